This design comes from an exercise in tuning for small area, a short achievable clock period and few clock cycles on the open sky130 flow, not from production work.
At most, simulation tests tie the RTL to the original design; equivalence was not proved.
The runs stand in the order in which they began. Some may have run side by side, so a run need not build on the results above it, and the first need not be the original design.
Not every run is shown, and edits may drop behaviour that the tests do not exercise.
For runs 4 to 8, only the layout was checked, not whether the RTL still works.
Power is estimated from default activity; no workload was simulated.

$ cat config.mk
export PLATFORM = sky130hd
export DESIGN_NAME = cache
export DESIGN_NICKNAME = cache
export VERILOG_FILES = /design/flow/design.v
export SDC_FILE = /design/flow/constraint.sdc
export NUM_CORES = 4
export LEC_CHECK = 0
export CAP_MARGIN = 20
export CORE_MARGIN = 2
export CORE_UTILIZATION = 45
export PLACE_DENSITY = 0.6
export SLEW_MARGIN = 20
$ cat constraint.sdc
create_clock -name core_clock -period 8.0 [get_ports {clk}]
set_input_delay 1.6000 -clock core_clock [delete_from_list [all_inputs] [get_ports {clk}]]
set_output_delay 1.6000 -clock core_clock [all_outputs]
set_load 0.01 [all_outputs]
$ cat design.v
module cache(
    clk,
    proc_reset,
    proc_read,
    proc_write,
    proc_addr,
    proc_wdata,
    proc_stall,
    proc_rdata,
    mem_read,
    mem_write,
    mem_addr,
    mem_rdata,
    mem_wdata,
    mem_ready
);
    input          clk;
    input          proc_reset;
    input          proc_read, proc_write;
    input   [29:0] proc_addr;
    input   [31:0] proc_wdata;
    output reg        proc_stall;
    output reg [31:0] proc_rdata;
    input  [127:0] mem_rdata;
    input          mem_ready;
    output reg     mem_read, mem_write;
    output reg [27:0] mem_addr;
    output reg [127:0] mem_wdata;
	reg [127:0] block0, block1, block2, block3, block4, block5, block6, block7, block; 	 
	reg [7:0] valid, valid_save;
	reg [7:0] dirty, dirty_save;
	reg [24:0] tag0, tag1, tag2, tag3, tag4, tag5, tag6, tag7;
	reg [24:0] tag0_save, tag1_save, tag2_save, tag3_save, tag4_save, tag5_save, tag6_save, tag7_save;
	reg hit, stall, dirty_bit, valid_bit;
	reg [24:0] tag, tag_save;
	reg [127:0] data_4word;
	reg [1:0] state, next_state;
	reg [127:0] mem_data;
	reg [127:0] block0_save, block1_save,block2_save,block3_save,block4_save,block5_save,block6_save,block7_save;
	wire clk_i, rst_i;
assign clk_i = clk;
assign rst_i = proc_reset;
	always@ (*) begin   
		case(proc_addr[4:2])
		3'd0: begin
			dirty_bit = dirty_save[0];
			data_4word = block0_save;
			tag = tag0_save;
			valid_bit = valid_save[0];
		end
		3'd1: begin
			dirty_bit = dirty_save[1];
			data_4word = block1_save;
			tag = tag1_save;
			valid_bit = valid_save[1];
		end
		3'd2: begin
			dirty_bit = dirty_save[2];
			data_4word = block2_save;
			tag = tag2_save;
			valid_bit = valid_save[2];
		end
		3'd3: begin
			dirty_bit = dirty_save[3];
			data_4word = block3_save;
			tag = tag3_save;
			valid_bit = valid_save[3];
		end
		3'd4: begin
			dirty_bit = dirty_save[4];
			data_4word = block4_save;
			tag = tag4_save;
			valid_bit = valid_save[4];
		end
		3'd5: begin
			dirty_bit = dirty_save[5];
			data_4word = block5_save;
			tag = tag5_save;
			valid_bit = valid_save[5];
		end
		3'd6: begin
			dirty_bit = dirty_save[6];
			data_4word = block6_save;
			tag = tag6_save;
			valid_bit = valid_save[6];
		end
		3'd7: begin
			dirty_bit = dirty_save[7];
			data_4word = block7_save;
			tag = tag7_save;
			valid_bit = valid_save[7];
		end
		endcase
	end
	always @(valid_bit or tag or proc_addr or state) begin
		if(valid_bit && (tag == proc_addr[29:5]) && ~state[1] && ~state[0]) begin
			stall = 1'b0;
			hit = 1'b1;
		end
		else begin
			stall = 1'b1;
			hit = 1'b0;
		end
	end
	always @(*) begin
			case(proc_addr[1:0])
				2'd0: begin block = data_4word; block[31:0] = proc_wdata; end
				2'd1: begin block = data_4word; block[63:32] = proc_wdata; end
				2'd2: begin block = data_4word; block[95:64] = proc_wdata; end
				2'd3: begin block = data_4word; block[127:96] = proc_wdata; end
			endcase
	end
	always @(*)begin	 
		case(state) 
		2'b00:begin
			tag0 = tag0_save;
			tag1 = tag1_save;
			tag2 = tag2_save;
			tag3 = tag3_save;
			tag4 = tag4_save;
			tag5 = tag5_save;
			tag6 = tag6_save;
			tag7 = tag7_save;
		if(proc_write && hit) begin
			case(proc_addr[4:2])
			3'd0: begin 
				valid = valid_save;
				dirty = dirty_save;
				valid[0] = 1'b1;
				dirty[0] = 1'b1;
				block0 = block;
				block1 = block1_save;
				block2 = block2_save;
				block3 = block3_save;
				block4 = block4_save;
				block5 = block5_save;
				block6 = block6_save;
				block7 = block7_save;
				end
			3'd1: begin 
				valid = valid_save;
				dirty = dirty_save;
				valid[1] = 1'b1; 
				dirty[1] = 1'b1;
				block1 = block;
				block0 = block0_save;
				block2 = block2_save;
				block3 = block3_save;
				block4 = block4_save;
				block5 = block5_save;
				block6 = block6_save;
				block7 = block7_save;				
			end
			3'd2: begin 
				valid = valid_save;
				dirty = dirty_save;
				valid[2] = 1'b1; 
				dirty[2] = 1'b1;
				block2 = block;
				block0 = block0_save;
				block1 = block1_save;
				block3 = block3_save;	
				block4 = block4_save;
				block5 = block5_save;
				block6 = block6_save;
				block7 = block7_save;
			end
			3'd3: begin
				valid = valid_save;
				dirty = dirty_save;
				valid[3] = 1'b1; 
				dirty[3] = 1'b1;
				block3 = block;	
				block0 = block0_save;
				block1 = block1_save;
				block2 = block2_save;
				block4 = block4_save;
				block5 = block5_save;
				block6 = block6_save;
				block7 = block7_save;	
			end
			3'd4: begin 
				valid = valid_save;
				dirty = dirty_save;
				valid[4] = 1'b1; 
				dirty[4] = 1'b1;
				block4 = block; 
				block0 = block0_save;
				block1 = block1_save;
				block2 = block2_save;
				block3 = block3_save;
				block5 = block5_save;
				block6 = block6_save;
				block7 = block7_save;
			end
			3'd5: begin 
				valid = valid_save;
				dirty = dirty_save;
				valid[5] = 1'b1; 
				dirty[5] = 1'b1;
				block5 = block;
				block0 = block0_save;
				block1 = block1_save;
				block2 = block2_save;
				block3 = block3_save;
				block4 = block4_save;
				block6 = block6_save;
				block7 = block7_save; 
			end
			3'd6: begin 
				valid = valid_save;
				dirty = dirty_save;
				valid[6] = 1'b1; 
				dirty[6] = 1'b1;
				block6 = block; 
				block0 = block0_save;
				block1 = block1_save;
				block2 = block2_save;
				block3 = block3_save;
				block4 = block4_save;
				block5 = block5_save;
				block7 = block7_save;
			end
			3'd7: begin 
				valid = valid_save;
				dirty = dirty_save;
				valid[7] = 1'b1; 
				dirty[7] = 1'b1;
				block7 = block; 
				block0 = block0_save;
				block1 = block1_save;
				block2 = block2_save;
				block3 = block3_save;
				block4 = block4_save;
				block5 = block5_save;
				block6 = block6_save;
			end
			endcase
		end
		else begin
			valid = valid_save;
			dirty = dirty_save;
			block0 = block0_save;
			block1 = block1_save;
			block2 = block2_save;
			block3 = block3_save;
			block4 = block4_save;
			block5 = block5_save;
			block6 = block6_save;
			block7 = block7_save;
		end
		end
		2'b10:begin
			case(proc_addr[4:2])
			3'd0: begin 	
				valid = valid_save;
				dirty = dirty_save;
				valid[0] = 1'b1; 
				tag0 = proc_addr[29:5];
				tag1 = tag1_save;
				tag2 = tag2_save;
				tag3 = tag3_save;
				tag4 = tag4_save;
				tag5 = tag5_save;
				tag6 = tag6_save;
				tag7 = tag7_save;
				dirty[0] = 1'b0;
				block0 = mem_rdata;
				block1 = block1_save;
				block2 = block2_save;
				block3 = block3_save;
				block4 = block4_save;
				block5 = block5_save;
				block6 = block6_save;
				block7 = block7_save;				 
			end
			3'd1: begin 
				valid = valid_save;
				dirty = dirty_save;
				valid[1] = 1'b1; 
				tag1 = proc_addr[29:5];
				tag0 = tag0_save;
				tag2 = tag2_save;
				tag3 = tag3_save;
				tag4 = tag4_save;
				tag5 = tag5_save;
				tag6 = tag6_save;
				tag7 = tag7_save;
				dirty[1] = 1'b0;
				block1 = mem_rdata; 
				block0 = block0_save;
				block2 = block2_save;
				block3 = block3_save;
				block4 = block4_save;
				block5 = block5_save;
				block6 = block6_save;
				block7 = block7_save;
			end
			3'd2: begin 
				valid = valid_save;
				dirty = dirty_save;
				valid[2] = 1'b1; 
				tag2 = proc_addr[29:5];
				tag0 = tag0_save;
				tag1 = tag1_save;
				tag3 = tag3_save;
				tag4 = tag4_save;
				tag5 = tag5_save;
				tag6 = tag6_save;
				tag7 = tag7_save;
				dirty[2] = 1'b0;
				block2 = mem_rdata; 
				block0 = block0_save;
				block1 = block1_save;
				block3 = block3_save;
				block4 = block4_save;
				block5 = block5_save;
				block6 = block6_save;
				block7 = block7_save;
			end
			3'd3: begin 
				valid = valid_save;
				dirty = dirty_save;
				valid[3] = 1'b1; 
				tag3 = proc_addr[29:5];
				tag0 = tag0_save;
				tag1 = tag1_save;
				tag2 = tag2_save;
				tag4 = tag4_save;
				tag5 = tag5_save;
				tag6 = tag6_save;
				tag7 = tag7_save;
				dirty[3] = 1'b0;
				block3 = mem_rdata; 
				block0 = block0_save;
				block1 = block1_save;
				block2 = block2_save;
				block4 = block4_save;
				block5 = block5_save;
				block6 = block6_save;
				block7 = block7_save;
			end
			3'd4: begin 
				valid = valid_save;
				dirty = dirty_save;
				valid[4] = 1'b1; 
				tag4 = proc_addr[29:5];
				tag0 = tag0_save;
				tag1 = tag1_save;
				tag2 = tag2_save;
				tag3 = tag3_save;
				tag5 = tag5_save;
				tag6 = tag6_save;
				tag7 = tag7_save;
				dirty[4] = 1'b0;
				block4 = mem_rdata; 
				block0 = block0_save;
				block1 = block1_save;
				block2 = block2_save;
				block3 = block3_save;
				block5 = block5_save;
				block6 = block6_save;
				block7 = block7_save;
			end
			3'd5: begin 
				valid = valid_save;
				dirty = dirty_save;
				valid[5] = 1'b1; 
				tag5 = proc_addr[29:5];
				tag0 = tag0_save;
				tag1 = tag1_save;
				tag2 = tag2_save;
				tag3 = tag3_save;
				tag4 = tag4_save;
				tag6 = tag6_save;
				tag7 = tag7_save;
				dirty[5] = 1'b0;
				block5 = mem_rdata; 
				block0 = block0_save;
				block1 = block1_save;
				block2 = block2_save;
				block3 = block3_save;
				block4 = block4_save;
				block6 = block6_save;
				block7 = block7_save;
			end
			3'd6: begin 
				valid = valid_save;
				dirty = dirty_save;
				valid[6] = 1'b1; 
				tag6 = proc_addr[29:5];
				tag0 = tag0_save;
				tag1 = tag1_save;
				tag2 = tag2_save;
				tag3 = tag3_save;
				tag4 = tag4_save;
				tag5 = tag5_save;
				tag7 = tag7_save;
				dirty[6] = 1'b0;
				block6 = mem_rdata; 
				block0 = block0_save;
				block1 = block1_save;
				block2 = block2_save;
				block3 = block3_save;
				block4 = block4_save;
				block5 = block5_save;
				block7 = block7_save;
			end
			3'd7: begin 
				valid = valid_save;
				dirty = dirty_save;
				valid[7] = 1'b1; 
				tag7 = proc_addr[29:5];
				tag0 = tag0_save;
				tag1 = tag1_save;
				tag2 = tag2_save;
				tag3 = tag3_save;
				tag4 = tag4_save;
				tag5 = tag5_save;
				tag6 = tag6_save;
				dirty[7] = 1'b0;
				block7 = mem_rdata; 
				block0 = block0_save;
				block1 = block1_save;
				block2 = block2_save;
				block3 = block3_save;
				block4 = block4_save;
				block5 = block5_save;
				block6 = block6_save;
			end
			endcase
		end
		default: begin
				valid = valid_save;
				dirty = dirty_save;
				tag0 = tag0_save;
				tag1 = tag1_save;
				tag2 = tag2_save;
				tag3 = tag3_save;
				tag4 = tag4_save;
				tag5 = tag5_save;
				tag6 = tag6_save;
				tag7 = tag7_save;
				block0 = block0_save;
				block1 = block1_save;
				block2 = block2_save;
				block3 = block3_save;
				block4 = block4_save;
				block5 = block5_save;
				block6 = block6_save;
				block7 = block7_save;	
		end
		endcase
	end
	always @(*) begin	 
		case(state) 
			2'b00:begin 	 
				if(hit || ~(proc_read || proc_write)) begin
					next_state = 2'b00;
				end
				else if(dirty_bit) begin
					next_state = 2'b11;
				end
				else begin
					next_state = 2'b10;
				end
			end
			2'b01:begin
				next_state = 2'b00;
			end
			2'b10:begin	 
				if(mem_ready) begin
					next_state = 2'b00;
				end
				else begin
					next_state = 2'b10;
				end
			end
			2'b11:begin	 
				if(mem_ready) begin
					next_state = 2'b10;
				end
				else begin
					next_state = 2'b11;
				end
			end
		endcase
	end
	always @(*) begin	 
		case(state)	
			2'b00:begin	 
				proc_stall = stall;
				mem_read = 1'b0;
				mem_write = 1'b0;
				mem_addr = 28'b0;
				mem_wdata = 128'b0;
				if(proc_read) begin
					case(proc_addr[1:0])
						2'd0: proc_rdata = data_4word[31:0];
						2'd1: proc_rdata = data_4word[63:32];
						2'd2: proc_rdata = data_4word[95:64];
						2'd3: proc_rdata = data_4word[127:96];
					endcase
				end
				else begin
					proc_rdata = 32'b0;
				end
			end
			2'b01: begin
				proc_stall = 1'b0;
				proc_rdata = 32'b0;
				mem_read = 1'b0;
				mem_write = 1'b0;
				mem_addr = 28'b0;
				mem_wdata = 128'b0;
			end
			2'b10:begin	 
				proc_stall = 1'b1;
				proc_rdata = 32'b0;
				mem_read = 1'b1;
				mem_write = 1'b0;
				mem_addr = proc_addr[29:2];
				mem_wdata = 128'b0;
			end
			2'b11:begin	 
				proc_stall = 1'b1;
				proc_rdata = 32'b0;
				mem_read = 1'b0;
				mem_write = 1'b1;
				mem_addr = {tag, proc_addr[4:2]};
				mem_wdata = data_4word;
			end
		endcase
	end
	always@( posedge clk or posedge proc_reset ) begin
	    if( proc_reset ) begin
	    	state <= 2'b00;
			valid_save <= 8'b0;
			dirty_save <= 8'b0;  
			tag0_save <= 25'b0;  
			tag1_save <= 25'b0;  
			tag2_save <= 25'b0;  
			tag3_save <= 25'b0;  
			tag4_save <= 25'b0;  
			tag5_save <= 25'b0;  
			tag6_save <= 25'b0;  
			tag7_save <= 25'b0;  
		end
	    else begin
	    	state <= next_state;
			valid_save <= valid;
			dirty_save <= dirty;
			tag0_save <= tag0;
			tag1_save <= tag1;
			tag2_save <= tag2;
			tag3_save <= tag3;
			tag4_save <= tag4;
			tag5_save <= tag5;
			tag6_save <= tag6;
			tag7_save <= tag7;
	    end
	end
	always @(posedge clk_i or posedge rst_i) begin
		if(rst_i) begin
			block0_save <= 128'b0;
			block1_save <= 128'b0;
			block2_save <= 128'b0;
			block3_save <= 128'b0;
			block4_save <= 128'b0;
			block5_save <= 128'b0;
			block6_save <= 128'b0;
			block7_save <= 128'b0;	
		end
		else begin
			block0_save <= block0;
			block1_save <= block1;
			block2_save <= block2;
			block3_save <= block3;
			block4_save <= block4;
			block5_save <= block5;
			block6_save <= block6;
			block7_save <= block7;
		end
	end
endmodule
$ cat run.sh
#!/bin/bash
# synth_recipe.tcl (not shown) runs the flow's synth.tcl, then flattens the netlist and writes it again
# the make line also repeats each setting of config.mk as NAME=value (left out here)
make -C /OpenROAD-flow-scripts/flow DESIGN_CONFIG=/design/flow/config.mk WORK_HOME=/design/flow/orfs CLKGATE_MAP_FILE= SYNTH_SCRIPT=/design/flow/synth_recipe.tcl finish
==> flow_summary.html, run 1 <==
<table>
<tr><th>Metric</th><th>Value</th></tr>
<tr><th colspan="2">Logic synthesis</th></tr>
<tr><td>Async set or reset register ratio after synthesis</td><td>100.0%</td></tr>
<tr><td>Dominant synthesized flop cell</td><td>sky130_fd_sc_hd__dfrtp_1</td></tr>
<tr><td>Distinct cells, synth</td><td>66</td></tr>
<tr><td>Area contributors post-synth</td><td>sky130_fd_sc_hd__dfrtp_1, sky130_fd_sc_hd__mux2_2, sky130_fd_sc_hd__mux2_1, sky130_fd_sc_hd__mux2i_1, sky130_fd_sc_hd__nand2_1</td></tr>
<tr><td>Count of state elements after synthesis</td><td>1242</td></tr>
<tr><td>Cell count after synthesis</td><td>5150</td></tr>
<tr><td>Number of synthesized flops with an enable pin</td><td>0</td></tr>
<tr><td>Yosys top cell area share</td><td>51.38%</td></tr>
<tr><td>Largest area contributor in the synthesized netlist</td><td>sky130_fd_sc_hd__dfrtp_1</td></tr>
<tr><td>Top-count cell post-synth</td><td>sky130_fd_sc_hd__dfrtp_1</td></tr>
<tr><td>Mean instance size in the synthesized netlist</td><td>11.75 sq um</td></tr>
<tr><td>Cell types with the highest counts after synthesis</td><td>sky130_fd_sc_hd__dfrtp_1, sky130_fd_sc_hd__mux2_2, sky130_fd_sc_hd__nand2_1</td></tr>
<tr><td>Yosys warning count</td><td>1</td></tr>
<tr><td>Post-synthesis instance area</td><td>0.06049 sq mm</td></tr>
<tr><td>Post-synthesis sequential area ratio</td><td>51.38%</td></tr>
<tr><td>Net count of the mapped netlist</td><td>5345</td></tr>
<tr><th colspan="2">Placed design</th></tr>
<tr><td>Post-detail-place hpwl</td><td>156.6 mm</td></tr>
<tr><td>Quantity of I/O buffers inserted on ports</td><td>385</td></tr>
<tr><td>Final estimated routing congestion in global placement</td><td>0.9213</td></tr>
<tr><th colspan="2">GRT</th></tr>
<tr><td>Via count of the first global-routing pass</td><td>46.16k</td></tr>
<tr><td>Number of antenna violations at the first check in global routing</td><td>18</td></tr>
<tr><td>Pin count of the biggest net entering global routing</td><td>160</td></tr>
<tr><td>Global-route wire length before repair</td><td>344.9 mm</td></tr>
<tr><td>Gr ovfl total</td><td>0</td></tr>
<tr><td>Total routing resource utilization after global routing</td><td>35.01%</td></tr>
<tr><th colspan="2">Clock tree</th></tr>
<tr><td>TritonCTS Sinks</td><td>1242</td></tr>
<tr><td>Number of instances resized during post-cts repair</td><td>0</td></tr>
<tr><td>Clock latency reported for the late side of the worst-skew pair</td><td>0.79 ns</td></tr>
<tr><td>TritonCTS clock tree</td><td>done</td></tr>
<tr><td>Largest buffer count on any clock path</td><td>3</td></tr>
<tr><td>Number of buffers inserted to repair setup after CTS</td><td>0</td></tr>
<tr><td>H-tree levels</td><td>4</td></tr>
<tr><td>Total CTS buffers</td><td>141</td></tr>
<tr><td>Clock slew seen by the registers of the worst setup and hold paths</td><td>0.06 ns</td></tr>
<tr><td>Hold-fix buffers, CTS</td><td>0</td></tr>
<tr><td>Cell at the root of the clock tree</td><td>sky130_fd_sc_hd__clkbuf_16</td></tr>
<tr><th colspan="2">Worst setup path</th></tr>
<tr><td>Worst endpoint data arrival time</td><td>5.82 ns</td></tr>
<tr><td>Critical Setup Path Class</td><td>input port to output pin</td></tr>
<tr><td>Worst Setup SP</td><td>proc_addr[2]</td></tr>
<tr><td>Depth of the worst register-to-register path</td><td>7</td></tr>
<tr><td>Nature of the critical path startpoint</td><td>input port</td></tr>
<tr><td>RR Endpoint</td><td>block7_save[105]</td></tr>
<tr><td>Largest driver fanout on the critical path</td><td>57</td></tr>
<tr><td>Critical path required time</td><td>6.40 ns</td></tr>
<tr><td>Setup slack of the worst register-to-register path</td><td>3.49 ns</td></tr>
<tr><td>Capture point of the worst path</td><td>proc_rdata[15]</td></tr>
<tr><td>Setup crit end kind</td><td>output pin</td></tr>
<tr><td>Critical register-to-register path startpoint</td><td>state[1]</td></tr>
<tr><th colspan="2">Finish</th></tr>
<tr><td>Synth-to-Final Area Change</td><td>18.15%</td></tr>
<tr><td>Final #Nets</td><td>5639</td></tr>
<tr><td>Share of post-route cells with drive strength above 1</td><td>28.27%</td></tr>
<tr><td>Total of fill cells in the finished design</td><td>11.73k</td></tr>
<tr><th colspan="2">Timing</th></tr>
<tr><td>Worst slew slack as a fraction of its limit</td><td>12.09%</td></tr>
<tr><td>Setup tns final</td><td>0 ns</td></tr>
<tr><td>Achievable clock frequency</td><td>0.1348 GHz</td></tr>
<tr><td>Clk_skew</td><td>0.02930 ns</td></tr>
<tr><td>Min cycle time layout</td><td>7.416 ns</td></tr>
<tr><td>Number of failing setup endpoints in the final timing report</td><td>0</td></tr>
<tr><td>Final Hold Fails</td><td>0</td></tr>
<tr><td>Slew at the pin closest to its max-slew limit</td><td>1.319 ns</td></tr>
<tr><td>Unrepaired setup endpoints after global routing</td><td>no</td></tr>
<tr><td>Final period util</td><td>92.71%</td></tr>
<tr><td>Final-report max-slew violation count</td><td>0</td></tr>
<tr><th colspan="2">Floorplanning</th></tr>
<tr><td>Die area</td><td>0.1374 sq mm</td></tr>
<tr><td>Io pins</td><td>386</td></tr>
<tr><td>Starting density of the core</td><td>45.33%</td></tr>
<tr><td>Floorplan row count</td><td>134</td></tr>
<tr><td>Core Footprint</td><td>0.1335 sq mm</td></tr>
<tr><td>Die boundary width</td><td>370.6 um</td></tr>
<tr><td>Height of the die</td><td>370.6 um</td></tr>
<tr><th colspan="2">Pwr</th></tr>
<tr><td>Pwr dens</td><td>362.2 mW/mm^2</td></tr>
<tr><td>Power consumption</td><td>25.89 mW</td></tr>
<tr><td>Largest voltage drop on the vdd net</td><td>0.0001670 V</td></tr>
<tr><td>Static leakage</td><td>31.00 nW</td></tr>
<tr><th colspan="2">Drt</th></tr>
<tr><td>Via count normalized by instance count</td><td>6.342</td></tr>
<tr><td>Mean routed wirelength per cell</td><td>32.92 um</td></tr>
<tr><td>1st-pass router iterations</td><td>5</td></tr>
<tr><td>DRC</td><td>0</td></tr>
<tr><td>DRT Wirelength</td><td>241.2 mm</td></tr>
<tr><td>Number of antenna-violating nets in the routed design</td><td>0</td></tr>
<tr><td>Number of violations reported at the end of detailed-routing iteration 0</td><td>5478</td></tr>
<tr><td>Number of vias after detailed routing</td><td>46.47k</td></tr>
<tr><th colspan="2">Run</th></tr>
<tr><td>Max_cap viols</td><td>0</td></tr>
<tr><th colspan="2">Status</th></tr>
<tr><td>Status</td><td>complete, no violations</td></tr>
<tr><th colspan="2">Min path</th></tr>
<tr><td>Worst min path class</td><td>register to register</td></tr>
</table>
==> cell usage in the layout, fill, tap and decap left out, types with 12 or more instances in the layout <==
cell type                         count
sky130_fd_sc_hd__clkbuf_16          152
sky130_fd_sc_hd__o22ai_1            101
sky130_fd_sc_hd__nand2_1            405
sky130_fd_sc_hd__clkbuf_1            37
sky130_fd_sc_hd__nand2b_1            24
sky130_fd_sc_hd__clkbuf_8            31
sky130_fd_sc_hd__nor2b_1             54
sky130_fd_sc_hd__mux4_2              51
sky130_fd_sc_hd__clkinv_2            21
sky130_fd_sc_hd__mux2_2            1067
sky130_fd_sc_hd__o21ai_0            199
sky130_fd_sc_hd__o221ai_1            35
sky130_fd_sc_hd__o21ai_1             49
sky130_fd_sc_hd__a31oi_1             87
sky130_fd_sc_hd__nor3_1              87
sky130_fd_sc_hd__a22o_1              30
sky130_fd_sc_hd__a221oi_1            88
sky130_fd_sc_hd__a21oi_1            150
sky130_fd_sc_hd__a22oi_1             45
sky130_fd_sc_hd__o21a_1              25
sky130_fd_sc_hd__dfrtp_1           1241
sky130_fd_sc_hd__mux2_1             159
sky130_fd_sc_hd__buf_12              36
sky130_fd_sc_hd__xnor2_1             12
sky130_fd_sc_hd__mux2i_1            176
sky130_fd_sc_hd__clkdlybuf4s50_1    380
sky130_fd_sc_hd__buf_4              149
sky130_fd_sc_hd__and2_1              58
sky130_fd_sc_hd__inv_1               31
sky130_fd_sc_hd__a211oi_1            42
sky130_fd_sc_hd__nor2_1             381
==> report_power, final <==
part	total, mW	switching (mW)	internal [mW]	leakage [nW]
clock network	6.61	2.71	3.90	2.31
registers	10.7	1.47	9.25	15.3
logic	8.56	4.60	3.96	13.4
total	25.9	8.79	17.1	31.0
==> flip-flops by register name, summed over array words and instances (netlist names), 128 cells and up <==
register / cells
block7_save: 128
block0_save: 128
block6_save: 128
block5_save: 128
block2_save: 128
block4_save: 128
block3_save: 128
block1_save: 128
==> cell families (layout without fill, tap and decap cells) <==
kind of cell	after synthesis	in the layout	synth area share, %
buffers and inverters	456	860	3.349
other	0	5	0
multiplexers	1453	1453	27.63
XOR/XNOR	14	14	0.2027
AO/OA/AOI/OAI	927	927	9.914
flip-flops	1242	1242	51.38
AND/OR/NAND/NOR	1058	1058	7.523
==> layout make-up <==
cell class,instances,area [sq um],share of cell area (%)
clock inverter,34,329.1,0.4604
clock buffer,219,4355,6.094
sequential,1242,31080,43.49
multi-input combinational,3452,27620,38.65
antenna,5,12.51,0.01751
timing repair buffer,569,5692,7.964
inverter,38,163.9,0.2293
tap,1768,2212,3.095
==> per-stage QoR <==
stage	utilization [%]	std cells	setup slack [ns]	cell area, sq um	hold slack, ns
floorplan	-	5150	-10.76	60500	0.4275
global placement	50.02	7069	0.7469	66760	0.4474
detailed placement	50.03	7069	0.7986	66770	0.4546
CTS	53.54	7322	0.7828	71460	0.4717
global route	53.54	7322	0.6155	71460	0.4878
finish	53.55	7327	0.5835	71470	0.4699
==> worst min-delay path by stage <==
stage	cells after the start	end	slack [ns]	start
floorplan	1	valid_save[0]	0.43	valid_save[0]
global placement	1	valid_save[4]	0.45	valid_save[4]
detailed placement	1	valid_save[4]	0.45	valid_save[4]
CTS	1	valid_save[4]	0.47	valid_save[4]
global route	1	valid_save[0]	0.49	valid_save[0]
finish	1	valid_save[4]	0.47	valid_save[4]
==> worst max-delay path: stages <==
cell and delay (ns):
sky130_fd_sc_hd__buf_8 0.45, sky130_fd_sc_hd__or3_4 0.64, sky130_fd_sc_hd__buf_12 0.29, sky130_fd_sc_hd__buf_4 0.17
sky130_fd_sc_hd__nor2_1 0.04, sky130_fd_sc_hd__a21oi_1 0.66, sky130_fd_sc_hd__a211oi_1 0.34, sky130_fd_sc_hd__buf_4 0.23
sky130_fd_sc_hd__a211oi_1 0.60, sky130_fd_sc_hd__clkdlybuf4s50_1 0.68
==> metal layers <==
layer	routed length (um)	track usage [%]
met1	100600	48.98
met2	103100	50.87
met3	23340	7.915
met4	14040	18.06
met5	122	0
Testbench counts, summed over its fixed seeds: cycles 238,859.
==> run 2, diff against run 1 <==
==> design.v (replaced) <==
module cache(
    clk,
    proc_reset,
    proc_read,
    proc_write,
    proc_addr,
    proc_wdata,
    proc_stall,
    proc_rdata,
    mem_read,
    mem_write,
    mem_addr,
    mem_rdata,
    mem_wdata,
    mem_ready
);
    input          clk;
    input          proc_reset;
    input          proc_read, proc_write;
    input   [29:0] proc_addr;
    input   [31:0] proc_wdata;
    output         proc_stall;
    output  [31:0] proc_rdata;
    input  [127:0] mem_rdata;
    input          mem_ready;
    output         mem_read, mem_write;
    output  [27:0] mem_addr;
    output [127:0] mem_wdata;
    reg        done_q;       
    reg        wb_q;         
    reg        rd_q;         
    reg [31:0]  rdata_q;
    reg [27:0]  maddr_q;
    reg [127:0] mwdata_q;
    reg [127:0] line  [0:7];
    reg [24:0]  tag   [0:7];
    reg [7:0]   valid;
    reg [7:0]   dirty;
    wire [2:0]  idx  = proc_addr[4:2];
    wire [1:0]  wsel = proc_addr[1:0];
    wire        req  = proc_read | proc_write;
    wire        look = ~done_q & ~wb_q & ~rd_q;
    wire [7:0] dec = 8'd1 << idx;
    reg  [7:0] match;
    reg  [127:0] line_sel;
    reg  [24:0]  tag_sel;
    integer i;
    always @(*) begin
        line_sel = 128'd0;
        tag_sel  = 25'd0;
        for (i = 0; i < 8; i = i + 1) begin
            match[i] = valid[i] & (tag[i] == proc_addr[29:5]);
            line_sel = line_sel | (line[i] & {128{dec[i]}});
            tag_sel  = tag_sel  | (tag[i]  & {25{dec[i]}});
        end
    end
    wire hit       = |(match & dec);
    wire vd        = |(valid & dirty & dec);
    wire go_wb     = look & req & ~hit & vd;
    wire go_rd     = (look & req & ~hit & ~vd) | (wb_q & mem_ready);
    wire fill      = rd_q & mem_ready;
    wire [31:0] cache_word = line_sel[32*wsel +: 32];
    wire [31:0] mem_word   = mem_rdata[32*wsel +: 32];
    always @(posedge clk or posedge proc_reset) begin
        if (proc_reset) begin
            done_q <= 1'b0;
            wb_q   <= 1'b0;
            rd_q   <= 1'b0;
        end else begin
            done_q <= (look & req & hit) | fill;
            wb_q   <= go_wb | (wb_q & ~mem_ready);
            rd_q   <= go_rd | (rd_q & ~mem_ready);
        end
    end
    always @(posedge clk) begin
        rdata_q       <= rd_q ? mem_word : cache_word;
        mwdata_q      <= line_sel;
        maddr_q[2:0]  <= idx;
        maddr_q[27:3] <= (go_wb | (wb_q & ~mem_ready)) ? tag_sel : proc_addr[29:5];
    end
    wire         wr    = done_q & proc_write;
    wire [127:0] wbus  = rd_q ? mem_rdata : {4{proc_wdata}};
    wire [3:0]   wdec  = 4'd1 << wsel;
    genvar g, w;
    generate
        for (g = 0; g < 8; g = g + 1) begin : L
            for (w = 0; w < 4; w = w + 1) begin : W
                always @(posedge clk)
                    if (dec[g] & (fill | (wr & wdec[w])))
                        line[g][32*w +: 32] <= wbus[32*w +: 32];
            end
            always @(posedge clk)
                if (dec[g] & fill)
                    tag[g] <= proc_addr[29:5];
            always @(posedge clk or posedge proc_reset) begin
                if (proc_reset)
                    valid[g] <= 1'b0;
                else if (dec[g] & fill)
                    valid[g] <= 1'b1;
            end
            always @(posedge clk)
                if (dec[g] & (fill | wr))
                    dirty[g] <= wr;
        end
    endgenerate
    assign proc_stall = ~done_q;
    assign proc_rdata = rdata_q;
    assign mem_read   = rd_q;
    assign mem_write  = wb_q;
    assign mem_addr   = maddr_q;
    assign mem_wdata  = mwdata_q;
endmodule
==> run 2 against run 1 <==
  * Synthesized area shrank 10%
  * Non-clock buffer count shrank 109
  * Routed wire length shrank 26%
  * Largest power group unchanged
  * Utilization grew 0.76 points
  * Still clean
==> flow_summary.html, run 2 <==
<table>
<tr><th>Metric</th><th>Value</th></tr>
<tr><th colspan="2">Min path</th></tr>
<tr><td>Worst min path class</td><td>register to register (unchanged)</td></tr>
<tr><td>Hold_sp</td><td>valid[6] (was valid_save[4])</td></tr>
<tr><th colspan="2">Pwr</th></tr>
<tr><td>Net switching fraction of the power</td><td>26.88% (was 33.94%)</td></tr>
<tr><td>Proportion of power drawn by the clock network</td><td>35.7% (was 25.5%)</td></tr>
<tr><td>Static leakage</td><td>21.31 nW (was 31.00 nW)</td></tr>
<tr><td>Relative contribution of sequential cells to total power</td><td>48.8% (was 41.4%)</td></tr>
<tr><td>Portion of total power attributed to combinational logic</td><td>15.5% (was 33.1%)</td></tr>
<tr><td>Largest voltage drop on the vdd net</td><td>0.0002353 V (was 0.0001670 V)</td></tr>
<tr><td>Pwr dens</td><td>295.0 mW/mm^2 (was 362.2 mW/mm^2)</td></tr>
<tr><td>Internal</td><td>14.03 mW (was 17.10 mW)</td></tr>
<tr><td>Sw power</td><td>5.161 mW (was 8.787 mW)</td></tr>
<tr><th colspan="2">Logic synthesis</th></tr>
<tr><td>Dominant synthesized flop cell</td><td>sky130_fd_sc_hd__edfxtp_1 (was sky130_fd_sc_hd__dfrtp_1)</td></tr>
<tr><td>Cell types with the highest counts after synthesis</td><td>sky130_fd_sc_hd__edfxtp_1, sky130_fd_sc_hd__a22oi_1, sky130_fd_sc_hd__nand2_1 (was sky130_fd_sc_hd__dfrtp_1, sky130_fd_sc_hd__mux2_2, sky130_fd_sc_hd__nand2_1)</td></tr>
<tr><td>Async set or reset register ratio after synthesis</td><td>0.7687% (was 100.0%)</td></tr>
<tr><td>Mean instance size in the synthesized netlist</td><td>16.53 sq um (was 11.75 sq um)</td></tr>
<tr><td>Yosys top cell area share</td><td>68.18% (was 51.38%)</td></tr>
<tr><td>Number of synthesized flops with an enable pin</td><td>1232 (was 0)</td></tr>
<tr><td>Cell count after synthesis</td><td>3283 (was 5150)</td></tr>
<tr><td>Largest area contributor in the synthesized netlist</td><td>sky130_fd_sc_hd__edfxtp_1 (was sky130_fd_sc_hd__dfrtp_1)</td></tr>
<tr><td>Post-synthesis sequential area ratio</td><td>75.62% (was 51.38%)</td></tr>
<tr><td>Yosys warning count</td><td>3 (was 1)</td></tr>
<tr><td>Top-count cell post-synth</td><td>sky130_fd_sc_hd__edfxtp_1 (was sky130_fd_sc_hd__dfrtp_1)</td></tr>
<tr><td>Post-synthesis instance area</td><td>0.05426 sq mm (was 0.06049 sq mm)</td></tr>
<tr><td>Distinct cells, synth</td><td>45 (was 66)</td></tr>
<tr><td>Area contributors post-synth</td><td>sky130_fd_sc_hd__edfxtp_1, sky130_fd_sc_hd__dfxtp_1, sky130_fd_sc_hd__a22oi_1, sky130_fd_sc_hd__xnor2_1, sky130_fd_sc_hd__mux4_2 (was sky130_fd_sc_hd__dfrtp_1, sky130_fd_sc_hd__mux2_2, sky130_fd_sc_hd__mux2_1, sky130_fd_sc_hd__mux2i_1, sky130_fd_sc_hd__nand2_1)</td></tr>
<tr><td>Count of state elements after synthesis</td><td>1431 (was 1242)</td></tr>
<tr><td>Net count of the mapped netlist</td><td>3478 (was 5345)</td></tr>
<tr><th colspan="2">Clock tree</th></tr>
<tr><td>Largest buffer count on any clock path</td><td>3 (unchanged)</td></tr>
<tr><td>Clock latency reported for the late side of the worst-skew pair</td><td>0.76 ns (was 0.79 ns)</td></tr>
<tr><td>Cell at the root of the clock tree</td><td>sky130_fd_sc_hd__clkbuf_16 (unchanged)</td></tr>
<tr><td>Hold-fix buffers, CTS</td><td>0 (unchanged)</td></tr>
<tr><td>Clock slew seen by the registers of the worst setup and hold paths</td><td>0.06 ns (about the same)</td></tr>
<tr><td>Number of instances resized during post-cts repair</td><td>0 (unchanged)</td></tr>
<tr><td>H-tree levels</td><td>4 (unchanged)</td></tr>
<tr><td>TritonCTS clock tree</td><td>done (unchanged)</td></tr>
<tr><td>TritonCTS Sinks</td><td>1431 (was 1242)</td></tr>
<tr><td>Total CTS buffers</td><td>149 (was 141)</td></tr>
<tr><td>Number of buffers inserted to repair setup after CTS</td><td>0 (unchanged)</td></tr>
<tr><th colspan="2">Drt</th></tr>
<tr><td>DRT Wirelength</td><td>178.3 mm (was 241.2 mm)</td></tr>
<tr><td>DRC</td><td>0 (unchanged)</td></tr>
<tr><td>Number of violations reported at the end of detailed-routing iteration 0</td><td>4650 (was 5478)</td></tr>
<tr><td>Number of antenna-violating nets in the routed design</td><td>0 (unchanged)</td></tr>
<tr><td>1st-pass router iterations</td><td>9 (was 5)</td></tr>
<tr><td>Via count normalized by instance count</td><td>6.106 (was 6.342)</td></tr>
<tr><td>Mean routed wirelength per cell</td><td>32.85 um (was 32.92 um)</td></tr>
<tr><td>Number of vias after detailed routing</td><td>33.14k (was 46.47k)</td></tr>
<tr><th colspan="2">Worst setup path</th></tr>
<tr><td>Setup slack of the worst register-to-register path</td><td>4.57 ns (was 3.49 ns)</td></tr>
<tr><td>Worst endpoint data arrival time</td><td>5.15 ns (was 5.82 ns)</td></tr>
<tr><td>Largest driver fanout on the critical path</td><td>78 (was 57)</td></tr>
<tr><td>Critical register-to-register path startpoint</td><td>rd_q (was state[1])</td></tr>
<tr><td>Worst Setup SP</td><td>proc_addr[2] (unchanged)</td></tr>
<tr><td>Setup crit end kind</td><td>register (was output pin)</td></tr>
<tr><td>Critical Setup Path Class</td><td>input port to register (was input port to output pin)</td></tr>
<tr><td>Critical path required time</td><td>8.45 ns (was 6.40 ns)</td></tr>
<tr><td>Nature of the critical path startpoint</td><td>input port (unchanged)</td></tr>
<tr><th colspan="2">Finish</th></tr>
<tr><td>Commonest cells after routing, fill and taps aside</td><td>sky130_fd_sc_hd__edfxtp_1, sky130_fd_sc_hd__clkdlybuf4s50_1, sky130_fd_sc_hd__a22oi_1 (was sky130_fd_sc_hd__dfrtp_1, sky130_fd_sc_hd__mux2_2, sky130_fd_sc_hd__nand2_1)</td></tr>
<tr><td>Share of post-route cells with drive strength above 1</td><td>13.69% (was 28.27%)</td></tr>
<tr><td>Max FFs per register</td><td>1024</td></tr>
<tr><td>Final cell utilization of the core</td><td>54.31% (was 53.55%)</td></tr>
<tr><td>Commonest non-fill, non-tap cell in the layout</td><td>sky130_fd_sc_hd__edfxtp_1 (was sky130_fd_sc_hd__dfrtp_1)</td></tr>
<tr><td>Largest registers</td><td>line: 1024 flops, tag: 200 flops, mwdata_q: 128 flops</td></tr>
<tr><td>Final #Nets</td><td>3885 (was 5639)</td></tr>
<tr><td>Synth-to-Final Area Change</td><td>19.92% (was 18.15%)</td></tr>
<tr><td>Top reg by flops</td><td>line</td></tr>
<tr><th colspan="2">Timing</th></tr>
<tr><td>Unrepaired setup endpoints after global routing</td><td>no (unchanged)</td></tr>
<tr><td>Final period util</td><td>58.73% (was 92.71%)</td></tr>
<tr><td>Number of failing setup endpoints in the final timing report</td><td>0 (unchanged)</td></tr>
<tr><td>Achievable clock frequency</td><td>0.2128 GHz (was 0.1348 GHz)</td></tr>
<tr><td>Slew at the pin closest to its max-slew limit</td><td>1.087 ns (was 1.319 ns)</td></tr>
<tr><td>Clk_skew</td><td>0.02389 ns (was 0.02930 ns)</td></tr>
<tr><td>Setup tns final</td><td>0 ns (unchanged)</td></tr>
<tr><td>Final-report max-slew violation count</td><td>0 (unchanged)</td></tr>
<tr><td>Worst slew slack as a fraction of its limit</td><td>27.51% (was 12.09%)</td></tr>
<tr><td>Min cycle time layout</td><td>4.699 ns (was 7.416 ns)</td></tr>
<tr><td>Final Hold Fails</td><td>0 (unchanged)</td></tr>
<tr><th colspan="2">Floorplanning</th></tr>
<tr><td>Die area</td><td>0.1234 sq mm (was 0.1374 sq mm)</td></tr>
<tr><td>Starting density of the core</td><td>45.29% (was 45.33%)</td></tr>
<tr><td>Floorplan row count</td><td>127 (was 134)</td></tr>
<tr><td>Height of the die</td><td>351.3 um (was 370.6 um)</td></tr>
<tr><td>Die boundary width</td><td>351.3 um (was 370.6 um)</td></tr>
<tr><td>Io pins</td><td>386 (unchanged)</td></tr>
<tr><td>Core Footprint</td><td>0.1198 sq mm (was 0.1335 sq mm)</td></tr>
<tr><th colspan="2">GRT</th></tr>
<tr><td>Via count of the first global-routing pass</td><td>31.72k (was 46.16k)</td></tr>
<tr><td>Number of antenna violations at the first check in global routing</td><td>8 (was 18)</td></tr>
<tr><td>Gr ovfl total</td><td>0 (unchanged)</td></tr>
<tr><td>Total routing resource utilization after global routing</td><td>28.69% (was 35.01%)</td></tr>
<tr><td>Global-route wire length before repair</td><td>246.6 mm (was 344.9 mm)</td></tr>
<tr><td>Pin count of the biggest net entering global routing</td><td>119 (was 160)</td></tr>
<tr><th colspan="2">Placed design</th></tr>
<tr><td>Quantity of I/O buffers inserted on ports</td><td>385 (unchanged)</td></tr>
<tr><td>Final estimated routing congestion in global placement</td><td>0.9497 (was 0.9213)</td></tr>
<tr><td>Post-detail-place hpwl</td><td>115.2 mm (was 156.6 mm)</td></tr>
<tr><th colspan="2">Status</th></tr>
<tr><td>Status</td><td>complete, no violations (unchanged)</td></tr>
<tr><th colspan="2">Run</th></tr>
<tr><td>Max_cap viols</td><td>0 (unchanged)</td></tr>
</table>
-- run 2: cell count changes in the layout (fill, tap and decap cells not counted), moves of 188 or more --
| cell | change |
|---|---|
| sky130_fd_sc_hd__dfxtp_1 | +188 |
| sky130_fd_sc_hd__edfxtp_1 | +1232 |
| sky130_fd_sc_hd__dfrtp_1 | -1231 |
| sky130_fd_sc_hd__nor2_1 | -325 |
| sky130_fd_sc_hd__mux2_2 | -989 |
| sky130_fd_sc_hd__a22oi_1 | +335 |
| sky130_fd_sc_hd__xnor2_1 | +188 |
-- run 2: area by class of cell --
cell class	count	area, sq um
inverter	17	63.81
timing repair buffer	460	4502
clock buffer	208	4239
tap	1612	2017
fill	9651	54740
multi-input combinational	1631	12610
sequential	1431	41040
clock inverter	67	598.1
antenna	2	5.005
-- run 2: critical path: stages --
cell and delay (ns):
sky130_fd_sc_hd__buf_4 0.48, sky130_fd_sc_hd__and3b_4 0.84, sky130_fd_sc_hd__buf_12 0.43, sky130_fd_sc_hd__nand2_1 0.41, sky130_fd_sc_hd__nor2_4 0.85, sky130_fd_sc_hd__buf_4 0.36
-- run 2: worst paths after layout --
kind                               end  depth (start not counted)
max                        line[3][14]                          6
min                           valid[6]                          1
max reg2reg                line[3][82]                          4
min reg2reg                   valid[6]                          1
max in group asynchronous         rd_q                          2
min in group asynchronous     valid[3]                          2
-- run 2: metrics by stage --
stage | hold slack, ns | std cells | power [mW] | setup WS (ns) | area [sq um]
2_1_floorplan | 0.4311 | 3283 | 10.87 | 2.971 | 54260
3_3_place_gp | 0.4452 | 5150 | 12.41 | 2.470 | 60200
3_5_place_dp | 0.4535 | 5151 | 12.46 | 2.532 | 60230
4_1_cts | 0.4683 | 5426 | 19.24 | 3.316 | 65070
5_1_grt | 0.4942 | 5427 | 19.73 | 3.169 | 65070
6_report | 0.4751 | 5428 | 19.20 | 3.301 | 65070
-- run 2: metal layers --
layer  part of all wire (%)  GRT usage [%]
met3                     10          6.451
met5                 0.0073              0
met2                     48          46.10
met1                     38          38.67
met4                    3.6          9.855
-- run 2: kinds of logic (layout without fill, tap and decap cells) --
logic type                after synthesis  count (layout)  share of synthesized area (%)
AOI/OAI and AO/OA                     595             595                          8.382
xor gates and xnor gates              200             200                          3.228
buffers and inverters                 221             752                          1.706
DFF                                  1431            1431                          75.62
muxes                                 193             193                          5.502
other                                   0               2                              0
and+or+nand+nor                       643             643                          5.559
-- run 2: power groups by stage --
| stage | Sequential [mW] | Combinational [mW] | Clock [mW] |
|---|---|---|---|
| after detailed placement | 9.52 | 2.95 | 0 |
| after floorplan | 9.48 | 1.39 | 0 |
| after global routing | 9.39 | 3.13 | 7.20 |
| final | 9.37 | 2.98 | 6.85 |
| after global placement | 9.52 | 2.89 | 0 |
| after CTS | 9.37 | 2.96 | 6.91 |
Testbench counts for the RTL of run 2, summed over its fixed seeds: cycles 247,454.
==> run 3, diff against run 2 <==
--- a/config.mk
+++ b/config.mk
@@ -10,3 +10,4 @@
 export CORE_UTILIZATION = 45
 export PLACE_DENSITY = 0.6
+export SETUP_SLACK_MARGIN = 5
 export SLEW_MARGIN = 20
==> run 3 against run 2 <==
  * Final cell count rose by 7.9%
  * Synthesized area did not move
  * Routed wire length rose by 20%
  * Register-to-register slack improved by 0.32 ns
  * Critical path type unchanged
==> flow_summary.html, run 3 <==
<table>
<tr><th>Metric</th><th>Value</th></tr>
<tr><th colspan="2">Status</th></tr>
<tr><td>Status</td><td>complete, no violations (unchanged)</td></tr>
<tr><th colspan="2">Clock tree</th></tr>
<tr><td>TritonCTS Sinks</td><td>1431 (unchanged)</td></tr>
<tr><td>TritonCTS clock tree</td><td>done (unchanged)</td></tr>
<tr><td>Clock slew seen by the registers of the worst setup and hold paths</td><td>0.06 ns (about the same)</td></tr>
<tr><td>Hold-fix buffers, CTS</td><td>0 (unchanged)</td></tr>
<tr><td>Total CTS buffers</td><td>148 (was 149)</td></tr>
<tr><td>Clock latency reported for the late side of the worst-skew pair</td><td>0.77 ns (was 0.76 ns)</td></tr>
<tr><td>Cell at the root of the clock tree</td><td>sky130_fd_sc_hd__clkbuf_16 (unchanged)</td></tr>
<tr><td>Largest buffer count on any clock path</td><td>3 (unchanged)</td></tr>
<tr><td>H-tree levels</td><td>4 (unchanged)</td></tr>
<tr><th colspan="2">Finish</th></tr>
<tr><td>Share of post-route cells with drive strength above 1</td><td>33.80% (was 13.69%)</td></tr>
<tr><td>Top reg by flops</td><td>line (unchanged)</td></tr>
<tr><td>Max FFs per register</td><td>1024 (unchanged)</td></tr>
<tr><td>Commonest non-fill, non-tap cell in the layout</td><td>sky130_fd_sc_hd__edfxtp_1 (unchanged)</td></tr>
<tr><td>Final #Nets</td><td>4311 (was 3885)</td></tr>
<tr><td>Final instance area</td><td>0.07389 sq mm (was 0.06507 sq mm)</td></tr>
<tr><td>Largest registers</td><td>line: 1024 flops, tag: 200 flops, mwdata_q: 128 flops (unchanged)</td></tr>
<tr><td>Total of fill cells in the finished design</td><td>8604 (was 9651)</td></tr>
<tr><td>Commonest cells after routing, fill and taps aside</td><td>sky130_fd_sc_hd__edfxtp_1, sky130_fd_sc_hd__nand2_1, sky130_fd_sc_hd__a22oi_1 (was sky130_fd_sc_hd__edfxtp_1, sky130_fd_sc_hd__clkdlybuf4s50_1, sky130_fd_sc_hd__a22oi_1)</td></tr>
<tr><td>Synth-to-Final Area Change</td><td>36.17% (was 19.92%)</td></tr>
<tr><td>Finished Layout Cells</td><td>5855 (was 5428)</td></tr>
<tr><td>Final cell utilization of the core</td><td>61.67% (was 54.31%)</td></tr>
<tr><th colspan="2">Placed design</th></tr>
<tr><td>Quantity of I/O buffers inserted on ports</td><td>385 (unchanged)</td></tr>
<tr><td>Worst-case setup slack after placement</td><td>2.539 ns (was 2.532 ns)</td></tr>
<tr><td>Final estimated routing congestion in global placement</td><td>0.8845 (was 0.9497)</td></tr>
<tr><td>Post-detail-place hpwl</td><td>114.4 mm (was 115.2 mm)</td></tr>
<tr><td>Cell count after placement</td><td>5149 (was 5151)</td></tr>
<tr><td>Area of placed instances</td><td>0.06101 sq mm (was 0.06023 sq mm)</td></tr>
<tr><th colspan="2">Timing</th></tr>
<tr><td>Final worst hold slack</td><td>0.4840 ns (was 0.4751 ns)</td></tr>
<tr><td>Unrepaired setup endpoints after global routing</td><td>yes (was no)</td></tr>
<tr><td>Final period util</td><td>41.68% (was 58.73%)</td></tr>
<tr><td>Final Hold Fails</td><td>0 (unchanged)</td></tr>
<tr><td>Setup tns final</td><td>0 ns (unchanged)</td></tr>
<tr><td>Min cycle time layout</td><td>3.334 ns (was 4.699 ns)</td></tr>
<tr><td>Final critical-path setup slack</td><td>4.666 ns (was 3.301 ns)</td></tr>
<tr><td>Achievable clock frequency</td><td>0.2999 GHz (was 0.2128 GHz)</td></tr>
<tr><td>Number of failing setup endpoints in the final timing report</td><td>0 (unchanged)</td></tr>
<tr><td>Clk_skew</td><td>0.03636 ns (was 0.02389 ns)</td></tr>
<tr><td>Final-report max-slew violation count</td><td>0 (unchanged)</td></tr>
<tr><td>Worst slew slack as a fraction of its limit</td><td>41.61% (was 27.51%)</td></tr>
<tr><td>Slew at the pin closest to its max-slew limit</td><td>0.8678 ns (was 1.087 ns)</td></tr>
<tr><th colspan="2">Pwr</th></tr>
<tr><td>Internal</td><td>14.53 mW (was 14.03 mW)</td></tr>
<tr><td>Static leakage</td><td>25.70 nW (was 21.31 nW)</td></tr>
<tr><td>Sw power</td><td>5.582 mW (was 5.161 mW)</td></tr>
<tr><td>Pwr dens</td><td>272.2 mW/mm^2 (was 295.0 mW/mm^2)</td></tr>
<tr><td>Largest voltage drop on the vdd net</td><td>0.0002155 V (was 0.0002353 V)</td></tr>
<tr><td>Net switching fraction of the power</td><td>27.75% (was 26.88%)</td></tr>
<tr><td>Relative contribution of sequential cells to total power</td><td>46.7% (was 48.8%)</td></tr>
<tr><td>Proportion of power drawn by the clock network</td><td>34.6% (was 35.7%)</td></tr>
<tr><td>Portion of total power attributed to combinational logic</td><td>18.6% (was 15.5%)</td></tr>
<tr><td>Power consumption</td><td>20.11 mW (was 19.20 mW)</td></tr>
<tr><th colspan="2">Min path</th></tr>
<tr><td>End of the worst hold path</td><td>mwdata_q[40] (was valid[6])</td></tr>
<tr><td>Worst Hold Path Cells</td><td>2 (was 1)</td></tr>
<tr><td>Worst min path class</td><td>register to register (unchanged)</td></tr>
<tr><td>Hold_sp</td><td>line[1][40] (was valid[6])</td></tr>
<tr><th colspan="2">GRT</th></tr>
<tr><td>Number of antenna violations at the first check in global routing</td><td>6 (was 8)</td></tr>
<tr><td>Global routing usage on met1</td><td>45.48% (was 38.67%)</td></tr>
<tr><td>Total routing resource utilization after global routing</td><td>33.36% (was 28.69%)</td></tr>
<tr><td>Via count of the first global-routing pass</td><td>34.79k (was 31.72k)</td></tr>
<tr><td>Global routing's busiest layer</td><td>met2 (unchanged)</td></tr>
<tr><td>Global Route met2 Usage</td><td>51.38% (was 46.10%)</td></tr>
<tr><td>Global-route wire length before repair</td><td>281.1 mm (was 246.6 mm)</td></tr>
<tr><td>Met3 capacity usage during global routing</td><td>7.430% (was 6.451%)</td></tr>
<tr><td>Pin count of the biggest net entering global routing</td><td>138 (was 119)</td></tr>
<tr><td>Gr ovfl total</td><td>0 (unchanged)</td></tr>
<tr><th colspan="2">Logic synthesis</th></tr>
<tr><td>Post-synthesis sequential area ratio</td><td>75.62% (unchanged)</td></tr>
<tr><td>Cell count after synthesis</td><td>3283 (unchanged)</td></tr>
<tr><td>Net count of the mapped netlist</td><td>3478 (unchanged)</td></tr>
<tr><td>Yosys top cell area share</td><td>68.18% (unchanged)</td></tr>
<tr><td>Dominant synthesized flop cell</td><td>sky130_fd_sc_hd__edfxtp_1 (unchanged)</td></tr>
<tr><td>Count of state elements after synthesis</td><td>1431 (unchanged)</td></tr>
<tr><td>Post-synthesis instance area</td><td>0.05426 sq mm (unchanged)</td></tr>
<tr><td>Yosys warning count</td><td>3 (unchanged)</td></tr>
<tr><td>Largest area contributor in the synthesized netlist</td><td>sky130_fd_sc_hd__edfxtp_1 (unchanged)</td></tr>
<tr><td>Area contributors post-synth</td><td>sky130_fd_sc_hd__edfxtp_1, sky130_fd_sc_hd__dfxtp_1, sky130_fd_sc_hd__a22oi_1, sky130_fd_sc_hd__xnor2_1, sky130_fd_sc_hd__mux4_2 (unchanged)</td></tr>
<tr><td>Async set or reset register ratio after synthesis</td><td>0.7687% (unchanged)</td></tr>
<tr><td>Number of synthesized flops with an enable pin</td><td>1232 (unchanged)</td></tr>
<tr><td>Cell types with the highest counts after synthesis</td><td>sky130_fd_sc_hd__edfxtp_1, sky130_fd_sc_hd__a22oi_1, sky130_fd_sc_hd__nand2_1 (unchanged)</td></tr>
<tr><td>Top-count cell post-synth</td><td>sky130_fd_sc_hd__edfxtp_1 (unchanged)</td></tr>
<tr><td>Distinct cells, synth</td><td>45 (unchanged)</td></tr>
<tr><td>Mean instance size in the synthesized netlist</td><td>16.53 sq um (unchanged)</td></tr>
<tr><th colspan="2">Floorplanning</th></tr>
<tr><td>Die area</td><td>0.1234 sq mm (unchanged)</td></tr>
<tr><td>Height of the die</td><td>351.3 um (unchanged)</td></tr>
<tr><td>Io pins</td><td>386 (unchanged)</td></tr>
<tr><td>Starting density of the core</td><td>45.29% (unchanged)</td></tr>
<tr><td>Floorplan row count</td><td>127 (unchanged)</td></tr>
<tr><td>Core Footprint</td><td>0.1198 sq mm (unchanged)</td></tr>
<tr><td>Die boundary width</td><td>351.3 um (unchanged)</td></tr>
<tr><th colspan="2">Worst setup path</th></tr>
<tr><td>Critical Setup Path Class</td><td>input port to register (unchanged)</td></tr>
<tr><td>Nature of the critical path startpoint</td><td>input port (unchanged)</td></tr>
<tr><td>Setup slack of the worst register-to-register path</td><td>4.89 ns (was 4.57 ns)</td></tr>
<tr><td>Setup crit end kind</td><td>register (unchanged)</td></tr>
<tr><td>Depth of the worst register-to-register path</td><td>5 (was 4)</td></tr>
<tr><td>Critical register-to-register path startpoint</td><td>rd_q (unchanged)</td></tr>
<tr><td>Largest driver fanout on the critical path</td><td>6 (was 78)</td></tr>
<tr><td>Worst-path cell with the longest stage delay</td><td>sky130_fd_sc_hd__mux4_2 (was sky130_fd_sc_hd__nor2_4)</td></tr>
<tr><td>RR Endpoint</td><td>line[0][74] (was line[3][82])</td></tr>
<tr><td>Most common cell on crit path</td><td>sky130_fd_sc_hd__buf_16 (was sky130_fd_sc_hd__buf_4)</td></tr>
<tr><td>Worst endpoint data arrival time</td><td>3.98 ns (was 5.15 ns)</td></tr>
<tr><td>Critical path, cell by cell</td><td>buf_16 &gt; buf_12 &gt; nor3b_4 &gt; buf_4 &gt; buf_8 &gt; buf_6 &gt; buf_16 &gt; a22o_1 &gt; a221oi_2 &gt; nand3_1 &gt; mux4_2 &gt; mux2_4 (was buf_4 &gt; and3b_4 &gt; buf_12 &gt; nand2_1 &gt; nor2_4 &gt; buf_4)</td></tr>
<tr><td>Critical path required time</td><td>8.65 ns (was 8.45 ns)</td></tr>
<tr><td>Longest individual stage delay on the worst path</td><td>0.62 ns (was 0.85 ns)</td></tr>
<tr><th colspan="2">Drt</th></tr>
<tr><td>DRT Wirelength</td><td>213.4 mm (was 178.3 mm)</td></tr>
<tr><td>Mean routed wirelength per cell</td><td>36.45 um (was 32.85 um)</td></tr>
<tr><td>Number of antenna-violating nets in the routed design</td><td>0 (unchanged)</td></tr>
<tr><td>DRC</td><td>0 (unchanged)</td></tr>
<tr><td>Via count normalized by instance count</td><td>6.297 (was 6.106)</td></tr>
<tr><td>Number of vias after detailed routing</td><td>36.87k (was 33.14k)</td></tr>
<tr><td>Number of violations reported at the end of detailed-routing iteration 0</td><td>5807 (was 4650)</td></tr>
<tr><td>1st-pass router iterations</td><td>6 (was 9)</td></tr>
<tr><th colspan="2">Run</th></tr>
<tr><td>Max_cap viols</td><td>0 (unchanged)</td></tr>
</table>
-- run 3: cell types whose count changed in the layout (fill, tap and decap cells not counted), moves of 50 or more --
cell / previous run / this run
sky130_fd_sc_hd__clkdlybuf4s50_1: 381 / 164
sky130_fd_sc_hd__a22oi_1: 380 / 234
sky130_fd_sc_hd__a22oi_2: 0 / 146
sky130_fd_sc_hd__buf_4: 72 / 216
sky130_fd_sc_hd__buf_6: 0 / 105
sky130_fd_sc_hd__dlygate4sd2_1: 0 / 86
sky130_fd_sc_hd__buf_16: 1 / 68
sky130_fd_sc_hd__buf_12: 6 / 72
sky130_fd_sc_hd__a221oi_1: 82 / 21
sky130_fd_sc_hd__dfxtp_1: 188 / 127
sky130_fd_sc_hd__a221oi_2: 0 / 50
sky130_fd_sc_hd__mux2_4: 0 / 50
-- run 3: cell type report --
class	count	area [sq um]	area share [%]
sequential	1431	41180	55.73
timing repair buffer	882	10850	14.68
clock buffer	207	4160	5.630
clock inverter	67	689.4	0.9330
antenna	3	7.507	0.01016
multi-input combinational	1636	14900	20.17
tap	1612	2017	2.730
inverter	17	83.83	0.1135
-- run 3: repair_timing --
item                                    in CTS  in global routing
buffers inserted                           265                 67
endpoints found under the setup margin    1565                938
resized for setup                         1086                191
pin swaps                                  140                 90
cloned                                      70                 27
-- run 3: power by group through the flow --
stage	registers (mW)	logic [mW]	clock network, mW
2_1_floorplan	9.47	1.55	0
3_3_place_gp	9.56	2.97	0
3_5_place_dp	9.56	3.02	0
4_1_cts	9.39	3.47	6.97
5_1_grt	9.42	3.85	7.29
6_report	9.40	3.75	6.97
-- run 3: kinds of logic (layout without fill, tap and decap cells) --
kind of cell	after synthesis	after routing	synth area share, %
AO/OA/AOI/OAI	595	595	8.382
XOR/XNOR	200	200	3.228
buffers and inverters	221	1173	1.706
flip-flops	1431	1431	75.62
multiplexers	193	193	5.502
other	0	3	0
AND/OR/NAND/NOR	643	648	5.559
-- run 3: per-layer routing --
| metal | share of wire (%) | up-vias | wire length [um] |
|---|---|---|---|
| li1 | - | 14791 | - |
| met1 | 37 | 18741 | 78910 |
| met2 | 45 | 2852 | 96850 |
| met3 | 12 | 482 | 26070 |
| met4 | 5.4 | 2 | 11570 |
| met5 | 0.0061 | - | 13 |
-- run 3: worst max path at each step --
stage                       startpoint      endpoint  cells after the start  slack (ns)
after detailed placement  proc_addr[4]  line[7][112]                      7        2.54
after CTS                 proc_addr[4]    maddr_q[5]                     11        4.66
final                     proc_addr[4]   rdata_q[11]                     12        4.67
after floorplan           proc_addr[4]    line[1][0]                      8        4.37
after global placement    proc_addr[4]   line[7][35]                      7        2.58
after global routing      proc_addr[4]    rdata_q[2]                     11        4.64
-- run 3: critical path: cells and delay by family --
family,cells,cell delay (ns)
buffers and inverters,6,0.80
multiplexers,2,0.93
AND/OR/NAND/NOR,2,0.22
AO/OA/AOI/OAI,2,0.42
==> run 4, diff against run 3 <==
--- a/design.v
+++ b/design.v
@@ -30,7 +30,11 @@
     reg        wb_q;         
     reg        rd_q;         
+    reg        fill_q;       
     reg [31:0]  rdata_q;
     reg [27:0]  maddr_q;
-    reg [127:0] mwdata_q;
+    reg [127:0] buf_q;       
+    reg [7:0]   ldec_q;      
+    reg [3:0]   wen_q;       
+    reg [3:0]   wsrc_q;      
     reg [127:0] line  [0:7];
     reg [24:0]  tag   [0:7];
@@ -41,5 +45,6 @@
     wire        req  = proc_read | proc_write;
     wire        look = ~done_q & ~wb_q & ~rd_q;
-    wire [7:0] dec = 8'd1 << idx;
+    wire [7:0] dec  = 8'd1 << idx;
+    wire [3:0] wdec = 4'd1 << wsel;
     reg  [7:0] match;
     reg  [127:0] line_sel;
@@ -55,9 +60,6 @@
         end
     end
-    wire hit       = |(match & dec);
-    wire vd        = |(valid & dirty & dec);
-    wire go_wb     = look & req & ~hit & vd;
-    wire go_rd     = (look & req & ~hit & ~vd) | (wb_q & mem_ready);
-    wire fill      = rd_q & mem_ready;
+    wire hit   = |(match & dec);
+    wire vd    = |(valid & dirty & dec);
     wire [31:0] cache_word = line_sel[32*wsel +: 32];
     wire [31:0] mem_word   = mem_rdata[32*wsel +: 32];
@@ -68,38 +70,44 @@
             rd_q   <= 1'b0;
         end else begin
-            done_q <= (look & req & hit) | fill;
-            wb_q   <= go_wb | (wb_q & ~mem_ready);
-            rd_q   <= go_rd | (rd_q & ~mem_ready);
+            done_q <= (look & req & hit) | (rd_q & mem_ready);
+            wb_q   <= (look & req & ~hit & vd) | (wb_q & ~mem_ready);
+            rd_q   <= (look & req & ~hit & ~vd) | (wb_q & mem_ready) | (rd_q & ~mem_ready);
         end
     end
     always @(posedge clk) begin
+        fill_q        <= rd_q;
         rdata_q       <= rd_q ? mem_word : cache_word;
-        mwdata_q      <= line_sel;
+        buf_q         <= rd_q ? mem_rdata : line_sel;
         maddr_q[2:0]  <= idx;
-        maddr_q[27:3] <= (go_wb | (wb_q & ~mem_ready)) ? tag_sel : proc_addr[29:5];
+        maddr_q[27:3] <= (vd & ~rd_q & ~(wb_q & mem_ready)) ? tag_sel : proc_addr[29:5];
+        ldec_q        <= dec;
+        wen_q         <= rd_q ? 4'b1111 : (proc_write ? wdec : 4'b0000);
+        wsrc_q        <= rd_q ? ~(proc_write ? wdec : 4'b0000) : 4'b0000;
     end
-    wire         wr    = done_q & proc_write;
-    wire [127:0] wbus  = rd_q ? mem_rdata : {4{proc_wdata}};
-    wire [3:0]   wdec  = 4'd1 << wsel;
+    wire [127:0] wbus;
     genvar g, w;
     generate
+        for (w = 0; w < 4; w = w + 1) begin : B
+            assign wbus[32*w +: 32] = wsrc_q[w] ? buf_q[32*w +: 32] : proc_wdata;
+        end
         for (g = 0; g < 8; g = g + 1) begin : L
+            wire sel = done_q & ldec_q[g];
             for (w = 0; w < 4; w = w + 1) begin : W
                 always @(posedge clk)
-                    if (dec[g] & (fill | (wr & wdec[w])))
+                    if (sel & wen_q[w])
                         line[g][32*w +: 32] <= wbus[32*w +: 32];
             end
             always @(posedge clk)
-                if (dec[g] & fill)
-                    tag[g] <= proc_addr[29:5];
+                if (sel & fill_q)
+                    tag[g] <= maddr_q[27:3];
             always @(posedge clk or posedge proc_reset) begin
                 if (proc_reset)
                     valid[g] <= 1'b0;
-                else if (dec[g] & fill)
+                else if (sel & fill_q)
                     valid[g] <= 1'b1;
             end
             always @(posedge clk)
-                if (dec[g] & (fill | wr))
-                    dirty[g] <= wr;
+                if (sel & (fill_q | proc_write))
+                    dirty[g] <= proc_write;
         end
     endgenerate
@@ -109,4 +117,4 @@
     assign mem_write  = wb_q;
     assign mem_addr   = maddr_q;
-    assign mem_wdata  = mwdata_q;
+    assign mem_wdata  = buf_q;
 endmodule
==> run 4 against run 3 <==
  * Synthesized area rose by 6.5%
  * Fmax rose by 10%
  * Via count fell by 0.42%
  * Largest cell class unchanged
  * Sequential power rose by 9.6%
  * Still clean
  * Critical path depth fell by 5
  * Highest routed layer unchanged
  * First-iteration DRC count fell by 3.4%
  * Clock skew fell by 0.0080 ns
  * Utilization fell by 6.4 points
  * Die area rose by 6.4%
  * Final area fell by 4.6%
  * Global-route usage fell by 1.5 points
==> flow_summary.html, run 4 <==
<table>
<tr><th>Metric</th><th>Value</th></tr>
<tr><th colspan="2">Status</th></tr>
<tr><td>Status</td><td>complete, no violations (unchanged)</td></tr>
<tr><th colspan="2">Finish</th></tr>
<tr><td>Finished Layout Cells</td><td>5659 (was 5855)</td></tr>
<tr><td>Commonest non-fill, non-tap cell in the layout</td><td>sky130_fd_sc_hd__edfxtp_1 (unchanged)</td></tr>
<tr><td>Largest registers</td><td>line: 1024 flops, tag: 200 flops, buf_q: 128 flops (was line: 1024 flops, tag: 200 flops, mwdata_q: 128 flops)</td></tr>
<tr><td>Commonest cells after routing, fill and taps aside</td><td>sky130_fd_sc_hd__edfxtp_1, sky130_fd_sc_hd__mux2_2, sky130_fd_sc_hd__xnor2_1 (was sky130_fd_sc_hd__edfxtp_1, sky130_fd_sc_hd__nand2_1, sky130_fd_sc_hd__a22oi_1)</td></tr>
<tr><td>Synth-to-Final Area Change</td><td>21.94% (was 36.17%)</td></tr>
<tr><td>Final #Nets</td><td>4059 (was 4311)</td></tr>
<tr><td>Top reg by flops</td><td>line (unchanged)</td></tr>
<tr><td>Final cell utilization of the core</td><td>55.25% (was 61.67%)</td></tr>
<tr><td>Max FFs per register</td><td>1024 (unchanged)</td></tr>
<tr><td>Total of fill cells in the finished design</td><td>10.05k (was 8604)</td></tr>
<tr><td>Share of post-route cells with drive strength above 1</td><td>29.49% (was 33.80%)</td></tr>
<tr><th colspan="2">Clock tree</th></tr>
<tr><td>Clock latency reported for the late side of the worst-skew pair</td><td>0.79 ns (was 0.77 ns)</td></tr>
<tr><td>Clock slew seen by the registers of the worst setup and hold paths</td><td>0.06 ns (about the same)</td></tr>
<tr><td>Largest buffer count on any clock path</td><td>3 (unchanged)</td></tr>
<tr><td>H-tree levels</td><td>4 (unchanged)</td></tr>
<tr><td>TritonCTS Sinks</td><td>1448 (was 1431)</td></tr>
<tr><td>TritonCTS clock tree</td><td>done (unchanged)</td></tr>
<tr><td>Cell at the root of the clock tree</td><td>sky130_fd_sc_hd__clkbuf_16 (unchanged)</td></tr>
<tr><td>Hold-fix buffers, CTS</td><td>0 (unchanged)</td></tr>
<tr><td>Total CTS buffers</td><td>153 (was 148)</td></tr>
<tr><th colspan="2">Worst setup path</th></tr>
<tr><td>Largest driver fanout on the critical path</td><td>9 (was 6)</td></tr>
<tr><td>Critical path required time</td><td>8.63 ns (was 8.65 ns)</td></tr>
<tr><td>Setup crit end kind</td><td>register (unchanged)</td></tr>
<tr><td>Worst-path cell with the longest stage delay</td><td>sky130_fd_sc_hd__dlygate4sd2_1 (was sky130_fd_sc_hd__mux4_2)</td></tr>
<tr><td>Critical Setup Path Class</td><td>input port to register (unchanged)</td></tr>
<tr><td>Most common cell on crit path</td><td>sky130_fd_sc_hd__nand4_1 (was sky130_fd_sc_hd__buf_16)</td></tr>
<tr><td>Critical path, cell by cell</td><td>dlygate4sd2_1 &gt; xnor2_2 &gt; nand4_1 &gt; nor4_1 &gt; a22oi_1 &gt; nand4_1 &gt; o221ai_1 (was buf_16 &gt; buf_12 &gt; nor3b_4 &gt; buf_4 &gt; buf_8 &gt; buf_6 &gt; buf_16 &gt; a22o_1 &gt; a221oi_2 &gt; nand3_1 &gt; mux4_2 &gt; mux2_4)</td></tr>
<tr><td>Worst endpoint data arrival time</td><td>3.65 ns (was 3.98 ns)</td></tr>
<tr><td>Nature of the critical path startpoint</td><td>input port (unchanged)</td></tr>
<tr><td>Longest individual stage delay on the worst path</td><td>0.63 ns (was 0.62 ns)</td></tr>
<tr><th colspan="2">Drt</th></tr>
<tr><td>Via count normalized by instance count</td><td>6.487 (was 6.297)</td></tr>
<tr><td>DRC</td><td>0 (unchanged)</td></tr>
<tr><td>1st-pass router iterations</td><td>6 (unchanged)</td></tr>
<tr><td>DRT Wirelength</td><td>214.4 mm (was 213.4 mm)</td></tr>
<tr><td>Number of vias after detailed routing</td><td>36.71k (was 36.87k)</td></tr>
<tr><td>Mean routed wirelength per cell</td><td>37.89 um (was 36.45 um)</td></tr>
<tr><td>Number of violations reported at the end of detailed-routing iteration 0</td><td>5609 (was 5807)</td></tr>
<tr><td>Number of antenna-violating nets in the routed design</td><td>0 (unchanged)</td></tr>
<tr><th colspan="2">Logic synthesis</th></tr>
<tr><td>Area contributors post-synth</td><td>sky130_fd_sc_hd__edfxtp_1, sky130_fd_sc_hd__dfxtp_1, sky130_fd_sc_hd__mux2_2, sky130_fd_sc_hd__mux4_2, sky130_fd_sc_hd__xnor2_1 (was sky130_fd_sc_hd__edfxtp_1, sky130_fd_sc_hd__dfxtp_1, sky130_fd_sc_hd__a22oi_1, sky130_fd_sc_hd__xnor2_1, sky130_fd_sc_hd__mux4_2)</td></tr>
<tr><td>Yosys warning count</td><td>3 (unchanged)</td></tr>
<tr><td>Post-synthesis instance area</td><td>0.05778 sq mm (was 0.05426 sq mm)</td></tr>
<tr><td>Post-synthesis sequential area ratio</td><td>71.61% (was 75.62%)</td></tr>
<tr><td>Cell types with the highest counts after synthesis</td><td>sky130_fd_sc_hd__edfxtp_1, sky130_fd_sc_hd__mux2_2, sky130_fd_sc_hd__dfxtp_1 (was sky130_fd_sc_hd__edfxtp_1, sky130_fd_sc_hd__a22oi_1, sky130_fd_sc_hd__nand2_1)</td></tr>
<tr><td>Distinct cells, synth</td><td>78 (was 45)</td></tr>
<tr><td>Mean instance size in the synthesized netlist</td><td>16.99 sq um (was 16.53 sq um)</td></tr>
<tr><td>Async set or reset register ratio after synthesis</td><td>0.7597% (was 0.7687%)</td></tr>
<tr><td>Dominant synthesized flop cell</td><td>sky130_fd_sc_hd__edfxtp_1 (unchanged)</td></tr>
<tr><td>Cell count after synthesis</td><td>3400 (was 3283)</td></tr>
<tr><td>Yosys top cell area share</td><td>64.03% (was 68.18%)</td></tr>
<tr><td>Net count of the mapped netlist</td><td>3595 (was 3478)</td></tr>
<tr><td>Largest area contributor in the synthesized netlist</td><td>sky130_fd_sc_hd__edfxtp_1 (unchanged)</td></tr>
<tr><td>Count of state elements after synthesis</td><td>1448 (was 1431)</td></tr>
<tr><td>Top-count cell post-synth</td><td>sky130_fd_sc_hd__edfxtp_1 (unchanged)</td></tr>
<tr><td>Number of synthesized flops with an enable pin</td><td>1232 (unchanged)</td></tr>
<tr><th colspan="2">Pwr</th></tr>
<tr><td>Largest voltage drop on the vdd net</td><td>0.0002726 V (was 0.0002155 V)</td></tr>
<tr><td>Power consumption</td><td>21.69 mW (was 20.11 mW)</td></tr>
<tr><td>Static leakage</td><td>23.67 nW (was 25.70 nW)</td></tr>
<tr><td>Pwr dens</td><td>307.8 mW/mm^2 (was 272.2 mW/mm^2)</td></tr>
<tr><th colspan="2">Timing</th></tr>
<tr><td>Setup tns final</td><td>0 ns (unchanged)</td></tr>
<tr><td>Achievable clock frequency</td><td>0.3306 GHz (was 0.2999 GHz)</td></tr>
<tr><td>Number of failing setup endpoints in the final timing report</td><td>0 (unchanged)</td></tr>
<tr><td>Slew at the pin closest to its max-slew limit</td><td>1.029 ns (was 0.8678 ns)</td></tr>
<tr><td>Final critical-path setup slack</td><td>4.975 ns (was 4.666 ns)</td></tr>
<tr><td>Min cycle time layout</td><td>3.025 ns (was 3.334 ns)</td></tr>
<tr><td>Final-report max-slew violation count</td><td>0 (unchanged)</td></tr>
<tr><td>Unrepaired setup endpoints after global routing</td><td>yes (unchanged)</td></tr>
<tr><td>Worst slew slack as a fraction of its limit</td><td>31.39% (was 41.61%)</td></tr>
<tr><td>Clk_skew</td><td>0.02840 ns (was 0.03636 ns)</td></tr>
<tr><td>Final Hold Fails</td><td>0 (unchanged)</td></tr>
<tr><td>Final period util</td><td>37.81% (was 41.68%)</td></tr>
<tr><th colspan="2">GRT</th></tr>
<tr><td>Total routing resource utilization after global routing</td><td>31.88% (was 33.36%)</td></tr>
<tr><td>Gr ovfl total</td><td>0 (unchanged)</td></tr>
<tr><td>Pin count of the biggest net entering global routing</td><td>53 (was 138)</td></tr>
<tr><td>Via count of the first global-routing pass</td><td>35.34k (was 34.79k)</td></tr>
<tr><td>Global-route wire length before repair</td><td>289.0 mm (was 281.1 mm)</td></tr>
<tr><td>Number of antenna violations at the first check in global routing</td><td>9 (was 6)</td></tr>
<tr><th colspan="2">Placed design</th></tr>
<tr><td>Quantity of I/O buffers inserted on ports</td><td>385 (unchanged)</td></tr>
<tr><td>Post-detail-place hpwl</td><td>119.3 mm (was 114.4 mm)</td></tr>
<tr><td>Final estimated routing congestion in global placement</td><td>0.8966 (was 0.8845)</td></tr>
<tr><td>Cell count after placement</td><td>5275 (was 5149)</td></tr>
<tr><td>Worst-case setup slack after placement</td><td>2.899 ns (was 2.539 ns)</td></tr>
<tr><th colspan="2">Run</th></tr>
<tr><td>Max_cap viols</td><td>0 (unchanged)</td></tr>
<tr><th colspan="2">Floorplanning</th></tr>
<tr><td>Die boundary width</td><td>362.3 um (was 351.3 um)</td></tr>
<tr><td>Starting density of the core</td><td>45.31% (was 45.29%)</td></tr>
<tr><td>Floorplan row count</td><td>131 (was 127)</td></tr>
<tr><td>Die area</td><td>0.1313 sq mm (was 0.1234 sq mm)</td></tr>
<tr><td>Height of the die</td><td>362.3 um (was 351.3 um)</td></tr>
<tr><td>Core Footprint</td><td>0.1275 sq mm (was 0.1198 sq mm)</td></tr>
<tr><td>Io pins</td><td>386 (unchanged)</td></tr>
<tr><th colspan="2">Min path</th></tr>
<tr><td>Worst min path class</td><td>register to register (unchanged)</td></tr>
</table>
==> run 4: cell types whose count changed after synthesis, sizes merged, moves of 38 or more <==
| cell | before | now |
|---|---|---|
| mux2i | 35 | 110 |
| mux2 | 82 | 265 |
| buf | 78 | 151 |
| a22oi | 380 | 141 |
| a221oi | 82 | 124 |
| o21ai | 21 | 84 |
| clkbuf | 126 | 88 |
| nand4 | 115 | 50 |
| nand3 | 62 | 19 |
| and3 | 3 | 48 |
| nand2 | 295 | 105 |
==> run 4: final timing paths <==
path | start | endpoint | slack, ns | cells after the start
max in group asynchronous | proc_reset | rd_q | 6.36 | 2
min in group asynchronous | proc_reset | done_q | 1.26 | 2
worst max-delay path | proc_addr[19] | rd_q | 4.98 | 7
worst max register to register | rd_q | rdata_q[19] | 5.12 | 6
worst min register to register | maddr_q[24] | tag[0][21] | 0.46 | 0
worst min-delay path | maddr_q[24] | tag[0][21] | 0.46 | 0
==> run 4: routing by layer <==
metal / up-vias / part of all wire, % / global-route usage [%]
met4: 2 / 3.9 / 12.15
met2: 2611 / 46 / 49.56
met1: 19093 / 39 / 44.17
li1: 14594 / - / -
met5: - / 0.0061 / 0
met3: 412 / 11 / 6.732
==> run 4: area by class of cell <==
type / count / area [sq um] / area share, %
Clock buffer: 201 / 4109 / 5.832
Timing Repair Buffer: 546 / 5904 / 8.380
Multi-Input combinational cell: 1695 / 15760 / 22.36
Tap cell: 1662 / 2079 / 2.951
Clock inverter: 84 / 823.3 / 1.169
Inverter: 19 / 95.09 / 0.1350
Sequential cell: 1448 / 41670 / 59.15
Antenna cell: 3 / 7.507 / 0.01066
Timing Repair inverter: 1 / 8.758 / 0.01243
==> run 4: cells by family (layout without fill, tap and decap cells) <==
family | count (synthesis) | count (layout) | synth area share, %
muxes | 466 | 466 | 10.70
AOI/OAI and AO/OA | 658 | 658 | 8.679
buffers and inverters | 258 | 851 | 2.707
other | 0 | 3 | 0
xor gates and xnor gates | 200 | 200 | 3.032
and+or+nand+nor | 370 | 371 | 3.281
DFF | 1448 | 1448 | 71.61
==> run 4: what timing repair did <==
item | CTS | global route
pin swaps | 8 | 8
buffers inserted | 51 | 19
endpoints found under the setup margin | 365 | 70
gates resized for setup | 878 | 53
gates cloned | 20 | 6
==> run 4: critical path, delay by kind of cell <==
kind	cells	cell delay [ns]
compound gates	2	0.29
simple gates	3	0.90
xor+xnor	1	0.23
buf+inv	1	0.63
==> run 4: stage by stage <==
step / hold slack [ns] / area [sq um]
2_1_floorplan: 0.4474 / 58360
3_3_place_gp: 0.4755 / 63330
3_5_place_dp: 0.4888 / 63330
4_1_cts: 0.4643 / 70030
5_1_grt: 0.4586 / 70450
6_report: 0.4619 / 70460
==> run 4: power breakdown <==
group	internal, mW	total (mW)	leakage [nW]	switching, mW
clock	4.00	7.04	2.40	3.04
sequential	9.65	10.3	13.0	0.630
combinational	1.60	4.37	8.30	2.77
total	15.3	21.7	23.7	6.44
==> run 5, diff against run 4 <==
==> design.v (replaced) <==
module cache(
    clk,
    proc_reset,
    proc_read,
    proc_write,
    proc_addr,
    proc_wdata,
    proc_stall,
    proc_rdata,
    mem_read,
    mem_write,
    mem_addr,
    mem_rdata,
    mem_wdata,
    mem_ready
);
    input          clk;
    input          proc_reset;
    input          proc_read, proc_write;
    input   [29:0] proc_addr;
    input   [31:0] proc_wdata;
    output         proc_stall;
    output  [31:0] proc_rdata;
    input  [127:0] mem_rdata;
    input          mem_ready;
    output         mem_read, mem_write;
    output  [27:0] mem_addr;
    output [127:0] mem_wdata;
    reg        done_q;       
    reg        wt_q;         
    reg        wb_q;         
    reg        rd_q;         
    reg        ph;           
    reg        fill_q;       
    reg [31:0]  rdata_q;
    reg [27:0]  maddr_q;
    reg [127:0] buf_q;       
    reg [3:0]   wen_q;       
    reg [127:0] sa [0:3];    
    reg [127:0] sb [0:3];    
    reg [24:0]  ta [0:3];
    reg [24:0]  tb [0:3];
    reg [7:0]   valid;
    reg [7:0]   dirty;
    wire [2:0]  idx  = proc_addr[4:2];
    wire [1:0]  wsel = proc_addr[1:0];
    wire        req  = proc_read | proc_write;
    wire        look = ~done_q & ~wt_q & ~wb_q & ~rd_q;
    wire        inb  = idx[0] ^ ph;             
    wire [7:0] dec  = 8'd1 << idx;
    wire [3:0] pdec = 4'd1 << idx[2:1];
    wire [3:0] wdec = 4'd1 << wsel;
    reg  [127:0] line_sel;
    reg  [24:0]  tag_sel;
    integer i;
    always @(*) begin
        line_sel = 128'd0;
        tag_sel  = 25'd0;
        for (i = 0; i < 4; i = i + 1) begin
            line_sel = line_sel | ((inb ? sb[i] : sa[i]) & {128{pdec[i]}});
            tag_sel  = tag_sel  | ((inb ? tb[i] : ta[i]) & {25{pdec[i]}});
        end
    end
    wire vld   = |(valid & dec);
    wire hit   = vld & (tag_sel == proc_addr[29:5]);
    wire vd    = |(valid & dirty & dec);
    wire hitw  = look & req & hit & proc_write & inb;    
    wire [31:0] cache_word = line_sel[32*wsel +: 32];
    wire [31:0] mem_word   = mem_rdata[32*wsel +: 32];
    always @(posedge clk or posedge proc_reset) begin
        if (proc_reset) begin
            done_q <= 1'b0;
            wt_q   <= 1'b0;
            wb_q   <= 1'b0;
            rd_q   <= 1'b0;
            ph     <= 1'b0;
        end else begin
            done_q <= (look & req & hit & ~hitw) | wt_q | (rd_q & mem_ready);
            wt_q   <= hitw;
            wb_q   <= (look & req & ~hit & vd) | (wb_q & ~mem_ready);
            rd_q   <= (look & req & ~hit & ~vd) | (wb_q & mem_ready) | (rd_q & ~mem_ready);
            ph     <= ~ph;
        end
    end
    always @(posedge clk) begin
        fill_q        <= rd_q;
        rdata_q       <= rd_q ? mem_word : cache_word;
        buf_q         <= rd_q ? mem_rdata : line_sel;
        maddr_q[2:0]  <= idx;
        maddr_q[27:3] <= (vd & ~rd_q & ~(wb_q & mem_ready)) ? tag_sel : proc_addr[29:5];
        wen_q         <= rd_q ? 4'b1111 : (proc_write ? wdec : 4'b0000);
    end
    wire         st_mem = rd_q & mem_ready;          
    wire [127:0] wbus;
    genvar g, w;
    generate
        for (w = 0; w < 4; w = w + 1) begin : B
            assign wbus[32*w +: 32] = (proc_write & wdec[w]) ? proc_wdata :
                                      rd_q ? mem_rdata[32*w +: 32] : buf_q[32*w +: 32];
        end
        for (g = 0; g < 4; g = g + 1) begin : P
            wire sel = pdec[g] & inb;
            for (w = 0; w < 4; w = w + 1) begin : W
                always @(posedge clk)
                    sa[g][32*w +: 32] <= (sel & (st_mem | (done_q & wen_q[w]))) ?
                                         wbus[32*w +: 32] : sb[g][32*w +: 32];
            end
            always @(posedge clk) begin
                sb[g] <= sa[g];
                tb[g] <= ta[g];
                ta[g] <= (sel & (st_mem | (done_q & fill_q))) ? proc_addr[29:5] : tb[g];
            end
        end
        for (g = 0; g < 8; g = g + 1) begin : L
            always @(posedge clk or posedge proc_reset) begin
                if (proc_reset)
                    valid[g] <= 1'b0;
                else if (done_q & dec[g] & fill_q)
                    valid[g] <= 1'b1;
            end
            always @(posedge clk)
                if (done_q & dec[g] & (fill_q | proc_write))
                    dirty[g] <= proc_write;
        end
    endgenerate
    assign proc_stall = ~done_q;
    assign proc_rdata = rdata_q;
    assign mem_read   = rd_q;
    assign mem_write  = wb_q;
    assign mem_addr   = maddr_q;
    assign mem_wdata  = buf_q;
endmodule
==> run 5 against run 4 <==
  * Clock-buffer cell count up 28
  * Synthesized area down 12%
  * Final area down 6.0%
  * Clock power down 1%
  * Utilization up 3.7 points
  * Global-route usage up 0.17 points
  * Worst setup slack worse by 0.63 ns
  * Via count up 15%
  * Total power up 25%
  * Sequential power up 22%
==> flow_summary.html, run 5 <==
<table>
<tr><th>Metric</th><th>Value</th></tr>
<tr><th colspan="2">Status</th></tr>
<tr><td>Status</td><td>complete, no violations (unchanged)</td></tr>
<tr><th colspan="2">GRT</th></tr>
<tr><td>Total routing resource utilization after global routing</td><td>32.04% (was 31.88%)</td></tr>
<tr><td>Global-route wire length before repair</td><td>273.3 mm (was 289.0 mm)</td></tr>
<tr><td>Gr ovfl total</td><td>0 (unchanged)</td></tr>
<tr><td>Via count of the first global-routing pass</td><td>39.06k (was 35.34k)</td></tr>
<tr><td>Number of antenna violations at the first check in global routing</td><td>18 (was 9)</td></tr>
<tr><td>Pin count of the biggest net entering global routing</td><td>77 (was 53)</td></tr>
<tr><th colspan="2">Placed design</th></tr>
<tr><td>Post-detail-place hpwl</td><td>107.6 mm (was 119.3 mm)</td></tr>
<tr><td>Cell count after placement</td><td>6932 (was 5275)</td></tr>
<tr><td>Quantity of I/O buffers inserted on ports</td><td>385 (unchanged)</td></tr>
<tr><td>Final estimated routing congestion in global placement</td><td>0.8693 (was 0.8966)</td></tr>
<tr><th colspan="2">Timing</th></tr>
<tr><td>Final-report max-slew violation count</td><td>0 (unchanged)</td></tr>
<tr><td>Setup tns final</td><td>0 ns (unchanged)</td></tr>
<tr><td>Worst slew slack as a fraction of its limit</td><td>22.94% (was 31.39%)</td></tr>
<tr><td>Final worst hold slack</td><td>0.3359 ns (was 0.4619 ns)</td></tr>
<tr><td>Clk_skew</td><td>0.03347 ns (was 0.02840 ns)</td></tr>
<tr><td>Achievable clock frequency</td><td>0.2734 GHz (was 0.3306 GHz)</td></tr>
<tr><td>Min cycle time layout</td><td>3.657 ns (was 3.025 ns)</td></tr>
<tr><td>Number of failing setup endpoints in the final timing report</td><td>0 (unchanged)</td></tr>
<tr><td>Unrepaired setup endpoints after global routing</td><td>yes (unchanged)</td></tr>
<tr><td>Final period util</td><td>45.71% (was 37.81%)</td></tr>
<tr><td>Final Hold Fails</td><td>0 (unchanged)</td></tr>
<tr><td>Slew at the pin closest to its max-slew limit</td><td>1.152 ns (was 1.029 ns)</td></tr>
<tr><th colspan="2">Worst setup path</th></tr>
<tr><td>CP bufs+invs</td><td>4 (was 1)</td></tr>
<tr><td>Setup slack of the worst register-to-register path</td><td>4.72 ns (was 5.12 ns)</td></tr>
<tr><td>Critical Setup Path Class</td><td>input port to register (unchanged)</td></tr>
<tr><td>Largest driver fanout on the critical path</td><td>4 (was 9)</td></tr>
<tr><td>Setup crit end kind</td><td>register (unchanged)</td></tr>
<tr><td>Family with the most delay on the worst path</td><td>simple AND/OR/NAND/NOR gates (unchanged)</td></tr>
<tr><td>Critical path required time</td><td>8.70 ns (was 8.63 ns)</td></tr>
<tr><td>Longest individual stage delay on the worst path</td><td>0.46 ns (was 0.63 ns)</td></tr>
<tr><td>Nature of the critical path startpoint</td><td>input port (unchanged)</td></tr>
<tr><td>Worst endpoint data arrival time</td><td>4.36 ns (was 3.65 ns)</td></tr>
<tr><td>Critical path, cell by cell</td><td>buf_12 &gt; xnor2_4 &gt; buf_12 &gt; buf_16 &gt; buf_6 &gt; mux2_4 &gt; or4_4 &gt; xor2_4 &gt; nor4_4 &gt; nand4_1 &gt; nor4_4 &gt; and4_1 (was dlygate4sd2_1 &gt; xnor2_2 &gt; nand4_1 &gt; nor4_1 &gt; a22oi_1 &gt; nand4_1 &gt; o221ai_1)</td></tr>
<tr><td>Worst-path cell with the longest stage delay</td><td>sky130_fd_sc_hd__or4_4 (was sky130_fd_sc_hd__dlygate4sd2_1)</td></tr>
<tr><th colspan="2">Min path</th></tr>
<tr><td>Worst min path class</td><td>register to register (unchanged)</td></tr>
<tr><th colspan="2">Logic synthesis</th></tr>
<tr><td>Area contributors post-synth</td><td>sky130_fd_sc_hd__dfxtp_1, sky130_fd_sc_hd__nand2_1, sky130_fd_sc_hd__mux2i_1, sky130_fd_sc_hd__o21ai_0, sky130_fd_sc_hd__a21oi_1 (was sky130_fd_sc_hd__edfxtp_1, sky130_fd_sc_hd__dfxtp_1, sky130_fd_sc_hd__mux2_2, sky130_fd_sc_hd__mux4_2, sky130_fd_sc_hd__xnor2_1)</td></tr>
<tr><td>Distinct cells, synth</td><td>42 (was 78)</td></tr>
<tr><td>Yosys top cell area share</td><td>55.75% (was 64.03%)</td></tr>
<tr><td>Number of synthesized flops with an enable pin</td><td>8 (was 1232)</td></tr>
<tr><td>Cell count after synthesis</td><td>5381 (was 3400)</td></tr>
<tr><td>Net count of the mapped netlist</td><td>5576 (was 3595)</td></tr>
<tr><td>Count of state elements after synthesis</td><td>1438 (was 1448)</td></tr>
<tr><td>Yosys warning count</td><td>5 (was 3)</td></tr>
<tr><td>Dominant synthesized flop cell</td><td>sky130_fd_sc_hd__dfxtp_1 (was sky130_fd_sc_hd__edfxtp_1)</td></tr>
<tr><td>Cell types with the highest counts after synthesis</td><td>sky130_fd_sc_hd__dfxtp_1, sky130_fd_sc_hd__nand2_1, sky130_fd_sc_hd__o21ai_0 (was sky130_fd_sc_hd__edfxtp_1, sky130_fd_sc_hd__mux2_2, sky130_fd_sc_hd__dfxtp_1)</td></tr>
<tr><td>Mean instance size in the synthesized netlist</td><td>9.456 sq um (was 16.99 sq um)</td></tr>
<tr><td>Top-count cell post-synth</td><td>sky130_fd_sc_hd__dfxtp_1 (was sky130_fd_sc_hd__edfxtp_1)</td></tr>
<tr><td>Largest area contributor in the synthesized netlist</td><td>sky130_fd_sc_hd__dfxtp_1 (was sky130_fd_sc_hd__edfxtp_1)</td></tr>
<tr><td>Post-synthesis instance area</td><td>0.05089 sq mm (was 0.05778 sq mm)</td></tr>
<tr><td>Async set or reset register ratio after synthesis</td><td>0.9040% (was 0.7597%)</td></tr>
<tr><td>Post-synthesis sequential area ratio</td><td>56.86% (was 71.61%)</td></tr>
<tr><th colspan="2">Finish</th></tr>
<tr><td>Synth-to-Final Area Change</td><td>30.16% (was 21.94%)</td></tr>
<tr><td>Commonest cells after routing, fill and taps aside</td><td>sky130_fd_sc_hd__dfxtp_1, sky130_fd_sc_hd__nand2_1, sky130_fd_sc_hd__o21ai_0 (was sky130_fd_sc_hd__edfxtp_1, sky130_fd_sc_hd__mux2_2, sky130_fd_sc_hd__xnor2_1)</td></tr>
<tr><td>Share of post-route cells with drive strength above 1</td><td>19.37% (was 29.49%)</td></tr>
<tr><td>Finished Layout Cells</td><td>7409 (was 5659)</td></tr>
<tr><td>Total of fill cells in the finished design</td><td>9429 (was 10.05k)</td></tr>
<tr><td>Final #Nets</td><td>5982 (was 4059)</td></tr>
<tr><td>Largest registers</td><td>sa: 512 flops, sb: 512 flops, buf_q: 128 flops (was line: 1024 flops, tag: 200 flops, buf_q: 128 flops)</td></tr>
<tr><td>Commonest non-fill, non-tap cell in the layout</td><td>sky130_fd_sc_hd__dfxtp_1 (was sky130_fd_sc_hd__edfxtp_1)</td></tr>
<tr><th colspan="2">Floorplanning</th></tr>
<tr><td>Height of the die</td><td>340.3 um (was 362.3 um)</td></tr>
<tr><td>Io pins</td><td>386 (unchanged)</td></tr>
<tr><td>Core Footprint</td><td>0.1123 sq mm (was 0.1275 sq mm)</td></tr>
<tr><td>Starting density of the core</td><td>45.29% (was 45.31%)</td></tr>
<tr><td>Die boundary width</td><td>340.3 um (was 362.3 um)</td></tr>
<tr><td>Die area</td><td>0.1158 sq mm (was 0.1313 sq mm)</td></tr>
<tr><td>Floorplan row count</td><td>123 (was 131)</td></tr>
<tr><th colspan="2">Drt</th></tr>
<tr><td>DRC</td><td>0 (unchanged)</td></tr>
<tr><td>Mean routed wirelength per cell</td><td>26.02 um (was 37.89 um)</td></tr>
<tr><td>Number of violations reported at the end of detailed-routing iteration 0</td><td>4499 (was 5609)</td></tr>
<tr><td>1st-pass router iterations</td><td>8 (was 6)</td></tr>
<tr><td>DRT Wirelength</td><td>192.7 mm (was 214.4 mm)</td></tr>
<tr><td>Via count normalized by instance count</td><td>5.695 (was 6.487)</td></tr>
<tr><td>Number of antenna-violating nets in the routed design</td><td>0 (unchanged)</td></tr>
<tr><td>Number of vias after detailed routing</td><td>42.19k (was 36.71k)</td></tr>
<tr><th colspan="2">Clock tree</th></tr>
<tr><td>Total CTS buffers</td><td>148 (was 153)</td></tr>
<tr><td>Largest buffer count on any clock path</td><td>3 (unchanged)</td></tr>
<tr><td>Cell at the root of the clock tree</td><td>sky130_fd_sc_hd__clkbuf_16 (unchanged)</td></tr>
<tr><td>Clock latency reported for the late side of the worst-skew pair</td><td>0.77 ns (was 0.79 ns)</td></tr>
<tr><td>TritonCTS Sinks</td><td>1438 (was 1448)</td></tr>
<tr><td>Clock slew seen by the registers of the worst setup and hold paths</td><td>0.06 ns (about the same)</td></tr>
<tr><td>H-tree levels</td><td>4 (unchanged)</td></tr>
<tr><td>Hold-fix buffers, CTS</td><td>0 (unchanged)</td></tr>
<tr><td>TritonCTS clock tree</td><td>done (unchanged)</td></tr>
<tr><th colspan="2">Pwr</th></tr>
<tr><td>Pwr dens</td><td>410.0 mW/mm^2 (was 307.8 mW/mm^2)</td></tr>
<tr><td>Static leakage</td><td>27.04 nW (was 23.67 nW)</td></tr>
<tr><td>Largest voltage drop on the vdd net</td><td>0.0002464 V (was 0.0002726 V)</td></tr>
<tr><th colspan="2">Run</th></tr>
<tr><td>Max_cap viols</td><td>0 (unchanged)</td></tr>
</table>
## run 5: cell count changes after synthesis, moves of 189 or more
| cell | delta |
|---|---|
| sky130_fd_sc_hd__a21oi_1 | +405 |
| sky130_fd_sc_hd__mux2i_1 | +324 |
| sky130_fd_sc_hd__dfxtp_1 | +1212 |
| sky130_fd_sc_hd__clkbuf_1 | +208 |
| sky130_fd_sc_hd__xnor2_1 | -189 |
| sky130_fd_sc_hd__edfxtp_1 | -1224 |
| sky130_fd_sc_hd__nand2_1 | +1136 |
| sky130_fd_sc_hd__o21ai_0 | +551 |
## run 5: worst paths after layout
check	start	endpoint	cells after the start
max in group asynchronous	proc_reset	rd_q	2
worst min-delay path	ta[1][15]	tb[1][15]	0
worst max-delay path	proc_addr[2]	wt_q	12
worst min register to register	ta[1][15]	tb[1][15]	0
min in group asynchronous	proc_reset	ph	2
worst max register to register	ph	wt_q	11
## run 5: repair_timing
item	in CTS	in global routing
buffers inserted	83	42
cloned	68	12
endpoints found under the setup margin	998	664
pin swaps	70	62
resized for setup	980	231
## run 5: per-stage QoR
stage               power, mW  utilization, %  cell area, sq um  setup WS (ns)
CTS                     26.68           57.75             64880          4.442
floorplan               16.00               -             52540          4.084
global placement        19.04           49.78             55920          2.292
finish                  27.15           58.96             66230          4.343
detailed placement      19.21           49.78             55920          2.228
global route            28.37           58.93             66200          4.250
## run 5: final cells by class
type / count / area, sq um / area share [%]
diodes: 12 / 30.03 / 0.04534
clock buffers: 229 / 4503 / 6.799
clock inverters: 31 / 364.1 / 0.5497
inverters: 133 / 505.5 / 0.7632
multi-input cells: 3441 / 21860 / 33.01
flip-flops and latches: 1438 / 29220 / 44.11
well taps: 1500 / 1877 / 2.834
repair buffers: 625 / 7874 / 11.89
## run 5: routing by layer
metal / up-vias / global-route usage, % / routed length (um)
li1: 19312 / - / -
met1: 20490 / 45.09 / 83450
met2: 2025 / 47.21 / 81800
met3: 355 / 6.909 / 18490
met4: 10 / 14.06 / 8946
met5: - / 0 / 62
## run 5: cell families after synthesis
group / Yosys count / synth area share [%]
flip-flops: 1438 / 56.86
buffers and inverters: 512 / 3.956
AND/OR/NAND/NOR: 1584 / 13.36
XOR/XNOR: 26 / 0.4844
multiplexers: 591 / 12.83
AO/OA/AOI/OAI: 1230 / 12.51
## run 5: power breakdown
part	total (mW)	leakage [nW]	switching, mW	internal, mW
logic	7.55	12.6	4.34	3.21
registers	12.6	12.1	1.98	10.7
clock network	6.97	2.40	2.88	4.09
==> run 6, diff against run 5 <==
--- a/config.mk
+++ b/config.mk
@@ -12,2 +12,3 @@
 export SETUP_SLACK_MARGIN = 5
 export SLEW_MARGIN = 20
+export TNS_END_PERCENT = 5
==> run 6 against run 5 <==
  * Sequential share of layout area up 1.2 points
  * Combinational power fell by 0.8%
  * Global-route usage shrank 2.0 points
  * Highest routed layer unchanged
  * Now fails the layout checks on antenna rules
  * Clock-buffer cell count grew 4
  * Critical endpoint unchanged
==> flow_summary.html, run 6 <==
<table>
<tr><th>Metric</th><th>Value</th></tr>
<tr><th colspan="2">Finish</th></tr>
<tr><td>Synth-to-Final Area Change</td><td>25.50% (was 30.16%)</td></tr>
<tr><td>Total of fill cells in the finished design</td><td>9736 (was 9429)</td></tr>
<tr><td>Sequential cell area in the final layout</td><td>0.02894 sq mm (was 0.02922 sq mm)</td></tr>
<tr><td>Commonest non-fill, non-tap cell in the layout</td><td>sky130_fd_sc_hd__dfxtp_1 (unchanged)</td></tr>
<tr><td>Share of post-route cells with drive strength above 1</td><td>12.00% (was 19.37%)</td></tr>
<tr><td>Largest registers</td><td>sa: 512 flops, sb: 512 flops, buf_q: 128 flops (unchanged)</td></tr>
<tr><td>Final cell utilization of the core</td><td>56.84% (was 58.96%)</td></tr>
<tr><td>Multi-input gate area</td><td>0.02092 sq mm (was 0.02186 sq mm)</td></tr>
<tr><td>Final #Nets</td><td>5916 (was 5982)</td></tr>
<tr><td>Commonest cells after routing, fill and taps aside</td><td>sky130_fd_sc_hd__dfxtp_1, sky130_fd_sc_hd__nand2_1, sky130_fd_sc_hd__o21ai_0 (unchanged)</td></tr>
<tr><th colspan="2">Pwr</th></tr>
<tr><td>Internal</td><td>17.92 mW (was 17.94 mW)</td></tr>
<tr><td>Net switching fraction of the power</td><td>33.28% (was 33.92%)</td></tr>
<tr><td>Static leakage</td><td>26.15 nW (was 27.04 nW)</td></tr>
<tr><td>Proportion of power drawn by the clock network</td><td>26.2% (was 25.7%)</td></tr>
<tr><td>Sw power</td><td>8.938 mW (was 9.210 mW)</td></tr>
<tr><td>Largest voltage drop on the vdd net</td><td>0.0002483 V (was 0.0002464 V)</td></tr>
<tr><td>Pwr dens</td><td>420.5 mW/mm^2 (was 410.0 mW/mm^2)</td></tr>
<tr><td>Relative contribution of sequential cells to total power</td><td>45.9% (was 46.5%)</td></tr>
<tr><td>Portion of total power attributed to combinational logic</td><td>27.9% (was 27.8%)</td></tr>
<tr><th colspan="2">Clock tree</th></tr>
<tr><td>Clock slew seen by the registers of the worst setup and hold paths</td><td>0.06 ns (about the same)</td></tr>
<tr><td>TritonCTS Sinks</td><td>1438 (unchanged)</td></tr>
<tr><td>Total CTS buffers</td><td>148 (unchanged)</td></tr>
<tr><td>TritonCTS clock tree</td><td>done (unchanged)</td></tr>
<tr><td>H-tree levels</td><td>4 (unchanged)</td></tr>
<tr><td>Hold-fix buffers, CTS</td><td>0 (unchanged)</td></tr>
<tr><td>Clock latency reported for the late side of the worst-skew pair</td><td>0.76 ns (was 0.77 ns)</td></tr>
<tr><td>Cell at the root of the clock tree</td><td>sky130_fd_sc_hd__clkbuf_16 (unchanged)</td></tr>
<tr><td>Largest buffer count on any clock path</td><td>3 (unchanged)</td></tr>
<tr><th colspan="2">Drt</th></tr>
<tr><td>1st-pass router iterations</td><td>7 (was 8)</td></tr>
<tr><td>DRT Wirelength</td><td>180.6 mm (was 192.7 mm)</td></tr>
<tr><td>Number of violations reported at the end of detailed-routing iteration 0</td><td>3935 (was 4499)</td></tr>
<tr><td>Mean routed wirelength per cell</td><td>24.58 um (was 26.02 um)</td></tr>
<tr><td>DRC</td><td>0 (unchanged)</td></tr>
<tr><td>Number of vias after detailed routing</td><td>41.03k (was 42.19k)</td></tr>
<tr><td>Number of antenna-violating nets in the routed design</td><td>1 (was 0)</td></tr>
<tr><td>Via count normalized by instance count</td><td>5.585 (was 5.695)</td></tr>
<tr><th colspan="2">GRT</th></tr>
<tr><td>Total routing resource utilization after global routing</td><td>30.03% (was 32.04%)</td></tr>
<tr><td>Number of antenna violations at the first check in global routing</td><td>20 (was 18)</td></tr>
<tr><td>Via count of the first global-routing pass</td><td>38.36k (was 39.06k)</td></tr>
<tr><td>Gr ovfl total</td><td>0 (unchanged)</td></tr>
<tr><td>Global-route wire length before repair</td><td>259.0 mm (was 273.3 mm)</td></tr>
<tr><td>Pin count of the biggest net entering global routing</td><td>139 (was 77)</td></tr>
<tr><th colspan="2">Logic synthesis</th></tr>
<tr><td>Yosys warning count</td><td>5 (unchanged)</td></tr>
<tr><td>Yosys top cell area share</td><td>55.75% (unchanged)</td></tr>
<tr><td>Post-synthesis sequential area ratio</td><td>56.86% (unchanged)</td></tr>
<tr><td>Top-count cell post-synth</td><td>sky130_fd_sc_hd__dfxtp_1 (unchanged)</td></tr>
<tr><td>Number of synthesized flops with an enable pin</td><td>8 (unchanged)</td></tr>
<tr><td>Largest area contributor in the synthesized netlist</td><td>sky130_fd_sc_hd__dfxtp_1 (unchanged)</td></tr>
<tr><td>Cell count after synthesis</td><td>5381 (unchanged)</td></tr>
<tr><td>Async set or reset register ratio after synthesis</td><td>0.9040% (unchanged)</td></tr>
<tr><td>Area contributors post-synth</td><td>sky130_fd_sc_hd__dfxtp_1, sky130_fd_sc_hd__nand2_1, sky130_fd_sc_hd__mux2i_1, sky130_fd_sc_hd__o21ai_0, sky130_fd_sc_hd__a21oi_1 (unchanged)</td></tr>
<tr><td>Dominant synthesized flop cell</td><td>sky130_fd_sc_hd__dfxtp_1 (unchanged)</td></tr>
<tr><td>Cell types with the highest counts after synthesis</td><td>sky130_fd_sc_hd__dfxtp_1, sky130_fd_sc_hd__nand2_1, sky130_fd_sc_hd__o21ai_0 (unchanged)</td></tr>
<tr><td>Net count of the mapped netlist</td><td>5576 (unchanged)</td></tr>
<tr><td>Distinct cells, synth</td><td>42 (unchanged)</td></tr>
<tr><td>Mean instance size in the synthesized netlist</td><td>9.456 sq um (unchanged)</td></tr>
<tr><td>Post-synthesis instance area</td><td>0.05089 sq mm (unchanged)</td></tr>
<tr><td>Count of state elements after synthesis</td><td>1438 (unchanged)</td></tr>
<tr><th colspan="2">Run</th></tr>
<tr><td>Max_cap viols</td><td>0 (unchanged)</td></tr>
<tr><th colspan="2">Worst setup path</th></tr>
<tr><td>RR Endpoint</td><td>wt_q (unchanged)</td></tr>
<tr><td>Worst endpoint data arrival time</td><td>4.37 ns (was 4.36 ns)</td></tr>
<tr><td>Critical path required time</td><td>8.68 ns (was 8.70 ns)</td></tr>
<tr><td>Setup crit end kind</td><td>register (unchanged)</td></tr>
<tr><td>Nature of the critical path startpoint</td><td>input port (unchanged)</td></tr>
<tr><td>Largest driver fanout on the critical path</td><td>7 (was 4)</td></tr>
<tr><td>Worst Setup SP</td><td>proc_addr[2] (unchanged)</td></tr>
<tr><td>Worst-path cell with the longest stage delay</td><td>sky130_fd_sc_hd__or4_4 (unchanged)</td></tr>
<tr><td>Critical path, cell by cell</td><td>buf_16 &gt; xnor2_4 &gt; buf_6 &gt; buf_6 &gt; buf_16 &gt; buf_4 &gt; buf_4 &gt; mux2i_1 &gt; or4_4 &gt; xor2_2 &gt; nor4_4 &gt; nand4_1 &gt; nor4_4 &gt; and4_1 (was buf_12 &gt; xnor2_4 &gt; buf_12 &gt; buf_16 &gt; buf_6 &gt; mux2_4 &gt; or4_4 &gt; xor2_4 &gt; nor4_4 &gt; nand4_1 &gt; nor4_4 &gt; and4_1)</td></tr>
<tr><td>Critical Setup Path Class</td><td>input port to register (unchanged)</td></tr>
<tr><td>Depth of the worst register-to-register path</td><td>13 (was 11)</td></tr>
<tr><td>Critical register-to-register path startpoint</td><td>ph (unchanged)</td></tr>
<tr><td>Setup slack of the worst register-to-register path</td><td>4.66 ns (was 4.72 ns)</td></tr>
<tr><td>Longest individual stage delay on the worst path</td><td>0.43 ns (was 0.46 ns)</td></tr>
<tr><th colspan="2">Floorplanning</th></tr>
<tr><td>Die boundary width</td><td>340.3 um (unchanged)</td></tr>
<tr><td>Io pins</td><td>386 (unchanged)</td></tr>
<tr><td>Die area</td><td>0.1158 sq mm (unchanged)</td></tr>
<tr><td>Core Footprint</td><td>0.1123 sq mm (unchanged)</td></tr>
<tr><td>Starting density of the core</td><td>45.29% (unchanged)</td></tr>
<tr><td>Height of the die</td><td>340.3 um (unchanged)</td></tr>
<tr><td>Floorplan row count</td><td>123 (unchanged)</td></tr>
<tr><th colspan="2">Min path</th></tr>
<tr><td>Hold_sp</td><td>sa[0][15] (was ta[1][15])</td></tr>
<tr><td>Worst min path class</td><td>register to register (unchanged)</td></tr>
<tr><td>Worst Hold Path Cells</td><td>0 (unchanged)</td></tr>
<tr><td>End of the worst hold path</td><td>sb[0][15] (was tb[1][15])</td></tr>
<tr><th colspan="2">Timing</th></tr>
<tr><td>Final Hold Fails</td><td>0 (unchanged)</td></tr>
<tr><td>Min cycle time layout</td><td>3.687 ns (was 3.657 ns)</td></tr>
<tr><td>Final period util</td><td>46.09% (was 45.71%)</td></tr>
<tr><td>Unrepaired setup endpoints after global routing</td><td>yes (unchanged)</td></tr>
<tr><td>Final-report max-slew violation count</td><td>0 (unchanged)</td></tr>
<tr><td>Number of failing setup endpoints in the final timing report</td><td>0 (unchanged)</td></tr>
<tr><td>Worst slew slack as a fraction of its limit</td><td>28.15% (was 22.94%)</td></tr>
<tr><td>Final critical-path setup slack</td><td>4.313 ns (was 4.343 ns)</td></tr>
<tr><td>Clk_skew</td><td>0.03247 ns (was 0.03347 ns)</td></tr>
<tr><td>Achievable clock frequency</td><td>0.2712 GHz (was 0.2734 GHz)</td></tr>
<tr><td>Slew at the pin closest to its max-slew limit</td><td>1.078 ns (was 1.152 ns)</td></tr>
<tr><td>Setup tns final</td><td>0 ns (unchanged)</td></tr>
<tr><td>Final worst hold slack</td><td>0.3353 ns (was 0.3359 ns)</td></tr>
<tr><th colspan="2">Placed design</th></tr>
<tr><td>Quantity of I/O buffers inserted on ports</td><td>385 (unchanged)</td></tr>
<tr><td>Worst-case setup slack after placement</td><td>1.866 ns (was 2.228 ns)</td></tr>
<tr><td>Post-detail-place hpwl</td><td>107.0 mm (was 107.6 mm)</td></tr>
<tr><td>Final estimated routing congestion in global placement</td><td>0.8546 (was 0.8693)</td></tr>
<tr><th colspan="2">Status</th></tr>
<tr><td>Blocking Checks</td><td>antenna rules</td></tr>
<tr><td>Status</td><td>failed layout checks (was complete, no violations)</td></tr>
</table>
## run 6: cell types whose count changed in the layout (fill, tap and decap cells not counted), sizes merged, moves of 2 or more
cell | before | now
clkdlybuf4s50 | 188 | 375
buf | 278 | 164
clkdlybuf4s15 | 98 | 0
dlygate4sd2 | 34 | 0
clkbuf | 250 | 241
nand2 | 1248 | 1243
bufbuf | 6 | 10
clkinv | 18 | 15
diode | 12 | 15
dlymetal6s2s | 0 | 3
nand3 | 33 | 35
## run 6: kinds of logic after synthesis
family / synth area share, %
compound gates: 12.51
flops: 56.86
xor+xnor: 0.4844
simple gates: 13.36
mux: 12.83
buf+inv: 3.956
## run 6: power by group through the flow
stage,clock (mW),sequential (mW),combinational [mW]
CTS,7.10,12.3,7.19
finish,7.03,12.3,7.49
detailed placement,0,12.4,6.78
global placement,0,12.3,6.72
floorplan,0,12.0,3.90
global route,7.40,12.6,8.08
## run 6: stage by stage
step           std cells  instance area, sq um  total power [mW]
2_1_floorplan       5381                 51250             15.88
3_3_place_gp        6950                 55920             19.01
3_5_place_dp        6950                 55920             19.18
4_1_cts             7296                 63100             26.56
5_1_grt             7332                 63830             28.12
6_report            7346                 63860             26.86
## run 6: layout make-up
class | count | share of cell area, %
repair buffers | 560 | 10.36
well taps | 1500 | 2.939
clock inverters | 27 | 0.5133
clock buffers | 233 | 7.253
inverters | 133 | 0.7876
multi-input cells | 3440 | 32.76
flip-flops and latches | 1438 | 45.32
diodes | 15 | 0.05878
## run 6: repair_timing
action                                  4_1_cts  5_1_grt
hold endpoints to repair                      0        0
buffers inserted                             48       29
resized for setup                           185       74
pin swaps                                    23       24
cloned                                       38        6
endpoints found under the setup margin      993      889
## run 6: how the worst max path moves through the flow
stage          cells after the start    endpoint  slack [ns]
6_report                          14        wt_q        4.31
4_1_cts                            2  proc_stall        4.30
2_1_floorplan                     10        wt_q        4.08
5_1_grt                           12        wt_q        4.23
3_3_place_gp                      10        wt_q        1.95
3_5_place_dp                      11        wt_q        1.87
## run 6: worst max-delay path: cells and delay by family
family                    cells  cell delay (ns)
xor gates and xnor gates      2             0.34
buffers and inverters         6             0.82
muxes                         1             0.11
and+or+nand+nor               5             1.46
## run 6: layer usage
metal / wire length [um] / vias up / part of all wire [%] / global-route usage, %
li1: - / 19151 / - / -
met1: 78290 / 19756 / 43 / 42.05
met2: 76650 / 1800 / 42 / 44.28
met3: 17550 / 314 / 9.7 / 6.937
met4: 8049 / 8 / 4.5 / 12.93
met5: 54 / - / 0.030 / 0
==> run 7, diff against run 6 <==
--- a/design.v
+++ b/design.v
@@ -62,6 +62,13 @@
         end
     end
+    reg  [3:0] mta, mtb;
+    always @(*)
+        for (i = 0; i < 4; i = i + 1) begin
+            mta[i] = (ta[i] == proc_addr[29:5]);
+            mtb[i] = (tb[i] == proc_addr[29:5]);
+        end
+    wire [3:0] mt  = inb ? mtb : mta;
     wire vld   = |(valid & dec);
-    wire hit   = vld & (tag_sel == proc_addr[29:5]);
+    wire hit   = vld & |(mt & pdec);
     wire vd    = |(valid & dirty & dec);
     wire hitw  = look & req & hit & proc_write & inb;    
==> flow/run.sh (new file) <==
#!/bin/bash
set -euo pipefail
export BUFFER_PORTS_ARGS="-buffer_cell sky130_fd_sc_hd__buf_2"
bash standard.sh > orfs_make.log 2>&1
==> standard.sh (new file) <==
#!/bin/bash
# synth_recipe.tcl (not shown) runs the flow's synth.tcl, then flattens the netlist and writes it again
# the make line also repeats each setting of config.mk as NAME=value (left out here)
make -C /OpenROAD-flow-scripts/flow DESIGN_CONFIG=/design/flow/config.mk WORK_HOME=/design/flow/orfs CLKGATE_MAP_FILE= SYNTH_SCRIPT=/design/flow/synth_recipe.tcl "${@:-finish}"
--- a/config.mk
+++ b/config.mk
@@ -12,3 +12,2 @@
 export SETUP_SLACK_MARGIN = 5
 export SLEW_MARGIN = 20
-export TNS_END_PERCENT = 5
removed: run.sh
==> run 7 against run 6 <==
  * Now clean on timing, DRC and antenna
  * Clock-buffer cell count decreased by 21
  * Non-clock buffer count increased by 73
  * Hold slack got worse by 0.020 ns
  * Largest power group unchanged
  * Final area increased by 3.3%
  * First-iteration DRC count increased by 35%
  * Fmax increased by 6.9%
==> flow_summary.html, run 7 <==
<table>
<tr><th>Metric</th><th>Value</th></tr>
<tr><th colspan="2">Drt</th></tr>
<tr><td>1st-pass router iterations</td><td>6 (was 7)</td></tr>
<tr><td>Number of violations reported at the end of detailed-routing iteration 0</td><td>5328 (was 3935)</td></tr>
<tr><td>DRC</td><td>0 (unchanged)</td></tr>
<tr><td>DRT Wirelength</td><td>213.1 mm (was 180.6 mm)</td></tr>
<tr><td>Detailed route wirelength on metal3</td><td>23.58 mm (was 17.55 mm)</td></tr>
<tr><td>Uppermost metal layer occupied by signal nets</td><td>met5 (unchanged)</td></tr>
<tr><td>DR WL met2</td><td>91.87 mm (was 76.65 mm)</td></tr>
<tr><td>Number of vias after detailed routing</td><td>45.02k (was 41.03k)</td></tr>
<tr><td>Mean routed wirelength per cell</td><td>27.95 um (was 24.58 um)</td></tr>
<tr><td>Via count normalized by instance count</td><td>5.906 (was 5.585)</td></tr>
<tr><td>Wire length on met1</td><td>85.11 mm (was 78.29 mm)</td></tr>
<tr><td>Number of antenna-violating nets in the routed design</td><td>0 (was 1)</td></tr>
<tr><th colspan="2">Floorplanning</th></tr>
<tr><td>Die area</td><td>0.1188 sq mm (was 0.1158 sq mm)</td></tr>
<tr><td>Floorplan row count</td><td>124 (was 123)</td></tr>
<tr><td>Io pins</td><td>386 (unchanged)</td></tr>
<tr><td>Height of the die</td><td>344.6 um (was 340.3 um)</td></tr>
<tr><td>Core Footprint</td><td>0.1147 sq mm (was 0.1123 sq mm)</td></tr>
<tr><td>Starting density of the core</td><td>45.53% (was 45.29%)</td></tr>
<tr><td>Die boundary width</td><td>344.6 um (was 340.3 um)</td></tr>
<tr><th colspan="2">Finish</th></tr>
<tr><td>Synth-to-Final Area Change</td><td>26.39% (was 25.50%)</td></tr>
<tr><td>Sequential cell area in the final layout</td><td>0.02902 sq mm (was 0.02894 sq mm)</td></tr>
<tr><td>Final instance area</td><td>0.06599 sq mm (was 0.06386 sq mm)</td></tr>
<tr><td>Total of fill cells in the finished design</td><td>9782 (was 9736)</td></tr>
<tr><td>Share of post-route cells with drive strength above 1</td><td>21.83% (was 12.00%)</td></tr>
<tr><td>Commonest cells after routing, fill and taps aside</td><td>sky130_fd_sc_hd__dfxtp_1, sky130_fd_sc_hd__nand2_1, sky130_fd_sc_hd__mux2i_1 (was sky130_fd_sc_hd__dfxtp_1, sky130_fd_sc_hd__nand2_1, sky130_fd_sc_hd__o21ai_0)</td></tr>
<tr><td>Largest registers</td><td>sa: 512 flops, sb: 512 flops, buf_q: 128 flops (unchanged)</td></tr>
<tr><td>Multi-input gate area</td><td>0.02320 sq mm (was 0.02092 sq mm)</td></tr>
<tr><td>Commonest non-fill, non-tap cell in the layout</td><td>sky130_fd_sc_hd__dfxtp_1 (unchanged)</td></tr>
<tr><td>Final #Nets</td><td>6174 (was 5916)</td></tr>
<tr><th colspan="2">Logic synthesis</th></tr>
<tr><td>Post-synthesis instance area</td><td>0.05221 sq mm (was 0.05089 sq mm)</td></tr>
<tr><td>Top-count cell post-synth</td><td>sky130_fd_sc_hd__dfxtp_1 (unchanged)</td></tr>
<tr><td>Distinct cells, synth</td><td>68 (was 42)</td></tr>
<tr><td>Count of state elements after synthesis</td><td>1438 (unchanged)</td></tr>
<tr><td>Largest area contributor in the synthesized netlist</td><td>sky130_fd_sc_hd__dfxtp_1 (unchanged)</td></tr>
<tr><td>Post-synthesis sequential area ratio</td><td>55.42% (was 56.86%)</td></tr>
<tr><td>Number of synthesized flops with an enable pin</td><td>8 (unchanged)</td></tr>
<tr><td>Cell types with the highest counts after synthesis</td><td>sky130_fd_sc_hd__dfxtp_1, sky130_fd_sc_hd__nand2_1, sky130_fd_sc_hd__o21ai_0 (unchanged)</td></tr>
<tr><td>Async set or reset register ratio after synthesis</td><td>0.9040% (unchanged)</td></tr>
<tr><td>Yosys warning count</td><td>5 (unchanged)</td></tr>
<tr><td>Net count of the mapped netlist</td><td>5764 (was 5576)</td></tr>
<tr><td>Cell count after synthesis</td><td>5569 (was 5381)</td></tr>
<tr><td>Mean instance size in the synthesized netlist</td><td>9.375 sq um (was 9.456 sq um)</td></tr>
<tr><td>Dominant synthesized flop cell</td><td>sky130_fd_sc_hd__dfxtp_1 (unchanged)</td></tr>
<tr><td>Area contributors post-synth</td><td>sky130_fd_sc_hd__dfxtp_1, sky130_fd_sc_hd__nand2_1, sky130_fd_sc_hd__mux2i_1, sky130_fd_sc_hd__o21ai_0, sky130_fd_sc_hd__a21oi_1 (unchanged)</td></tr>
<tr><td>Yosys top cell area share</td><td>54.34% (was 55.75%)</td></tr>
<tr><th colspan="2">Clock tree</th></tr>
<tr><td>H-tree levels</td><td>4 (unchanged)</td></tr>
<tr><td>Clock slew seen by the registers of the worst setup and hold paths</td><td>0.06 ns (about the same)</td></tr>
<tr><td>Cell at the root of the clock tree</td><td>sky130_fd_sc_hd__clkbuf_16 (unchanged)</td></tr>
<tr><td>Largest buffer count on any clock path</td><td>3 (unchanged)</td></tr>
<tr><td>TritonCTS Sinks</td><td>1438 (unchanged)</td></tr>
<tr><td>Clock latency reported for the late side of the worst-skew pair</td><td>0.79 ns (was 0.76 ns)</td></tr>
<tr><td>Hold-fix buffers, CTS</td><td>0 (unchanged)</td></tr>
<tr><td>Total CTS buffers</td><td>151 (was 148)</td></tr>
<tr><td>TritonCTS clock tree</td><td>done (unchanged)</td></tr>
<tr><th colspan="2">Timing</th></tr>
<tr><td>Final period util</td><td>43.11% (was 46.09%)</td></tr>
<tr><td>Achievable clock frequency</td><td>0.2900 GHz (was 0.2712 GHz)</td></tr>
<tr><td>Unrepaired setup endpoints after global routing</td><td>yes (unchanged)</td></tr>
<tr><td>Final worst hold slack</td><td>0.3156 ns (was 0.3353 ns)</td></tr>
<tr><td>Final-report max-slew violation count</td><td>0 (unchanged)</td></tr>
<tr><td>Setup tns final</td><td>0 ns (unchanged)</td></tr>
<tr><td>Number of failing setup endpoints in the final timing report</td><td>0 (unchanged)</td></tr>
<tr><td>Min cycle time layout</td><td>3.449 ns (was 3.687 ns)</td></tr>
<tr><td>Worst slew slack as a fraction of its limit</td><td>41.76% (was 28.15%)</td></tr>
<tr><td>Clk_skew</td><td>0.05279 ns (was 0.03247 ns)</td></tr>
<tr><td>Final Hold Fails</td><td>0 (unchanged)</td></tr>
<tr><td>Slew at the pin closest to its max-slew limit</td><td>0.8706 ns (was 1.078 ns)</td></tr>
<tr><th colspan="2">GRT</th></tr>
<tr><td>Via count of the first global-routing pass</td><td>41.50k (was 38.36k)</td></tr>
<tr><td>Number of antenna violations at the first check in global routing</td><td>37 (was 20)</td></tr>
<tr><td>Global-route wire length before repair</td><td>290.8 mm (was 259.0 mm)</td></tr>
<tr><td>Gr ovfl total</td><td>0 (unchanged)</td></tr>
<tr><td>Pin count of the biggest net entering global routing</td><td>73 (was 139)</td></tr>
<tr><td>Total routing resource utilization after global routing</td><td>33.60% (was 30.03%)</td></tr>
<tr><th colspan="2">Pwr</th></tr>
<tr><td>Largest voltage drop on the vdd net</td><td>0.0002588 V (was 0.0002483 V)</td></tr>
<tr><td>Relative contribution of sequential cells to total power</td><td>45.1% (was 45.9%)</td></tr>
<tr><td>Sw power</td><td>10.26 mW (was 8.938 mW)</td></tr>
<tr><td>Internal</td><td>18.33 mW (was 17.92 mW)</td></tr>
<tr><td>Net switching fraction of the power</td><td>35.87% (was 33.28%)</td></tr>
<tr><td>Static leakage</td><td>27.75 nW (was 26.15 nW)</td></tr>
<tr><td>Proportion of power drawn by the clock network</td><td>25.7% (was 26.2%)</td></tr>
<tr><td>Pwr dens</td><td>433.3 mW/mm^2 (was 420.5 mW/mm^2)</td></tr>
<tr><td>Portion of total power attributed to combinational logic</td><td>29.2% (was 27.9%)</td></tr>
<tr><th colspan="2">Worst setup path</th></tr>
<tr><td>Worst endpoint data arrival time</td><td>4.15 ns (was 4.37 ns)</td></tr>
<tr><td>Critical Setup Path Class</td><td>input port to register (unchanged)</td></tr>
<tr><td>Largest driver fanout on the critical path</td><td>5 (was 7)</td></tr>
<tr><td>Critical path required time</td><td>8.70 ns (was 8.68 ns)</td></tr>
<tr><td>Critical register-to-register path startpoint</td><td>ph (unchanged)</td></tr>
<tr><td>Worst Setup SP</td><td>proc_addr[2] (unchanged)</td></tr>
<tr><td>Setup crit end kind</td><td>register (unchanged)</td></tr>
<tr><td>Nature of the critical path startpoint</td><td>input port (unchanged)</td></tr>
<tr><th colspan="2">Placed design</th></tr>
<tr><td>Quantity of I/O buffers inserted on ports</td><td>385 (unchanged)</td></tr>
<tr><td>Post-detail-place hpwl</td><td>117.7 mm (was 107.0 mm)</td></tr>
<tr><td>Area of placed instances</td><td>0.05544 sq mm (was 0.05592 sq mm)</td></tr>
<tr><td>Final estimated routing congestion in global placement</td><td>0.8980 (was 0.8546)</td></tr>
<tr><th colspan="2">Min path</th></tr>
<tr><td>Worst min path class</td><td>register to register (unchanged)</td></tr>
<tr><td>Hold_sp</td><td>sa[0][51] (was sa[0][15])</td></tr>
<tr><th colspan="2">Status</th></tr>
<tr><td>Status</td><td>complete, no violations (was failed layout checks)</td></tr>
<tr><th colspan="2">Run</th></tr>
<tr><td>Max_cap viols</td><td>0 (unchanged)</td></tr>
</table>
-- run 7: cell types whose count changed after synthesis, sizes merged, moves of 13 or more --
| cell | previous run | this run |
|---|---|---|
| a21oi | 452 | 467 |
| inv | 133 | 173 |
| nand3 | 33 | 17 |
| xnor2 | 12 | 50 |
| mux2i | 434 | 449 |
| nand3b | 61 | 4 |
| mux2 | 120 | 89 |
| nor3b | 29 | 1 |
| o21ai | 629 | 651 |
| nor2 | 47 | 62 |
| o22ai | 133 | 151 |
| xor2 | 14 | 35 |
| nand2 | 1241 | 1228 |
| buf | 89 | 114 |
-- run 7: power groups by stage --
stage	combinational, mW	sequential, mW	clock [mW]
finish	8.34	12.9	7.36
global route	8.90	13.2	7.69
CTS	7.88	12.7	7.39
detailed placement	7.05	12.8	0
global placement	6.98	12.7	0
floorplan	4.64	12.3	0
-- run 7: final timing paths --
path / endpoint / slack (ns) / cells past startpoint
min in group asynchronous: valid[7] / 0.87 / 2
setup / recovery: wt_q / 4.55 / 11
hold / removal: sb[0][51] / 0.32 / 0
hold reg to reg: sb[0][51] / 0.32 / 0
max in group asynchronous: rd_q / 6.71 / 2
setup reg to reg: wt_q / 4.91 / 10
-- run 7: critical path, cell delays in order --
cell and delay (ns):
sky130_fd_sc_hd__buf_16 0.12, sky130_fd_sc_hd__xnor2_4 0.27, sky130_fd_sc_hd__buf_12 0.18, sky130_fd_sc_hd__bufbuf_16 0.30, sky130_fd_sc_hd__mux2i_2 0.35, sky130_fd_sc_hd__xnor2_1 0.24
sky130_fd_sc_hd__nand4_1 0.19, sky130_fd_sc_hd__nor4_2 0.24, sky130_fd_sc_hd__a41oi_1 0.11, sky130_fd_sc_hd__a31oi_4 0.29, sky130_fd_sc_hd__and4_1 0.23
-- run 7: logic make-up (layout without fill, tap and decap cells) --
group / after synthesis / after routing / share of synthesized area, %
buffers and inverters: 573 / 1082 / 4.326
AO/OA/AOI/OAI: 1377 / 1377 / 14.29
AND/OR/NAND/NOR: 1511 / 1533 / 11.95
other: 0 / 9 / 0
multiplexers: 585 / 585 / 12.56
flip-flops: 1438 / 1438 / 55.42
XOR/XNOR: 85 / 86 / 1.455
-- run 7: area by class of cell --
cell class	instances	area share (%)
Antenna cell	9	0.03413
Multi-Input combinational cell	3581	35.16
Clock inverter	63	1.354
Sequential cell	1438	43.99
Clock buffer	212	6.563
Timing Repair Buffer	633	9.016
Inverter	174	1.020
Tap cell	1512	2.867
-- run 7: metal layers --
layer / GRT usage [%] / vias up
met4: 17.47 / 30
li1: - / 20091
met3: 8.982 / 506
met2: 50.52 / 2581
met1: 44.30 / 21807
met5: 0 / -
-- run 7: what timing repair did --
item,4_1_cts,5_1_grt
gates cloned,62,21
buffers inserted,83,54
pin swaps,42,38
gates resized for setup,341,129
endpoints found under the hold margin,0,0
setup endpoints to repair,853,473
-- run 7: metrics by stage --
step	setup slack [ns]	std cells	util [%]	power (mW)
after global placement	2.813	7118	48.35	19.70
after CTS	4.672	7538	56.22	28.00
after detailed placement	2.744	7118	48.35	19.88
after floorplan	4.461	5569	-	16.91
after global routing	4.509	7615	57.54	29.75
final	4.551	7622	57.55	28.59
==> run 8, diff against run 7 <==
==> run.sh (new file) <==
#!/bin/bash
# synth_recipe.tcl (not shown) runs the flow's synth.tcl, then flattens the netlist and writes it again
# the make line also repeats each setting of config.mk as NAME=value (left out here)
make -C /OpenROAD-flow-scripts/flow DESIGN_CONFIG=/design/flow/config.mk WORK_HOME=/design/flow/orfs CLKGATE_MAP_FILE= SYNTH_SCRIPT=/design/flow/synth_recipe.tcl finish
removed: flow/run.sh
removed: standard.sh
==> run 8 against run 7 <==
  * First-iteration DRC count is 9.4% higher
  * Total power rose by 0.20%
  * Synthesized cell count unchanged
  * Hold slack better by 0.013 ns
  * Die area is the same
  * Clock-buffer cell count grew 4
  * Highest routed layer unchanged
  * Critical path depth stayed put
  * Fmax decreased by 1.5%
  * Worst setup slack worse by 0.053 ns
  * Global-route usage decreased by 0.095 points
  * Synthesized area did not move
  * Utilization grew 1.4 points
==> flow_summary.html, run 8 <==
<table>
<tr><th>Metric</th><th>Value</th></tr>
<tr><th colspan="2">Status</th></tr>
<tr><td>Status</td><td>complete, no violations (unchanged)</td></tr>
<tr><th colspan="2">Placed design</th></tr>
<tr><td>Quantity of I/O buffers inserted on ports</td><td>385 (unchanged)</td></tr>
<tr><td>Final estimated routing congestion in global placement</td><td>0.9183 (was 0.8980)</td></tr>
<tr><td>Post-detail-place hpwl</td><td>121.6 mm (was 117.7 mm)</td></tr>
<tr><td>Cell count after placement</td><td>7130 (was 7118)</td></tr>
<tr><th colspan="2">Drt</th></tr>
<tr><td>Number of vias after detailed routing</td><td>45.82k (was 45.02k)</td></tr>
<tr><td>Number of violations reported at the end of detailed-routing iteration 0</td><td>5827 (was 5328)</td></tr>
<tr><td>Via count normalized by instance count</td><td>6.010 (was 5.906)</td></tr>
<tr><td>Number of antenna-violating nets in the routed design</td><td>0 (unchanged)</td></tr>
<tr><td>DRT Wirelength</td><td>217.2 mm (was 213.1 mm)</td></tr>
<tr><td>1st-pass router iterations</td><td>6 (unchanged)</td></tr>
<tr><td>Mean routed wirelength per cell</td><td>28.49 um (was 27.95 um)</td></tr>
<tr><td>DRC</td><td>0 (unchanged)</td></tr>
<tr><th colspan="2">Logic synthesis</th></tr>
<tr><td>Mean instance size in the synthesized netlist</td><td>9.375 sq um (unchanged)</td></tr>
<tr><td>Largest area contributor in the synthesized netlist</td><td>sky130_fd_sc_hd__dfxtp_1 (unchanged)</td></tr>
<tr><td>Post-synthesis sequential area ratio</td><td>55.42% (unchanged)</td></tr>
<tr><td>Async set or reset register ratio after synthesis</td><td>0.9040% (unchanged)</td></tr>
<tr><td>Number of synthesized flops with an enable pin</td><td>8 (unchanged)</td></tr>
<tr><td>Count of state elements after synthesis</td><td>1438 (unchanged)</td></tr>
<tr><td>Dominant synthesized flop cell</td><td>sky130_fd_sc_hd__dfxtp_1 (unchanged)</td></tr>
<tr><td>Yosys top cell area share</td><td>54.34% (unchanged)</td></tr>
<tr><td>Distinct cells, synth</td><td>68 (unchanged)</td></tr>
<tr><td>Yosys warning count</td><td>5 (unchanged)</td></tr>
<tr><td>Post-synthesis instance area</td><td>0.05221 sq mm (unchanged)</td></tr>
<tr><td>Top-count cell post-synth</td><td>sky130_fd_sc_hd__dfxtp_1 (unchanged)</td></tr>
<tr><td>Net count of the mapped netlist</td><td>5764 (unchanged)</td></tr>
<tr><td>Cell types with the highest counts after synthesis</td><td>sky130_fd_sc_hd__dfxtp_1, sky130_fd_sc_hd__nand2_1, sky130_fd_sc_hd__o21ai_0 (unchanged)</td></tr>
<tr><td>Area contributors post-synth</td><td>sky130_fd_sc_hd__dfxtp_1, sky130_fd_sc_hd__nand2_1, sky130_fd_sc_hd__mux2i_1, sky130_fd_sc_hd__o21ai_0, sky130_fd_sc_hd__a21oi_1 (unchanged)</td></tr>
<tr><td>Cell count after synthesis</td><td>5569 (unchanged)</td></tr>
<tr><th colspan="2">Min path</th></tr>
<tr><td>Worst min path class</td><td>register to register (unchanged)</td></tr>
<tr><th colspan="2">Worst setup path</th></tr>
<tr><td>Setup crit end kind</td><td>register (unchanged)</td></tr>
<tr><td>Critical register-to-register path startpoint</td><td>ph (unchanged)</td></tr>
<tr><td>Critical path required time</td><td>8.70 ns (about the same)</td></tr>
<tr><td>Critical Setup Path Class</td><td>input port to register (unchanged)</td></tr>
<tr><td>Worst endpoint data arrival time</td><td>4.21 ns (was 4.15 ns)</td></tr>
<tr><td>RR Endpoint</td><td>wt_q (unchanged)</td></tr>
<tr><td>Capture point of the worst path</td><td>wt_q (unchanged)</td></tr>
<tr><td>Setup slack of the worst register-to-register path</td><td>4.88 ns (was 4.91 ns)</td></tr>
<tr><td>Worst Setup SP</td><td>proc_addr[2] (unchanged)</td></tr>
<tr><td>Largest driver fanout on the critical path</td><td>24 (was 5)</td></tr>
<tr><td>Nature of the critical path startpoint</td><td>input port (unchanged)</td></tr>
<tr><td>Depth of the worst register-to-register path</td><td>10 (unchanged)</td></tr>
<tr><th colspan="2">Timing</th></tr>
<tr><td>Final period util</td><td>43.78% (was 43.11%)</td></tr>
<tr><td>Number of failing setup endpoints in the final timing report</td><td>0 (unchanged)</td></tr>
<tr><td>Unrepaired setup endpoints after global routing</td><td>yes (unchanged)</td></tr>
<tr><td>Final-report max-slew violation count</td><td>0 (unchanged)</td></tr>
<tr><td>Clk_skew</td><td>0.03673 ns (was 0.05279 ns)</td></tr>
<tr><td>Achievable clock frequency</td><td>0.2855 GHz (was 0.2900 GHz)</td></tr>
<tr><td>Worst slew slack as a fraction of its limit</td><td>35.96% (was 41.76%)</td></tr>
<tr><td>Min cycle time layout</td><td>3.502 ns (was 3.449 ns)</td></tr>
<tr><td>Final Hold Fails</td><td>0 (unchanged)</td></tr>
<tr><td>Setup tns final</td><td>0 ns (unchanged)</td></tr>
<tr><td>Slew at the pin closest to its max-slew limit</td><td>0.9575 ns (was 0.8706 ns)</td></tr>
<tr><th colspan="2">GRT</th></tr>
<tr><td>Via count of the first global-routing pass</td><td>41.19k (was 41.50k)</td></tr>
<tr><td>Pin count of the biggest net entering global routing</td><td>72 (was 73)</td></tr>
<tr><td>Total routing resource utilization after global routing</td><td>33.51% (was 33.60%)</td></tr>
<tr><td>Global-route wire length before repair</td><td>290.8 mm (about the same)</td></tr>
<tr><td>Number of antenna violations at the first check in global routing</td><td>22 (was 37)</td></tr>
<tr><td>Gr ovfl total</td><td>0 (unchanged)</td></tr>
<tr><th colspan="2">Finish</th></tr>
<tr><td>Multi-input gate area</td><td>0.02314 sq mm (was 0.02320 sq mm)</td></tr>
<tr><td>Commonest non-fill, non-tap cell in the layout</td><td>sky130_fd_sc_hd__dfxtp_1 (unchanged)</td></tr>
<tr><td>Commonest cells after routing, fill and taps aside</td><td>sky130_fd_sc_hd__dfxtp_1, sky130_fd_sc_hd__nand2_1, sky130_fd_sc_hd__o21ai_1 (was sky130_fd_sc_hd__dfxtp_1, sky130_fd_sc_hd__nand2_1, sky130_fd_sc_hd__mux2i_1)</td></tr>
<tr><td>Share of post-route cells with drive strength above 1</td><td>18.88% (was 21.83%)</td></tr>
<tr><td>Total of fill cells in the finished design</td><td>9712 (was 9782)</td></tr>
<tr><td>Largest registers</td><td>sa: 512 flops, sb: 512 flops, buf_q: 128 flops (unchanged)</td></tr>
<tr><td>Synth-to-Final Area Change</td><td>29.57% (was 26.39%)</td></tr>
<tr><td>Final #Nets</td><td>6190 (was 6174)</td></tr>
<tr><td>Sequential cell area in the final layout</td><td>0.02923 sq mm (was 0.02902 sq mm)</td></tr>
<tr><td>Finished Layout Cells</td><td>7623 (was 7622)</td></tr>
<tr><th colspan="2">Clock tree</th></tr>
<tr><td>H-tree levels</td><td>4 (unchanged)</td></tr>
<tr><td>Largest buffer count on any clock path</td><td>3 (unchanged)</td></tr>
<tr><td>Hold-fix buffers, CTS</td><td>0 (unchanged)</td></tr>
<tr><td>Total CTS buffers</td><td>149 (was 151)</td></tr>
<tr><td>Cell at the root of the clock tree</td><td>sky130_fd_sc_hd__clkbuf_16 (unchanged)</td></tr>
<tr><td>TritonCTS clock tree</td><td>done (unchanged)</td></tr>
<tr><td>Clock slew seen by the registers of the worst setup and hold paths</td><td>0.06 ns (about the same)</td></tr>
<tr><td>Clock latency reported for the late side of the worst-skew pair</td><td>0.78 ns (was 0.79 ns)</td></tr>
<tr><td>TritonCTS Sinks</td><td>1438 (unchanged)</td></tr>
<tr><th colspan="2">Floorplanning</th></tr>
<tr><td>Die boundary width</td><td>344.6 um (unchanged)</td></tr>
<tr><td>Floorplan row count</td><td>124 (unchanged)</td></tr>
<tr><td>Starting density of the core</td><td>45.53% (unchanged)</td></tr>
<tr><td>Core Footprint</td><td>0.1147 sq mm (unchanged)</td></tr>
<tr><td>Die area</td><td>0.1188 sq mm (unchanged)</td></tr>
<tr><td>Height of the die</td><td>344.6 um (unchanged)</td></tr>
<tr><td>Io pins</td><td>386 (unchanged)</td></tr>
<tr><th colspan="2">Pwr</th></tr>
<tr><td>Static leakage</td><td>27.80 nW (was 27.75 nW)</td></tr>
<tr><td>Pwr dens</td><td>423.5 mW/mm^2 (was 433.3 mW/mm^2)</td></tr>
<tr><td>Largest voltage drop on the vdd net</td><td>0.0002664 V (was 0.0002588 V)</td></tr>
<tr><th colspan="2">Run</th></tr>
<tr><td>Max_cap viols</td><td>0 (unchanged)</td></tr>
</table>
## run 8: cell counts after synthesis
Identical to the previous run, type by type.
## run 8: cell families after synthesis
logic type      count (synthesis)  share of synthesized area (%)
buf+inv                       573                          4.326
simple gates                 1511                          11.95
compound gates               1377                          14.29
mux                           585                          12.56
xor+xnor                       85                          1.455
flops                        1438                          55.42
## run 8: repair_timing
item / CTS / global route
endpoints found under the setup margin: 993 / 553
buffers inserted: 115 / 32
resized for setup: 1106 / 207
gates cloned: 55 / 24
pin swaps: 78 / 75
## run 8: power breakdown
part / leakage, nW / switching (mW) / total (mW) / internal (mW)
sequential: 12.1 / 2.34 / 13.1 / 10.8
clock: 2.40 / 2.95 / 7.03 / 4.08
combinational: 13.3 / 4.83 / 8.48 / 3.65
## run 8: worst min path at each step
stage | start | endpoint | slack [ns] | cells past startpoint
3_5_place_dp | sa[0][65] | sb[0][65] | 0.33 | 0
6_report | sa[1][107] | sb[1][107] | 0.33 | 0
5_1_grt | sa[3][118] | sb[3][118] | 0.34 | 0
2_1_floorplan | sa[0][0] | sb[0][0] | 0.33 | 0
4_1_cts | sa[3][63] | sb[3][63] | 0.33 | 0
3_3_place_gp | sa[1][69] | sb[1][69] | 0.33 | 0
## run 8: worst max-delay path: stages
cell,delay (ns)
sky130_fd_sc_hd__buf_16,0.12
sky130_fd_sc_hd__xnor2_4,0.17
sky130_fd_sc_hd__buf_12,0.15
sky130_fd_sc_hd__buf_12,0.19
sky130_fd_sc_hd__mux2i_2,0.32
sky130_fd_sc_hd__xnor2_1,0.27
sky130_fd_sc_hd__nand4_1,0.26
sky130_fd_sc_hd__nor4_2,0.41
sky130_fd_sc_hd__a41oi_2,0.10
sky130_fd_sc_hd__a31oi_4,0.36
sky130_fd_sc_hd__and4_1,0.23
## run 8: cell type report
cell class	instances	area share [%]
clock inverters	42	0.7546
diodes	9	0.03329
well taps	1512	2.797
clock buffers	216	6.457
inverters	174	1.001
multi-input cells	3576	34.21
repair buffers	656	11.53
flip-flops and latches	1438	43.22
## run 8: metrics by stage
stage / worst slack [ns] / hold WS, ns / util (%) / power, mW / cell area, sq um
floorplan: 4.461 / 0.3301 / - / 16.91 / 53780
global placement: 2.254 / 0.3313 / 50.18 / 20.23 / 57540
detailed placement: 2.209 / 0.3339 / 50.18 / 20.38 / 57540
CTS: 4.648 / 0.3345 / 57.70 / 27.93 / 66160
global route: 4.509 / 0.3371 / 58.99 / 29.82 / 67630
finish: 4.498 / 0.3283 / 59.00 / 28.65 / 67650
## run 8: metal layers
metal / up-vias / GRT usage, % / routed length (um)
met1: 22335 / 46.14 / 87980
li1: 20096 / - / -
met4: 4 / 16.39 / 11950
met5: - / 0 / 27
met2: 2848 / 50.46 / 94460
met3: 532 / 6.409 / 22760
==> run 9, diff against run 8 <==
--- a/design.v
+++ b/design.v
@@ -32,5 +32,8 @@
     reg        rd_q;         
     reg        ph;           
+    reg [3:0]  phd [0:3];
+    reg [3:0]  pht;
     reg        fill_q;       
+    reg        done_o, wb_o, rd_o;   
     reg [31:0]  rdata_q;
     reg [27:0]  maddr_q;
@@ -53,11 +56,16 @@
     reg  [127:0] line_sel;
     reg  [24:0]  tag_sel;
-    integer i;
+    integer i, j;
     always @(*) begin
         line_sel = 128'd0;
         tag_sel  = 25'd0;
         for (i = 0; i < 4; i = i + 1) begin
-            line_sel = line_sel | ((inb ? sb[i] : sa[i]) & {128{pdec[i]}});
-            tag_sel  = tag_sel  | ((inb ? tb[i] : ta[i]) & {25{pdec[i]}});
+            for (j = 0; j < 4; j = j + 1)
+                line_sel[32*j +: 32] = line_sel[32*j +: 32] |
+                    (sa[i][32*j +: 32] & {32{pdec[i] & ~(idx[0] ^ phd[i][j])}}) |
+                    (sb[i][32*j +: 32] & {32{pdec[i] &  (idx[0] ^ phd[i][j])}});
+            tag_sel  = tag_sel |
+                    (ta[i] & {25{pdec[i] & ~(idx[0] ^ pht[i])}}) |
+                    (tb[i] & {25{pdec[i] &  (idx[0] ^ pht[i])}});
         end
     end
@@ -68,7 +76,7 @@
             mtb[i] = (tb[i] == proc_addr[29:5]);
         end
-    wire [3:0] mt  = inb ? mtb : mta;
-    wire vld   = |(valid & dec);
-    wire hit   = vld & |(mt & pdec);
+    wire [7:0] mline = ph ? {mta[3], mtb[3], mta[2], mtb[2], mta[1], mtb[1], mta[0], mtb[0]}
+                          : {mtb[3], mta[3], mtb[2], mta[2], mtb[1], mta[1], mtb[0], mta[0]};
+    wire hit   = |(mline & valid & dec);
     wire vd    = |(valid & dirty & dec);
     wire hitw  = look & req & hit & proc_write & inb;    
@@ -82,5 +90,14 @@
             rd_q   <= 1'b0;
             ph     <= 1'b0;
+            pht    <= 4'b0000;
+            for (i = 0; i < 4; i = i + 1)
+                phd[i] <= 4'b0000;
+            done_o <= 1'b0;
+            wb_o   <= 1'b0;
+            rd_o   <= 1'b0;
         end else begin
+            done_o <= (~done_o & ~wt_q & ~wb_o & ~rd_o & req & hit & ~hitw) | wt_q | (rd_o & mem_ready);
+            wb_o   <= (~done_o & ~wt_q & ~wb_o & ~rd_o & req & ~hit & vd) | (wb_o & ~mem_ready);
+            rd_o   <= (~done_o & ~wt_q & ~wb_o & ~rd_o & req & ~hit & ~vd) | (wb_o & mem_ready) | (rd_o & ~mem_ready);
             done_q <= (look & req & hit & ~hitw) | wt_q | (rd_q & mem_ready);
             wt_q   <= hitw;
@@ -88,4 +105,7 @@
             rd_q   <= (look & req & ~hit & ~vd) | (wb_q & mem_ready) | (rd_q & ~mem_ready);
             ph     <= ~ph;
+            pht    <= ~pht;
+            for (i = 0; i < 4; i = i + 1)
+                phd[i] <= ~phd[i];
         end
     end
@@ -107,6 +127,6 @@
         end
         for (g = 0; g < 4; g = g + 1) begin : P
-            wire sel = pdec[g] & inb;
             for (w = 0; w < 4; w = w + 1) begin : W
+                wire sel = pdec[g] & (idx[0] ^ phd[g][w]);
                 always @(posedge clk)
                     sa[g][32*w +: 32] <= (sel & (st_mem | (done_q & wen_q[w]))) ?
@@ -116,5 +136,6 @@
                 sb[g] <= sa[g];
                 tb[g] <= ta[g];
-                ta[g] <= (sel & (st_mem | (done_q & fill_q))) ? proc_addr[29:5] : tb[g];
+                ta[g] <= (pdec[g] & (idx[0] ^ pht[g]) & (st_mem | (done_q & fill_q))) ?
+                         proc_addr[29:5] : tb[g];
             end
         end
@@ -131,8 +152,8 @@
         end
     endgenerate
-    assign proc_stall = ~done_q;
+    assign proc_stall = ~done_o;
     assign proc_rdata = rdata_q;
-    assign mem_read   = rd_q;
-    assign mem_write  = wb_q;
+    assign mem_read   = rd_o;
+    assign mem_write  = wb_o;
     assign mem_addr   = maddr_q;
     assign mem_wdata  = buf_q;
==> flow/run.sh (new file) <==
#!/bin/bash
set -euo pipefail
export BUFFER_PORTS_ARGS="-buffer_cell sky130_fd_sc_hd__buf_2"
bash standard.sh > orfs_make.log 2>&1
==> standard.sh (new file) <==
#!/bin/bash
# synth_recipe.tcl (not shown) runs the flow's synth.tcl, then flattens the netlist and writes it again
# the make line also repeats each setting of config.mk as NAME=value (left out here)
make -C /OpenROAD-flow-scripts/flow DESIGN_CONFIG=/design/flow/config.mk WORK_HOME=/design/flow/orfs CLKGATE_MAP_FILE= SYNTH_SCRIPT=/design/flow/synth_recipe.tcl "${@:-finish}"
--- a/config.mk
+++ b/config.mk
@@ -8,6 +8,8 @@
 export CAP_MARGIN = 20
 export CORE_MARGIN = 2
-export CORE_UTILIZATION = 45
-export PLACE_DENSITY = 0.6
+export CORE_UTILIZATION = 65
+export CTS_CLUSTER_DIAMETER = 150
+export CTS_CLUSTER_SIZE = 20
+export PLACE_DENSITY = 0.75
 export SETUP_SLACK_MARGIN = 5
 export SLEW_MARGIN = 20
removed: run.sh
==> run 9 against run 8 <==
  * Critical path depth down 2
  * Fmax up 4.8%
  * First-iteration DRC count up 0.91%
  * Total power down 15%
  * Final area down 10%
  * Non-clock buffer count down 44
  * Synthesized area down 3.5%
  * Synthesized cell count down 14%
  * Clock power down 39%
==> flow_summary.html, run 9 <==
<table>
<tr><th>Metric</th><th>Value</th></tr>
<tr><th colspan="2">Worst setup path</th></tr>
<tr><td>Setup slack of the worst register-to-register path</td><td>5.04 ns (was 4.88 ns)</td></tr>
<tr><td>Nature of the critical path startpoint</td><td>input port (unchanged)</td></tr>
<tr><td>Critical path required time</td><td>8.56 ns (was 8.70 ns)</td></tr>
<tr><td>Worst endpoint data arrival time</td><td>3.91 ns (was 4.21 ns)</td></tr>
<tr><td>Setup crit end kind</td><td>register (unchanged)</td></tr>
<tr><td>Largest driver fanout on the critical path</td><td>13 (was 24)</td></tr>
<tr><td>Critical Setup Path Class</td><td>input port to register (unchanged)</td></tr>
<tr><th colspan="2">GRT</th></tr>
<tr><td>Number of antenna violations at the first check in global routing</td><td>31 (was 22)</td></tr>
<tr><td>Gr ovfl total</td><td>0 (unchanged)</td></tr>
<tr><td>Global-route wire length before repair</td><td>258.7 mm (was 290.8 mm)</td></tr>
<tr><td>Total routing resource utilization after global routing</td><td>44.13% (was 33.51%)</td></tr>
<tr><td>Via count of the first global-routing pass</td><td>39.00k (was 41.19k)</td></tr>
<tr><td>Pin count of the biggest net entering global routing</td><td>149 (was 72)</td></tr>
<tr><th colspan="2">Floorplanning</th></tr>
<tr><td>Die area</td><td>0.07973 sq mm (was 0.1188 sq mm)</td></tr>
<tr><td>Floorplan row count</td><td>102 (was 124)</td></tr>
<tr><td>Height of the die</td><td>282.4 um (was 344.6 um)</td></tr>
<tr><td>Io pins</td><td>386 (unchanged)</td></tr>
<tr><td>Core Footprint</td><td>0.07708 sq mm (was 0.1147 sq mm)</td></tr>
<tr><td>Die boundary width</td><td>282.4 um (was 344.6 um)</td></tr>
<tr><td>Starting density of the core</td><td>65.34% (was 45.53%)</td></tr>
<tr><th colspan="2">Logic synthesis</th></tr>
<tr><td>Mean instance size in the synthesized netlist</td><td>10.57 sq um (was 9.375 sq um)</td></tr>
<tr><td>Number of synthesized flops with an enable pin</td><td>8 (unchanged)</td></tr>
<tr><td>Area contributors post-synth</td><td>sky130_fd_sc_hd__dfxtp_1, sky130_fd_sc_hd__a22oi_1, sky130_fd_sc_hd__o21ai_0, sky130_fd_sc_hd__mux2_2, sky130_fd_sc_hd__nand2_1 (was sky130_fd_sc_hd__dfxtp_1, sky130_fd_sc_hd__nand2_1, sky130_fd_sc_hd__mux2i_1, sky130_fd_sc_hd__o21ai_0, sky130_fd_sc_hd__a21oi_1)</td></tr>
<tr><td>Post-synthesis instance area</td><td>0.05037 sq mm (was 0.05221 sq mm)</td></tr>
<tr><td>Cell types with the highest counts after synthesis</td><td>sky130_fd_sc_hd__dfxtp_1, sky130_fd_sc_hd__nand2_1, sky130_fd_sc_hd__o21ai_0 (unchanged)</td></tr>
<tr><td>Post-synthesis sequential area ratio</td><td>58.59% (was 55.42%)</td></tr>
<tr><td>Distinct cells, synth</td><td>49 (was 68)</td></tr>
<tr><td>Yosys warning count</td><td>6 (was 5)</td></tr>
<tr><td>Largest area contributor in the synthesized netlist</td><td>sky130_fd_sc_hd__dfxtp_1 (unchanged)</td></tr>
<tr><td>Cell count after synthesis</td><td>4765 (was 5569)</td></tr>
<tr><td>Async set or reset register ratio after synthesis</td><td>2.464% (was 0.9040%)</td></tr>
<tr><td>Top-count cell post-synth</td><td>sky130_fd_sc_hd__dfxtp_1 (unchanged)</td></tr>
<tr><td>Yosys top cell area share</td><td>56.32% (was 54.34%)</td></tr>
<tr><td>Net count of the mapped netlist</td><td>4960 (was 5764)</td></tr>
<tr><td>Count of state elements after synthesis</td><td>1461 (was 1438)</td></tr>
<tr><td>Dominant synthesized flop cell</td><td>sky130_fd_sc_hd__dfxtp_1 (unchanged)</td></tr>
<tr><th colspan="2">Clock tree</th></tr>
<tr><td>Clock latency reported for the late side of the worst-skew pair</td><td>0.68 ns (was 0.78 ns)</td></tr>
<tr><td>Total CTS buffers</td><td>83 (was 149)</td></tr>
<tr><td>TritonCTS clock tree</td><td>done (unchanged)</td></tr>
<tr><td>H-tree levels</td><td>3 (was 4)</td></tr>
<tr><td>Largest buffer count on any clock path</td><td>3 (unchanged)</td></tr>
<tr><td>TritonCTS Sinks</td><td>1461 (was 1438)</td></tr>
<tr><td>Cell at the root of the clock tree</td><td>sky130_fd_sc_hd__clkbuf_16 (unchanged)</td></tr>
<tr><td>Clock slew seen by the registers of the worst setup and hold paths</td><td>0.09 ns (was 0.06 ns)</td></tr>
<tr><th colspan="2">Drt</th></tr>
<tr><td>Number of violations reported at the end of detailed-routing iteration 0</td><td>5880 (was 5827)</td></tr>
<tr><td>DRT Wirelength</td><td>187.7 mm (was 217.2 mm)</td></tr>
<tr><td>Via count normalized by instance count</td><td>6.763 (was 6.010)</td></tr>
<tr><td>Number of vias after detailed routing</td><td>42.15k (was 45.82k)</td></tr>
<tr><td>1st-pass router iterations</td><td>7 (was 6)</td></tr>
<tr><td>DRC</td><td>0 (unchanged)</td></tr>
<tr><td>Mean routed wirelength per cell</td><td>30.12 um (was 28.49 um)</td></tr>
<tr><td>Number of antenna-violating nets in the routed design</td><td>0 (unchanged)</td></tr>
<tr><th colspan="2">Timing</th></tr>
<tr><td>Final Hold Fails</td><td>0 (unchanged)</td></tr>
<tr><td>Final worst hold slack</td><td>0.3435 ns (was 0.3283 ns)</td></tr>
<tr><td>Min cycle time layout</td><td>3.342 ns (was 3.502 ns)</td></tr>
<tr><td>Setup tns final</td><td>0 ns (unchanged)</td></tr>
<tr><td>Final-report max-slew violation count</td><td>0 (unchanged)</td></tr>
<tr><td>Final period util</td><td>41.77% (was 43.78%)</td></tr>
<tr><td>Slew at the pin closest to its max-slew limit</td><td>1.281 ns (was 0.9575 ns)</td></tr>
<tr><td>Worst slew slack as a fraction of its limit</td><td>14.63% (was 35.96%)</td></tr>
<tr><td>Unrepaired setup endpoints after global routing</td><td>yes (unchanged)</td></tr>
<tr><td>Clk_skew</td><td>0.03168 ns (was 0.03673 ns)</td></tr>
<tr><td>Number of failing setup endpoints in the final timing report</td><td>0 (unchanged)</td></tr>
<tr><td>Achievable clock frequency</td><td>0.2992 GHz (was 0.2855 GHz)</td></tr>
<tr><th colspan="2">Finish</th></tr>
<tr><td>Commonest non-fill, non-tap cell in the layout</td><td>sky130_fd_sc_hd__dfxtp_1 (unchanged)</td></tr>
<tr><td>Final instance area</td><td>0.06079 sq mm (was 0.06765 sq mm)</td></tr>
<tr><td>Commonest cells after routing, fill and taps aside</td><td>sky130_fd_sc_hd__dfxtp_1, sky130_fd_sc_hd__nand2_1, sky130_fd_sc_hd__o21ai_0 (was sky130_fd_sc_hd__dfxtp_1, sky130_fd_sc_hd__nand2_1, sky130_fd_sc_hd__o21ai_1)</td></tr>
<tr><td>Synth-to-Final Area Change</td><td>20.70% (was 29.57%)</td></tr>
<tr><td>Final #Nets</td><td>5342 (was 6190)</td></tr>
<tr><td>Final cell utilization of the core</td><td>78.87% (was 59.00%)</td></tr>
<tr><td>Share of post-route cells with drive strength above 1</td><td>24.65% (was 18.88%)</td></tr>
<tr><td>Largest registers</td><td>sa: 512 flops, sb: 512 flops, buf_q: 128 flops (unchanged)</td></tr>
<tr><th colspan="2">Pwr</th></tr>
<tr><td>Pwr dens</td><td>399.5 mW/mm^2 (was 423.5 mW/mm^2)</td></tr>
<tr><td>Largest voltage drop on the vdd net</td><td>0.0002334 V (was 0.0002664 V)</td></tr>
<tr><td>Power consumption</td><td>24.29 mW (was 28.65 mW)</td></tr>
<tr><td>Static leakage</td><td>24.76 nW (was 27.80 nW)</td></tr>
<tr><th colspan="2">Min path</th></tr>
<tr><td>Worst min path class</td><td>register to register (unchanged)</td></tr>
<tr><th colspan="2">Status</th></tr>
<tr><td>Status</td><td>complete, no violations (unchanged)</td></tr>
<tr><th colspan="2">Placed design</th></tr>
<tr><td>Quantity of I/O buffers inserted on ports</td><td>385 (unchanged)</td></tr>
<tr><td>Final estimated routing congestion in global placement</td><td>0.9347 (was 0.9183)</td></tr>
<tr><td>Post-detail-place hpwl</td><td>106.0 mm (was 121.6 mm)</td></tr>
<tr><td>Area of placed instances</td><td>0.05346 sq mm (was 0.05754 sq mm)</td></tr>
<tr><th colspan="2">Run</th></tr>
<tr><td>Max_cap viols</td><td>0 (unchanged)</td></tr>
</table>
-- run 9: timing repair --
| action | in CTS | in global routing |
|---|---|---|
| setup buffers | 99 | 43 |
| pin swaps | 120 | 79 |
| endpoints found under the setup margin | 786 | 396 |
| hold buffers | 0 | 0 |
| gates resized for setup | 390 | 163 |
| cloned | 45 | 15 |
-- run 9: metrics by stage --
step / cells / worst slack (ns)
after floorplan: 4765 / 4.582
after global placement: 5900 / 3.058
after detailed placement: 5900 / 2.913
after CTS: 6142 / 4.789
after global routing: 6209 / 4.661
final: 6232 / 4.658
-- run 9: cell families after synthesis --
| family | Yosys count | synth area share, % |
|---|---|---|
| flops | 1461 | 58.59 |
| mux | 390 | 9.117 |
| compound gates | 1338 | 16.91 |
| xor+xnor | 221 | 3.843 |
| simple gates | 980 | 8.533 |
| buf+inv | 375 | 3.016 |
-- run 9: path summary, 6_finish.rpt --
check / start / to / depth (start not counted)
max: proc_addr[15] / wb_o / 9
min: sa[2][62] / sb[2][62] / 0
max reg2reg: rd_q / sa[1][90] / 5
min reg2reg: sa[2][62] / sb[2][62] / 0
max in group asynchronous: proc_reset / rd_q / 3
min in group asynchronous: proc_reset / valid[7] / 3
-- run 9: cell type report --
class	instances	area [sq um]
Sequential cell	1461	29510
Tap cell	1040	1301
Fill cell	4829	16290
Clock buffer	95	2165
Clock inverter	3	37.54
Inverter	27	101.3
Antenna cell	32	80.08
Timing Repair Buffer	612	5259
Multi-Input combinational cell	2962	22340
-- run 9: power breakdown --
group	internal [mW]	leakage, nW	total (mW)	switching (mW)
logic	2.99	11.4	6.97	3.98
clock network	1.92	1.08	4.31	2.39
registers	10.6	12.3	13.0	2.37
-- run 9: critical path, stage by stage --
cell and delay [ns]:
sky130_fd_sc_hd__buf_4 0.19, sky130_fd_sc_hd__xnor2_1 0.38, sky130_fd_sc_hd__nand4_1 0.16, sky130_fd_sc_hd__nor3_1 0.28
sky130_fd_sc_hd__nand4_1 0.32, sky130_fd_sc_hd__o211a_4 0.34, sky130_fd_sc_hd__a22oi_2 0.24, sky130_fd_sc_hd__nor4_4 0.10
sky130_fd_sc_hd__a32o_1 0.29
-- run 9: routing by layer --
| metal | part of all wire, % | vias to the layer above | global-route usage (%) |
|---|---|---|---|
| li1 | - | 17857 | - |
| met4 | 8.6 | 24 | 31.07 |
| met5 | 0.099 | - | 0 |
| met1 | 36 | 20304 | 57.03 |
| met2 | 43 | 3156 | 64.39 |
| met3 | 13 | 808 | 11.79 |
Testbench counts for the RTL of run 9, summed over its fixed seeds: cycles 248,862.
==> run 10, diff against run 9 <==
==> run.sh (new file) <==
#!/bin/bash
# synth_recipe.tcl (not shown) runs the flow's synth.tcl, then flattens the netlist and writes it again
# the make line also repeats each setting of config.mk as NAME=value (left out here)
make -C /OpenROAD-flow-scripts/flow DESIGN_CONFIG=/design/flow/config.mk WORK_HOME=/design/flow/orfs CLKGATE_MAP_FILE= SYNTH_SCRIPT=/design/flow/synth_recipe.tcl finish
removed: flow/run.sh
removed: standard.sh
==> run 10 against run 9 <==
  * Non-clock buffer count increased by 59
  * Critical path type unchanged
  * Hold slack got worse by 0.0071 ns
  * Final area increased by 5.4%
  * Synthesized cell count unchanged
  * Sequential power about the same
==> flow_summary.html, run 10 <==
<table>
<tr><th>Metric</th><th>Value</th></tr>
<tr><th colspan="2">Finish</th></tr>
<tr><td>Commonest cells after routing, fill and taps aside</td><td>sky130_fd_sc_hd__dfxtp_1, sky130_fd_sc_hd__nand2_1, sky130_fd_sc_hd__o21ai_0 (unchanged)</td></tr>
<tr><td>Commonest non-fill, non-tap cell in the layout</td><td>sky130_fd_sc_hd__dfxtp_1 (unchanged)</td></tr>
<tr><td>Final instance area</td><td>0.06408 sq mm (was 0.06079 sq mm)</td></tr>
<tr><td>Total of fill cells in the finished design</td><td>4483 (was 4829)</td></tr>
<tr><td>Synth-to-Final Area Change</td><td>27.22% (was 20.70%)</td></tr>
<tr><td>Multi-input gate area</td><td>0.02261 sq mm (was 0.02234 sq mm)</td></tr>
<tr><td>Largest registers</td><td>sa: 512 flops, sb: 512 flops, buf_q: 128 flops (unchanged)</td></tr>
<tr><td>Final #Nets</td><td>5383 (was 5342)</td></tr>
<tr><td>Sequential cell area in the final layout</td><td>0.02955 sq mm (was 0.02951 sq mm)</td></tr>
<tr><td>Share of post-route cells with drive strength above 1</td><td>20.59% (was 24.65%)</td></tr>
<tr><th colspan="2">Logic synthesis</th></tr>
<tr><td>Yosys top cell area share</td><td>56.32% (unchanged)</td></tr>
<tr><td>Dominant synthesized flop cell</td><td>sky130_fd_sc_hd__dfxtp_1 (unchanged)</td></tr>
<tr><td>Largest area contributor in the synthesized netlist</td><td>sky130_fd_sc_hd__dfxtp_1 (unchanged)</td></tr>
<tr><td>Post-synthesis instance area</td><td>0.05037 sq mm (unchanged)</td></tr>
<tr><td>Count of state elements after synthesis</td><td>1461 (unchanged)</td></tr>
<tr><td>Async set or reset register ratio after synthesis</td><td>2.464% (unchanged)</td></tr>
<tr><td>Number of synthesized flops with an enable pin</td><td>8 (unchanged)</td></tr>
<tr><td>Net count of the mapped netlist</td><td>4960 (unchanged)</td></tr>
<tr><td>Top-count cell post-synth</td><td>sky130_fd_sc_hd__dfxtp_1 (unchanged)</td></tr>
<tr><td>Cell types with the highest counts after synthesis</td><td>sky130_fd_sc_hd__dfxtp_1, sky130_fd_sc_hd__nand2_1, sky130_fd_sc_hd__o21ai_0 (unchanged)</td></tr>
<tr><td>Cell count after synthesis</td><td>4765 (unchanged)</td></tr>
<tr><td>Post-synthesis sequential area ratio</td><td>58.59% (unchanged)</td></tr>
<tr><td>Area contributors post-synth</td><td>sky130_fd_sc_hd__dfxtp_1, sky130_fd_sc_hd__a22oi_1, sky130_fd_sc_hd__o21ai_0, sky130_fd_sc_hd__mux2_2, sky130_fd_sc_hd__nand2_1 (unchanged)</td></tr>
<tr><td>Distinct cells, synth</td><td>49 (unchanged)</td></tr>
<tr><td>Yosys warning count</td><td>6 (unchanged)</td></tr>
<tr><td>Mean instance size in the synthesized netlist</td><td>10.57 sq um (unchanged)</td></tr>
<tr><th colspan="2">Placed design</th></tr>
<tr><td>Area of placed instances</td><td>0.05543 sq mm (was 0.05346 sq mm)</td></tr>
<tr><td>Post-detail-place hpwl</td><td>107.0 mm (was 106.0 mm)</td></tr>
<tr><td>Quantity of I/O buffers inserted on ports</td><td>385 (unchanged)</td></tr>
<tr><td>Final estimated routing congestion in global placement</td><td>0.9399 (was 0.9347)</td></tr>
<tr><th colspan="2">Drt</th></tr>
<tr><td>DRT Wirelength</td><td>196.3 mm (was 187.7 mm)</td></tr>
<tr><td>Number of antenna-violating nets in the routed design</td><td>0 (unchanged)</td></tr>
<tr><td>Number of vias after detailed routing</td><td>42.84k (was 42.15k)</td></tr>
<tr><td>Mean routed wirelength per cell</td><td>31.38 um (was 30.12 um)</td></tr>
<tr><td>Via count normalized by instance count</td><td>6.846 (was 6.763)</td></tr>
<tr><td>Number of violations reported at the end of detailed-routing iteration 0</td><td>6325 (was 5880)</td></tr>
<tr><td>DRC</td><td>0 (unchanged)</td></tr>
<tr><td>1st-pass router iterations</td><td>6 (was 7)</td></tr>
<tr><th colspan="2">Floorplanning</th></tr>
<tr><td>Die area</td><td>0.07973 sq mm (unchanged)</td></tr>
<tr><td>Starting density of the core</td><td>65.34% (unchanged)</td></tr>
<tr><td>Floorplan row count</td><td>102 (unchanged)</td></tr>
<tr><td>Io pins</td><td>386 (unchanged)</td></tr>
<tr><td>Core Footprint</td><td>0.07708 sq mm (unchanged)</td></tr>
<tr><td>Die boundary width</td><td>282.4 um (unchanged)</td></tr>
<tr><td>Height of the die</td><td>282.4 um (unchanged)</td></tr>
<tr><th colspan="2">GRT</th></tr>
<tr><td>Global Route met2 Usage</td><td>66.97% (was 64.39%)</td></tr>
<tr><td>Via count of the first global-routing pass</td><td>39.96k (was 39.00k)</td></tr>
<tr><td>Pin count of the biggest net entering global routing</td><td>67 (was 149)</td></tr>
<tr><td>Met3 capacity usage during global routing</td><td>14.00% (was 11.79%)</td></tr>
<tr><td>Gr ovfl total</td><td>0 (unchanged)</td></tr>
<tr><td>Global routing usage on met1</td><td>58.52% (was 57.03%)</td></tr>
<tr><td>Total routing resource utilization after global routing</td><td>46.14% (was 44.13%)</td></tr>
<tr><td>Global-route wire length before repair</td><td>268.9 mm (was 258.7 mm)</td></tr>
<tr><td>Global routing's busiest layer</td><td>met2 (unchanged)</td></tr>
<tr><td>Number of antenna violations at the first check in global routing</td><td>27 (was 31)</td></tr>
<tr><th colspan="2">Timing</th></tr>
<tr><td>Final period util</td><td>42.47% (was 41.77%)</td></tr>
<tr><td>Setup tns final</td><td>0 ns (unchanged)</td></tr>
<tr><td>Final Hold Fails</td><td>0 (unchanged)</td></tr>
<tr><td>Number of failing setup endpoints in the final timing report</td><td>0 (unchanged)</td></tr>
<tr><td>Worst slew slack as a fraction of its limit</td><td>24.76% (was 14.63%)</td></tr>
<tr><td>Slew at the pin closest to its max-slew limit</td><td>1.125 ns (was 1.281 ns)</td></tr>
<tr><td>Clk_skew</td><td>0.02118 ns (was 0.03168 ns)</td></tr>
<tr><td>Final-report max-slew violation count</td><td>0 (unchanged)</td></tr>
<tr><td>Unrepaired setup endpoints after global routing</td><td>yes (unchanged)</td></tr>
<tr><td>Achievable clock frequency</td><td>0.2943 GHz (was 0.2992 GHz)</td></tr>
<tr><td>Min cycle time layout</td><td>3.398 ns (was 3.342 ns)</td></tr>
<tr><th colspan="2">Worst setup path</th></tr>
<tr><td>Setup slack of the worst register-to-register path</td><td>5.14 ns (was 5.04 ns)</td></tr>
<tr><td>Largest driver fanout on the critical path</td><td>8 (was 13)</td></tr>
<tr><td>Critical Setup Path Class</td><td>input port to register (unchanged)</td></tr>
<tr><td>Worst endpoint data arrival time</td><td>3.94 ns (was 3.91 ns)</td></tr>
<tr><td>Setup crit end kind</td><td>register (unchanged)</td></tr>
<tr><td>Critical path required time</td><td>8.54 ns (was 8.56 ns)</td></tr>
<tr><td>Nature of the critical path startpoint</td><td>input port (unchanged)</td></tr>
<tr><th colspan="2">Pwr</th></tr>
<tr><td>Largest voltage drop on the vdd net</td><td>0.0003002 V (was 0.0002334 V)</td></tr>
<tr><td>Static leakage</td><td>25.85 nW (was 24.76 nW)</td></tr>
<tr><td>Pwr dens</td><td>387.7 mW/mm^2 (was 399.5 mW/mm^2)</td></tr>
<tr><th colspan="2">Clock tree</th></tr>
<tr><td>TritonCTS Sinks</td><td>1461 (unchanged)</td></tr>
<tr><td>TritonCTS clock tree</td><td>done (unchanged)</td></tr>
<tr><td>Cell at the root of the clock tree</td><td>sky130_fd_sc_hd__clkbuf_16 (unchanged)</td></tr>
<tr><td>Clock slew seen by the registers of the worst setup and hold paths</td><td>0.09 ns (about the same)</td></tr>
<tr><td>Largest buffer count on any clock path</td><td>3 (unchanged)</td></tr>
<tr><td>Hold-fix buffers, CTS</td><td>0 (unchanged)</td></tr>
<tr><td>Clock latency reported for the late side of the worst-skew pair</td><td>0.68 ns (about the same)</td></tr>
<tr><td>Total CTS buffers</td><td>83 (unchanged)</td></tr>
<tr><td>H-tree levels</td><td>3 (unchanged)</td></tr>
<tr><th colspan="2">Run</th></tr>
<tr><td>Max_cap viols</td><td>0 (unchanged)</td></tr>
<tr><th colspan="2">Status</th></tr>
<tr><td>Status</td><td>complete, no violations (unchanged)</td></tr>
<tr><th colspan="2">Min path</th></tr>
<tr><td>Worst min path class</td><td>register to register (unchanged)</td></tr>
</table>
==> run 10: final timing paths <==
check,from,depth (start not counted),endpoint
min in group asynchronous,proc_reset,3,rd_o
worst min register to register,sa[2][17],0,sb[2][17]
worst max register to register,rd_q,4,rdata_q[6]
worst max-delay path,proc_addr[3],11,rdata_q[29]
max in group asynchronous,proc_reset,3,rd_q
worst min-delay path,sa[2][17],0,sb[2][17]
==> run 10: cell families after synthesis <==
group	Yosys count	share of synthesized area, %
multiplexers	390	9.117
XOR/XNOR	221	3.843
AO/OA/AOI/OAI	1338	16.91
AND/OR/NAND/NOR	980	8.533
flip-flops	1461	58.59
buffers and inverters	375	3.016
==> run 10: cell type report <==
cell class,instances,area share (%)
repair buffers,671,12.84
flip-flops and latches,1461,46.12
clock buffers,93,3.366
multi-input cells,2944,35.29
inverters,27,0.1582
diodes,17,0.06639
clock inverters,5,0.1269
well taps,1040,2.031
==> run 10: through the flow <==
stage	utilization [%]	setup WS, ns	instances	hold WS (ns)	total power, mW
floorplan	-	4.582	4765	0.3308	16.09
global placement	71.85	2.967	5904	0.3320	19.00
detailed placement	71.91	2.943	5906	0.3355	19.21
CTS	80.95	4.777	6180	0.3389	23.85
global route	83.10	4.667	6251	0.3391	25.64
finish	83.13	4.602	6258	0.3364	24.84
==> run 10: power breakdown <==
part	internal (mW)	total (mW)	switching (mW)
Clock	1.93	4.35	2.42
Sequential	10.7	13.1	2.41
Combinational	3.27	7.42	4.15
==> run 10: timing repair <==
action,in CTS,in global routing
cloned,67,13
endpoints found under the setup margin,995,549
pin swaps,130,107
gates resized for setup,895,235
buffers inserted,109,48
==> run 10: worst max-delay path, cell delays in order <==
cell	delay, ns
sky130_fd_sc_hd__buf_12	0.12
sky130_fd_sc_hd__or2_4	0.17
sky130_fd_sc_hd__buf_4	0.14
sky130_fd_sc_hd__buf_12	0.14
sky130_fd_sc_hd__nor2_4	0.07
sky130_fd_sc_hd__buf_12	0.14
sky130_fd_sc_hd__buf_16	0.14
sky130_fd_sc_hd__a22oi_1	0.18
sky130_fd_sc_hd__nand4_1	0.37
sky130_fd_sc_hd__mux2_4	0.41
sky130_fd_sc_hd__mux4_2	0.45
==> run 10: layer usage <==
metal / up-vias / wire, um
li1: 17900 / -
met1: 20613 / 69880
met2: 3404 / 82880
met3: 903 / 25450
met4: 24 / 17920
met5: - / 218
==> run 11, diff against run 10 <==
--- a/design.v
+++ b/design.v
@@ -81,6 +81,8 @@
     wire vd    = |(valid & dirty & dec);
     wire hitw  = look & req & hit & proc_write & inb;    
-    wire [31:0] cache_word = line_sel[32*wsel +: 32];
-    wire [31:0] mem_word   = mem_rdata[32*wsel +: 32];
+    wire [3:0]  wdl = wdec & {4{~rd_q}};
+    wire [31:0] rd_word = (line_sel[31:0]   & {32{wdl[0]}}) | (line_sel[63:32]  & {32{wdl[1]}}) |
+                          (line_sel[95:64]  & {32{wdl[2]}}) | (line_sel[127:96] & {32{wdl[3]}}) |
+                          (mem_rdata[32*wsel +: 32] & {32{rd_q}});
     always @(posedge clk or posedge proc_reset) begin
         if (proc_reset) begin
@@ -112,5 +114,5 @@
     always @(posedge clk) begin
         fill_q        <= rd_q;
-        rdata_q       <= rd_q ? mem_word : cache_word;
+        rdata_q       <= rd_word;
         buf_q         <= rd_q ? mem_rdata : line_sel;
         maddr_q[2:0]  <= idx;
==> flow/run.sh (new file) <==
#!/bin/bash
set -euo pipefail
export BUFFER_PORTS_ARGS="-buffer_cell sky130_fd_sc_hd__buf_2"
bash standard.sh > orfs_make.log 2>&1
==> standard.sh (new file) <==
#!/bin/bash
# synth_recipe.tcl (not shown) runs the flow's synth.tcl, then flattens the netlist and writes it again
# the make line also repeats each setting of config.mk as NAME=value (left out here)
make -C /OpenROAD-flow-scripts/flow DESIGN_CONFIG=/design/flow/config.mk WORK_HOME=/design/flow/orfs CLKGATE_MAP_FILE= SYNTH_SCRIPT=/design/flow/synth_recipe.tcl "${@:-finish}"
--- a/config.mk
+++ b/config.mk
@@ -8,8 +8,8 @@
 export CAP_MARGIN = 20
 export CORE_MARGIN = 2
-export CORE_UTILIZATION = 65
+export CORE_UTILIZATION = 55
 export CTS_CLUSTER_DIAMETER = 150
 export CTS_CLUSTER_SIZE = 20
-export PLACE_DENSITY = 0.75
+export PLACE_DENSITY = 0.65
 export SETUP_SLACK_MARGIN = 5
 export SLEW_MARGIN = 20
removed: run.sh
==> run 11 against run 10 <==
  * Worst setup slack gained 0.25 ns
  * Clock-buffer cell count did not move
  * Register-to-register slack worse by 0.14 ns
  * Critical endpoint is now rdata_q[20]
  * Largest power group unchanged
==> flow_summary.html, run 11 <==
<table>
<tr><th>Metric</th><th>Value</th></tr>
<tr><th colspan="2">Status</th></tr>
<tr><td>Status</td><td>complete, no violations (unchanged)</td></tr>
<tr><th colspan="2">Pwr</th></tr>
<tr><td>Internal</td><td>15.23 mW (was 15.85 mW)</td></tr>
<tr><td>Sw power</td><td>8.602 mW (was 8.985 mW)</td></tr>
<tr><td>Static leakage</td><td>24.70 nW (was 25.85 nW)</td></tr>
<tr><td>Proportion of power drawn by the clock network</td><td>18.2% (was 17.5%)</td></tr>
<tr><td>Largest voltage drop on the vdd net</td><td>0.0002438 V (was 0.0003002 V)</td></tr>
<tr><td>Net switching fraction of the power</td><td>36.09% (was 36.17%)</td></tr>
<tr><td>Pwr dens</td><td>391.4 mW/mm^2 (was 387.7 mW/mm^2)</td></tr>
<tr><td>Portion of total power attributed to combinational logic</td><td>27.9% (was 29.9%)</td></tr>
<tr><td>Relative contribution of sequential cells to total power</td><td>53.9% (was 52.6%)</td></tr>
<tr><th colspan="2">Logic synthesis</th></tr>
<tr><td>Cell types with the highest counts after synthesis</td><td>sky130_fd_sc_hd__dfxtp_1, sky130_fd_sc_hd__nand2_1, sky130_fd_sc_hd__o21ai_0 (unchanged)</td></tr>
<tr><td>Post-synthesis instance area</td><td>0.05170 sq mm (was 0.05037 sq mm)</td></tr>
<tr><td>Yosys warning count</td><td>6 (unchanged)</td></tr>
<tr><td>Dominant synthesized flop cell</td><td>sky130_fd_sc_hd__dfxtp_1 (unchanged)</td></tr>
<tr><td>Synth Area in Compound Gates</td><td>18.91% (was 16.91%)</td></tr>
<tr><td>Distinct cells, synth</td><td>66 (was 49)</td></tr>
<tr><td>Mean instance size in the synthesized netlist</td><td>10.20 sq um (was 10.57 sq um)</td></tr>
<tr><td>Net count of the mapped netlist</td><td>5265 (was 4960)</td></tr>
<tr><td>Count of state elements after synthesis</td><td>1461 (unchanged)</td></tr>
<tr><td>Yosys top cell area share</td><td>54.87% (was 56.32%)</td></tr>
<tr><td>Area contributors post-synth</td><td>sky130_fd_sc_hd__dfxtp_1, sky130_fd_sc_hd__a22oi_1, sky130_fd_sc_hd__o21ai_0, sky130_fd_sc_hd__nand2_1, sky130_fd_sc_hd__mux2_2 (was sky130_fd_sc_hd__dfxtp_1, sky130_fd_sc_hd__a22oi_1, sky130_fd_sc_hd__o21ai_0, sky130_fd_sc_hd__mux2_2, sky130_fd_sc_hd__nand2_1)</td></tr>
<tr><td>Post-synthesis sequential area ratio</td><td>57.08% (was 58.59%)</td></tr>
<tr><td>Synth Area in XOR/XNOR</td><td>3.759% (was 3.843%)</td></tr>
<tr><td>Async set or reset register ratio after synthesis</td><td>2.464% (unchanged)</td></tr>
<tr><td>Fraction of the mapped netlist area in simple logic gates</td><td>9.952% (was 8.533%)</td></tr>
<tr><td>Cell count after synthesis</td><td>5070 (was 4765)</td></tr>
<tr><td>Top-count cell post-synth</td><td>sky130_fd_sc_hd__dfxtp_1 (unchanged)</td></tr>
<tr><td>Number of synthesized flops with an enable pin</td><td>8 (unchanged)</td></tr>
<tr><td>Largest area contributor in the synthesized netlist</td><td>sky130_fd_sc_hd__dfxtp_1 (unchanged)</td></tr>
<tr><td>Adder and majority cell fraction of the synthesized area</td><td>0% (unchanged)</td></tr>
<tr><td>Dominant combinational cell family by area after synthesis</td><td>compound AO/OA/AOI/OAI gates (unchanged)</td></tr>
<tr><td>Share of synthesized area spent on multiplexers</td><td>6.643% (was 9.117%)</td></tr>
<tr><th colspan="2">Worst setup path</th></tr>
<tr><td>Setup crit end kind</td><td>register (unchanged)</td></tr>
<tr><td>Nature of the critical path startpoint</td><td>input port (unchanged)</td></tr>
<tr><td>RR Endpoint</td><td>sa[0][51] (was rdata_q[6])</td></tr>
<tr><td>Largest driver fanout on the critical path</td><td>56 (was 8)</td></tr>
<tr><td>Critical path required time</td><td>8.59 ns (was 8.54 ns)</td></tr>
<tr><td>Worst endpoint data arrival time</td><td>3.73 ns (was 3.94 ns)</td></tr>
<tr><td>Critical register-to-register path startpoint</td><td>rd_q (unchanged)</td></tr>
<tr><td>Setup slack of the worst register-to-register path</td><td>5.00 ns (was 5.14 ns)</td></tr>
<tr><td>Critical Setup Path Class</td><td>input port to register (unchanged)</td></tr>
<tr><td>Depth of the worst register-to-register path</td><td>6 (was 4)</td></tr>
<tr><th colspan="2">Clock tree</th></tr>
<tr><td>TritonCTS clock tree</td><td>done (unchanged)</td></tr>
<tr><td>Clock latency reported for the late side of the worst-skew pair</td><td>0.70 ns (was 0.68 ns)</td></tr>
<tr><td>Clock slew seen by the registers of the worst setup and hold paths</td><td>0.09 ns (about the same)</td></tr>
<tr><td>Total CTS buffers</td><td>83 (unchanged)</td></tr>
<tr><td>H-tree levels</td><td>3 (unchanged)</td></tr>
<tr><td>Largest buffer count on any clock path</td><td>3 (unchanged)</td></tr>
<tr><td>Cell at the root of the clock tree</td><td>sky130_fd_sc_hd__clkbuf_16 (unchanged)</td></tr>
<tr><td>TritonCTS Sinks</td><td>1461 (unchanged)</td></tr>
<tr><th colspan="2">Timing</th></tr>
<tr><td>Final critical-path setup slack</td><td>4.854 ns (was 4.602 ns)</td></tr>
<tr><td>Setup tns final</td><td>0 ns (unchanged)</td></tr>
<tr><td>Unrepaired setup endpoints after global routing</td><td>yes (unchanged)</td></tr>
<tr><td>Final Hold Fails</td><td>0 (unchanged)</td></tr>
<tr><td>Worst slew slack as a fraction of its limit</td><td>35.93% (was 24.76%)</td></tr>
<tr><td>Slew at the pin closest to its max-slew limit</td><td>0.9600 ns (was 1.125 ns)</td></tr>
<tr><td>Final-report max-slew violation count</td><td>0 (unchanged)</td></tr>
<tr><td>Final period util</td><td>39.33% (was 42.47%)</td></tr>
<tr><td>Number of failing setup endpoints in the final timing report</td><td>0 (unchanged)</td></tr>
<tr><td>Min cycle time layout</td><td>3.146 ns (was 3.398 ns)</td></tr>
<tr><td>Achievable clock frequency</td><td>0.3178 GHz (was 0.2943 GHz)</td></tr>
<tr><td>Final worst hold slack</td><td>0.3342 ns (was 0.3364 ns)</td></tr>
<tr><td>Clk_skew</td><td>0.03080 ns (was 0.02118 ns)</td></tr>
<tr><th colspan="2">Finish</th></tr>
<tr><td>Synth-to-Final Area Change</td><td>17.80% (was 27.22%)</td></tr>
<tr><td>Largest registers</td><td>sa: 512 flops, sb: 512 flops, buf_q: 128 flops (unchanged)</td></tr>
<tr><td>Final #Nets</td><td>5603 (was 5383)</td></tr>
<tr><td>Commonest cells after routing, fill and taps aside</td><td>sky130_fd_sc_hd__dfxtp_1, sky130_fd_sc_hd__nand2_1, sky130_fd_sc_hd__o21ai_0 (unchanged)</td></tr>
<tr><td>Commonest non-fill, non-tap cell in the layout</td><td>sky130_fd_sc_hd__dfxtp_1 (unchanged)</td></tr>
<tr><td>Share of post-route cells with drive strength above 1</td><td>21.35% (was 20.59%)</td></tr>
<tr><th colspan="2">Run</th></tr>
<tr><td>Max_cap viols</td><td>0 (unchanged)</td></tr>
<tr><th colspan="2">Floorplanning</th></tr>
<tr><td>Io pins</td><td>386 (unchanged)</td></tr>
<tr><td>Core Footprint</td><td>0.09319 sq mm (was 0.07708 sq mm)</td></tr>
<tr><td>Die boundary width</td><td>310.6 um (was 282.4 um)</td></tr>
<tr><td>Die area</td><td>0.09647 sq mm (was 0.07973 sq mm)</td></tr>
<tr><td>Starting density of the core</td><td>55.48% (was 65.34%)</td></tr>
<tr><td>Height of the die</td><td>310.6 um (was 282.4 um)</td></tr>
<tr><td>Floorplan row count</td><td>112 (was 102)</td></tr>
<tr><th colspan="2">Min path</th></tr>
<tr><td>Worst Hold Path Cells</td><td>0 (unchanged)</td></tr>
<tr><td>Hold_sp</td><td>sa[1][123] (was sa[2][17])</td></tr>
<tr><td>Worst min path class</td><td>register to register (unchanged)</td></tr>
<tr><td>End of the worst hold path</td><td>sb[1][123] (was sb[2][17])</td></tr>
<tr><th colspan="2">Placed design</th></tr>
<tr><td>Quantity of I/O buffers inserted on ports</td><td>385 (unchanged)</td></tr>
<tr><td>Final estimated routing congestion in global placement</td><td>1.017 (was 0.9399)</td></tr>
<tr><td>Worst-case setup slack after placement</td><td>2.882 ns (was 2.943 ns)</td></tr>
<tr><td>Post-detail-place hpwl</td><td>122.8 mm (was 107.0 mm)</td></tr>
<tr><th colspan="2">GRT</th></tr>
<tr><td>Global-route wire length before repair</td><td>279.3 mm (was 268.9 mm)</td></tr>
<tr><td>Number of antenna violations at the first check in global routing</td><td>28 (was 27)</td></tr>
<tr><td>Pin count of the biggest net entering global routing</td><td>78 (was 67)</td></tr>
<tr><td>Via count of the first global-routing pass</td><td>39.15k (was 39.96k)</td></tr>
<tr><td>Total routing resource utilization after global routing</td><td>39.05% (was 46.14%)</td></tr>
<tr><td>Gr ovfl total</td><td>0 (unchanged)</td></tr>
<tr><th colspan="2">Drt</th></tr>
<tr><td>1st-pass router iterations</td><td>9 (was 6)</td></tr>
<tr><td>Mean routed wirelength per cell</td><td>30.05 um (was 31.38 um)</td></tr>
<tr><td>DRC</td><td>0 (unchanged)</td></tr>
<tr><td>Number of violations reported at the end of detailed-routing iteration 0</td><td>6423 (was 6325)</td></tr>
<tr><td>Via count normalized by instance count</td><td>6.429 (was 6.846)</td></tr>
<tr><td>Number of vias after detailed routing</td><td>43.01k (was 42.84k)</td></tr>
<tr><td>Number of antenna-violating nets in the routed design</td><td>0 (unchanged)</td></tr>
<tr><td>DRT Wirelength</td><td>201.0 mm (was 196.3 mm)</td></tr>
</table>
==> run 11: how the worst max path moves through the flow <==
stage / cells after the start / start / endpoint
CTS: 10 / proc_addr[4] / rdata_q[28]
global placement: 9 / proc_addr[2] / rdata_q[12]
finish: 6 / proc_addr[1] / rdata_q[20]
floorplan: 11 / proc_addr[2] / buf_q[56]
detailed placement: 9 / proc_addr[2] / rdata_q[12]
global route: 6 / proc_addr[1] / sa[2][37]
==> run 11: area by class of cell <==
class,instances,area [sq um]
diodes,13,32.53
well taps,1254,1569
inverters,63,241.5
clock buffers,93,2136
flip-flops and latches,1461,29520
fillers,7465,32290
repair buffers,609,4996
clock inverters,7,80.08
multi-input cells,3190,22320
==> run 11: critical path: stages <==
cell and delay [ns]:
sky130_fd_sc_hd__buf_6 0.35, sky130_fd_sc_hd__buf_6 0.61, sky130_fd_sc_hd__or2_2 0.44, sky130_fd_sc_hd__a41oi_1 0.09, sky130_fd_sc_hd__o21a_2 0.29, sky130_fd_sc_hd__a221o_1 0.27
==> run 11: layer usage <==
| metal | routed length [um] | track usage [%] |
|---|---|---|
| met1 | 81240 | 55.46 |
| met2 | 84210 | 55.97 |
| met3 | 26570 | 11.33 |
| met4 | 8942 | 14.98 |
| met5 | 48 | 0 |
==> run 11: logic make-up (layout without fill, tap and decap cells) <==
kind of cell              Yosys count  after routing
AOI/OAI and AO/OA                1484           1484
xor gates and xnor gates          221            221
buffers and inverters             436            772
DFF                              1461           1461
muxes                             294            294
other                               0             13
and+or+nand+nor                  1174           1191
==> run 11: stage by stage <==
stage               cells  power (mW)  cell area, sq um  utilization (%)
floorplan            5070       15.89             52460                -
global placement     6398       18.50             54540            58.52
detailed placement   6398       18.62             54540            58.52
CTS                  6594       23.20             58940            63.25
global route         6684       24.79             60890            65.34
finish               6690       23.84             60900            65.35
==> run 11: what timing repair did <==
action,CTS,global route
setup endpoints to repair,810,311
cloned,25,14
hold buffers,0,0
pin swaps,51,95
resized for setup,241,228
setup buffers,71,69
==> run 11: power groups by stage <==
stage,Sequential [mW],Clock (mW),Combinational (mW)
floorplan,12.3,0,3.64
CTS,12.6,4.34,6.21
detailed placement,12.8,0,5.84
global route,13.1,4.59,7.10
finish,12.8,4.35,6.64
global placement,12.7,0,5.76
Testbench counts for the RTL of run 11, summed over its fixed seeds: cycles 248,862.
==> run 12, diff against run 11 <==
--- a/design.v
+++ b/design.v
@@ -32,15 +32,14 @@
     reg        rd_q;         
     reg        ph;           
-    reg [3:0]  phd [0:3];
-    reg [3:0]  pht;
+    reg [3:0]  pht;          
+    reg        done_o, wb_o, rd_o;   
     reg        fill_q;       
-    reg        done_o, wb_o, rd_o;   
     reg [31:0]  rdata_q;
     reg [27:0]  maddr_q;
     reg [127:0] buf_q;       
     reg [3:0]   wen_q;       
-    reg [127:0] sa [0:3];    
-    reg [127:0] sb [0:3];    
-    reg [24:0]  ta [0:3];
+    reg [63:0]  da [0:7];    
+    reg [63:0]  db [0:7];    
+    reg [24:0]  ta [0:3];    
     reg [24:0]  tb [0:3];
     reg [7:0]   valid;
@@ -50,24 +49,25 @@
     wire        req  = proc_read | proc_write;
     wire        look = ~done_q & ~wt_q & ~wb_q & ~rd_q;
-    wire        inb  = idx[0] ^ ph;             
     wire [7:0] dec  = 8'd1 << idx;
     wire [3:0] pdec = 4'd1 << idx[2:1];
     wire [3:0] wdec = 4'd1 << wsel;
-    reg  [127:0] line_sel;
-    reg  [24:0]  tag_sel;
-    integer i, j;
+    reg  [63:0] raw_a, raw_b;    
+    reg  [24:0] tag_sel;
+    integer i;
     always @(*) begin
-        line_sel = 128'd0;
-        tag_sel  = 25'd0;
-        for (i = 0; i < 4; i = i + 1) begin
-            for (j = 0; j < 4; j = j + 1)
-                line_sel[32*j +: 32] = line_sel[32*j +: 32] |
-                    (sa[i][32*j +: 32] & {32{pdec[i] & ~(idx[0] ^ phd[i][j])}}) |
-                    (sb[i][32*j +: 32] & {32{pdec[i] &  (idx[0] ^ phd[i][j])}});
-            tag_sel  = tag_sel |
-                    (ta[i] & {25{pdec[i] & ~(idx[0] ^ pht[i])}}) |
-                    (tb[i] & {25{pdec[i] &  (idx[0] ^ pht[i])}});
+        raw_a   = 64'd0;
+        raw_b   = 64'd0;
+        tag_sel = 25'd0;
+        for (i = 0; i < 8; i = i + 1) begin
+            raw_a = raw_a | (da[i] & {64{dec[i]}});
+            raw_b = raw_b | (db[i] & {64{dec[i]}});
         end
+        for (i = 0; i < 4; i = i + 1)
+            tag_sel = tag_sel |
+                (ta[i] & {25{pdec[i] & ~(idx[0] ^ pht[i])}}) |
+                (tb[i] & {25{pdec[i] &  (idx[0] ^ pht[i])}});
     end
+    wire [127:0] line_sel = ph ? {raw_a[63:32], raw_b[63:32], raw_a[31:0], raw_b[31:0]}
+                               : {raw_b[63:32], raw_a[63:32], raw_b[31:0], raw_a[31:0]};
     reg  [3:0] mta, mtb;
     always @(*)
@@ -80,8 +80,11 @@
     wire hit   = |(mline & valid & dec);
     wire vd    = |(valid & dirty & dec);
-    wire hitw  = look & req & hit & proc_write & inb;    
-    wire [3:0]  wdl = wdec & {4{~rd_q}};
-    wire [31:0] rd_word = (line_sel[31:0]   & {32{wdl[0]}}) | (line_sel[63:32]  & {32{wdl[1]}}) |
-                          (line_sel[95:64]  & {32{wdl[2]}}) | (line_sel[127:96] & {32{wdl[3]}}) |
+    wire inbw  = wsel[0] ^ ph;                           
+    wire hitw  = look & req & hit & proc_write & inbw;   
+    wire [1:0]  ws  = {wsel[1], 1'b0};
+    wire        rsa = ~rd_q & ~inbw;
+    wire        rsb = ~rd_q &  inbw;
+    wire [31:0] rd_word = (raw_a[31:0]  & {32{rsa & ~wsel[1]}}) | (raw_b[31:0]  & {32{rsb & ~wsel[1]}}) |
+                          (raw_a[63:32] & {32{rsa &  wsel[1]}}) | (raw_b[63:32] & {32{rsb &  wsel[1]}}) |
                           (mem_rdata[32*wsel +: 32] & {32{rd_q}});
     always @(posedge clk or posedge proc_reset) begin
@@ -93,6 +96,4 @@
             ph     <= 1'b0;
             pht    <= 4'b0000;
-            for (i = 0; i < 4; i = i + 1)
-                phd[i] <= 4'b0000;
             done_o <= 1'b0;
             wb_o   <= 1'b0;
@@ -108,6 +109,4 @@
             ph     <= ~ph;
             pht    <= ~pht;
-            for (i = 0; i < 4; i = i + 1)
-                phd[i] <= ~phd[i];
         end
     end
@@ -120,21 +119,23 @@
         wen_q         <= rd_q ? 4'b1111 : (proc_write ? wdec : 4'b0000);
     end
-    wire         st_mem = rd_q & mem_ready;          
-    wire [127:0] wbus;
-    genvar g, w;
+    wire st_mem = rd_q & mem_ready;          
+    genvar g, p;
     generate
-        for (w = 0; w < 4; w = w + 1) begin : B
-            assign wbus[32*w +: 32] = (proc_write & wdec[w]) ? proc_wdata :
-                                      rd_q ? mem_rdata[32*w +: 32] : buf_q[32*w +: 32];
+        for (p = 0; p < 2; p = p + 1) begin : W
+            wire [1:0]  win  = {p[0], ~ph};
+            wire [31:0] wbus = (proc_write & (wsel == win)) ? proc_wdata :
+                               rd_q ? mem_rdata[32*win +: 32] : buf_q[32*win +: 32];
+            wire        wst  = st_mem | (done_q & wen_q[win]);
+            for (g = 0; g < 8; g = g + 1) begin : L
+                always @(posedge clk)
+                    da[g][32*p +: 32] <= (dec[g] & wst) ? wbus : db[g][32*p +: 32];
+            end
         end
-        for (g = 0; g < 4; g = g + 1) begin : P
-            for (w = 0; w < 4; w = w + 1) begin : W
-                wire sel = pdec[g] & (idx[0] ^ phd[g][w]);
-                always @(posedge clk)
-                    sa[g][32*w +: 32] <= (sel & (st_mem | (done_q & wen_q[w]))) ?
-                                         wbus[32*w +: 32] : sb[g][32*w +: 32];
-            end
+        for (g = 0; g < 8; g = g + 1) begin : D
+            always @(posedge clk)
+                db[g] <= da[g];
+        end
+        for (g = 0; g < 4; g = g + 1) begin : T
             always @(posedge clk) begin
-                sb[g] <= sa[g];
                 tb[g] <= ta[g];
                 ta[g] <= (pdec[g] & (idx[0] ^ pht[g]) & (st_mem | (done_q & fill_q))) ?
@@ -142,5 +143,5 @@
             end
         end
-        for (g = 0; g < 8; g = g + 1) begin : L
+        for (g = 0; g < 8; g = g + 1) begin : V
             always @(posedge clk or posedge proc_reset) begin
                 if (proc_reset)
==> run 12 against run 11 <==
  * Sequential cell count is 16 lower
  * Sequential power is 5% higher
  * Final cell count shrank 5.0%
  * Worst setup slack better by 0.10 ns
  * First-iteration DRC count is 17% lower
  * Clock power about the same
  * Combinational power is 12% higher
  * Clock-buffer cell count stayed put
  * Fmax up 3.3%
  * Global-route usage down 0.85 points
  * Critical endpoint is now wb_q
==> flow_summary.html, run 12 <==
<table>
<tr><th>Metric</th><th>Value</th></tr>
<tr><th colspan="2">Clock tree</th></tr>
<tr><td>Largest buffer count on any clock path</td><td>3 (unchanged)</td></tr>
<tr><td>Clock latency reported for the late side of the worst-skew pair</td><td>0.70 ns (about the same)</td></tr>
<tr><td>Total CTS buffers</td><td>82 (was 83)</td></tr>
<tr><td>Hold-fix buffers, CTS</td><td>0 (unchanged)</td></tr>
<tr><td>Clock slew seen by the registers of the worst setup and hold paths</td><td>0.09 ns (about the same)</td></tr>
<tr><td>TritonCTS clock tree</td><td>done (unchanged)</td></tr>
<tr><td>H-tree levels</td><td>3 (unchanged)</td></tr>
<tr><td>TritonCTS Sinks</td><td>1445 (was 1461)</td></tr>
<tr><td>Cell at the root of the clock tree</td><td>sky130_fd_sc_hd__clkbuf_16 (unchanged)</td></tr>
<tr><th colspan="2">Run</th></tr>
<tr><td>Max_cap viols</td><td>0 (unchanged)</td></tr>
<tr><th colspan="2">Status</th></tr>
<tr><td>Status</td><td>complete, no violations (unchanged)</td></tr>
<tr><th colspan="2">Logic synthesis</th></tr>
<tr><td>Cell count after synthesis</td><td>4840 (was 5070)</td></tr>
<tr><td>Post-synthesis sequential area ratio</td><td>56.55% (was 57.08%)</td></tr>
<tr><td>Share of synthesized area spent on multiplexers</td><td>10.93% (was 6.643%)</td></tr>
<tr><td>Fraction of the mapped netlist area in simple logic gates</td><td>8.058% (was 9.952%)</td></tr>
<tr><td>Synth Area in Compound Gates</td><td>17.83% (was 18.91%)</td></tr>
<tr><td>Async set or reset register ratio after synthesis</td><td>1.384% (was 2.464%)</td></tr>
<tr><td>Yosys top cell area share</td><td>55.11% (was 54.87%)</td></tr>
<tr><td>Dominant combinational cell family by area after synthesis</td><td>compound AO/OA/AOI/OAI gates (unchanged)</td></tr>
<tr><td>Post-synthesis instance area</td><td>0.05148 sq mm (was 0.05170 sq mm)</td></tr>
<tr><td>Largest area contributor in the synthesized netlist</td><td>sky130_fd_sc_hd__dfxtp_1 (unchanged)</td></tr>
<tr><td>Synth Area in XOR/XNOR</td><td>3.488% (was 3.759%)</td></tr>
<tr><td>Mean instance size in the synthesized netlist</td><td>10.64 sq um (was 10.20 sq um)</td></tr>
<tr><td>Top-count cell post-synth</td><td>sky130_fd_sc_hd__dfxtp_1 (unchanged)</td></tr>
<tr><td>Cell types with the highest counts after synthesis</td><td>sky130_fd_sc_hd__dfxtp_1, sky130_fd_sc_hd__a22oi_1, sky130_fd_sc_hd__nor2_1 (was sky130_fd_sc_hd__dfxtp_1, sky130_fd_sc_hd__nand2_1, sky130_fd_sc_hd__o21ai_0)</td></tr>
<tr><td>Distinct cells, synth</td><td>54 (was 66)</td></tr>
<tr><td>Count of state elements after synthesis</td><td>1445 (was 1461)</td></tr>
<tr><td>Adder and majority cell fraction of the synthesized area</td><td>0% (unchanged)</td></tr>
<tr><td>Area contributors post-synth</td><td>sky130_fd_sc_hd__dfxtp_1, sky130_fd_sc_hd__a22oi_1, sky130_fd_sc_hd__a21oi_1, sky130_fd_sc_hd__mux4_2, sky130_fd_sc_hd__nor2_1 (was sky130_fd_sc_hd__dfxtp_1, sky130_fd_sc_hd__a22oi_1, sky130_fd_sc_hd__o21ai_0, sky130_fd_sc_hd__nand2_1, sky130_fd_sc_hd__mux2_2)</td></tr>
<tr><td>Dominant synthesized flop cell</td><td>sky130_fd_sc_hd__dfxtp_1 (unchanged)</td></tr>
<tr><td>Yosys warning count</td><td>5 (was 6)</td></tr>
<tr><td>Number of synthesized flops with an enable pin</td><td>8 (unchanged)</td></tr>
<tr><td>Net count of the mapped netlist</td><td>5035 (was 5265)</td></tr>
<tr><th colspan="2">Drt</th></tr>
<tr><td>1st-pass router iterations</td><td>6 (was 9)</td></tr>
<tr><td>Number of violations reported at the end of detailed-routing iteration 0</td><td>5363 (was 6423)</td></tr>
<tr><td>DRC</td><td>0 (unchanged)</td></tr>
<tr><td>DRT Wirelength</td><td>190.4 mm (was 201.0 mm)</td></tr>
<tr><td>Number of vias after detailed routing</td><td>41.16k (was 43.01k)</td></tr>
<tr><td>Number of antenna-violating nets in the routed design</td><td>0 (unchanged)</td></tr>
<tr><td>Mean routed wirelength per cell</td><td>29.94 um (was 30.05 um)</td></tr>
<tr><td>Detailed route wirelength on metal3</td><td>21.63 mm (was 26.57 mm)</td></tr>
<tr><td>DR WL met2</td><td>81.75 mm (was 84.21 mm)</td></tr>
<tr><td>Wire length on met1</td><td>78.51 mm (was 81.24 mm)</td></tr>
<tr><td>Via count normalized by instance count</td><td>6.475 (was 6.429)</td></tr>
<tr><td>Uppermost metal layer occupied by signal nets</td><td>met5 (unchanged)</td></tr>
<tr><th colspan="2">GRT</th></tr>
<tr><td>Total routing resource utilization after global routing</td><td>38.20% (was 39.05%)</td></tr>
<tr><td>Number of antenna violations at the first check in global routing</td><td>15 (was 28)</td></tr>
<tr><td>Gr ovfl total</td><td>0 (unchanged)</td></tr>
<tr><td>Via count of the first global-routing pass</td><td>38.59k (was 39.15k)</td></tr>
<tr><td>Pin count of the biggest net entering global routing</td><td>195 (was 78)</td></tr>
<tr><td>Global-route wire length before repair</td><td>268.7 mm (was 279.3 mm)</td></tr>
<tr><th colspan="2">Placed design</th></tr>
<tr><td>Area of placed instances</td><td>0.05599 sq mm (was 0.05454 sq mm)</td></tr>
<tr><td>Post-detail-place hpwl</td><td>109.1 mm (was 122.8 mm)</td></tr>
<tr><td>Final estimated routing congestion in global placement</td><td>0.9513 (was 1.017)</td></tr>
<tr><td>Quantity of I/O buffers inserted on ports</td><td>385 (unchanged)</td></tr>
<tr><th colspan="2">Finish</th></tr>
<tr><td>Final instance area</td><td>0.06085 sq mm (was 0.06090 sq mm)</td></tr>
<tr><td>Total of fill cells in the finished design</td><td>7439 (was 7465)</td></tr>
<tr><td>Final #Nets</td><td>5277 (was 5603)</td></tr>
<tr><td>Largest registers</td><td>da: 512 flops, db: 512 flops, buf_q: 128 flops (was sa: 512 flops, sb: 512 flops, buf_q: 128 flops)</td></tr>
<tr><td>Synth-to-Final Area Change</td><td>18.22% (was 17.80%)</td></tr>
<tr><td>Share of post-route cells with drive strength above 1</td><td>24.03% (was 21.35%)</td></tr>
<tr><td>Final cell utilization of the core</td><td>65.40% (was 65.35%)</td></tr>
<tr><td>Commonest non-fill, non-tap cell in the layout</td><td>sky130_fd_sc_hd__dfxtp_1 (unchanged)</td></tr>
<tr><td>Commonest cells after routing, fill and taps aside</td><td>sky130_fd_sc_hd__dfxtp_1, sky130_fd_sc_hd__nor2_1, sky130_fd_sc_hd__a21oi_1 (was sky130_fd_sc_hd__dfxtp_1, sky130_fd_sc_hd__nand2_1, sky130_fd_sc_hd__o21ai_0)</td></tr>
<tr><th colspan="2">Floorplanning</th></tr>
<tr><td>Height of the die</td><td>309.9 um (was 310.6 um)</td></tr>
<tr><td>Die area</td><td>0.09606 sq mm (was 0.09647 sq mm)</td></tr>
<tr><td>Starting density of the core</td><td>55.32% (was 55.48%)</td></tr>
<tr><td>Core Footprint</td><td>0.09305 sq mm (was 0.09319 sq mm)</td></tr>
<tr><td>Floorplan row count</td><td>112 (unchanged)</td></tr>
<tr><td>Die boundary width</td><td>309.9 um (was 310.6 um)</td></tr>
<tr><td>Io pins</td><td>386 (unchanged)</td></tr>
<tr><th colspan="2">Worst setup path</th></tr>
<tr><td>Depth of the worst register-to-register path</td><td>8 (was 6)</td></tr>
<tr><td>Longest individual stage delay on the worst path</td><td>0.36 ns (was 0.61 ns)</td></tr>
<tr><td>Setup crit end kind</td><td>register (unchanged)</td></tr>
<tr><td>Critical path, cell by cell</td><td>buf_6 &gt; xnor2_1 &gt; nand4_1 &gt; nor4_1 &gt; nand3_1 &gt; o21ai_1 &gt; a2111oi_4 &gt; buf_6 &gt; a32o_1 (was buf_6 &gt; buf_6 &gt; or2_2 &gt; a41oi_1 &gt; o21a_2 &gt; a221o_1)</td></tr>
<tr><td>Nature of the critical path startpoint</td><td>input port (unchanged)</td></tr>
<tr><td>Critical path required time</td><td>8.58 ns (was 8.59 ns)</td></tr>
<tr><td>Most common cell on crit path</td><td>sky130_fd_sc_hd__buf_6 (unchanged)</td></tr>
<tr><td>Worst endpoint data arrival time</td><td>3.62 ns (was 3.73 ns)</td></tr>
<tr><td>Critical Setup Path Class</td><td>input port to register (unchanged)</td></tr>
<tr><td>Largest driver fanout on the critical path</td><td>13 (was 56)</td></tr>
<tr><td>Worst-path cell with the longest stage delay</td><td>sky130_fd_sc_hd__nor4_1 (was sky130_fd_sc_hd__buf_6)</td></tr>
<tr><th colspan="2">Pwr</th></tr>
<tr><td>Pwr dens</td><td>413.8 mW/mm^2 (was 391.4 mW/mm^2)</td></tr>
<tr><td>Power consumption</td><td>25.18 mW (was 23.84 mW)</td></tr>
<tr><td>Static leakage</td><td>23.82 nW (was 24.70 nW)</td></tr>
<tr><td>Largest voltage drop on the vdd net</td><td>0.0002494 V (was 0.0002438 V)</td></tr>
<tr><th colspan="2">Timing</th></tr>
<tr><td>Worst slew slack as a fraction of its limit</td><td>28.19% (was 35.93%)</td></tr>
<tr><td>Clk_skew</td><td>0.03497 ns (was 0.03080 ns)</td></tr>
<tr><td>Slew at the pin closest to its max-slew limit</td><td>1.076 ns (was 0.9600 ns)</td></tr>
<tr><td>Final worst hold slack</td><td>0.3437 ns (was 0.3342 ns)</td></tr>
<tr><td>Min cycle time layout</td><td>3.045 ns (was 3.146 ns)</td></tr>
<tr><td>Final period util</td><td>38.06% (was 39.33%)</td></tr>
<tr><td>Setup tns final</td><td>0 ns (unchanged)</td></tr>
<tr><td>Final Hold Fails</td><td>0 (unchanged)</td></tr>
<tr><td>Achievable clock frequency</td><td>0.3285 GHz (was 0.3178 GHz)</td></tr>
<tr><td>Final-report max-slew violation count</td><td>0 (unchanged)</td></tr>
<tr><td>Number of failing setup endpoints in the final timing report</td><td>0 (unchanged)</td></tr>
<tr><td>Unrepaired setup endpoints after global routing</td><td>yes (unchanged)</td></tr>
<tr><th colspan="2">Min path</th></tr>
<tr><td>Worst min path class</td><td>register to register (unchanged)</td></tr>
<tr><td>Worst Hold Path Cells</td><td>0 (unchanged)</td></tr>
</table>
run 12: cell count changes in the layout (fill, tap and decap cells not counted), sizes merged, moves of 43 or more:
cell,before,now
a21oi,64,515
a22oi,496,630
a41o,52,0
buf,585,509
inv,69,12
mux2i,126,192
mux4,25,96
nand2,778,150
nand2b,74,5
nand3,55,12
nand4,59,162
nor2,104,554
o21ai,621,165
run 12: metal layers:
layer	vias to the layer above	global-route usage (%)
met4	8	16.23
met5	-	0
met2	2324	55.80
li1	18096	-
met1	20280	54.06
met3	452	9.256
run 12: power breakdown:
part           total [mW]  switching, mW  internal (mW)
Combinational        7.41           4.18           3.23
Sequential           13.4           2.45           11.0
Clock                4.33           2.38           1.95
Total                25.2           9.01           16.2
run 12: cell type report:
| class | instances | area (sq um) | share of cell area [%] |
|---|---|---|---|
| multi-input cells | 3022 | 23830 | 39.16 |
| well taps | 1254 | 1569 | 2.578 |
| repair buffers | 521 | 4036 | 6.633 |
| clock buffers | 93 | 2200 | 3.615 |
| clock inverters | 2 | 25.02 | 0.04112 |
| flip-flops and latches | 1445 | 29120 | 47.85 |
| diodes | 10 | 25.02 | 0.04112 |
| inverters | 10 | 45.04 | 0.07402 |
run 12: per-stage QoR:
| stage | cells | setup WS [ns] |
|---|---|---|
| floorplan | 4840 | 4.697 |
| global placement | 6151 | 3.072 |
| detailed placement | 6152 | 3.024 |
| CTS | 6307 | 4.988 |
| global route | 6355 | 4.948 |
| finish | 6357 | 4.955 |
run 12: cell families (layout without fill, tap and decap cells):
kind of cell	Yosys count	in the layout
DFF	1445	1445
AOI/OAI and AO/OA	1439	1439
and+or+nand+nor	940	953
muxes	425	425
buffers and inverters	386	626
xor gates and xnor gates	205	205
other	0	10
run 12: critical path, delay by kind of cell:
family          cells  cell delay, ns
xor+xnor            1            0.33
simple gates        3            0.79
buf+inv             2            0.31
compound gates      3            0.59
run 12: worst paths after layout:
path | from | to | slack, ns
min reg2reg | da[4][4] | db[4][4] | 0.34
min in group asynchronous | proc_reset | pht[0] | 1.13
min | da[4][4] | db[4][4] | 0.34
max reg2reg | ph | wb_q | 5.01
max in group asynchronous | proc_reset | ph | 6.15
max | proc_addr[25] | wb_q | 4.96
run 12: what timing repair did:
action | CTS | global route
resized for setup | 222 | 61
endpoints found under the setup margin | 762 | 383
setup buffers | 37 | 36
pin swaps | 39 | 34
cloned | 23 | 4
Testbench counts for the RTL of run 12, summed over its fixed seeds: cycles 248,918.
==> run 13, diff against run 12 <==
--- a/config.mk
+++ b/config.mk
@@ -9,6 +9,6 @@
 export CORE_MARGIN = 2
 export CORE_UTILIZATION = 55
-export CTS_CLUSTER_DIAMETER = 150
-export CTS_CLUSTER_SIZE = 20
+export CTS_CLUSTER_DIAMETER = 120
+export CTS_CLUSTER_SIZE = 24
 export PLACE_DENSITY = 0.65
 export SETUP_SLACK_MARGIN = 5
==> run 13 against run 12 <==
  * Still clean on timing, DRC and antenna
  * Routed wire length down 0.95%
  * Worst setup slack worse by 0.038 ns
  * Total power down 1.5%
==> flow_summary.html, run 13 <==
<table>
<tr><th>Metric</th><th>Value</th></tr>
<tr><th colspan="2">Logic synthesis</th></tr>
<tr><td>Cell types with the highest counts after synthesis</td><td>sky130_fd_sc_hd__dfxtp_1, sky130_fd_sc_hd__a22oi_1, sky130_fd_sc_hd__nor2_1 (unchanged)</td></tr>
<tr><td>Dominant synthesized flop cell</td><td>sky130_fd_sc_hd__dfxtp_1 (unchanged)</td></tr>
<tr><td>Yosys top cell area share</td><td>55.11% (unchanged)</td></tr>
<tr><td>Post-synthesis instance area</td><td>0.05148 sq mm (unchanged)</td></tr>
<tr><td>Area contributors post-synth</td><td>sky130_fd_sc_hd__dfxtp_1, sky130_fd_sc_hd__a22oi_1, sky130_fd_sc_hd__a21oi_1, sky130_fd_sc_hd__mux4_2, sky130_fd_sc_hd__nor2_1 (unchanged)</td></tr>
<tr><td>Yosys warning count</td><td>5 (unchanged)</td></tr>
<tr><td>Post-synthesis sequential area ratio</td><td>56.55% (unchanged)</td></tr>
<tr><td>Net count of the mapped netlist</td><td>5035 (unchanged)</td></tr>
<tr><td>Largest area contributor in the synthesized netlist</td><td>sky130_fd_sc_hd__dfxtp_1 (unchanged)</td></tr>
<tr><td>Async set or reset register ratio after synthesis</td><td>1.384% (unchanged)</td></tr>
<tr><td>Count of state elements after synthesis</td><td>1445 (unchanged)</td></tr>
<tr><td>Cell count after synthesis</td><td>4840 (unchanged)</td></tr>
<tr><td>Mean instance size in the synthesized netlist</td><td>10.64 sq um (unchanged)</td></tr>
<tr><td>Distinct cells, synth</td><td>54 (unchanged)</td></tr>
<tr><td>Number of synthesized flops with an enable pin</td><td>8 (unchanged)</td></tr>
<tr><td>Top-count cell post-synth</td><td>sky130_fd_sc_hd__dfxtp_1 (unchanged)</td></tr>
<tr><th colspan="2">Finish</th></tr>
<tr><td>Final #Nets</td><td>5257 (was 5277)</td></tr>
<tr><td>Synth-to-Final Area Change</td><td>17.37% (was 18.22%)</td></tr>
<tr><td>Share of post-route cells with drive strength above 1</td><td>23.67% (was 24.03%)</td></tr>
<tr><td>Largest registers</td><td>da: 512 flops, db: 512 flops, buf_q: 128 flops (unchanged)</td></tr>
<tr><td>Commonest cells after routing, fill and taps aside</td><td>sky130_fd_sc_hd__dfxtp_1, sky130_fd_sc_hd__nor2_1, sky130_fd_sc_hd__a21oi_1 (unchanged)</td></tr>
<tr><td>Final cell utilization of the core</td><td>64.93% (was 65.40%)</td></tr>
<tr><td>Commonest non-fill, non-tap cell in the layout</td><td>sky130_fd_sc_hd__dfxtp_1 (unchanged)</td></tr>
<tr><td>Final instance area</td><td>0.06042 sq mm (was 0.06085 sq mm)</td></tr>
<tr><th colspan="2">Worst setup path</th></tr>
<tr><td>Depth of the worst register-to-register path</td><td>9 (was 8)</td></tr>
<tr><td>Worst-path cell with the longest stage delay</td><td>sky130_fd_sc_hd__buf_4 (was sky130_fd_sc_hd__nor4_1)</td></tr>
<tr><td>Nature of the critical path startpoint</td><td>input port (unchanged)</td></tr>
<tr><td>Longest individual stage delay on the worst path</td><td>0.71 ns (was 0.36 ns)</td></tr>
<tr><td>Worst endpoint data arrival time</td><td>3.64 ns (was 3.62 ns)</td></tr>
<tr><td>Setup crit end kind</td><td>register (unchanged)</td></tr>
<tr><td>Critical Setup Path Class</td><td>input port to register (unchanged)</td></tr>
<tr><td>Critical path required time</td><td>8.56 ns (was 8.58 ns)</td></tr>
<tr><td>Largest driver fanout on the critical path</td><td>39 (was 13)</td></tr>
<tr><td>Critical path, cell by cell</td><td>buf_6 &gt; buf_4 &gt; mux4_2 &gt; a22oi_1 &gt; o21ai_1 (was buf_6 &gt; xnor2_1 &gt; nand4_1 &gt; nor4_1 &gt; nand3_1 &gt; o21ai_1 &gt; a2111oi_4 &gt; buf_6 &gt; a32o_1)</td></tr>
<tr><th colspan="2">Timing</th></tr>
<tr><td>Final-report max-slew violation count</td><td>0 (unchanged)</td></tr>
<tr><td>Final Hold Fails</td><td>0 (unchanged)</td></tr>
<tr><td>Final critical-path setup slack</td><td>4.918 ns (was 4.955 ns)</td></tr>
<tr><td>Setup tns final</td><td>0 ns (unchanged)</td></tr>
<tr><td>Achievable clock frequency</td><td>0.3244 GHz (was 0.3285 GHz)</td></tr>
<tr><td>Unrepaired setup endpoints after global routing</td><td>yes (unchanged)</td></tr>
<tr><td>Final period util</td><td>38.53% (was 38.06%)</td></tr>
<tr><td>Worst slew slack as a fraction of its limit</td><td>28.77% (was 28.19%)</td></tr>
<tr><td>Slew at the pin closest to its max-slew limit</td><td>1.067 ns (was 1.076 ns)</td></tr>
<tr><td>Min cycle time layout</td><td>3.082 ns (was 3.045 ns)</td></tr>
<tr><td>Clk_skew</td><td>0.03471 ns (was 0.03497 ns)</td></tr>
<tr><td>Number of failing setup endpoints in the final timing report</td><td>0 (unchanged)</td></tr>
<tr><th colspan="2">Placed design</th></tr>
<tr><td>Final estimated routing congestion in global placement</td><td>0.9513 (unchanged)</td></tr>
<tr><td>Worst-case setup slack after placement</td><td>3.024 ns (unchanged)</td></tr>
<tr><td>Quantity of I/O buffers inserted on ports</td><td>385 (unchanged)</td></tr>
<tr><td>Area of placed instances</td><td>0.05599 sq mm (unchanged)</td></tr>
<tr><td>Post-detail-place hpwl</td><td>109.1 mm (unchanged)</td></tr>
<tr><th colspan="2">Floorplanning</th></tr>
<tr><td>Floorplan row count</td><td>112 (unchanged)</td></tr>
<tr><td>Core Footprint</td><td>0.09305 sq mm (unchanged)</td></tr>
<tr><td>Die boundary width</td><td>309.9 um (unchanged)</td></tr>
<tr><td>Io pins</td><td>386 (unchanged)</td></tr>
<tr><td>Height of the die</td><td>309.9 um (unchanged)</td></tr>
<tr><td>Die area</td><td>0.09606 sq mm (unchanged)</td></tr>
<tr><td>Starting density of the core</td><td>55.32% (unchanged)</td></tr>
<tr><th colspan="2">Clock tree</th></tr>
<tr><td>Total CTS buffers</td><td>70 (was 82)</td></tr>
<tr><td>Cell at the root of the clock tree</td><td>sky130_fd_sc_hd__clkbuf_16 (unchanged)</td></tr>
<tr><td>TritonCTS Sinks</td><td>1445 (unchanged)</td></tr>
<tr><td>H-tree levels</td><td>3 (unchanged)</td></tr>
<tr><td>Clock slew seen by the registers of the worst setup and hold paths</td><td>0.10 ns (was 0.09 ns)</td></tr>
<tr><td>Clock latency reported for the late side of the worst-skew pair</td><td>0.70 ns (about the same)</td></tr>
<tr><td>Largest buffer count on any clock path</td><td>3 (unchanged)</td></tr>
<tr><td>TritonCTS clock tree</td><td>done (unchanged)</td></tr>
<tr><th colspan="2">Drt</th></tr>
<tr><td>Number of antenna-violating nets in the routed design</td><td>0 (unchanged)</td></tr>
<tr><td>DRC</td><td>0 (unchanged)</td></tr>
<tr><td>1st-pass router iterations</td><td>6 (unchanged)</td></tr>
<tr><td>Via count normalized by instance count</td><td>6.475 (about the same)</td></tr>
<tr><td>Number of vias after detailed routing</td><td>41.02k (was 41.16k)</td></tr>
<tr><td>Number of violations reported at the end of detailed-routing iteration 0</td><td>5023 (was 5363)</td></tr>
<tr><td>DRT Wirelength</td><td>188.5 mm (was 190.4 mm)</td></tr>
<tr><td>Mean routed wirelength per cell</td><td>29.76 um (was 29.94 um)</td></tr>
<tr><th colspan="2">Pwr</th></tr>
<tr><td>Largest voltage drop on the vdd net</td><td>0.0002055 V (was 0.0002494 V)</td></tr>
<tr><td>Static leakage</td><td>23.59 nW (was 23.82 nW)</td></tr>
<tr><td>Power consumption</td><td>24.81 mW (was 25.18 mW)</td></tr>
<tr><td>Pwr dens</td><td>410.6 mW/mm^2 (was 413.8 mW/mm^2)</td></tr>
<tr><th colspan="2">Min path</th></tr>
<tr><td>Worst min path class</td><td>register to register (unchanged)</td></tr>
<tr><td>Worst Hold Path Cells</td><td>0 (unchanged)</td></tr>
<tr><th colspan="2">Status</th></tr>
<tr><td>Status</td><td>complete, no violations (unchanged)</td></tr>
<tr><th colspan="2">Run</th></tr>
<tr><td>Max_cap viols</td><td>0 (unchanged)</td></tr>
<tr><th colspan="2">GRT</th></tr>
<tr><td>Pin count of the biggest net entering global routing</td><td>195 (unchanged)</td></tr>
<tr><td>Gr ovfl total</td><td>0 (unchanged)</td></tr>
<tr><td>Total routing resource utilization after global routing</td><td>38.01% (was 38.20%)</td></tr>
<tr><td>Number of antenna violations at the first check in global routing</td><td>15 (unchanged)</td></tr>
<tr><td>Global-route wire length before repair</td><td>266.8 mm (was 268.7 mm)</td></tr>
<tr><td>Via count of the first global-routing pass</td><td>38.20k (was 38.59k)</td></tr>
</table>
run 13: cell count changes in the layout (fill, tap and decap cells not counted), sizes merged:
cell,previous run,this run
buf,509,504
bufbuf,8,6
clkbuf,97,83
diode,10,7
inv,12,15
nand2,150,149
run 13: routing by layer:
| layer | GRT usage, % | vias to the layer above | share of wire [%] |
|---|---|---|---|
| met5 | 0 | - | 0.030 |
| met3 | 9.195 | 448 | 11 |
| met4 | 15.98 | 10 | 4.8 |
| met1 | 53.83 | 20328 | 42 |
| li1 | - | 18044 | - |
| met2 | 55.54 | 2191 | 42 |
run 13: worst paths after layout:
path | endpoint | start | slack [ns]
worst max-delay path | rdata_q[2] | proc_addr[1] | 4.92
max in group asynchronous | ph | proc_reset | 6.16
worst min-delay path | db[2][28] | da[2][28] | 0.34
worst max register to register | wb_q | ph | 4.97
min in group asynchronous | pht[0] | proc_reset | 1.14
worst min register to register | db[2][28] | da[2][28] | 0.34
run 13: power breakdown:
part / leakage [nW] / switching, mW / internal [mW]
sequential: 12.2 / 2.44 / 11.0
combinational: 10.4 / 4.15 / 3.22
clock: 0.935 / 2.34 / 1.67
run 13: area by class of cell:
cell class | instances | area, sq um
antenna | 7 | 17.52
multi-input combinational | 3021 | 23830
clock buffer | 79 | 1849
inverter | 10 | 42.54
timing repair buffer | 514 | 3926
clock inverter | 5 | 55.05
fill | 7523 | 32630
sequential | 1445 | 29130
tap | 1254 | 1569
run 13: critical path, delay by kind of cell:
kind	cells	cell delay, ns
buffers and inverters	2	1.07
AO/OA/AOI/OAI	2	0.47
multiplexers	1	0.42
run 13: repair_timing:
item | CTS | global route
pin swaps | 37 | 41
hold buffers | 0 | 0
gates cloned | 22 | 3
gates resized for setup | 199 | 73
setup buffers | 37 | 30
setup endpoints to repair | 762 | 405
run 13: stage by stage:
step | hold slack, ns | instances
final | 0.3438 | 6335
after global routing | 0.3450 | 6334
after CTS | 0.3463 | 6295
after detailed placement | 0.3367 | 6152
after global placement | 0.3318 | 6151
after floorplan | 0.3311 | 4840
run 13: kinds of logic after synthesis:
family,synth area share (%)
flops,56.55
compound gates,17.83
simple gates,8.058
mux,10.93
buf+inv,3.143
xor+xnor,3.488
==> run 14, diff against run 13 <==
--- a/config.mk
+++ b/config.mk
@@ -14,2 +14,3 @@
 export SETUP_SLACK_MARGIN = 5
 export SLEW_MARGIN = 20
+export TNS_END_PERCENT = 20
==> run 14 against run 13 <==
  * First-iteration DRC count increased by 6.0%
  * Synthesized cell count unchanged
  * Total power decreased by 0.99%
  * Final area decreased by 2.8%
  * Sequential cell count unchanged
  * Combinational power decreased by 4.2%
  * Sequential power about the same
  * Critical endpoint is now mem_wdata[115]
  * Largest cell class unchanged
==> flow_summary.html, run 14 <==
<table>
<tr><th>Metric</th><th>Value</th></tr>
<tr><th colspan="2">Worst setup path</th></tr>
<tr><td>Critical path required time</td><td>6.40 ns (was 8.56 ns)</td></tr>
<tr><td>Setup crit end kind</td><td>output pin (was register)</td></tr>
<tr><td>Longest individual stage delay on the worst path</td><td>0.73 ns (was 0.71 ns)</td></tr>
<tr><td>Worst endpoint data arrival time</td><td>1.65 ns (was 3.64 ns)</td></tr>
<tr><td>Critical path, cell by cell</td><td>buf_2 (was buf_6 &gt; buf_4 &gt; mux4_2 &gt; a22oi_1 &gt; o21ai_1)</td></tr>
<tr><td>Family with the most delay on the worst path</td><td>flip-flops (was buffers and inverters)</td></tr>
<tr><td>Critical register-to-register path startpoint</td><td>ph (unchanged)</td></tr>
<tr><td>Depth of the worst register-to-register path</td><td>4 (was 9)</td></tr>
<tr><td>RR Endpoint</td><td>buf_q[116] (was wb_q)</td></tr>
<tr><td>Worst Setup SP</td><td>buf_q[115] (was proc_addr[1])</td></tr>
<tr><td>Setup slack of the worst register-to-register path</td><td>5.00 ns (was 4.97 ns)</td></tr>
<tr><td>Worst-path cell with the longest stage delay</td><td>sky130_fd_sc_hd__dfxtp_1 (was sky130_fd_sc_hd__buf_4)</td></tr>
<tr><td>CP bufs+invs</td><td>1 (was 2)</td></tr>
<tr><td>Nature of the critical path startpoint</td><td>register (was input port)</td></tr>
<tr><td>Critical Setup Path Class</td><td>register to output pin (was input port to register)</td></tr>
<tr><td>Largest driver fanout on the critical path</td><td>2 (was 39)</td></tr>
<tr><th colspan="2">Timing</th></tr>
<tr><td>Worst slew slack as a fraction of its limit</td><td>26.64% (was 28.77%)</td></tr>
<tr><td>Final period util</td><td>40.61% (was 38.53%)</td></tr>
<tr><td>Final critical-path setup slack</td><td>4.751 ns (was 4.918 ns)</td></tr>
<tr><td>Min cycle time layout</td><td>3.249 ns (was 3.082 ns)</td></tr>
<tr><td>Slew at the pin closest to its max-slew limit</td><td>1.099 ns (was 1.067 ns)</td></tr>
<tr><td>Setup tns final</td><td>0 ns (unchanged)</td></tr>
<tr><td>Clk_skew</td><td>0.02570 ns (was 0.03471 ns)</td></tr>
<tr><td>Final Hold Fails</td><td>0 (unchanged)</td></tr>
<tr><td>Final worst hold slack</td><td>0.3356 ns (was 0.3438 ns)</td></tr>
<tr><td>Achievable clock frequency</td><td>0.3078 GHz (was 0.3244 GHz)</td></tr>
<tr><td>Number of failing setup endpoints in the final timing report</td><td>0 (unchanged)</td></tr>
<tr><td>Final-report max-slew violation count</td><td>0 (unchanged)</td></tr>
<tr><td>Unrepaired setup endpoints after global routing</td><td>yes (unchanged)</td></tr>
<tr><th colspan="2">Floorplanning</th></tr>
<tr><td>Starting density of the core</td><td>55.32% (unchanged)</td></tr>
<tr><td>Io pins</td><td>386 (unchanged)</td></tr>
<tr><td>Floorplan row count</td><td>112 (unchanged)</td></tr>
<tr><td>Height of the die</td><td>309.9 um (unchanged)</td></tr>
<tr><td>Die boundary width</td><td>309.9 um (unchanged)</td></tr>
<tr><td>Die area</td><td>0.09606 sq mm (unchanged)</td></tr>
<tr><td>Core Footprint</td><td>0.09305 sq mm (unchanged)</td></tr>
<tr><th colspan="2">Logic synthesis</th></tr>
<tr><td>Top-count cell post-synth</td><td>sky130_fd_sc_hd__dfxtp_1 (unchanged)</td></tr>
<tr><td>Dominant combinational cell family by area after synthesis</td><td>compound AO/OA/AOI/OAI gates (unchanged)</td></tr>
<tr><td>Dominant synthesized flop cell</td><td>sky130_fd_sc_hd__dfxtp_1 (unchanged)</td></tr>
<tr><td>Async set or reset register ratio after synthesis</td><td>1.384% (unchanged)</td></tr>
<tr><td>Largest area contributor in the synthesized netlist</td><td>sky130_fd_sc_hd__dfxtp_1 (unchanged)</td></tr>
<tr><td>Share of synthesized area spent on multiplexers</td><td>10.93% (unchanged)</td></tr>
<tr><td>Yosys top cell area share</td><td>55.11% (unchanged)</td></tr>
<tr><td>Net count of the mapped netlist</td><td>5035 (unchanged)</td></tr>
<tr><td>Adder and majority cell fraction of the synthesized area</td><td>0% (unchanged)</td></tr>
<tr><td>Synth Area in XOR/XNOR</td><td>3.488% (unchanged)</td></tr>
<tr><td>Synth Area in Compound Gates</td><td>17.83% (unchanged)</td></tr>
<tr><td>Cell types with the highest counts after synthesis</td><td>sky130_fd_sc_hd__dfxtp_1, sky130_fd_sc_hd__a22oi_1, sky130_fd_sc_hd__nor2_1 (unchanged)</td></tr>
<tr><td>Yosys warning count</td><td>5 (unchanged)</td></tr>
<tr><td>Fraction of the mapped netlist area in simple logic gates</td><td>8.058% (unchanged)</td></tr>
<tr><td>Post-synthesis sequential area ratio</td><td>56.55% (unchanged)</td></tr>
<tr><td>Number of synthesized flops with an enable pin</td><td>8 (unchanged)</td></tr>
<tr><td>Distinct cells, synth</td><td>54 (unchanged)</td></tr>
<tr><td>Count of state elements after synthesis</td><td>1445 (unchanged)</td></tr>
<tr><td>Cell count after synthesis</td><td>4840 (unchanged)</td></tr>
<tr><td>Mean instance size in the synthesized netlist</td><td>10.64 sq um (unchanged)</td></tr>
<tr><td>Post-synthesis instance area</td><td>0.05148 sq mm (unchanged)</td></tr>
<tr><td>Area contributors post-synth</td><td>sky130_fd_sc_hd__dfxtp_1, sky130_fd_sc_hd__a22oi_1, sky130_fd_sc_hd__a21oi_1, sky130_fd_sc_hd__mux4_2, sky130_fd_sc_hd__nor2_1 (unchanged)</td></tr>
<tr><th colspan="2">Drt</th></tr>
<tr><td>Number of antenna-violating nets in the routed design</td><td>0 (unchanged)</td></tr>
<tr><td>Number of vias after detailed routing</td><td>41.23k (was 41.02k)</td></tr>
<tr><td>DRC</td><td>0 (unchanged)</td></tr>
<tr><td>Via count normalized by instance count</td><td>6.518 (was 6.475)</td></tr>
<tr><td>Mean routed wirelength per cell</td><td>30.43 um (was 29.76 um)</td></tr>
<tr><td>Number of violations reported at the end of detailed-routing iteration 0</td><td>5325 (was 5023)</td></tr>
<tr><td>DRT Wirelength</td><td>192.5 mm (was 188.5 mm)</td></tr>
<tr><td>1st-pass router iterations</td><td>6 (unchanged)</td></tr>
<tr><th colspan="2">Placed design</th></tr>
<tr><td>Post-detail-place hpwl</td><td>115.7 mm (was 109.1 mm)</td></tr>
<tr><td>Final estimated routing congestion in global placement</td><td>0.9605 (was 0.9513)</td></tr>
<tr><td>Area of placed instances</td><td>0.05462 sq mm (was 0.05599 sq mm)</td></tr>
<tr><td>Quantity of I/O buffers inserted on ports</td><td>385 (unchanged)</td></tr>
<tr><td>Cell count after placement</td><td>6153 (was 6152)</td></tr>
<tr><td>Worst-case setup slack after placement</td><td>3.068 ns (was 3.024 ns)</td></tr>
<tr><th colspan="2">GRT</th></tr>
<tr><td>Global-route wire length before repair</td><td>269.9 mm (was 266.8 mm)</td></tr>
<tr><td>Via count of the first global-routing pass</td><td>38.45k (was 38.20k)</td></tr>
<tr><td>Pin count of the biggest net entering global routing</td><td>185 (was 195)</td></tr>
<tr><td>Number of antenna violations at the first check in global routing</td><td>56 (was 15)</td></tr>
<tr><td>Total routing resource utilization after global routing</td><td>38.55% (was 38.01%)</td></tr>
<tr><td>Gr ovfl total</td><td>0 (unchanged)</td></tr>
<tr><th colspan="2">Min path</th></tr>
<tr><td>End of the worst hold path</td><td>db[4][34] (was db[2][28])</td></tr>
<tr><td>Worst Hold Path Cells</td><td>0 (unchanged)</td></tr>
<tr><td>Hold_sp</td><td>da[4][34] (was da[2][28])</td></tr>
<tr><td>Worst min path class</td><td>register to register (unchanged)</td></tr>
<tr><th colspan="2">Finish</th></tr>
<tr><td>Commonest cells after routing, fill and taps aside</td><td>sky130_fd_sc_hd__dfxtp_1, sky130_fd_sc_hd__a22oi_1, sky130_fd_sc_hd__nor2_1 (was sky130_fd_sc_hd__dfxtp_1, sky130_fd_sc_hd__nor2_1, sky130_fd_sc_hd__a21oi_1)</td></tr>
<tr><td>Final instance area</td><td>0.05870 sq mm (was 0.06042 sq mm)</td></tr>
<tr><td>Total of fill cells in the finished design</td><td>7682 (was 7523)</td></tr>
<tr><td>Finished Layout Cells</td><td>6325 (was 6335)</td></tr>
<tr><td>Share of post-route cells with drive strength above 1</td><td>19.67% (was 23.67%)</td></tr>
<tr><td>Largest registers</td><td>da: 512 flops, db: 512 flops, buf_q: 128 flops (unchanged)</td></tr>
<tr><td>Commonest non-fill, non-tap cell in the layout</td><td>sky130_fd_sc_hd__dfxtp_1 (unchanged)</td></tr>
<tr><td>Final cell utilization of the core</td><td>63.08% (was 64.93%)</td></tr>
<tr><td>Final #Nets</td><td>5233 (was 5257)</td></tr>
<tr><td>Synth-to-Final Area Change</td><td>14.03% (was 17.37%)</td></tr>
<tr><th colspan="2">Clock tree</th></tr>
<tr><td>Cell at the root of the clock tree</td><td>sky130_fd_sc_hd__clkbuf_16 (unchanged)</td></tr>
<tr><td>Total CTS buffers</td><td>70 (unchanged)</td></tr>
<tr><td>TritonCTS clock tree</td><td>done (unchanged)</td></tr>
<tr><td>TritonCTS Sinks</td><td>1445 (unchanged)</td></tr>
<tr><td>H-tree levels</td><td>3 (unchanged)</td></tr>
<tr><td>Clock slew seen by the registers of the worst setup and hold paths</td><td>0.09 ns (was 0.10 ns)</td></tr>
<tr><td>Largest buffer count on any clock path</td><td>3 (unchanged)</td></tr>
<tr><td>Hold-fix buffers, CTS</td><td>0 (unchanged)</td></tr>
<tr><td>Clock latency reported for the late side of the worst-skew pair</td><td>0.68 ns (was 0.70 ns)</td></tr>
<tr><th colspan="2">Pwr</th></tr>
<tr><td>Largest voltage drop on the vdd net</td><td>0.0002227 V (was 0.0002055 V)</td></tr>
<tr><td>Static leakage</td><td>22.97 nW (was 23.59 nW)</td></tr>
<tr><td>Pwr dens</td><td>418.5 mW/mm^2 (was 410.6 mW/mm^2)</td></tr>
<tr><td>Power consumption</td><td>24.56 mW (was 24.81 mW)</td></tr>
<tr><th colspan="2">Run</th></tr>
<tr><td>Max_cap viols</td><td>0 (unchanged)</td></tr>
<tr><th colspan="2">Status</th></tr>
<tr><td>Status</td><td>complete, no violations (unchanged)</td></tr>
</table>
[run 14: logic make-up (layout without fill, tap and decap cells)]
logic type             count (synthesis)  in the layout
AO/OA/AOI/OAI                       1439           1439
XOR/XNOR                             205            205
buffers and inverters                386            583
flip-flops                          1445           1445
multiplexers                         425            425
other                                  0             23
AND/OR/NAND/NOR                      940            951
[run 14: power by group]
group / switching (mW) / internal, mW / total, mW
Combinational: 4.08 / 2.99 / 7.06
Clock: 2.32 / 1.68 / 4.00
Sequential: 2.52 / 11.0 / 13.5
[run 14: worst max-delay path by stage]
stage	slack, ns	end	depth (start not counted)
final	4.75	mem_wdata[115]	1
after global routing	4.77	mem_wdata[115]	1
after CTS	4.67	wb_o	8
after detailed placement	3.07	da[7][1]	7
after global placement	3.10	maddr_q[25]	8
after floorplan	4.69	wb_q	7
[run 14: cell type report]
class,count,area [sq um],area share [%]
sequential,1445,29120,49.61
multi-input combinational,3020,22390,38.15
timing repair buffer,491,3598,6.130
clock buffer,78,1867,3.180
tap,1254,1569,2.673
antenna,23,57.56,0.09805
clock inverter,4,53.80,0.09166
inverter,10,40.04,0.06821
[run 14: worst reg2reg max path, cell delays in order, from the launching register on]
cell and delay [ns]:
sky130_fd_sc_hd__dfrtp_4 0.69, sky130_fd_sc_hd__inv_4 0.67, sky130_fd_sc_hd__buf_4 0.87, sky130_fd_sc_hd__mux2i_1 0.48
sky130_fd_sc_hd__o21ai_0 0.16
[run 14: repair_timing]
action / 4_1_cts / 5_1_grt
endpoints found under the setup margin: 789 / 501
resized for setup: 114 / 182
gates cloned: 15 / 5
pin swaps: 21 / 28
setup buffers: 28 / 19
[run 14: routing by layer]
layer,vias to the layer above,share of wire (%),global-route usage [%]
met5,-,0.35,3.539
met1,20139,40,52.72
li1,18008,-,-
met4,54,4.6,15.43
met3,545,13,13.44
met2,2482,42,55.40

## re-timing with driven ports
The results above use ideal ports. As a check the final layouts listed here were re-extracted and re-timed, cells and wires unchanged.
Step 1 sets driving cells, clkbuf_16 on the clock port and buf_2 on the other inputs (assumed; they add their load-dependent delay and slew).
Step 2 moves the port delays by t, midway between the first and last clock arrival at a register: inputs arrive t later, outputs are due t later. That takes back most of the time a late clock gives input paths.
Slacks: no drivers / after step 1 / after step 2; pairs: no drivers / after step 1.
run | t (ns) | slack for setup (ns) | worst setup path at the end | worst data-port slew with drivers (ns) | cell pins on the clock port's net
run 1 | 0.869 | 0.584 / 0.533 / 0.533 | input to output | 0.12 | 1
run 2 | 0.833 | 3.301 / 3.357 / 2.524 | input to register | 0.11 | 1
run 3 | 0.839 | 4.666 / 4.492 / 3.654 | input to register | 0.28 | 1
run 4 | 0.851 | 4.975 / 4.806 / 3.956 | input to register | 0.36 | 1
run 5 | 0.829 | 4.343 / 4.369 / 3.540 | input to register | 0.20 | 1
run 6 | 0.820 | 4.313 / 4.327 / 3.507 | input to register | 0.14 | 1
run 7 | 0.845 | 4.551 / 4.570 / 3.725 | input to register | 0.15 | 1
run 8 | 0.841 | 4.498 / 4.512 / 3.671 | input to register | 0.17 | 1
run 9 | 0.737 | 4.658 / 4.568 / 3.831 | input to register | 0.32 | 1
run 10 | 0.738 | 4.602 / 4.608 / 3.871 | input to register | 0.12 | 1
run 11 | 0.764 | 4.854 / 4.840 / 4.076 | input to register | 0.13 | 1
run 12 | 0.752 | 4.955 / 4.866 / 4.114 | input to register | 0.18 | 1
run 13 | 0.756 | 4.918 / 4.876 / 4.120 | input to register | 0.18 | 1
run 14 | 0.746 | 4.751 / 4.674 / 4.070 | input to register | 0.24 | 1
For run 4, which loses most, drivers alone change the setup slack by -0.169 ns; drivers and shift together by -1.019 ns.
